This is an optimization exercise on Yosys and OpenROAD, whose aim is small area, a short achievable clock period and few clock cycles, not a production implementation. Function was checked by simulation only, so behaviour that the tests miss may differ from the original. Runs are listed by start time; runs that overlapped did not see each other's results, and the first one shown may already differ from the original design. Some runs may be left out. An edit can pass the tests and still lose a function that they never use. Power figures rest on the tool's default switching activity, not on a simulated workload.

File: flow/config.mk
export PLATFORM = sky130hd
export DESIGN_NAME = mips
export DESIGN_NICKNAME = mips
export VERILOG_FILES = /design/flow/design.v
export SDC_FILE = /design/flow/constraint.sdc
export NUM_CORES = 4
export LEC_CHECK = 0
export CAP_MARGIN = 20
export CORE_MARGIN = 2
export CORE_UTILIZATION = 35
export PLACE_DENSITY = 0.6
export SLEW_MARGIN = 20
File: flow/constraint.sdc
create_clock -name core_clock -period 18.0 [get_ports {clk}]
set_input_delay 3.6000 -clock core_clock [delete_from_list [all_inputs] [get_ports {clk}]]
set_output_delay 3.6000 -clock core_clock [all_outputs]
set_load 0.01 [all_outputs]
File: flow/design.v
`timescale 1ns / 1ps
module alu(
    input [31:0] A,
    input [31:0] B,
    input [3:0] ALUOp,
    output reg [31:0] C,
    output N,
    output Z,
    output reg V,
    output reg Carry
    );
	assign N = C[31];
	assign Z = ~(|C);
	reg CS;
	integer i;
	always @(*) begin
		V = 0;
		Carry = 0;
		CS = 0;
		C = 32'b0;
		case (ALUOp)
			4'b0000: begin
				C = 32'b0;
			end
			4'b0001: begin
				{CS, C[30:0]} = A[30:0] + B[30:0];
				{Carry, C[31]} = A[31] + B[31] + CS;
				V = CS ^ Carry;
			end
			4'b0010: begin
				{CS, C[30:0]} = A[30:0] - B[30:0];
				{Carry, C[31]} = A[31] - B[31] - CS;
				V = CS ^ Carry;
			end
			4'b0011: begin
				C = A & B;
			end
			4'b0100: begin
				C = A | B;
			end
			4'b0101: begin
				C = ~(A|B);
			end
			4'b0110: begin
				C = A ^ B;
			end
			4'b0111: begin
				C = ($signed(A)<$signed(B)) ? 32'b1 : 32'b0;
			end
			4'b1000: begin
				C = ($unsigned(A)<$unsigned(B)) ? 32'b1 : 32'b0;
			end
			4'b1001: begin
				C = B << A[4:0];
			end
			4'b1010: begin
				C = $signed(B) >>> A[4:0];
			end
			4'b1011: begin
				C = B >> A[4:0];
			end
		endcase
	end
endmodule
`timescale 1ns / 1ps
module be(
    input [31:0] Addr,
    input [1:0] BEOp,
    output reg [3:0] Be,
    output reg ade
    );
	assign timer = (($unsigned(Addr) >= 32'h00007f00 && $unsigned(Addr) <= 32'h00007f0b) ||
									($unsigned(Addr) >= 32'h00007f10 && $unsigned(Addr) <= 32'h00007f1b)) ? 1 : 0;
	always @(*) begin
		case (BEOp)
			2'b00: begin
				Be = (Addr[1:0] == 2'b00) ? 4'b0001 :
						(Addr[1:0] == 2'b01) ? 4'b0010 :
						(Addr[1:0] == 2'b10) ? 4'b0100 :
						(Addr[1:0] == 2'b11) ? 4'b1000 :
						4'b0000;
				ade = timer;
			end
			2'b01: begin
				Be = (Addr[1] == 1'b0) ? 4'b0011 : 
						(Addr[1] == 1'b1) ? 4'b1100 :
						4'b0000;
				ade = Addr[0] || timer;
			end
			2'b10: begin
				Be = 4'b1111;
				ade = (Addr[1:0] == 2'b00) ? 0 : 1;
			end
			default: begin
				Be = 4'b1111;
				ade = (Addr[1:0] == 2'b00) ? 0 : 1;
			end
		endcase
	end
endmodule
`timescale 1ns / 1ps
module bridge(
    input [31:2] PrAddr,
    output [31:0] PrRD,
    input [31:0] PrWD,
    input PrWe,
    output [1:0] timer_addr,
    input [31:0] timer1_RD,
    input [31:0] timer2_RD,
    output [31:0] timer_WD,
    output timer1_We,
	 output timer2_We
    );
	assign timer1_hit = (PrAddr[31:4] == 28'h00007f0) ? 1 : 0;
	assign timer2_hit = (PrAddr[31:4] == 28'h00007f1) ? 1 : 0;
	assign timer1_We = (PrWe && timer1_hit) ? 1 : 0;
	assign timer2_We = (PrWe && timer2_hit) ? 1 : 0;
	assign timer_addr = PrAddr[4:2];
	assign PrRD = (timer1_hit) ? timer1_RD :
							(timer2_hit) ? timer2_RD :
							32'h17230000;
	assign timer_WD = PrWD;
endmodule
`timescale 1ns / 1ps
module cmp(
    input [31:0] Rd1,
    input [31:0] Rd2,
    input [2:0] CmpOp,
    output Branch
    );
	assign Branch = ((CmpOp == 3'b000 && Rd1 == Rd2) || 
							(CmpOp == 3'b001 && $signed(Rd1) >= 0) || 
							(CmpOp == 3'b010 && $signed(Rd1) > 0) ||
							(CmpOp == 3'b011 && $signed(Rd1) <= 0) || 
							(CmpOp == 3'b100 && $signed(Rd1) < 0) || 
							(CmpOp == 3'b101 && Rd1 != Rd2)) ? 1 : 0;
endmodule
`timescale 1ns / 1ps
module cp0(
	 input bdM,
    input [4:0] Addr,
    input [31:0] Din,
    input [31:0] PC4M,
    input [31:0] IRW,
    input [6:2] ExcCodeM,
    input [15:10] HWInt,
    input We,
	 input EXLSet,
    input EXLClr,
    input Clk,
    input Reset,
    output IntReq,
    output [31:0] ePC,
	 output exl,
    output [31:0] Dout
    );
	reg [7:2] IM;
	reg EXL, IE;
	assign exl = EXL;
	reg BD;
	reg [7:2] IP;
	reg [6:2] ExcCode;
	reg [31:2] EPC;
	assign ePC = {EPC, 2'b00};
	reg [31:0] PrID;
	assign Dout = ({1, Addr} == 6'b101100) ? {16'b0, IM[7:2], 8'b0, EXL, IE} :
						({1, Addr} == 6'b101101) ? {BD, 15'b0, IP[7:2], 3'b0, ExcCode[6:2], 2'b0} :
						({1, Addr} == 6'b101110) ? {EPC, 2'b00} :
						({1, Addr} == 6'b101111) ? PrID :
						32'h17230005;
	wire [3:0] ic;
	assign IntReq = (|(HWInt & IM) && IE && ~EXL) ? 1 : 0;
	integer i;
	always @(posedge Clk) begin
		if (Reset) begin
			IM <= 6'b0;
			EXL <= 0;
			IE <= 0;
			BD <= 0;
			IP <= 6'b0;
			ExcCode <= 5'b11111;
			EPC <= 0;
			PrID <= 0;
		end else begin
			if (~EXL)
				IP <= HWInt;
			if (EXLSet || IntReq) begin
				EXL <= 1;
				BD <= ((ic == 4'b0101 && bdM) || (ic == 4'b0110 && IRW != 32'h4200_0018) || ic == 4'b0111 || ic == 4'b1000 || ic == 4'b1001) ? 1 : 0;
				ExcCode <= ExcCodeM;
				EPC <= ((((ic == 4'b0101 && bdM) || (ic == 4'b0110 && IRW != 32'h4200_0018) || ic == 4'b0111 || ic == 4'b1000 || ic == 4'b1001) ? 1 : 0) ? PC4M - 8 : PC4M - 4) >> 2;
			end else if (EXLClr) begin
				EXL <= 0;
			end else if (We) begin
				case ({1, Addr})
					6'b101100: begin
						IM <= Din[15:10];
						{EXL, IE} <= {Din[1:0]};
					end
					6'b101110: EPC <= Din >> 2;
				endcase
			end
		end
	end
	ctrl atCP0 (
    .instr(IRW), 
    .ic(ic)
    );
endmodule
`timescale 1ns / 1ps
module ctrl(
    input [31:0] instr,
	 output [1:0] NPC_Sel,
	 output NPCOp,
	 output [2:0] CmpOp,
    output [1:0] ExtOp,
	 output ALUASrc,
	 output ALUBSrc,
    output [3:0] ALUOp,
	 output [2:0] MuDiOp,
	 output MuDiWrite,
	 output MuDiStart,
	 output AOSrc, 
	 output [1:0] BEOp, 
	 output MemWrite,
	 output [1:0] RegDst,
	 output LoadExtOp, 
	 output [1:0] DataSrc,
    output RegWrite,
	 output [3:0] ic,
	 output [5:0] A1,
	 output [5:0] A2,
	 output [5:0] A3,
	 output RI_exp,
	 output iseret,
	 output iscp0,
	 output cp0_we
    );
	wire [31:26] OpCode; 
	wire [25:21] rs; 
	wire [20:16] rt; 
	wire [15:11] rd; 
	wire [10:6] Shamt; 
	wire [5:0] Funct;
	wire [15:0] imm;
	wire [25:0] instr_index;
	assign OpCode = instr[31:26];
	assign rs = instr[25:21];
	assign rt = instr[20:16];
	assign rd = instr[15:11];
	assign Shamt = instr[10:6];
	assign Funct = instr[5:0];
	assign imm = instr[15:0];
	assign instr_index = instr[25:0];
		assign nop = (instr == 32'h0000_0000) ? 1 : 0;
		assign sll = (OpCode == 6'b000000 && rs == 5'b0 && (rt != 5'b0 || rd != 5'b0 || Shamt != 5'b0) && Funct == 6'b000000) ? 1 : 0;
		assign srl = (OpCode == 6'b000000 && rs == 5'b0 && Funct == 6'b000010) ? 1 : 0;
		assign sra = (OpCode == 6'b000000 && rs == 5'b0 && Funct == 6'b000011) ? 1 : 0;
		assign sllv = (OpCode == 6'b000000 && Shamt == 5'b0 && Funct == 6'b000100) ? 1 : 0;
		assign srlv = (OpCode == 6'b000000 && Shamt == 5'b0 && Funct == 6'b000110) ? 1 : 0;
		assign srav = (OpCode == 6'b000000 && Shamt == 5'b0 && Funct == 6'b000111) ? 1 : 0;
		assign jr = (OpCode == 6'b000000 && rt == 5'b0 && rd == 5'b0 && Shamt == 5'b0 && Funct == 6'b001000) ? 1 : 0;
		assign jalr = (OpCode == 6'b000000 && rt == 5'b0 && Shamt == 5'b0 && Funct == 6'b001001) ? 1 : 0;
		assign mfhi = (OpCode == 6'b000000 && rs == 5'b0 &&rt == 5'b0 && Shamt == 5'b0 && Funct == 6'b010000) ? 1 : 0;
		assign mthi = (OpCode == 6'b000000 && rt == 5'b0 && rd == 5'b0 && Shamt == 5'b0 && Funct == 6'b010001) ? 1 : 0;
		assign mflo = (OpCode == 6'b000000 && rs == 5'b0 &&rt == 5'b0 && Shamt == 5'b0 && Funct == 6'b010010) ? 1 : 0;
		assign mtlo = (OpCode == 6'b000000 && rt == 5'b0 && rd == 5'b0 && Shamt == 5'b0 && Funct == 6'b010011) ? 1 : 0;
		assign mult = (OpCode == 6'b000000 && rd == 5'b0 && Shamt == 5'b0 && Funct == 6'b011000) ? 1 : 0;
		assign multu = (OpCode == 6'b000000 && rd == 5'b0 && Shamt == 5'b0 && Funct == 6'b011001) ? 1 : 0;
		assign div = (OpCode == 6'b000000 && rd == 5'b0 && Shamt == 5'b0 && Funct == 6'b011010) ? 1 : 0;
		assign divu = (OpCode == 6'b000000 && rd == 5'b0 && Shamt == 5'b0 && Funct == 6'b011011) ? 1 : 0;
		assign add = (OpCode == 6'b000000 && Shamt == 5'b0 && Funct == 6'b100000) ? 1 : 0;
		assign addu = (OpCode == 6'b000000 && Shamt == 5'b0 && Funct == 6'b100001) ? 1 : 0;
		assign sub = (OpCode == 6'b000000 && Shamt == 5'b0 && Funct == 6'b100010) ? 1 : 0;
		assign subu = (OpCode == 6'b000000 && Shamt == 5'b0 && Funct == 6'b100011) ? 1 : 0;
		assign is_and = (OpCode == 6'b000000 && Shamt == 5'b0 && Funct == 6'b100100) ? 1 : 0;
		assign is_nor = (OpCode == 6'b000000 && Shamt == 5'b0 && Funct == 6'b100111) ? 1 : 0;
		assign is_or = (OpCode == 6'b000000 && Shamt == 5'b0 && Funct == 6'b100101) ? 1 : 0;
		assign is_xor = (OpCode == 6'b000000 && Shamt == 5'b0 && Funct == 6'b100110) ? 1 : 0;
		assign slt = (OpCode == 6'b000000 && Shamt == 5'b0 && Funct == 6'b101010) ? 1 : 0;
		assign sltu = (OpCode == 6'b000000 && Shamt == 5'b0 && Funct == 6'b101011) ? 1 : 0;
		assign bgez = (OpCode == 6'b000001 && rt == 5'b00001) ? 1 : 0;
		assign bltz = (OpCode == 6'b000001 && rt == 5'b00000) ? 1 : 0;
		assign beq = (OpCode == 6'b000100) ? 1 : 0;
		assign bne = (OpCode == 6'b000101) ? 1 : 0;
		assign blez = (OpCode == 6'b000110 && rt == 5'b00000) ? 1 : 0;
		assign bgtz = (OpCode == 6'b000111 && rt == 5'b00000) ? 1 : 0;
		assign addi = (OpCode == 6'b001000) ? 1 : 0;
		assign addiu = (OpCode == 6'b001001) ? 1 : 0;
		assign slti = (OpCode == 6'b001010) ? 1 : 0;
		assign sltiu = (OpCode == 6'b001011) ? 1 : 0;
		assign andi = (OpCode == 6'b001100) ? 1 : 0;
		assign ori = (OpCode == 6'b001101) ? 1 : 0;
		assign xori = (OpCode == 6'b001110) ? 1 : 0;
		assign lui = (OpCode == 6'b001111 && rs == 5'b0) ? 1 : 0;
		assign lb = (OpCode == 6'b100000) ? 1 : 0;
		assign lh = (OpCode == 6'b100001) ? 1 : 0;
		assign lw = (OpCode == 6'b100011) ? 1 : 0;
		assign lbu = (OpCode == 6'b100100) ? 1 : 0;
		assign lhu = (OpCode == 6'b100101) ? 1 : 0;
		assign sb = (OpCode == 6'b101000) ? 1 : 0;
		assign sh = (OpCode == 6'b101001) ? 1 : 0;
		assign sw = (OpCode == 6'b101011) ? 1 : 0;
		assign j = (OpCode == 6'b000010) ? 1 : 0;
		assign jal = (OpCode == 6'b000011) ? 1 : 0;
		assign mfc0 = (OpCode == 6'b010000 && rs == 5'b0 && Shamt == 5'b0 && Funct == 6'b0) ? 1 : 0;
		assign mtc0 = (OpCode == 6'b010000 && rs == 5'b00100 && Shamt == 5'b0 && Funct == 6'b0) ? 1 : 0;
		assign eret = (instr == 32'h4200_0018) ? 1 : 0;
	assign iseret = eret;
	assign cp0_we = mtc0;
	assign iscp0 = (mfc0 || mtc0) ? 1 : 0;
	assign RI_exp = (ic == 4'b1111) ? 1 : 0;
	assign ic = (add + addu + is_and + is_nor + is_or + sll + sllv + slt + sltu + sra + srav + srl + srlv + sub + subu + is_xor) ? 4'b0001 : 
	            (addi + addiu + andi + lui + ori + slti + sltiu + xori) ? 4'b0010 :
					(lb + lbu + lh + lhu + lw) ? 4'b0011 :
					(sb + sh + sw) ? 4'b0100 :
					(beq + bgez + bgtz + blez + bltz + bne) ? 4'b0101 :
					(j + eret) ? 4'b0110 :
					(jr) ? 4'b0111 :
					(jal) ? 4'b1000 :
					(jalr) ? 4'b1001 :
					(mfhi + mflo) ? 4'b1010 :
					(mthi + mtlo) ? 4'b1011 : 
					(div + divu + mult + multu) ? 4'b1100 :
					(mfc0) ? 4'b1101 :
					(mtc0) ? 4'b1110 :
					(nop) ? 4'b0000 :
					4'b1111;
	assign A1 = (ic == 4'b0101 || (ic == 4'b0010 && ~lui) || (ic == 4'b0001 && ~sll && ~sra && ~srl) || jalr || jr || ic == 4'b0011 || ic == 4'b1011 || ic == 4'b1100 || ic == 4'b0100) ? {1'b0, rs} :
					(ic == 4'b1101) ? {1, rd} :
					(mfhi) ? 6'b100001 :
					(mflo) ? 6'b100010 :
					6'b0;
	assign A2 = (beq || bne || ic == 4'b0001 || ic == 4'b1100 || mtc0 || ic == 4'b0100) ? {1'b0, rt} :
					6'b0;
	assign A3 = (ic == 4'b0001 || jalr || ic == 4'b1010) ? {0, rd} :
					(ic == 4'b0010 || ic == 4'b0011 || mfc0) ? {0, rt} :
					(jal) ? 6'b011111 :
					(mthi) ? 6'b100001 :
					(mtlo) ? 6'b100010 :
					(mtc0) ? {1, rd} :
					6'b0;
	assign NPC_Sel = (ic == 4'b0000 || ic == 4'b0010 || ic == 4'b0001 || ic == 4'b0011 || mfc0 || ic == 4'b1010 || ic == 4'b1011 || ic == 4'b1100 || mtc0 || ic == 4'b0100) ? 2'b00 :
	                 (j + jal) ? 2'b01 :
						  (ic == 4'b0101) ? 2'b10 :
						  (jr + jalr) ? 2'b11 :
						  2'b00;
	assign NPCOp = (j + jal) ? 1'b1 :
	               (ic == 4'b0101) ? 1'b0 :
						1'b0;
	assign CmpOp = (beq) ? 3'b000 :
						(bgez) ? 3'b001 :
						(bgtz) ? 3'b010 :
						(blez) ? 3'b011 :
						(bltz) ? 3'b100 :
						(bne) ? 3'b101 :
						3'b000;
	assign ExtOp = (andi + xori + ori) ? 2'b00 :
	               (addi || addiu || slti || sltiu || ic == 4'b0011 || ic == 4'b0100) ? 2'b01 :
						(lui) ? 2'b10 :
						2'b11; 
	assign ALUASrc = (ic == 4'b0010 || (ic == 4'b0001 && ~sll && ~sra && ~srl) || ic == 4'b0011 || ic == 4'b0100 || ic == 4'b1100) ? 1'b0 :
							(sll + sra + srl) ? 1'b1 :
							1'b0;
	assign ALUBSrc = (ic == 4'b0001 || ic == 4'b1100) ? 1'b0 :
	                (ic == 4'b0010 || ic == 4'b0011 || ic == 4'b0100) ? 1'b1 :
						 1'b0;
	assign ALUOp = ((addi + addiu + add + addu) || ic == 4'b0011 || ic == 4'b0100) ? 4'b0001 :
	               (sub + subu) ? 4'b0010 :
						(andi + is_and) ? 4'b0011 : 
						(lui + ori + is_or) ? 4'b0100 :
						(is_nor) ? 4'b0101 :
						(xori + is_xor) ? 4'b0110 :
						(slti + slt) ? 4'b0111 :
						(sltiu + sltu) ? 4'b1000 :
						(sll + sllv) ? 4'b1001 :
						(sra + srav) ? 4'b1010 :
						(srl + srlv) ? 4'b1011 :
						4'b0000;
	assign MuDiOp = (div) ? 3'b000 :
							(divu) ? 3'b001 :
							(mult) ? 3'b010 :
							(multu) ? 3'b011 :
							(mthi) ? 3'b110 :
							(mtlo) ? 3'b111 :
							(mfhi) ? 3'b100 :
							(mflo) ? 3'b101 :
							3'b000;
	assign MuDiWrite = (ic == 4'b1011) ? 1 : 0;
	assign MuDiStart = (ic == 4'b1100) ? 1 : 0;
	assign AOSrc = (ic == 4'b1010) ? 1'b0 : 1'b1;
	assign BEOp = (lb + lbu + sb) ? 2'b00 :
						(lh + lhu + sh) ? 2'b01 :
						(lw + sw) ? 2'b10 :
						2'b10; 
	assign MemWrite = (ic == 4'b0100) ? 1 : 0;
	assign RegDst = (ic == 4'b0001 || jalr || ic == 4'b1010) ? 2'b00 :
	                (ic == 4'b0010 || ic == 4'b0011 || mfc0) ? 2'b01 :
						 (jal) ? 2'b10 :
						 2'b00;
	assign LoadExtOp = (lb + lh) ? 1'b0 :
								(lbu + lhu) ? 1'b1 : 
								1'b0;
	assign DataSrc = (ic == 4'b0001 || ic == 4'b0010 || ic == 4'b1010) ? 2'b00 :
	                 (ic == 4'b0011 || mfc0) ? 2'b01 :
						  (jalr + jal) ? 2'b10 :
						  2'b00;
	assign RegWrite = (ic == 4'b0010 || ic == 4'b0001 || ic == 4'b0011 || jal || jalr || mfc0 || ic == 4'b1010) ? 1 : 0;
endmodule
`timescale 1ns / 1ps
module D(
	 input bdD,
    input [31:0] IRD,
    input [31:0] PC4D,
    input Clk,
    input Reset,
    input FlushE,
    input [2:0] Forward_RS_D_Sel,
    input [2:0] Forward_RT_D_Sel,
    input [31:0] PC4fromE,
    input [31:0] AO,
    input [31:0] PC4fromM,
    input [31:0] MUX_RF_WD_OUT,
    output Branch,
    output [1:0] NPC_Sel,
    output [31:0] NPC,
	 output [31:0] MF_RS_D_OUT,
    output reg [31:0] IRE,
    output reg [31:0] PC4E,
    output reg [31:0] RSE,
    output reg [31:0] RTE,
    output reg [31:0] EXTE,
    input [4:0] MUX_RF_A3_OUT,
    input We,
	 input exp_in,
	 input [6:2] ExcCodeF,
	 output iseretD,
	 output reg [6:2] ExcCodeE,
	 output reg bdE
    );
	wire [31:0] Rd1, Rd2, Ext, MF_RT_D_OUT;
	wire [2:0] CmpOp;
	wire [1:0] ExtOp;
	wire NPCOp;
	wire [6:2] ExcCode;
	always @(posedge Clk) begin
		if (Reset || exp_in) begin
			IRE <= 32'b0;
			PC4E <= 32'b0;
			RSE <= 32'b0;
			RTE <= 32'b0;
			EXTE <= 32'b0;
			ExcCodeE <= 5'b11111;
			bdE <= 0;
		end else if (FlushE) begin
			IRE <= 32'b0;
			PC4E <= PC4D;
			RSE <= 32'b0;
			RTE <= 32'b0;
			EXTE <= 32'b0;
			ExcCodeE <= 5'b11111;
			bdE <= 0;
		end else begin
			IRE <= IRD;
			PC4E <= PC4D;
			RSE <= MF_RS_D_OUT;
			RTE <= MF_RT_D_OUT;
			EXTE <= Ext;
			ExcCodeE <= ExcCode;
			bdE <= bdD;
		end
	end
	expD EXPD (
    .ExcCodeF(ExcCodeF), 
    .IRD(IRD), 
    .ExcCodeE(ExcCode)
    );
	ctrl controllerD (
    .instr(IRD),
    .NPC_Sel(NPC_Sel), 
	 .NPCOp(NPCOp),
	 .CmpOp(CmpOp),
    .ExtOp(ExtOp),
	 .iseret(iseretD)
    );
	grf GRFD (
    .A1(IRD[25:21]), 
    .A2(IRD[20:16]), 
    .A3(MUX_RF_A3_OUT), 
    .Wd(MUX_RF_WD_OUT), 
    .We(We), 
    .Clk(Clk), 
    .Reset(Reset), 
    .Rd1(Rd1), 
    .Rd2(Rd2)
    );
	cmp CMPD (
    .Rd1(MF_RS_D_OUT), 
    .Rd2(MF_RT_D_OUT), 
    .CmpOp(CmpOp), 
    .Branch(Branch)
    );
	npc NPCD (
    .PC4(PC4D), 
    .I26(IRD[25:0]), 
    .NPCOp(NPCOp), 
    .NPC(NPC)
    );
	ext EXTD (
    .ExtOp(ExtOp), 
    .Imm(IRD[15:0]), 
    .Ext(Ext)
    );
	mf MF_RS_D (
    .PC4E(PC4fromE), 
    .AO(AO), 
    .PC4M(PC4fromM), 
    .Wd(MUX_RF_WD_OUT), 
    .Rd(Rd1), 
    .Forward_Sel(Forward_RS_D_Sel), 
    .MF_OUT(MF_RS_D_OUT)
    );
	mf MF_RT_D (
    .PC4E(PC4fromE), 
    .AO(AO), 
    .PC4M(PC4fromM), 
    .Wd(MUX_RF_WD_OUT), 
    .Rd(Rd2), 
    .Forward_Sel(Forward_RT_D_Sel), 
    .MF_OUT(MF_RT_D_OUT)
    );
endmodule
`timescale 1ns / 1ps
module E(
	 input bdE,
    input [31:0] IRE,
    input [31:0] PC4E,
    input [31:0] RSE,
    input [31:0] RTE,
    input [31:0] EXTE,
    input Clk,
    input Reset,
	 output MuDiBusy,
	 output MuDiStart,
    output reg [31:0] IRM,
    output reg [31:0] PC4M,
    output reg [31:0] AOM,
    output reg [31:0] RTM,
    input [2:0] Forward_RS_E_Sel,
    input [2:0] Forward_RT_E_Sel,
    input [31:0] AO,
    input [31:0] PC4fromM,
    input [31:0] MUX_RF_WD_OUT,
	 input exp_in,
	 input [6:2] ExcCodeE,
	 output reg [6:2] ExcCodeM,
	 output reg bdM
    );
	wire [31:0] ALUASrcOut, ALUBSrcOut, C, MF_RS_E_OUT, MF_RT_E_OUT, MuDiOut;
	wire [3:0] ALUOp;
	wire [2:0] MuDiOp;
	wire ALUASrc, ALUBSrc, N, Z, V, Carry, MuDiWrite, AOSrc;
	wire [6:2] ExcCode;
	always @(posedge Clk) begin
		if (Reset || exp_in) begin
			IRM <= 32'b0;
			PC4M <= 32'b0;
			AOM <= 32'b0;
			RTM <= 32'b0;
			ExcCodeM <= 5'b11111;
			bdM <= 0;
		end else begin
			IRM <= IRE;
			PC4M <= PC4E;
			AOM <= (AOSrc == 1'b1) ? C : MuDiOut;
			RTM <= MF_RT_E_OUT;
			ExcCodeM <= ExcCode;
			bdM <= bdE;
		end
	end
	expE EXPE (
    .ExcCodeE(ExcCodeE), 
    .V(V), 
    .IRE(IRE), 
    .ExcCodeM(ExcCode)
    );
	ctrl controllerE (
    .instr(IRE),
    .ALUASrc(ALUASrc),
	 .ALUBSrc(ALUBSrc),
    .ALUOp(ALUOp),
	 .MuDiOp(MuDiOp),
	 .MuDiWrite(MuDiWrite),
	 .MuDiStart(MuDiStart),
	 .AOSrc(AOSrc)
    );
	mudi MuDi (
    .A(ALUASrcOut), 
    .B(ALUBSrcOut), 
    .MuDiOp(MuDiOp), 
    .start(MuDiStart), 
    .We(MuDiWrite), 
    .Din(MF_RS_E_OUT), 
    .Clk(Clk), 
    .Reset(Reset), 
    .buzy(MuDiBusy), 
    .Dout(MuDiOut), 
    .exp_in(exp_in)
    );
	alu ALUE (
    .A(ALUASrcOut), 
    .B(ALUBSrcOut), 
    .ALUOp(ALUOp), 
    .C(C), 
    .N(N), 
    .Z(Z), 
    .V(V), 
    .Carry(Carry)
    );
	MUX_ALU_A mux_alu_a_E (
    .Rd1(MF_RS_E_OUT), 
    .Shamt({27'b0, IRE[10:6]}), 
    .ALUSrc(ALUASrc), 
    .ALUSrcOut(ALUASrcOut)
    );
	MUX_ALU_B mux_alu_b_E (
    .Rd2(MF_RT_E_OUT), 
    .Ext(EXTE), 
    .ALUSrc(ALUBSrc), 
    .ALUSrcOut(ALUBSrcOut)
    );
	mf MF_RS_E (
    .AO(AO), 
    .PC4M(PC4fromM), 
    .Wd(MUX_RF_WD_OUT), 
    .Rd(RSE), 
    .Forward_Sel(Forward_RS_E_Sel), 
    .MF_OUT(MF_RS_E_OUT)
    );
	mf MF_RT_E (
    .AO(AO), 
    .PC4M(PC4fromM), 
    .Wd(MUX_RF_WD_OUT), 
    .Rd(RTE), 
    .Forward_Sel(Forward_RT_E_Sel), 
    .MF_OUT(MF_RT_E_OUT)
    );
endmodule
`timescale 1ns / 1ps
module F(
    input [31:0] NPC,
    input [1:0] NPC_Sel,
	 input Branch,
	 input [31:0] MF_RS_D_OUT,
    input Clk,
    input Reset,
    input StallF,
    input StallD,
    output reg [31:0] IRD,
    output reg [31:0] PC4D,
	 input exp_in,
	 input iseretD,
	 input [31:0] EPC,
	 output reg [6:2] ExcCodeF,
	 output reg bdD,
	 output [31:0] IAddr,
	 input [31:0] IData
    );
	wire [31:0] PCF_OUT, Instr, PC4, MUX_PC_OUT, NPC_exp;
	wire [6:2] ExcCode;
	assign PC4 = PCF_OUT + 4;
	assign NPC_exp = (exp_in) ? 32'h0000_4180 :
								(iseretD) ? EPC :
								MUX_PC_OUT;
	always @(posedge Clk) begin
		if (Reset || exp_in) begin
			IRD <= 32'b0;
			PC4D <= 32'b0;
			ExcCodeF <= 5'b11111;
			bdD <= 0;
		end else if (iseretD && ~StallD) begin
			IRD <= 32'b0;
			PC4D <= EPC + 4;
			ExcCodeF <= 5'b11111;
			bdD <= 0;
		end else if (~StallD) begin
			IRD <= (ExcCode == 5'b00100) ? 32'h8c001723 : Instr;
			PC4D <= PC4;
			ExcCodeF <= ExcCode;
			bdD <= Branch;
		end
	end
	expF EXPF (
    .PC(PCF_OUT), 
    .ExcCodeF(ExcCode)
    );
	pc PCF (
    .NPC(NPC_exp), 
    .Clk(Clk), 
    .Reset(Reset), 
    .En(exp_in || ~StallF), 
    .PC(PCF_OUT)
    );
	assign IAddr = PCF_OUT;
	assign Instr = IData;
	MUX_PC mux_pc_F (
    .add4(PC4), 
    .NPC(NPC), 
    .mf(MF_RS_D_OUT), 
    .NPC_Sel(NPC_Sel), 
    .Branch(Branch), 
    .MUX_PC_OUT(MUX_PC_OUT)
    );
endmodule
`timescale 1ns / 1ps
module M(
    input [31:0] IRM,
    input [31:0] PC4M,
    input [31:0] AOM,
    input [31:0] RTM,
    input Clk,
    input Reset,
    output reg [31:0] IRW,
    output reg [31:0] PC4W,
    output reg [31:0] AOW,
    output reg [31:0] DRW,
    input [2:0] Forward_RT_M_Sel,
    input [31:0] MUX_RF_WD_OUT,
	 output [31:0] D2write,
	 input [31:0] Dread_exp,
	 input exp_in,
	 input [6:2] ExcCodeM,
	 output [6:2] ExcCode,
	 input [31:0] PrRD,
	 output [31:2] PrAddr,
	 output [31:0] PrWD,
	 output PrWe,
	 output [11:0] DAddr,
	 output [31:0] DWData,
	 output [3:0] DBe,
	 output DWe,
	 input [31:0] DRData
    );
	wire [31:0] MF_RT_M_OUT, Dout;
	wire [3:0] Be;
	wire [1:0] BEOp;
	wire MemWrite;
	wire iscp0, ade_be;
	assign D2write = MF_RT_M_OUT;
	assign PrAddr = AOM[31:2];
	assign PrWD = MF_RT_M_OUT;
	assign PrWe = MemWrite;
	always @(posedge Clk) begin
		if (Reset || exp_in) begin
			IRW <= 32'b0;
			PC4W <= 32'b0;
			AOW <= 32'b0;
			DRW <= 32'b0;
		end else begin
			IRW <= IRM;
			PC4W <= PC4M;
			AOW <= AOM;
			DRW <= (iscp0) ? Dread_exp : 
						($unsigned(AOM) < 32'h0000_3000) ? Dout :
						PrRD;
		end
	end
	expM EXPM (
    .ExcCodeM(ExcCodeM), 
    .AOM(AOM), 
    .IRM(IRM), 
	 .ade_be(ade_be),
    .ExcCode(ExcCode)
    );
	ctrl controllerM (
    .instr(IRM),
    .MemWrite(MemWrite), 
	 .BEOp(BEOp), 
	 .iscp0(iscp0)
    );
	be BE (
    .Addr(AOM), 
    .BEOp(BEOp), 
    .Be(Be), 
    .ade(ade_be)
    );
	assign DAddr = AOM[13:2];
	assign DWData = MF_RT_M_OUT;
	assign DBe = Be;
	assign DWe = MemWrite && ~exp_in;
	assign Dout = DRData;
	mf MF_RT_M (
    .Wd(MUX_RF_WD_OUT), 
    .Rd(RTM), 
    .Forward_Sel(Forward_RT_M_Sel), 
    .MF_OUT(MF_RT_M_OUT)
    );
endmodule
`timescale 1ns / 1ps
module W(
    input [31:0] IRW,
    input [31:0] PC4W,
    input [31:0] AOW,
    input [31:0] DRW,
    output [4:0] MUX_RF_A3_OUT,
    output [31:0] MUX_RF_WD_OUT,
	 output RegWrite
    );
	wire [31:0] load_ext_out;
	wire [1:0] RegDst, DataSrc, BEOp;
	wire LoadExtOp;
	ctrl contorllerW (
    .instr(IRW),
	 .BEOp(BEOp),
	 .LoadExtOp(LoadExtOp),
    .RegDst(RegDst), 
    .DataSrc(DataSrc), 
    .RegWrite(RegWrite)
    );
	MUX_RF_A3 mux_rf_a3_W (
    .A3(IRW[15:11]), 
    .A2(IRW[20:16]), 
    .RegDst(RegDst), 
    .RegDstOut(MUX_RF_A3_OUT)
    );
	loadExt load_ext (
    .Dr(DRW), 
    .Addr(AOW[1:0]), 
    .BEOp(BEOp), 
    .LoadExtOp(LoadExtOp), 
    .Ext(load_ext_out)
    );
	MUX_RF_WD mux_rf_wd_W (
    .C(AOW), 
    .Dout(load_ext_out), 
    .PC(PC4W+4), 
    .DataSrc(DataSrc), 
    .DataSrcOut(MUX_RF_WD_OUT)
    );
endmodule
`timescale 1ns / 1ps
module datapath(
    input StallF,
    input StallD,
    input FlushE,
    input [2:0] Forward_RS_D_Sel,
    input [2:0] Forward_RT_D_Sel,
    input [2:0] Forward_RS_E_Sel,
    input [2:0] Forward_RT_E_Sel,
    input [2:0] Forward_RT_M_Sel,
    input Clk,
    input Reset,
    output [31:0] IRD,
	 output MuDiBusy,
	 output MuDiStart,
	 input [7:2] HWInt,
	 input [31:0] PrRD,
	 output [31:2] PrAddr,
	 output [31:0] PrWD,
	 output PrWe,
	 output [31:0] IAddr,
	 input [31:0] IData,
	 output [11:0] DAddr,
	 output [31:0] DWData,
	 output [3:0] DBe,
	 output DWe,
	 input [31:0] DRData
    );
	wire EXLSet, iseretD, cp0_we;
	wire [6:2] ExcCodeF, ExcCodeE, ExcCodeM, ExcCode;
	wire [31:0] EPC, D2write, Dread_exp;
	wire RegWrite, PrWeDM;
	assign PrWe = (PrWeDM && ~EXLSet) ? 1 : 0;
	wire [31:0] PC4D;
	wire [31:0] IRE, PC4E, RSE, RTE, EXTE;
	wire [31:0] IRM, PC4M, AOM, RTM;
	wire [31:0] IRW, PC4W, AOW, DRW;
	wire [31:0] NPC, MF_RS_D_OUT, MUX_RF_WD_OUT;
	wire [4:0] MUX_RF_A3_OUT;
	wire [1:0] NPC_Sel;
	wire Branch, bdD, bdE, bdM;
	wire [31:0] MF_EPC_OUT;
	assign MF_EPC_OUT = (IRD == 32'h4200_0018 && IRM[31:26] == 6'b010000 && IRM[25:21] == 5'b00100 && {1, IRM[15:11]} == 6'b101110) ?
								D2write : EPC;
	exception EXP (
    .Clk(Clk), 
    .Reset(Reset), 
	 .bdM(bdM),
    .IRM(IRM), 
    .D2write(D2write), 
    .PC4M(PC4M), 
    .IRW(IRW), 
    .ExcCode(ExcCode), 
    .HWInt(HWInt), 
    .EXLSet(EXLSet), 
    .EPC(EPC), 
    .Dread(Dread_exp)
    );
	F f (
    .NPC(NPC), 
    .NPC_Sel(NPC_Sel), 
    .Branch(Branch), 
	 .MF_RS_D_OUT(MF_RS_D_OUT),
    .Clk(Clk), 
    .Reset(Reset), 
    .StallF(StallF), 
    .StallD(StallD), 
    .IRD(IRD), 
    .PC4D(PC4D),
	 .exp_in(EXLSet),
	 .iseretD(iseretD),
	 .EPC(MF_EPC_OUT),
	 .ExcCodeF(ExcCodeF),
	 .bdD(bdD),
	 .IAddr(IAddr),
	 .IData(IData)
    );
	D d (
	 .bdD(bdD),
    .IRD(IRD), 
    .PC4D(PC4D), 
    .Clk(Clk), 
    .Reset(Reset), 
    .FlushE(FlushE), 
    .Forward_RS_D_Sel(Forward_RS_D_Sel), 
    .Forward_RT_D_Sel(Forward_RT_D_Sel), 
    .PC4fromE(PC4E), 
    .AO(AOM), 
    .PC4fromM(PC4M), 
    .MUX_RF_WD_OUT(MUX_RF_WD_OUT), 
    .Branch(Branch), 
    .NPC_Sel(NPC_Sel), 
    .NPC(NPC), 
	 .MF_RS_D_OUT(MF_RS_D_OUT),
    .IRE(IRE), 
    .PC4E(PC4E), 
    .RSE(RSE), 
    .RTE(RTE), 
    .EXTE(EXTE), 
    .MUX_RF_A3_OUT(MUX_RF_A3_OUT), 
    .We(RegWrite),
	 .exp_in(EXLSet),
	 .ExcCodeF(ExcCodeF),
	 .iseretD(iseretD),
	 .ExcCodeE(ExcCodeE),
	 .bdE(bdE)
    );
	E e (
	 .bdE(bdE),
    .IRE(IRE), 
    .PC4E(PC4E), 
    .RSE(RSE), 
    .RTE(RTE), 
    .EXTE(EXTE), 
	 .MuDiBusy(MuDiBusy),
	 .MuDiStart(MuDiStart),
    .Clk(Clk), 
    .Reset(Reset), 
    .IRM(IRM), 
    .PC4M(PC4M), 
    .AOM(AOM), 
    .RTM(RTM), 
    .Forward_RS_E_Sel(Forward_RS_E_Sel), 
    .Forward_RT_E_Sel(Forward_RT_E_Sel), 
    .AO(AOM), 
    .PC4fromM(PC4M), 
    .MUX_RF_WD_OUT(MUX_RF_WD_OUT),
	 .exp_in(EXLSet),
	 .ExcCodeE(ExcCodeE),
	 .ExcCodeM(ExcCodeM),
	 .bdM(bdM)
    );
	M m (
    .IRM(IRM), 
    .PC4M(PC4M), 
    .AOM(AOM), 
    .RTM(RTM), 
    .Clk(Clk), 
    .Reset(Reset), 
    .IRW(IRW), 
    .PC4W(PC4W), 
    .AOW(AOW), 
    .DRW(DRW), 
    .Forward_RT_M_Sel(Forward_RT_M_Sel), 
    .MUX_RF_WD_OUT(MUX_RF_WD_OUT),
	 .D2write(D2write),
	 .Dread_exp(Dread_exp),
	 .exp_in(EXLSet),
	 .ExcCodeM(ExcCodeM),
	 .ExcCode(ExcCode),
	 .PrRD(PrRD),
	 .PrAddr(PrAddr),
	 .PrWD(PrWD),
	 .PrWe(PrWeDM),
	 .DAddr(DAddr),
	 .DWData(DWData),
	 .DBe(DBe),
	 .DWe(DWe),
	 .DRData(DRData)
    );
	W w (
    .IRW(IRW), 
    .PC4W(PC4W), 
    .AOW(AOW), 
    .DRW(DRW), 
    .MUX_RF_A3_OUT(MUX_RF_A3_OUT), 
    .MUX_RF_WD_OUT(MUX_RF_WD_OUT), 
    .RegWrite(RegWrite)
    );
endmodule
`timescale 1ns / 1ps
module exception(
    input Clk,
    input Reset,
	 input bdM,
	 input [31:0] IRM,
	 input [31:0] D2write,
	 input [31:0] PC4M,
	 input [31:0] IRW,
	 input [6:2] ExcCode,
	 input [7:2] HWInt,
	 output EXLSet, 
	 output [31:0] EPC,
	 output [31:0] Dread
    );
	wire EXL, iseret, cp0_we, IntReq;
	assign EXLSet = ((~EXL && ExcCode != 5'b11111) || IntReq) ? 1 : 0;
	wire [6:2] ExcCode_int;
	assign ExcCode_int = (IntReq) ? 5'b0 : ExcCode;
	cp0 CP0 (
	 .bdM(bdM),
    .Addr(IRM[15:11]), 
    .Din(D2write), 
    .PC4M(PC4M), 
    .IRW(IRW), 
    .ExcCodeM(ExcCode_int), 
    .HWInt(HWInt), 
    .We(cp0_we), 
    .EXLSet(EXLSet), 
    .EXLClr(iseret), 
    .Clk(Clk), 
    .Reset(Reset), 
    .IntReq(IntReq), 
    .ePC(EPC), 
	 .exl(EXL),
    .Dout(Dread)
    );
	ctrl controllerExp (
    .instr(IRM),
    .iseret(iseret), 
    .cp0_we(cp0_we)
    );
endmodule
`timescale 1ns / 1ps
module expD(
    input [6:2] ExcCodeF,
    input [31:0] IRD,
    output [6:2] ExcCodeE
    );
	wire RI_exp;
	assign ExcCodeE = (RI_exp) ? 5'b01010 :
								ExcCodeF;
	ctrl riD (
    .instr(IRD),
    .RI_exp(RI_exp)
    );
endmodule
`timescale 1ns / 1ps
module expE(
    input [6:2] ExcCodeE,
    input V,
    input [31:0] IRE,
    output [6:2] ExcCodeM
    );
	wire cal_ov;
	assign cal_ov = ((IRE[31:26] == 6'b000000 && IRE[10:6] == 5'b0 && IRE[5:0] == 6'b100000) ||
							(IRE[31:26] == 6'b000000 && IRE[10:6] == 5'b0 && IRE[5:0] == 6'b100010) || 
							(IRE[31:26] == 6'b001000)) ? 1 : 0;
	wire [3:0] ic;
	assign ExcCodeM = (V && ic == 4'b0011) ? 5'b00100 :
								(V && ic == 4'b0100) ? 5'b00101 :
								(V && cal_ov) ? 5'b01100 :
								ExcCodeE;
	ctrl atE (
    .instr(IRE), 
    .ic(ic)
    );
endmodule
`timescale 1ns / 1ps
module expF(
    input [31:0] PC,
    output [6:2] ExcCodeF
    );
	assign ExcCodeF = (PC[1:0] != 2'b00 || 
								$unsigned(PC) > 32'h0000_4fff ||
								$unsigned(PC) < 32'h0000_3000) ? 5'b00100 :
								5'b11111;
endmodule
`timescale 1ns / 1ps
module expM(
    input [6:2] ExcCodeM,
    input [31:0] AOM,
    input [31:0] IRM,
	 input ade_be,
    output [6:2] ExcCode
    );
	wire [3:0] ic;
	assign addr_overflow = ($unsigned(AOM) < 32'h0000_3000 || 
										($unsigned(AOM) >= 32'h00007f00 && $unsigned(AOM) <= 32'h00007f0b) ||
										($unsigned(AOM) >= 32'h00007f10 && $unsigned(AOM) <= 32'h00007f1b)) ? 0 : 1;
	assign ExcCode = ((addr_overflow || ade_be) && ic == 4'b0011) ? 5'b00100 :
								((addr_overflow || ade_be || AOM == 32'h00007f08 || AOM == 32'h00007f18) && ic == 4'b0100) ? 
								5'b00101 : ExcCodeM;
	ctrl atM (
    .instr(IRM), 
    .ic(ic)
    );
endmodule
`timescale 1ns / 1ps
module ext(
    input [1:0] ExtOp,
    input [15:0] Imm,
    output reg [31:0] Ext
    );
	always @(*) begin
		case (ExtOp)
			2'b00: begin
				Ext = {16'b0, Imm};
			end
			2'b01: begin
				Ext = {{16{Imm[15]}}, Imm};
			end
			2'b10: begin
				Ext = {Imm, 16'b0};
			end
			2'b11: begin
				Ext = 32'h17230006;
			end
		endcase
	end
endmodule
`timescale 1ns / 1ps
module grf(
    input [4:0] A1,
    input [4:0] A2,
    input [4:0] A3,
    input [31:0] Wd,
    input We,
    input Clk,
    input Reset,
    output [31:0] Rd1,
    output [31:0] Rd2
    );
	reg [31:0] generalRegister[31:0];
	integer i;
	assign Rd1 = generalRegister[A1];
	assign Rd2 = generalRegister[A2];
	always @(posedge Clk) begin
		if (Reset) begin
			for(i=0; i<32; i=i+1) begin
				generalRegister[i] <= 0;
			end
		end else begin
			if (We == 1 && A3 != 0) begin
				generalRegister[A3] <= Wd;
			end
		end
	end
endmodule
`timescale 1ns / 1ps
module hazard(
    input [31:0] Instr,
	 input MuDiBusy,
    input Clk,
    input Reset,
    output stall,
    output [2:0] Forward_RS_D_Sel,
    output [2:0] Forward_RT_D_Sel,
    output [2:0] Forward_RS_E_Sel,
    output [2:0] Forward_RT_E_Sel,
    output [2:0] Forward_RT_M_Sel
    );
	wire [5:0] A1D, A2D, A3D;
	wire [3:0] icD;
	reg [5:0] A1E, A2E, A3E, A1M, A2M, A3M, A1W, A2W, A3W;
	reg [3:0] icE, icM, icW;
	wire stall_E, stall_M, stall_E_cal_r, stall_E_cal_i, stall_E_load, stall_M_load;
	assign stall = stall_E || stall_M || 
							(Instr == 32'h4200_0018 && icE == 4'b1110 && A3E == 6'b101110) ||  
							(((icD == 4'b1010) || (icD == 4'b1011) || (icD == 4'b1100)) && MuDiBusy); 
		assign stall_E = (A3E != 6'b0 && (
							  (icE == 4'b0001 && stall_E_cal_r) || 
							  (icE == 4'b0010 && stall_E_cal_i) || 
							  (icE == 4'b1010 && stall_E_mf) ||
							  (icE == 4'b0011 && stall_E_load) ||
							  (icE == 4'b1101 && stall_E_cp0_load)));
			assign stall_E_cal_r = ((icD == 4'b0101 && 
												((A1D != 6'b0 && A1D == A3E) || (A2D != 6'b0 && A2D == A3E))) || 
										  (icD == 4'b0111 && 
												A1D != 6'b0 && A1D == A3E) || 
										  (icD == 4'b1001 && 
												A1D != 6'b0 && A1D == A3E));
			assign stall_E_cal_i = stall_E_cal_r;
			assign stall_E_mf = stall_E_cal_r;
			assign stall_E_load = ((icD == 4'b0101 && 
												((A1D != 6'b0 && A1D == A3E) || (A2D != 6'b0 && A2D == A3E))) ||
										 (icD == 4'b0001 && 
												((A1D != 6'b0 && A1D == A3E) || (A2D != 6'b0 && A2D == A3E))) ||
										 (icD == 4'b0010 && 
												A1D != 6'b0 && A1D == A3E) ||
										 (icD == 4'b0011 && 
												A1D != 6'b0 && A1D == A3E) ||
										 (icD == 4'b0100 && 
												A1D != 6'b0 && A1D == A3E) ||
										 (icD == 4'b0111 && 
												A1D != 6'b0 && A1D == A3E) || 
										 (icD == 4'b1001 && 
												A1D != 6'b0 && A1D == A3E) ||
										 (icD == 4'b1100 && 
												((A1D != 6'b0 && A1D == A3E) || (A2D != 6'b0 && A2D == A3E))) || 
										 (icD == 4'b1011 && 
												A1D != 6'b0 && A1D == A3E));
			assign stall_E_cp0_load = stall_E_load;
		assign stall_M = (A3M != 6'b0 && (
								(icM == 4'b0011 && stall_M_load) ||
								(icM == 4'b1101 && stall_M_cp0_load)));
			assign stall_M_load = ((icD == 4'b0101 && 
												(A1D != 6'b0 && A1D == A3M || A2D != 6'b0 && A2D == A3M)) || 
										 (icD == 4'b0111 && 
												A1D != 6'b0 && A1D == A3M) || 
										 (icD == 4'b1001 && 
												A1D != 6'b0 && A1D == A3M));
			assign stall_M_cp0_load = stall_M_load;
	assign Forward_RS_D_Sel = ((A1D != 6'b0 && A3E != 6'b0 && A1D == A3E && 
												(icE == 4'b1000 || icE == 4'b1001)) ? 3'b100 :
										(A1D != 6'b0 && A3M != 6'b0 && A1D == A3M && 
												(icM == 4'b0001 || icM == 4'b0010 || icM == 4'b1010)) ? 3'b011 :
										(A1D != 6'b0 && A3M != 6'b0 && A1D == A3M && 
												(icM == 4'b1000 || icM == 4'b1001)) ? 3'b010 :
										(A1D != 6'b0 && A3W != 6'b0 && A1D == A3W && 
												(icW == 4'b0001 || icW == 4'b0010 || icW == 4'b0011 || icW == 4'b1000 || icW == 4'b1001 || icW == 4'b1010 || icW == 4'b1101)) ? 3'b001 :
										3'b000);
	assign Forward_RT_D_Sel = ((A2D != 6'b0 && A3E != 6'b0 && A2D == A3E && 
												(icE == 4'b1000 || icE == 4'b1001)) ? 3'b100 :
										(A2D != 6'b0 && A3M != 6'b0 && A2D == A3M && 
												(icM == 4'b0001 || icM == 4'b0010 || icM == 4'b1010)) ? 3'b011 :
										(A2D != 6'b0 && A3M != 6'b0 && A2D == A3M && 
												(icM == 4'b1000 || icM == 4'b1001)) ? 3'b010 :
										(A2D != 6'b0 && A3W != 6'b0 && A2D == A3W && 
												(icW == 4'b0001 || icW == 4'b0010 || icW == 4'b0011 || icW == 4'b1000 || icW == 4'b1001 || icW == 4'b1010 || icW == 4'b1101)) ? 3'b001 :
										3'b000);
	assign Forward_RS_E_Sel = ((A1E != 6'b0 && A3M != 6'b0 && A1E == A3M && 
												(icM == 4'b0001 || icM == 4'b0010 || icM == 4'b1010)) ? 3'b011 :
										(A1E != 6'b0 && A3M != 6'b0 && A1E == A3M && 
												(icM == 4'b1000 || icM == 4'b1001)) ? 3'b010 :
										(A1E != 6'b0 && A3W != 6'b0 && A1E == A3W && 
												(icW == 4'b0001 || icW == 4'b0010 || icW == 4'b0011 || icW == 4'b1000 || icW == 4'b1001 || icW == 4'b1010 || icW == 4'b1101)) ? 3'b001 :
										3'b000);
	assign Forward_RT_E_Sel = ((A2E != 6'b0 && A3M != 6'b0 && A2E == A3M && 
												(icM == 4'b0001 || icM == 4'b0010 || icM == 4'b1010)) ? 3'b011 :
										(A2E != 6'b0 && A3M != 6'b0 && A2E == A3M && 
												(icM == 4'b1000 || icM == 4'b1001)) ? 3'b010 :
										(A2E != 6'b0 && A3W != 6'b0 && A2E == A3W && 
												(icW == 4'b0001 || icW == 4'b0010 || icW == 4'b0011 || icW == 4'b1000 || icW == 4'b1001 || icW == 4'b1010 || icW == 4'b1101)) ? 3'b001 :
										3'b000);
	assign Forward_RT_M_Sel = ((A2M != 6'b0 && A3W != 6'b0 && A2M == A3W && 
												(icW == 4'b0001 || icW == 4'b0010 || icW == 4'b0011 || icW == 4'b1000 || icW == 4'b1001 || icW == 4'b1010 || icW == 4'b1101)) ? 3'b001 :
										3'b000);
	always @(posedge Clk) begin
		if (Reset) begin
			A1E <= 6'b0; A2E <= 6'b0; A3E <= 6'b0; 
			A1M <= 6'b0; A2M <= 6'b0; A3M <= 6'b0; 
			A1W <= 6'b0; A2W <= 6'b0; A3W <= 6'b0; 
			icE <= 4'b0; icM <= 4'b0; icW <= 4'b0;
		end else if (stall) begin
			A1E <= 6'b0; A2E <= 6'b0; A3E <= 6'b0; 
			A1M <= A1E; A2M <= A2E; A3M <= A3E; 
			A1W <= A1M; A2W <= A2M; A3W <= A3M; 
			icE <= icD; icM <= icE; icW <= icM;
		end else begin
			A1E <= A1D; A2E <= A2D; A3E <= A3D; 
			A1M <= A1E; A2M <= A2E; A3M <= A3E; 
			A1W <= A1M; A2W <= A2M; A3W <= A3M; 
			icE <= icD; icM <= icE; icW <= icM;
		end
	end
	ctrl at (
    .instr(Instr), 
    .A1(A1D), 
    .A2(A2D), 
    .A3(A3D), 
    .ic(icD)
    );
endmodule
`timescale 1ns / 1ps
module loadExt(
    input [31:0] Dr,
    input [1:0] Addr,
    input [1:0] BEOp,
    input LoadExtOp,
    output reg [31:0] Ext
    );
	always @(*) begin
		Ext = Dr;
		case (BEOp) 
			2'b00: begin
				case (Addr)
					2'b00: Ext = (LoadExtOp == 1'b0) ? {{24{Dr[7]}}, Dr[7:0]} : {24'b0, Dr[7:0]};
					2'b01: Ext = (LoadExtOp == 1'b0) ? {{24{Dr[15]}}, Dr[15:8]} : {24'b0, Dr[15:8]};
					2'b10: Ext = (LoadExtOp == 1'b0) ? {{24{Dr[23]}}, Dr[23:16]} : {24'b0, Dr[23:16]};
					2'b11: Ext = (LoadExtOp == 1'b0) ? {{24{Dr[31]}}, Dr[31:24]} : {24'b0, Dr[31:24]};
				endcase
			end
			2'b01: begin
				case (Addr[1])
					1'b0: Ext = (LoadExtOp == 1'b0) ? {{16{Dr[15]}}, Dr[15:0]} : {16'b0, Dr[15:0]};
					1'b1: Ext = (LoadExtOp == 1'b0) ? {{16{Dr[31]}}, Dr[31:16]} : {16'b0, Dr[31:16]};
				endcase
			end
			2'b10: begin
				Ext = Dr;
			end
		endcase
	end
endmodule
`timescale 1ns / 1ps
module mf(
    input [31:0] PC4E,
    input [31:0] AO,
    input [31:0] PC4M,
    input [31:0] Wd,
    input [31:0] Rd,
    input [2:0] Forward_Sel,
    output [31:0] MF_OUT
    );
	assign MF_OUT = (Forward_Sel == 3'b100) ? (PC4E+4) : 
	                (Forward_Sel == 3'b011) ? AO : 
						 (Forward_Sel == 3'b010) ? (PC4M+4) : 
						 (Forward_Sel == 3'b001) ? Wd : 
						 (Forward_Sel == 3'b000) ? Rd : 
						 32'h17230007; 
endmodule
`timescale 1ns / 1ps
module mudi(
    input [31:0] A,
    input [31:0] B,
    input [2:0] MuDiOp,
	 input start,
    input We,
    input [31:0] Din,
	 input Clk,
	 input Reset,
	 output buzy,
    output [31:0] Dout,
	 input exp_in
    );
	reg [31:0] hi_temp, lo_temp, hi, lo;
	reg is_mt_M;
	reg is_mudi_M;
	reg [31:0] dvsr;
	reg neg_q, neg_r, is_div;
	reg [32:0] part_rem;
	integer counter;
	assign buzy = (counter == 0) ? 0 : 1;
	assign Dout = (MuDiOp == 3'b100) ? hi : 
						(MuDiOp == 3'b101) ? lo :
						32'h17230004;
	always @(posedge Clk) begin
		if (Reset) begin
			hi_temp <= 32'b0;
			lo_temp <= 32'b0;
			hi <= 32'b0;
			lo <= 32'b0;
			is_mt_M <= 0;
			is_mudi_M <= 0;
			counter <= 0;
			is_div <= 0;
		end else if (exp_in) begin
			if (is_mt_M) begin
				hi <= hi_temp;
				lo <= lo_temp;
				hi_temp <= 0;
				lo_temp <= 0;
				is_mt_M <= 0;
				is_mudi_M <= 0;
				counter <= 0;
			end else if (is_mudi_M) begin
				hi_temp <= 0;
				lo_temp <= 0;
				is_mt_M <= 0;
				is_mudi_M <= 0;
				counter <= 0;
			end
		end else if (counter == 0 && start) begin
			case (MuDiOp)
				3'b000: begin
					if (B != 32'h0000_0000) begin
						lo_temp <= A[31] ? -A : A;
						hi_temp <= 32'b0;
						dvsr <= B[31] ? -B : B;
						neg_q <= A[31] ^ B[31];
						neg_r <= A[31];
						is_div <= 1;
						counter <= 34;
					end
				end
				3'b001: begin
					if (B != 32'h0000_0000) begin
						lo_temp <= A;
						hi_temp <= 32'b0;
						dvsr <= B;
						neg_q <= 0;
						neg_r <= 0;
						is_div <= 1;
						counter <= 34;
					end
				end
				3'b010: begin
					{hi_temp, lo_temp} <= $signed(A) * $signed(B);
					is_div <= 0;
					counter <= 5;
				end
				3'b011: begin
					{hi_temp, lo_temp} <= $unsigned(A) * $unsigned(B);
					is_div <= 0;
					counter <= 5;
				end
			endcase
		end else if (counter == 0 && ~start && We) begin
			case (MuDiOp)
				3'b110: begin
					hi_temp <= hi;
					lo_temp <= lo;
					hi <= Din;
				end
				3'b111: begin
					hi_temp <= hi;
					lo_temp <= lo;
					lo <= Din;
				end
			endcase
		end else if (counter == 1) begin
			hi <= hi_temp;
			lo <= lo_temp;
			hi_temp <= 0;
			lo_temp <= 0;
			counter <= 0;
		end else if (counter > 1) begin
			if (is_div && counter > 2) begin
				part_rem = {hi_temp, lo_temp[31]};
				if (part_rem >= {1'b0, dvsr}) begin
					hi_temp <= part_rem[31:0] - dvsr;
					lo_temp <= {lo_temp[30:0], 1'b1};
				end else begin
					hi_temp <= part_rem[31:0];
					lo_temp <= {lo_temp[30:0], 1'b0};
				end
			end else if (is_div) begin
				if (neg_q) lo_temp <= -lo_temp;
				if (neg_r) hi_temp <= -hi_temp;
			end
			counter <= counter - 1;
		end
		is_mt_M <= We;
		is_mudi_M <= start;
	end
endmodule
`timescale 1ns / 1ps
module MUX_RF_A3(
    input [4:0] A3,
    input [4:0] A2,
    input [1:0] RegDst,
    output reg [4:0] RegDstOut
    );
	always @(*) begin
		RegDstOut = A3;
		case(RegDst)
			2'b00: begin
				RegDstOut = A3;
			end
			2'b01: begin
				RegDstOut = A2;
			end
			2'b10: begin
				RegDstOut = 31;
			end
		endcase
	end
endmodule
module MUX_ALU_A(
    input [31:0] Rd1,
	 input [31:0] Shamt,
	 input ALUSrc,
	 output [31:0] ALUSrcOut
	 );
	assign ALUSrcOut = (ALUSrc == 1'b1) ? Shamt : Rd1;
endmodule
module MUX_ALU_B(
    input [31:0] Rd2,
	 input [31:0] Ext,
	 input ALUSrc,
	 output [31:0] ALUSrcOut
	 );
	assign ALUSrcOut = (ALUSrc == 1'b1) ? Ext : Rd2;
endmodule
module MUX_RF_WD(
    input [31:0] C,
	 input [31:0] Dout,
	 input [31:0] PC,
	 input [1:0] DataSrc,
	 output reg [31:0] DataSrcOut
	 );
	always @(*) begin
		DataSrcOut = C;
		case (DataSrc)
			2'b00: begin
				DataSrcOut = C;
			end
			2'b01: begin
				DataSrcOut = Dout;
			end
			2'b10: begin
				DataSrcOut = PC;
			end
		endcase
	end
endmodule
module MUX_PC(
	 input [31:0] add4,
	 input [31:0] NPC,
	 input [31:0] mf,
	 input [1:0] NPC_Sel,
	 input Branch,
	 output reg [31:0] MUX_PC_OUT
	 );
	always @(*) begin
		case (NPC_Sel)
			2'b00: begin
				MUX_PC_OUT = add4;
			end
			2'b01: begin
				MUX_PC_OUT = NPC;
			end
			2'b10: begin
				MUX_PC_OUT = (Branch == 1) ? NPC : add4;
			end
			2'b11: begin
				MUX_PC_OUT = mf;
			end
		endcase
	end
endmodule
`timescale 1ns / 1ps
module npc(
    input [31:0] PC4,
    input [25:0] I26,
    input NPCOp,
    output [31:0] NPC
    );
	assign NPC = (NPCOp == 1'b1) ? {PC4[31:28], I26[25:0], 2'b00} :
						(NPCOp == 1'b0) ? PC4 + {{14{I26[15]}}, I26[15:0], 2'b00} :
						32'h17230003;
endmodule
`timescale 1ns / 1ps
module pc(
    input [31:0] NPC,
    input Clk,
    input Reset,
    input En,
    output reg [31:0] PC
    );
	always @(posedge Clk) begin
		if (Reset) begin
			PC <= 32'h0000_3000;
		end else begin
			if (En) begin
				PC <= NPC;
			end
		end
	end
endmodule
`timescale 1ns / 1ps
module timer(
    input [1:0] Addr,
    input [31:0] Wd,
    input We,
	 input Clk,
	 input Reset,
    output [31:0] Rd,
    output IRQ
    );
	reg [1:0] state;
	reg IM, Enable;
	reg [2:1] Mode;
	reg [31:0] preset;
	reg [31:0] count;
	reg IR;
	assign Rd = (Addr == 2'b00) ? {28'b0, IM, Mode, Enable} :
						(Addr == 2'b01) ? preset :
						(Addr == 2'b10) ? count :
						32'h17230001;
	assign IRQ = (IR && IM) ? 1 : 0;
	always @(posedge Clk) begin
		if (Reset) begin
			IR <= 0;
			state <= 2'b00;
			{IM, Mode, Enable} <= 4'b0;
			preset <= 32'b0;
			count <= 32'b0;
		end else if (We) begin
			case (Addr)
				2'b00: {IM, Mode, Enable} <= Wd[3:0];
				2'b01: preset <= Wd;
			endcase
		end else begin
			case(state)
				2'b00: begin
					if (Enable) begin
						IR <= 0;
						state <= 2'b01;
					end
				end
				2'b01: begin
					count <= preset;
					state <= 2'b10;
				end
				2'b10: begin
					count <= count - 1;
					if (Enable == 1'b0) state <= 2'b00;
					else if (count == 32'd1) begin
						IR <= 1;
						state <= 2'b11;
					end
				end
				2'b11: begin
					if (Mode == 2'b01) begin
						IR <= 0;
					end
					if (Mode == 2'b00) Enable <= 0;
					state <= 2'b00;
				end
			endcase
		end
	end
endmodule
`timescale 1ns / 1ps
module cpu(
    input Clk,
    input Reset,
	 input [7:2] HWInt,
	 input [31:0] PrRD,
	 output [31:2] PrAddr,
	 output [31:0] PrWD,
	 output PrWe,
	 output [31:0] IAddr,
	 input [31:0] IData,
	 output [11:0] DAddr,
	 output [31:0] DWData,
	 output [3:0] DBe,
	 output DWe,
	 input [31:0] DRData
    );
	wire Stall, MuDiBusy, MuDiStart;
	wire [2:0] Forward_RS_D_Sel, Forward_RT_D_Sel, Forward_RS_E_Sel, Forward_RT_E_Sel, Forward_RT_M_Sel;
	wire [31:0] Instr;
	datapath pipeline_dp (
    .StallF(Stall), 
    .StallD(Stall), 
    .FlushE(Stall), 
    .Forward_RS_D_Sel(Forward_RS_D_Sel), 
    .Forward_RT_D_Sel(Forward_RT_D_Sel), 
    .Forward_RS_E_Sel(Forward_RS_E_Sel), 
    .Forward_RT_E_Sel(Forward_RT_E_Sel), 
    .Forward_RT_M_Sel(Forward_RT_M_Sel), 
    .Clk(Clk), 
    .Reset(Reset), 
    .IRD(Instr),
	 .MuDiBusy(MuDiBusy),
	 .MuDiStart(MuDiStart),
	 .HWInt(HWInt),
	 .PrRD(PrRD),
	 .PrAddr(PrAddr),
	 .PrWD(PrWD),
	 .PrWe(PrWe),
	 .IAddr(IAddr),
	 .IData(IData),
	 .DAddr(DAddr),
	 .DWData(DWData),
	 .DBe(DBe),
	 .DWe(DWe),
	 .DRData(DRData)
    );
	hazard pipeline_hzd (
    .Instr(Instr), 
	 .MuDiBusy(MuDiBusy || MuDiStart),
    .Clk(Clk), 
    .Reset(Reset), 
    .stall(Stall), 
    .Forward_RS_D_Sel(Forward_RS_D_Sel), 
    .Forward_RT_D_Sel(Forward_RT_D_Sel), 
    .Forward_RS_E_Sel(Forward_RS_E_Sel), 
    .Forward_RT_E_Sel(Forward_RT_E_Sel), 
    .Forward_RT_M_Sel(Forward_RT_M_Sel)
    );
endmodule
`timescale 1ns / 1ps
module mips(
    input clk,
    input reset,
    output [31:0] i_addr,
    input [31:0] i_data,
    output [11:0] d_addr,
    output [31:0] d_wdata,
    output [3:0] d_be,
    output d_we,
    input [31:0] d_rdata
    );
	wire [31:2] PrAddr;
	wire [31:0] PrRD, PrWD, timer1_RD, timer2_RD, timer_WD;
	wire PrWe, timer1_We, timer2_We, IRQ1, IRQ2;
	wire [1:0] timer_addr;
	cpu CPU ( 
    .Clk(clk), 
    .Reset(reset), 
    .HWInt({4'b0, IRQ2, IRQ1}), 
    .PrRD(PrRD), 
    .PrAddr(PrAddr), 
    .PrWD(PrWD), 
    .PrWe(PrWe),
    .IAddr(i_addr),
    .IData(i_data),
    .DAddr(d_addr),
    .DWData(d_wdata),
    .DBe(d_be),
    .DWe(d_we),
    .DRData(d_rdata)
    );
	bridge Bridge (
    .PrAddr(PrAddr), 
    .PrRD(PrRD), 
    .PrWD(PrWD), 
    .PrWe(PrWe), 
    .timer_addr(timer_addr), 
    .timer1_RD(timer1_RD), 
    .timer2_RD(timer2_RD), 
    .timer_WD(timer_WD), 
    .timer1_We(timer1_We), 
    .timer2_We(timer2_We)
    );
	timer timer1 (
    .Addr(timer_addr), 
    .Wd(timer_WD), 
    .We(timer1_We), 
    .Clk(clk), 
    .Reset(reset), 
    .Rd(timer1_RD), 
    .IRQ(IRQ1)
    );
	timer timer2 (
    .Addr(timer_addr), 
    .Wd(timer_WD), 
    .We(timer2_We), 
    .Clk(clk), 
    .Reset(reset), 
    .Rd(timer2_RD), 
    .IRQ(IRQ2)
    );
endmodule
File: flow/run.sh
#!/bin/bash
# synth_recipe.tcl (not shown) runs the flow's synth.tcl, then flattens the netlist and writes it again
# the make line also repeats each setting of config.mk as NAME=value (left out here)
make -C /OpenROAD-flow-scripts/flow DESIGN_CONFIG=/design/flow/config.mk WORK_HOME=/design/flow/orfs CLKGATE_MAP_FILE= SYNTH_SCRIPT=/design/flow/synth_recipe.tcl finish
==> flow_summary.yaml, run 1 <==
place:
  place_congestion: 1.11
  hpwl_um: 598000
  place_ws_ns: 2.75
  numPortBuffers: 146
cells_and_area:
  layout.nets: 20042
  layout-drive-gt1-share: 0.109
  top_register: "CPU.pipeline_dp.d.GRFD.generalRegister"
  largest_reg_flops: 1024
  area_growth_pct: 10.6
timing:
  rsz0062_at_grt: "false"
  fin_ws_ns: 2.46
  tightestPinTransition_ns: 1.29
  setup_viol: 0
  hold_viol: 0
  final.setup_skew_ns: 0.110
  relSlewSlack: 0.115
  drv_slew: 0
  clock.fmax_mhz: 64.3
  period_share: 0.864
  setup-tns-final_ns: 0
  period_needed_ns: 15.54
cts:
  cts_buffers: 221
  cts_setup_buffers: 0
  post_cts_resized: 0
  clk_pin_slew_worst_paths_ns: 0.06
  cts-root-buf: "clkbuf_16"
  cts_sinks: 1989
  clock_latency_ns: 0.96
  holdBufCountCts: 0
  clockBufferDepth: 4
  cts-htree-levels: 4
  cts_tree: "done"
critical_path:
  worstReg2RegEnd: "CPU.pipeline_dp.e.MuDi.hi_temp[29]$_SDFFE_PP0P_"
  path_class: "reg2reg"
  arrival_ns: 16.34
  timing.rr.start: "CPU.pipeline_dp.m.IRW[9]$_SDFF_PP0_"
  crit_path_start: "CPU.pipeline_dp.m.IRW[9]$_SDFF_PP0_"
  crit_top_cell: "fa_1"
  slowest_delay_ns: 0.87
  crit_slowest_cell: "inv_1"
  critPathLaunchType: "register"
  r2r.worst_path.cells: 45
  rrSetupSlack_ns: 2.46
  crit_fanout: 37
  critPathCapture: "CPU.pipeline_dp.e.MuDi.hi_temp[29]$_SDFFE_PP0P_"
  critical_path.endpoint_type: "register"
  worstPathRequired_ns: 18.79
floorplan:
  initial_core_util: 0.352
  fp.dieH_um: 700
  num_rows: 255
  die_w_um: 700
  die_area_um2: 490000
  core_area_um2: 482000
  pin_count: 147
synthesis:
  async_reset_ff_frac: 0
  syn_inst: 18228
  yosysWarnings: 238
  synth_enable_flop_cells: 1058
  synth_seq_area_share: 0.297
  syn_area_per_cell_um2: 9.30
  synthDistinctLibCells: 126
  yosysTopAreaCellShare: 0.187
  synth_area_um2: 170000
  netlist_top_cells_area: "edfxtp_1, fa_1, dfxtp_1"
  synth_flop_cell: "edfxtp_1"
  yosysTopAreaCell: "edfxtp_1"
  ys_ff_latch: 1989
global_routing:
  antenna_found_initial: 113
  overflow: 0
  grt_pass1_vias: 143974
  track_usage: 0.326
  grt_pass1_wl_um: 1130000
  grt_max_degree: 162
routing:
  via_per_inst: 6.16
  wl_per_cell_um: 33.3
  firstDrtPassIters: 7
  route.detailed.drc: 0
  dr.first_iter.drc_count: 23987
  ant_nets: 0
  routed_wl_um: 820000
  via_count: 151654
run_status:
  status: "timing/DRC/antenna clean"
worst_hold_path:
  hp-class: "reg2reg"
run:
  maxCapViolations: 0
-- synth_stat cells (45+ instances only) --
cell type	n
o21bai_1	45
o221ai_1	45
clkbuf_1	1051
o31ai_1	51
nand2b_1	87
buf_1	167
or4_1	47
o22ai_1	125
and2_1	86
a22oi_1	118
o21a_1	50
ha_1	585
mux2_2	45
nor2b_1	88
inv_1	2019
o21ai_0	563
nand3_1	286
nor4_1	112
a31oi_1	125
or3_1	105
nand4_1	103
nand2_1	1612
a21o_1	114
a221oi_1	104
a211oi_1	275
nor2_1	2901
xor2_1	204
and3_1	312
nor3_1	295
a21oi_1	1031
fa_1	1476
mux2i_1	167
edfxtp_1	1058
xnor2_1	296
dfxtp_1	931
mux4_2	648
a311oi_1	68
o211ai_1	119
buf_2	53
-- stage by stage --
stage                     std cells  hold slack, ns  area (µm²)   util
final                         24610           0.472      188000  0.389
after floorplan               18259           0.395      170000      -
after global placement        24111           0.457      180000  0.373
after detailed placement      24112           0.461      180000  0.373
after global routing          24539           0.484      187000  0.388
after CTS                     24515           0.461      187000  0.388
-- how the worst min path moves through the flow --
| stage | to | cells past startpoint | startpoint | slack [ns] |
|---|---|---|---|---|
| detailed placement | timer2.preset[23]$_SDFFE_PP0P_ | 2 | timer2.preset[23]$_SDFFE_PP0P_ | 0.46 |
| global placement | timer2.preset[13]$_SDFFE_PP0P_ | 2 | timer2.preset[13]$_SDFFE_PP0P_ | 0.46 |
| floorplan | CPU.pipeline_dp.e.ExcCodeM[4]$_SDFF_PP1_ | 2 | CPU.pipeline_dp.d.ExcCodeE[4]$_SDFF_PP1_ | 0.40 |
| finish | timer2.preset[4]$_SDFFE_PP0P_ | 2 | timer2.preset[4]$_SDFFE_PP0P_ | 0.47 |
| global route | CPU.pipeline_hzd.icM[0]$_SDFF_PP0_ | 1 | CPU.pipeline_hzd.icE[0]$_SDFF_PP0_ | 0.48 |
| CTS | CPU.pipeline_dp.e.ExcCodeM[4]$_SDFF_PP1_ | 2 | CPU.pipeline_dp.d.ExcCodeE[4]$_SDFF_PP1_ | 0.46 |
-- critical path: cells and delay by family (launching register included) --
kind	cells	cell delay (ns)
adders and majority gates	9	4.67
AOI/OAI and AO/OA	14	4.58
and+or+nand+nor	12	3.61
buffers and inverters	9	2.01
DFF	1	0.30
xor gates and xnor gates	1	0.17
-- cell type report --
type	count	area (µm²)
inverters	2046	7690
diodes	90	225
clock inverters	122	1270
fillers	47820	295000
repair buffers	743	6100
well taps	6425	8040
clock buffers	281	6000
flip-flops and latches	1989	50400
multi-input cells	12914	108000
-- logic make-up after synthesis --
group                    share of synthesized area
AND/OR/NAND/NOR                              0.162
buffers and inverters                       0.0757
AO/OA/AOI/OAI                                0.123
adder cells (fa/ha/maj)                      0.217
flip-flops                                   0.297
multiplexers                                0.0993
XOR/XNOR                                    0.0258
other                                    0.0000221
-- placed cells by master, fill, tap and decap left out, drive strengths merged, types with 596 or more instances in the layout --
cell / Yosys / final
nor2: 2905 / 2905
inv: 2028 / 2042
nand2: 1615 / 1615
fa: 1476 / 1476
edfxtp: 1058 / 1058
a21oi: 1031 / 1031
dfxtp: 931 / 931
mux4: 648 / 648
o21ai: 597 / 597
buf: 257 / 596
-- metal layers --
metal,share of wire,up-vias,routed length [µm],GRT usage
met2,0.40,11369,332000,0.457
met1,0.37,75745,304000,0.420
met5,0.0013,-,1030,0.0105
li1,-,62004,-,-
met4,0.072,76,59000,0.191
met3,0.15,2460,124000,0.131
Testbench counts, summed over its fixed seeds: cycles 63,897.
Power of run 1 is not shown: default switching activity piles up to over one toggle a cycle in this logic, so the estimate is an artifact.
==> run 2: changes to the inputs <==
--- a/flow/design.v
+++ b/flow/design.v
@@ -1355,110 +1355,150 @@
 	 input exp_in
     );
-	reg [31:0] hi_temp, lo_temp, hi, lo;
-	reg is_mt_M;
-	reg is_mudi_M;
-	reg [31:0] dvsr;
-	reg neg_q, neg_r, is_div;
-	reg [32:0] part_rem;
-	integer counter;
-	assign buzy = (counter == 0) ? 0 : 1;
-	assign Dout = (MuDiOp == 3'b100) ? hi : 
-						(MuDiOp == 3'b101) ? lo :
-						32'h17230004;
+	localparam R = 4;
+	localparam NIT = 32 / R;
+	localparam S_IDLE = 3'd0;
+	localparam S_MUL  = 3'd1;
+	localparam S_NORM = 3'd2;
+	localparam S_DIV  = 3'd3;
+	localparam S_FIX  = 3'd4;
+	reg [31:0] hi, lo;
+	reg [2:0] state;
+	reg [32:0] acc;    
+	reg [31:0] ql;     
+	reg [32:0] mc;     
+	reg [4:0] cnt;
+	reg sgn, neg_q, neg_r, undo_hi;
+	reg is_mt_M, is_mudi_M;
+	assign buzy = (state != S_IDLE);
+	assign Dout = MuDiOp[0] ? lo : hi;
+	wire last_mul = (cnt == NIT - 1);
+	wire signed [R:0] digit = {ql[R-1] & sgn & last_mul, ql[R-1:0]};
+	wire signed [R+34:0] prod = $signed(mc) * digit;
+	wire signed [R+34:0] msum = $signed({{(R+2){acc[32]}}, acc}) + prod;
+	wire [32:0] acc_n = msum[R+32:R];
+	wire [31:0] ql_n = {msum[R-1:0], ql[31:R]};
+	function [5:0] clz32;
+		input [31:0] x;
+		integer i;
+		reg found;
+		begin
+			clz32 = 6'd32;
+			found = 1'b0;
+			for (i = 31; i >= 0; i = i - 1)
+				if (!found && x[i]) begin
+					clz32 = 6'd31 - i[5:0];
+					found = 1'b1;
+				end
+		end
+	endfunction
+	wire [5:0] la = clz32(acc[31:0]);
+	wire [5:0] lb = clz32(mc[31:0]);
+	wire [5:0] kdiff = lb - la;
+	wire a_small = (la > lb);
+	wire [32:0] dsub = {1'b0, acc[31:0]} - {1'b0, mc[31:0]};
+	wire dge = ~dsub[32];
 	always @(posedge Clk) begin
 		if (Reset) begin
-			hi_temp <= 32'b0;
-			lo_temp <= 32'b0;
 			hi <= 32'b0;
 			lo <= 32'b0;
-			is_mt_M <= 0;
-			is_mudi_M <= 0;
-			counter <= 0;
-			is_div <= 0;
+			state <= S_IDLE;
+			cnt <= 5'd0;
 		end else if (exp_in) begin
 			if (is_mt_M) begin
-				hi <= hi_temp;
-				lo <= lo_temp;
-				hi_temp <= 0;
-				lo_temp <= 0;
-				is_mt_M <= 0;
-				is_mudi_M <= 0;
-				counter <= 0;
+				if (undo_hi) hi <= acc[31:0];
+				else lo <= acc[31:0];
+				state <= S_IDLE;
 			end else if (is_mudi_M) begin
-				hi_temp <= 0;
-				lo_temp <= 0;
-				is_mt_M <= 0;
-				is_mudi_M <= 0;
-				counter <= 0;
+				state <= S_IDLE;
 			end
-		end else if (counter == 0 && start) begin
-			case (MuDiOp)
-				3'b000: begin
-					if (B != 32'h0000_0000) begin
-						lo_temp <= A[31] ? -A : A;
-						hi_temp <= 32'b0;
-						dvsr <= B[31] ? -B : B;
-						neg_q <= A[31] ^ B[31];
-						neg_r <= A[31];
-						is_div <= 1;
-						counter <= 34;
+		end else begin
+			case (state)
+				S_IDLE: begin
+					if (start) begin
+						case (MuDiOp)
+							3'b000: begin
+								if (B != 32'h0000_0000) begin
+									acc <= {1'b0, A[31] ? -A : A};
+									mc <= {1'b0, B[31] ? -B : B};
+									neg_q <= A[31] ^ B[31];
+									neg_r <= A[31];
+									state <= S_NORM;
+								end
+							end
+							3'b001: begin
+								if (B != 32'h0000_0000) begin
+									acc <= {1'b0, A};
+									mc <= {1'b0, B};
+									neg_q <= 1'b0;
+									neg_r <= 1'b0;
+									state <= S_NORM;
+								end
+							end
+							3'b010: begin
+								acc <= 33'b0;
+								mc <= {A[31], A};
+								ql <= B;
+								sgn <= 1'b1;
+								cnt <= 5'd0;
+								state <= S_MUL;
+							end
+							3'b011: begin
+								acc <= 33'b0;
+								mc <= {1'b0, A};
+								ql <= B;
+								sgn <= 1'b0;
+								cnt <= 5'd0;
+								state <= S_MUL;
+							end
+						endcase
+					end else if (We) begin
+						case (MuDiOp)
+							3'b110: begin
+								acc <= {1'b0, hi};
+								undo_hi <= 1'b1;
+								hi <= Din;
+							end
+							3'b111: begin
+								acc <= {1'b0, lo};
+								undo_hi <= 1'b0;
+								lo <= Din;
+							end
+						endcase
 					end
 				end
-				3'b001: begin
-					if (B != 32'h0000_0000) begin
-						lo_temp <= A;
-						hi_temp <= 32'b0;
-						dvsr <= B;
-						neg_q <= 0;
-						neg_r <= 0;
-						is_div <= 1;
-						counter <= 34;
+				S_MUL: begin
+					acc <= acc_n;
+					ql <= ql_n;
+					cnt <= cnt + 5'd1;
+					if (last_mul) begin
+						hi <= acc_n[31:0];
+						lo <= ql_n;
+						state <= S_IDLE;
 					end
 				end
-				3'b010: begin
-					{hi_temp, lo_temp} <= $signed(A) * $signed(B);
-					is_div <= 0;
-					counter <= 5;
-				end
-				3'b011: begin
-					{hi_temp, lo_temp} <= $unsigned(A) * $unsigned(B);
-					is_div <= 0;
-					counter <= 5;
+				S_NORM: begin
+					ql <= 32'b0;
+					if (a_small) begin
+						state <= S_FIX;
+					end else begin
+						mc <= {1'b0, mc[31:0] << kdiff[4:0]};
+						cnt <= kdiff[4:0];
+						state <= S_DIV;
+					end
 				end
-			endcase
-		end else if (counter == 0 && ~start && We) begin
-			case (MuDiOp)
-				3'b110: begin
-					hi_temp <= hi;
-					lo_temp <= lo;
-					hi <= Din;
-				end
-				3'b111: begin
-					hi_temp <= hi;
-					lo_temp <= lo;
-					lo <= Din;
+				S_DIV: begin
+					if (dge) acc <= dsub;
+					ql <= {ql[30:0], dge};
+					mc <= {1'b0, 1'b0, mc[31:1]};
+					cnt <= cnt - 5'd1;
+					if (cnt == 5'd0) state <= S_FIX;
+				end
+				S_FIX: begin
+					hi <= neg_r ? -acc[31:0] : acc[31:0];
+					lo <= neg_q ? -ql : ql;
+					state <= S_IDLE;
 				end
+				default: state <= S_IDLE;
 			endcase
-		end else if (counter == 1) begin
-			hi <= hi_temp;
-			lo <= lo_temp;
-			hi_temp <= 0;
-			lo_temp <= 0;
-			counter <= 0;
-		end else if (counter > 1) begin
-			if (is_div && counter > 2) begin
-				part_rem = {hi_temp, lo_temp[31]};
-				if (part_rem >= {1'b0, dvsr}) begin
-					hi_temp <= part_rem[31:0] - dvsr;
-					lo_temp <= {lo_temp[30:0], 1'b1};
-				end else begin
-					hi_temp <= part_rem[31:0];
-					lo_temp <= {lo_temp[30:0], 1'b0};
-				end
-			end else if (is_div) begin
-				if (neg_q) lo_temp <= -lo_temp;
-				if (neg_r) hi_temp <= -hi_temp;
-			end
-			counter <= counter - 1;
 		end
 		is_mt_M <= We;
==> run 2 against run 1 <==
Effect of this change: still clean; non-clock buffer count is 166 lower; sequential share of layout area is 9.0 points higher; die area is 25% lower; routed wire length is 27% lower; final area is 25% lower; core utilization is 0.46 points higher; worst setup slack better by 4.9 ns; count of clock-buffer cells in the layout is 19 higher; via count is 25% lower; register-to-register slack better by 4.9 ns; cell count is 27% lower; largest cell class unchanged.
==> flow_summary.yaml, run 2 <==
global_routing:
  grt_pass1_wl_um: 825000
  grt_pass1_vias: 105935
  antenna_found_initial: 62
  overflow: 0
  track_usage: 0.316
  grt_max_degree: 98
synthesis:
  netlist_top_cells_area: "edfxtp_1, dfxtp_1, mux4_2"
  synth_enable_flop_cells: 1126
  yosysWarnings: 238
  ys_ff_latch: 1968
  synth_flop_cell: "edfxtp_1"
  synth_area_um2: 126000
  syn_inst: 13261
  yosysTopAreaCell: "edfxtp_1"
  async_reset_ff_frac: 0
  synthDistinctLibCells: 116
  synth_seq_area_share: 0.401
  syn_area_per_cell_um2: 9.54
  yosysMostFrequentCell: "nor2_1"
  yosysTopAreaCellShare: 0.267
  synth_common_cells: "nor2_1, nand2_1, edfxtp_1"
place:
  place_congestion: 1.06
  dp.cells: 17535
  hpwl_um: 422000
  placed_area_um2: 134000
  numPortBuffers: 146
  place_ws_ns: 7.81
critical_path:
  critPathLaunchType: "register"
  crit_family: "compound AO/OA/AOI/OAI gates"
  cp_num_buf_inv: 6
  worstPathRequired_ns: 18.79
  arrival_ns: 11.48
  crit_slowest_cell: "nor4_1"
  critical_path.endpoint_type: "register"
  crit_fanout: 68
  rrSetupSlack_ns: 7.31
  path_class: "reg2reg"
  slowest_delay_ns: 0.77
  crit_top_cell: "a21oi_1"
floorplan:
  fp.dieH_um: 605
  die_w_um: 605
  num_rows: 220
  core_area_um2: 359000
  die_area_um2: 366000
  initial_core_util: 0.352
  pin_count: 147
routing:
  via_per_inst: 6.30
  via_count: 113256
  route.detailed.drc: 0
  firstDrtPassIters: 11
  ant_nets: 0
  dr.first_iter.drc_count: 17613
  wl_per_cell_um: 33.2
  routed_wl_um: 596000
cts:
  holdBufCountCts: 0
  clockBufferDepth: 4
  cts_sinks: 1968
  cts_tree: "done"
  post_cts_resized: 0
  cts_setup_buffers: 0
  clk_pin_slew_worst_paths_ns: 0.06
  cts_buffers: 222
  cts-root-buf: "clkbuf_16"
  cts-htree-levels: 4
  clock_latency_ns: 0.96
timing:
  hold_viol: 0
  relSlewSlack: 0.0801
  timing.hold.ws_ns: 0.436
  drv_slew: 0
  period_needed_ns: 10.69
  fin_ws_ns: 7.31
  setup-tns-final_ns: 0
  rsz0062_at_grt: "false"
  period_share: 0.594
  setup_viol: 0
  tightestPinTransition_ns: 1.38
  clock.fmax_mhz: 93.6
  final.setup_skew_ns: 0.0965
run:
  maxCapViolations: 0
cells_and_area:
  layout.nets: 13470
  layout-drive-gt1-share: 0.135
  final_area_um2: 141000
  largestRegisters: "CPU.pipeline_dp.d.GRFD.generalRegister (1024), CPU.pipeline_dp.e.MuDi.acc (33), CPU.pipeline_dp.e.MuDi.mc (33)"
  final_util: 0.393
  fillers: 35599
  layout_common_cells: "nor2_1, nand2_1, edfxtp_1"
  top_register: "CPU.pipeline_dp.d.GRFD.generalRegister"
  final_common_cell: "nor2_1"
  fin_cells: 17966
  largest_reg_flops: 1024
  area_growth_pct: 11.7
run_status:
  status: "timing/DRC/antenna clean"
power:
  p_total_mw: 24.9
  peakVddDrop_mv: 0.127
  p_per_area_nw_per_um2: 176
  power.leakage_nw: 49.2
worst_hold_path:
  hp-class: "reg2reg"
[run 2: cell type report]
type | count | area [µm²] | area share
Multi-Input combinational cell | 9826 | 71100 | 0.503
Sequential cell | 1968 | 50700 | 0.359
Clock buffer | 300 | 6170 | 0.0437
Tap cell | 4773 | 5970 | 0.0423
Timing Repair Buffer | 577 | 4750 | 0.0336
Inverter | 392 | 1470 | 0.0104
Clock inverter | 105 | 1070 | 0.00756
Antenna cell | 25 | 62.6 | 0.000443
[run 2: where the power goes]
| group | switching, mW | internal (mW) | total (mW) |
|---|---|---|---|
| sequential | 0.663 | 5.32 | 5.99 |
| combinational | 9.69 | 4.49 | 14.2 |
| clock | 2.07 | 2.62 | 4.69 |
| total | 12.4 | 12.4 | 24.9 |
[run 2: cells by family after synthesis]
group           synth area share
flops                      0.401
compound gates             0.150
xor+xnor                  0.0284
other cells            0.0000297
simple gates               0.178
buf+inv                   0.0458
mux                        0.147
fa+ha+maj                 0.0496
[run 2: per-layer routing]
| layer | share of wire | GRT usage | up-vias |
|---|---|---|---|
| met5 | 0.00047 | 0 | - |
| met4 | 0.076 | 0.205 | 38 |
| met3 | 0.12 | 0.0854 | 1560 |
| met2 | 0.43 | 0.466 | 7535 |
| met1 | 0.37 | 0.407 | 56110 |
| li1 | - | - | 48013 |
[run 2: path summary, 6_finish.rpt]
path | from | end | depth (start not counted)
worst max-delay path | CPU.pipeline_dp.m.IRW[28]$_SDFF_PP0_ | CPU.pipeline_dp.e.ExcCodeM[2]$_SDFF_PP1_ | 39
worst min-delay path | CPU.pipeline_dp.d.IRE[15]$_SDFF_PP0_ | CPU.pipeline_dp.e.IRM[15]$_SDFF_PP0_ | 1
worst max register to register | CPU.pipeline_dp.m.IRW[28]$_SDFF_PP0_ | CPU.pipeline_dp.e.ExcCodeM[2]$_SDFF_PP1_ | 39
worst min register to register | CPU.pipeline_dp.d.IRE[15]$_SDFF_PP0_ | CPU.pipeline_dp.e.IRM[15]$_SDFF_PP0_ | 1
Testbench counts for the RTL of run 2, summed over its fixed seeds: cycles 58,994.
==> run 3: changes to the inputs <==
--- a/flow/design.v
+++ b/flow/design.v
@@ -12,52 +12,42 @@
 	assign N = C[31];
 	assign Z = ~(|C);
-	reg CS;
+	wire sub = (ALUOp != 4'b0001);
+	wire [31:0] Bx = sub ? ~B : B;
+	wire [33:0] Sg = {1'b0, A, 1'b1} + {1'b0, Bx, sub};
+	wire [32:0] S = Sg[33:1];
+	wire ovf = (A[31] == Bx[31]) && (S[31] != A[31]);
+	wire lt = S[31] ^ ovf;
+	wire ltu = ~S[32];
+	wire left = (ALUOp == 4'b1001);
+	reg [31:0] Brev, Rrev;
 	integer i;
+	always @(*) for (i = 0; i < 32; i = i + 1) Brev[i] = B[31 - i];
+	wire [31:0] Sin = left ? Brev : B;
+	wire fill = (ALUOp == 4'b1010) & B[31];
+	wire [63:0] Sx = {{32{fill}}, Sin} >> A[4:0];
+	always @(*) for (i = 0; i < 32; i = i + 1) Rrev[i] = Sx[31 - i];
+	wire [31:0] SH = left ? Rrev : Sx[31:0];
 	always @(*) begin
 		V = 0;
 		Carry = 0;
-		CS = 0;
 		C = 32'b0;
 		case (ALUOp)
-			4'b0000: begin
-				C = 32'b0;
-			end
 			4'b0001: begin
-				{CS, C[30:0]} = A[30:0] + B[30:0];
-				{Carry, C[31]} = A[31] + B[31] + CS;
-				V = CS ^ Carry;
+				C = S[31:0];
+				V = ovf;
 			end
 			4'b0010: begin
-				{CS, C[30:0]} = A[30:0] - B[30:0];
-				{Carry, C[31]} = A[31] - B[31] - CS;
-				V = CS ^ Carry;
-			end
-			4'b0011: begin
-				C = A & B;
-			end
-			4'b0100: begin
-				C = A | B;
-			end
-			4'b0101: begin
-				C = ~(A|B);
-			end
-			4'b0110: begin
-				C = A ^ B;
-			end
-			4'b0111: begin
-				C = ($signed(A)<$signed(B)) ? 32'b1 : 32'b0;
-			end
-			4'b1000: begin
-				C = ($unsigned(A)<$unsigned(B)) ? 32'b1 : 32'b0;
-			end
-			4'b1001: begin
-				C = B << A[4:0];
-			end
-			4'b1010: begin
-				C = $signed(B) >>> A[4:0];
-			end
-			4'b1011: begin
-				C = B >> A[4:0];
+				C = S[31:0];
+				V = ovf;
 			end
+			4'b0011: C = A & B;
+			4'b0100: C = A | B;
+			4'b0101: C = ~(A | B);
+			4'b0110: C = A ^ B;
+			4'b0111: C = {31'b0, lt};
+			4'b1000: C = {31'b0, ltu};
+			4'b1001: C = SH;
+			4'b1010: C = SH;
+			4'b1011: C = SH;
 		endcase
 	end
@@ -142,5 +132,5 @@
     input [31:0] Din,
     input [31:0] PC4M,
-    input [31:0] IRW,
+    input [1:0] JmpW,
     input [6:2] ExcCodeM,
     input [15:10] HWInt,
@@ -169,5 +159,5 @@
 						({1, Addr} == 6'b101111) ? PrID :
 						32'h17230005;
-	wire [3:0] ic;
+	wire bd = (JmpW[1] && bdM) || JmpW[0];
 	assign IntReq = (|(HWInt & IM) && IE && ~EXL) ? 1 : 0;
 	integer i;
@@ -187,7 +177,7 @@
 			if (EXLSet || IntReq) begin
 				EXL <= 1;
-				BD <= ((ic == 4'b0101 && bdM) || (ic == 4'b0110 && IRW != 32'h4200_0018) || ic == 4'b0111 || ic == 4'b1000 || ic == 4'b1001) ? 1 : 0;
+				BD <= bd;
 				ExcCode <= ExcCodeM;
-				EPC <= ((((ic == 4'b0101 && bdM) || (ic == 4'b0110 && IRW != 32'h4200_0018) || ic == 4'b0111 || ic == 4'b1000 || ic == 4'b1001) ? 1 : 0) ? PC4M - 8 : PC4M - 4) >> 2;
+				EPC <= (bd ? PC4M - 12 : PC4M - 8) >> 2;
 			end else if (EXLClr) begin
 				EXL <= 0;
@@ -203,8 +193,4 @@
 		end
 	end
-	ctrl atCP0 (
-    .instr(IRW), 
-    .ic(ic)
-    );
 endmodule
 `timescale 1ns / 1ps
@@ -311,16 +297,16 @@
 	assign iscp0 = (mfc0 || mtc0) ? 1 : 0;
 	assign RI_exp = (ic == 4'b1111) ? 1 : 0;
-	assign ic = (add + addu + is_and + is_nor + is_or + sll + sllv + slt + sltu + sra + srav + srl + srlv + sub + subu + is_xor) ? 4'b0001 : 
-	            (addi + addiu + andi + lui + ori + slti + sltiu + xori) ? 4'b0010 :
-					(lb + lbu + lh + lhu + lw) ? 4'b0011 :
-					(sb + sh + sw) ? 4'b0100 :
-					(beq + bgez + bgtz + blez + bltz + bne) ? 4'b0101 :
-					(j + eret) ? 4'b0110 :
+	assign ic = (add | addu | is_and | is_nor | is_or | sll | sllv | slt | sltu | sra | srav | srl | srlv | sub | subu | is_xor) ? 4'b0001 : 
+	            (addi | addiu | andi | lui | ori | slti | sltiu | xori) ? 4'b0010 :
+					(lb | lbu | lh | lhu | lw) ? 4'b0011 :
+					(sb | sh | sw) ? 4'b0100 :
+					(beq | bgez | bgtz | blez | bltz | bne) ? 4'b0101 :
+					(j | eret) ? 4'b0110 :
 					(jr) ? 4'b0111 :
 					(jal) ? 4'b1000 :
 					(jalr) ? 4'b1001 :
-					(mfhi + mflo) ? 4'b1010 :
-					(mthi + mtlo) ? 4'b1011 : 
-					(div + divu + mult + multu) ? 4'b1100 :
+					(mfhi | mflo) ? 4'b1010 :
+					(mthi | mtlo) ? 4'b1011 : 
+					(div | divu | mult | multu) ? 4'b1100 :
 					(mfc0) ? 4'b1101 :
 					(mtc0) ? 4'b1110 :
@@ -342,9 +328,9 @@
 					6'b0;
 	assign NPC_Sel = (ic == 4'b0000 || ic == 4'b0010 || ic == 4'b0001 || ic == 4'b0011 || mfc0 || ic == 4'b1010 || ic == 4'b1011 || ic == 4'b1100 || mtc0 || ic == 4'b0100) ? 2'b00 :
-	                 (j + jal) ? 2'b01 :
+	                 (j | jal) ? 2'b01 :
 						  (ic == 4'b0101) ? 2'b10 :
-						  (jr + jalr) ? 2'b11 :
+						  (jr | jalr) ? 2'b11 :
 						  2'b00;
-	assign NPCOp = (j + jal) ? 1'b1 :
+	assign NPCOp = (j | jal) ? 1'b1 :
 	               (ic == 4'b0101) ? 1'b0 :
 						1'b0;
@@ -356,25 +342,25 @@
 						(bne) ? 3'b101 :
 						3'b000;
-	assign ExtOp = (andi + xori + ori) ? 2'b00 :
+	assign ExtOp = (andi | xori | ori) ? 2'b00 :
 	               (addi || addiu || slti || sltiu || ic == 4'b0011 || ic == 4'b0100) ? 2'b01 :
 						(lui) ? 2'b10 :
 						2'b11; 
 	assign ALUASrc = (ic == 4'b0010 || (ic == 4'b0001 && ~sll && ~sra && ~srl) || ic == 4'b0011 || ic == 4'b0100 || ic == 4'b1100) ? 1'b0 :
-							(sll + sra + srl) ? 1'b1 :
+							(sll | sra | srl) ? 1'b1 :
 							1'b0;
 	assign ALUBSrc = (ic == 4'b0001 || ic == 4'b1100) ? 1'b0 :
 	                (ic == 4'b0010 || ic == 4'b0011 || ic == 4'b0100) ? 1'b1 :
 						 1'b0;
-	assign ALUOp = ((addi + addiu + add + addu) || ic == 4'b0011 || ic == 4'b0100) ? 4'b0001 :
-	               (sub + subu) ? 4'b0010 :
-						(andi + is_and) ? 4'b0011 : 
-						(lui + ori + is_or) ? 4'b0100 :
+	assign ALUOp = ((addi | addiu | add | addu) || ic == 4'b0011 || ic == 4'b0100) ? 4'b0001 :
+	               (sub | subu) ? 4'b0010 :
+						(andi | is_and) ? 4'b0011 : 
+						(lui | ori | is_or) ? 4'b0100 :
 						(is_nor) ? 4'b0101 :
-						(xori + is_xor) ? 4'b0110 :
-						(slti + slt) ? 4'b0111 :
-						(sltiu + sltu) ? 4'b1000 :
-						(sll + sllv) ? 4'b1001 :
-						(sra + srav) ? 4'b1010 :
-						(srl + srlv) ? 4'b1011 :
+						(xori | is_xor) ? 4'b0110 :
+						(slti | slt) ? 4'b0111 :
+						(sltiu | sltu) ? 4'b1000 :
+						(sll | sllv) ? 4'b1001 :
+						(sra | srav) ? 4'b1010 :
+						(srl | srlv) ? 4'b1011 :
 						4'b0000;
 	assign MuDiOp = (div) ? 3'b000 :
@@ -390,7 +376,7 @@
 	assign MuDiStart = (ic == 4'b1100) ? 1 : 0;
 	assign AOSrc = (ic == 4'b1010) ? 1'b0 : 1'b1;
-	assign BEOp = (lb + lbu + sb) ? 2'b00 :
-						(lh + lhu + sh) ? 2'b01 :
-						(lw + sw) ? 2'b10 :
+	assign BEOp = (lb | lbu | sb) ? 2'b00 :
+						(lh | lhu | sh) ? 2'b01 :
+						(lw | sw) ? 2'b10 :
 						2'b10; 
 	assign MemWrite = (ic == 4'b0100) ? 1 : 0;
@@ -399,13 +385,117 @@
 						 (jal) ? 2'b10 :
 						 2'b00;
-	assign LoadExtOp = (lb + lh) ? 1'b0 :
-								(lbu + lhu) ? 1'b1 : 
+	assign LoadExtOp = (lb | lh) ? 1'b0 :
+								(lbu | lhu) ? 1'b1 : 
 								1'b0;
 	assign DataSrc = (ic == 4'b0001 || ic == 4'b0010 || ic == 4'b1010) ? 2'b00 :
 	                 (ic == 4'b0011 || mfc0) ? 2'b01 :
-						  (jalr + jal) ? 2'b10 :
+						  (jalr | jal) ? 2'b10 :
 						  2'b00;
 	assign RegWrite = (ic == 4'b0010 || ic == 4'b0001 || ic == 4'b0011 || jal || jalr || mfc0 || ic == 4'b1010) ? 1 : 0;
 endmodule
+module dec(
+    input [31:0] instr,
+    output [28:0] ctl
+    );
+	wire [3:0] ALUOp, ic;
+	wire [2:0] MuDiOp;
+	wire [1:0] BEOp, RegDst, DataSrc;
+	wire ALUASrc, ALUBSrc, MuDiWrite, MuDiStart, AOSrc, MemWrite, iscp0, LoadExtOp, RegWrite, iseret, cp0_we;
+	wire cal_ov = ((instr[31:26] == 6'b000000 && instr[10:6] == 5'b0 && instr[5:0] == 6'b100000) ||
+						(instr[31:26] == 6'b000000 && instr[10:6] == 5'b0 && instr[5:0] == 6'b100010) || 
+						(instr[31:26] == 6'b001000)) ? 1 : 0;
+	ctrl c (
+    .instr(instr),
+    .ALUASrc(ALUASrc),
+	 .ALUBSrc(ALUBSrc),
+    .ALUOp(ALUOp),
+	 .MuDiOp(MuDiOp),
+	 .MuDiWrite(MuDiWrite),
+	 .MuDiStart(MuDiStart),
+	 .AOSrc(AOSrc),
+    .MemWrite(MemWrite), 
+	 .BEOp(BEOp), 
+	 .iscp0(iscp0),
+	 .LoadExtOp(LoadExtOp),
+    .RegDst(RegDst), 
+    .DataSrc(DataSrc), 
+    .RegWrite(RegWrite),
+	 .ic(ic),
+	 .iseret(iseret),
+	 .cp0_we(cp0_we)
+    );
+	assign ctl = {cp0_we, iseret,
+	              ((ic == 4'b0110 && instr != 32'h4200_0018) || ic == 4'b0111 || ic == 4'b1000 || ic == 4'b1001),
+	              (ic == 4'b0101),
+	              RegWrite, DataSrc, RegDst, LoadExtOp, iscp0, BEOp, MemWrite,
+	              cal_ov, (ic == 4'b0100), (ic == 4'b0011),
+	              AOSrc, MuDiStart, MuDiWrite, MuDiOp, ALUBSrc, ALUASrc, ALUOp};
+endmodule
+module pdec(
+    input [31:0] instr,
+    output [22:0] pd
+    );
+	wire [5:0] op = instr[31:26];
+	wire [4:0] rs = instr[25:21];
+	wire [4:0] rt = instr[20:16];
+	wire [4:0] rd = instr[15:11];
+	wire [4:0] sh = instr[10:6];
+	wire [5:0] fn = instr[5:0];
+	wire R = (op == 6'b000000);
+	wire rs0 = (rs == 5'b0), rt0 = (rt == 5'b0), rd0 = (rd == 5'b0), sh0 = (sh == 5'b0);
+	wire sll = R && rs0 && !(rt0 && rd0 && sh0) && fn == 6'b000000;
+	wire srl = R && rs0 && fn == 6'b000010;
+	wire sra = R && rs0 && fn == 6'b000011;
+	wire shv = R && sh0 && (fn == 6'b000100 || fn == 6'b000110 || fn == 6'b000111);
+	wire alur = R && sh0 && (fn == 6'b100000 || fn == 6'b100001 || fn == 6'b100010 || fn == 6'b100011 ||
+	                         fn == 6'b100100 || fn == 6'b100101 || fn == 6'b100110 || fn == 6'b100111 ||
+	                         fn == 6'b101010 || fn == 6'b101011);
+	wire jr = R && rt0 && rd0 && sh0 && fn == 6'b001000;
+	wire jalr = R && rt0 && sh0 && fn == 6'b001001;
+	wire mfhi = R && rs0 && rt0 && sh0 && fn == 6'b010000;
+	wire mflo = R && rs0 && rt0 && sh0 && fn == 6'b010010;
+	wire mt = R && rt0 && rd0 && sh0 && (fn == 6'b010001 || fn == 6'b010011);
+	wire md = R && rd0 && sh0 && (fn == 6'b011000 || fn == 6'b011001 || fn == 6'b011010 || fn == 6'b011011);
+	wire cal_r = sll || srl || sra || shv || alur;
+	wire bgez = (op == 6'b000001) && rt == 5'b00001;
+	wire bltz = (op == 6'b000001) && rt0;
+	wire beq = (op == 6'b000100);
+	wire bne = (op == 6'b000101);
+	wire blez = (op == 6'b000110) && rt0;
+	wire bgtz = (op == 6'b000111) && rt0;
+	wire b = bgez || bltz || beq || bne || blez || bgtz;
+	wire lui = (op == 6'b001111) && rs0;
+	wire cal_i_nl = (op == 6'b001000 || op == 6'b001001 || op == 6'b001010 || op == 6'b001011 ||
+	                 op == 6'b001100 || op == 6'b001101 || op == 6'b001110);
+	wire cal_i = cal_i_nl || lui;
+	wire load = (op == 6'b100000 || op == 6'b100001 || op == 6'b100011 || op == 6'b100100 || op == 6'b100101);
+	wire store = (op == 6'b101000 || op == 6'b101001 || op == 6'b101011);
+	wire j = (op == 6'b000010);
+	wire jal = (op == 6'b000011);
+	wire cop0 = (op == 6'b010000) && sh0 && fn == 6'b0;
+	wire mfc0 = cop0 && rs0;
+	wire mtc0 = cop0 && rs == 5'b00100;
+	wire eret = (instr == 32'h4200_0018);
+	wire nop = (instr == 32'b0);
+	wire known = cal_r || cal_i || load || store || b || j || eret || jr || jal || jalr ||
+	             mfhi || mflo || mt || md || mfc0 || mtc0 || nop;
+	wire [3:0] ic;
+	assign ic[0] = !known || cal_r || load || b || jr || jalr || mt || mfc0;
+	assign ic[1] = !known || cal_i || load || j || eret || jr || mfhi || mflo || mt || mtc0;
+	assign ic[2] = !known || store || b || j || eret || jr || md || mfc0 || mtc0;
+	assign ic[3] = !known || jal || jalr || mfhi || mflo || mt || md || mfc0 || mtc0;
+	wire use_rs = b || cal_i_nl || (cal_r && !sll && !sra && !srl) || jalr || jr || load || mt || md || store;
+	wire [5:0] A1 = use_rs ? {1'b0, rs} :
+	                mfc0 ? {1'b1, rd} :
+	                mfhi ? 6'b100001 :
+	                mflo ? 6'b100010 :
+	                6'b0;
+	wire [5:0] A2 = (beq || bne || cal_r || md || mtc0 || store) ? {1'b0, rt} : 6'b0;
+	wire [1:0] NPC_Sel = (j || jal) ? 2'b01 : b ? 2'b10 : (jr || jalr) ? 2'b11 : 2'b00;
+	wire NPCOp = j || jal;
+	wire [2:0] CmpOp = beq ? 3'b000 : bgez ? 3'b001 : bgtz ? 3'b010 : blez ? 3'b011 :
+	                   bltz ? 3'b100 : bne ? 3'b101 : 3'b000;
+	assign pd = {ic, A2, A1, eret, CmpOp, NPCOp, NPC_Sel};
+endmodule
 `timescale 1ns / 1ps
 module D(
@@ -437,5 +527,7 @@
 	 output iseretD,
 	 output reg [6:2] ExcCodeE,
-	 output reg bdE
+	 output reg bdE,
+	 output reg [28:0] ctlE,
+	 input [22:0] pdD
     );
 	wire [31:0] Rd1, Rd2, Ext, MF_RT_D_OUT;
@@ -444,8 +536,11 @@
 	wire NPCOp;
 	wire [6:2] ExcCode;
+	wire [28:0] ctlD, ctl0;
+	dec decD (.instr(IRD), .ctl(ctlD));
+	dec dec0 (.instr(32'b0), .ctl(ctl0));
 	always @(posedge Clk) begin
 		if (Reset || exp_in) begin
 			IRE <= 32'b0;
-			PC4E <= 32'b0;
+			PC4E <= 32'd4;
 			RSE <= 32'b0;
 			RTE <= 32'b0;
@@ -453,7 +548,8 @@
 			ExcCodeE <= 5'b11111;
 			bdE <= 0;
+			ctlE <= ctl0;
 		end else if (FlushE) begin
 			IRE <= 32'b0;
-			PC4E <= PC4D;
+			PC4E <= PC4D + 32'd4;
 			RSE <= 32'b0;
 			RTE <= 32'b0;
@@ -461,7 +557,8 @@
 			ExcCodeE <= 5'b11111;
 			bdE <= 0;
+			ctlE <= ctl0;
 		end else begin
 			IRE <= IRD;
-			PC4E <= PC4D;
+			PC4E <= PC4D + 32'd4;
 			RSE <= MF_RS_D_OUT;
 			RTE <= MF_RT_D_OUT;
@@ -469,4 +566,5 @@
 			ExcCodeE <= ExcCode;
 			bdE <= bdD;
+			ctlE <= ctlD;
 		end
 	end
@@ -478,10 +576,10 @@
 	ctrl controllerD (
     .instr(IRD),
-    .NPC_Sel(NPC_Sel), 
-	 .NPCOp(NPCOp),
-	 .CmpOp(CmpOp),
-    .ExtOp(ExtOp),
-	 .iseret(iseretD)
+    .ExtOp(ExtOp)
     );
+	assign NPC_Sel = pdD[1:0];
+	assign NPCOp = pdD[2];
+	assign CmpOp = pdD[5:3];
+	assign iseretD = pdD[6];
 	grf GRFD (
     .A1(IRD[25:21]), 
@@ -555,5 +653,9 @@
 	 input [6:2] ExcCodeE,
 	 output reg [6:2] ExcCodeM,
-	 output reg bdM
+	 output reg bdM,
+	 input [28:0] ctlE,
+	 output reg [28:0] ctlM,
+	 output [11:0] AOnext,
+	 output [31:0] RT_E
     );
 	wire [31:0] ALUASrcOut, ALUBSrcOut, C, MF_RS_E_OUT, MF_RT_E_OUT, MuDiOut;
@@ -562,12 +664,15 @@
 	wire ALUASrc, ALUBSrc, N, Z, V, Carry, MuDiWrite, AOSrc;
 	wire [6:2] ExcCode;
+	assign AOnext = C[13:2];
+	assign RT_E = MF_RT_E_OUT;    
 	always @(posedge Clk) begin
 		if (Reset || exp_in) begin
 			IRM <= 32'b0;
-			PC4M <= 32'b0;
+			PC4M <= 32'd4;
 			AOM <= 32'b0;
 			RTM <= 32'b0;
 			ExcCodeM <= 5'b11111;
 			bdM <= 0;
+			ctlM <= ctl0;
 		end else begin
 			IRM <= IRE;
@@ -577,4 +682,5 @@
 			ExcCodeM <= ExcCode;
 			bdM <= bdE;
+			ctlM <= ctlE;
 		end
 	end
@@ -582,17 +688,18 @@
     .ExcCodeE(ExcCodeE), 
     .V(V), 
-    .IRE(IRE), 
+    .isLoad(ctlE[12]), 
+    .isStore(ctlE[13]), 
+    .calOv(ctlE[14]), 
     .ExcCodeM(ExcCode)
     );
-	ctrl controllerE (
-    .instr(IRE),
-    .ALUASrc(ALUASrc),
-	 .ALUBSrc(ALUBSrc),
-    .ALUOp(ALUOp),
-	 .MuDiOp(MuDiOp),
-	 .MuDiWrite(MuDiWrite),
-	 .MuDiStart(MuDiStart),
-	 .AOSrc(AOSrc)
-    );
+	wire [28:0] ctl0;
+	dec dec0 (.instr(32'b0), .ctl(ctl0));
+	assign ALUASrc = ctlE[4];
+	assign ALUBSrc = ctlE[5];
+	assign ALUOp = ctlE[3:0];
+	assign MuDiOp = ctlE[8:6];
+	assign MuDiWrite = ctlE[9];
+	assign MuDiStart = ctlE[10];
+	assign AOSrc = ctlE[11];
 	mudi MuDi (
     .A(ALUASrcOut), 
@@ -665,5 +772,6 @@
 	 output reg bdD,
 	 output [31:0] IAddr,
-	 input [31:0] IData
+	 input [31:0] IData,
+	 output reg [22:0] pdD
     );
 	wire [31:0] PCF_OUT, Instr, PC4, MUX_PC_OUT, NPC_exp;
@@ -673,4 +781,8 @@
 								(iseretD) ? EPC :
 								MUX_PC_OUT;
+	wire [31:0] Inext = (ExcCode == 5'b00100) ? 32'h8c001723 : Instr;
+	wire [22:0] pd_n, pd_0;
+	pdec pdn (.instr(Inext), .pd(pd_n));
+	pdec pd0 (.instr(32'b0), .pd(pd_0));
 	always @(posedge Clk) begin
 		if (Reset || exp_in) begin
@@ -679,4 +791,5 @@
 			ExcCodeF <= 5'b11111;
 			bdD <= 0;
+			pdD <= pd_0;
 		end else if (iseretD && ~StallD) begin
 			IRD <= 32'b0;
@@ -684,6 +797,8 @@
 			ExcCodeF <= 5'b11111;
 			bdD <= 0;
+			pdD <= pd_0;
 		end else if (~StallD) begin
-			IRD <= (ExcCode == 5'b00100) ? 32'h8c001723 : Instr;
+			IRD <= Inext;
+			pdD <= pd_n;
 			PC4D <= PC4;
 			ExcCodeF <= ExcCode;
@@ -721,8 +836,8 @@
     input Clk,
     input Reset,
-    output reg [31:0] IRW,
-    output reg [31:0] PC4W,
-    output reg [31:0] AOW,
-    output reg [31:0] DRW,
+    output reg [31:0] WDW,
+    output reg [4:0] A3W,
+    output reg RegWriteW,
+    output reg [1:0] JmpW,
     input [2:0] Forward_RT_M_Sel,
     input [31:0] MUX_RF_WD_OUT,
@@ -740,5 +855,7 @@
 	 output [3:0] DBe,
 	 output DWe,
-	 input [31:0] DRData
+	 input [31:0] DRData,
+	 input [28:0] ctlM,
+	 input [11:0] AOnext
     );
 	wire [31:0] MF_RT_M_OUT, Dout;
@@ -746,4 +863,8 @@
 	wire [1:0] BEOp;
 	wire MemWrite;
+	wire [1:0] RegDst, DataSrc;
+	wire LoadExtOp, RegWrite;
+	wire [4:0] A3;
+	wire [31:0] DR, load_ext_out, WD;
 	wire iscp0, ade_be;
 	assign D2write = MF_RT_M_OUT;
@@ -751,32 +872,63 @@
 	assign PrWD = MF_RT_M_OUT;
 	assign PrWe = MemWrite;
+	wire memsel = !iscp0 && ($unsigned(AOM) < 32'h0000_3000);
+	wire [31:0] DRo = iscp0 ? Dread_exp : PrRD;
+	wire [31:0] ext_mem, ext_oth;
+	assign load_ext_out = memsel ? ext_mem : ext_oth;
 	always @(posedge Clk) begin
 		if (Reset || exp_in) begin
-			IRW <= 32'b0;
-			PC4W <= 32'b0;
-			AOW <= 32'b0;
-			DRW <= 32'b0;
+			WDW <= 32'b0;
+			A3W <= 5'b0;
+			RegWriteW <= 1'b0;
+			JmpW <= 2'b0;
 		end else begin
-			IRW <= IRM;
-			PC4W <= PC4M;
-			AOW <= AOM;
-			DRW <= (iscp0) ? Dread_exp : 
-						($unsigned(AOM) < 32'h0000_3000) ? Dout :
-						PrRD;
+			WDW <= WD;
+			A3W <= A3;
+			RegWriteW <= RegWrite;
+			JmpW <= {ctlM[25], ctlM[26]};
 		end
 	end
+	MUX_RF_A3 mux_rf_a3_M (
+    .A3(IRM[15:11]), 
+    .A2(IRM[20:16]), 
+    .RegDst(RegDst), 
+    .RegDstOut(A3)
+    );
+	loadExt load_ext_mem (
+    .Dr(Dout), 
+    .Addr(AOM[1:0]), 
+    .BEOp(BEOp), 
+    .LoadExtOp(LoadExtOp), 
+    .Ext(ext_mem)
+    );
+	loadExt load_ext_oth (
+    .Dr(DRo), 
+    .Addr(AOM[1:0]), 
+    .BEOp(BEOp), 
+    .LoadExtOp(LoadExtOp), 
+    .Ext(ext_oth)
+    );
+	MUX_RF_WD mux_rf_wd_M (
+    .C(AOM), 
+    .Dout(load_ext_out), 
+    .PC(PC4M), 
+    .DataSrc(DataSrc), 
+    .DataSrcOut(WD)
+    );
 	expM EXPM (
     .ExcCodeM(ExcCodeM), 
     .AOM(AOM), 
-    .IRM(IRM), 
+    .isLoad(ctlM[12]), 
+    .isStore(ctlM[13]), 
 	 .ade_be(ade_be),
     .ExcCode(ExcCode)
     );
-	ctrl controllerM (
-    .instr(IRM),
-    .MemWrite(MemWrite), 
-	 .BEOp(BEOp), 
-	 .iscp0(iscp0)
-    );
+	assign MemWrite = ctlM[15];
+	assign BEOp = ctlM[17:16];
+	assign iscp0 = ctlM[18];
+	assign LoadExtOp = ctlM[19];
+	assign RegDst = ctlM[21:20];
+	assign DataSrc = ctlM[23:22];
+	assign RegWrite = ctlM[24];
 	be BE (
     .Addr(AOM), 
@@ -785,8 +937,19 @@
     .ade(ade_be)
     );
-	assign DAddr = AOM[13:2];
-	assign DWData = MF_RT_M_OUT;
-	assign DBe = Be;
-	assign DWe = MemWrite && ~exp_in;
+	reg swe;
+	reg [11:0] daddr;
+	reg [31:0] swdata;
+	reg [3:0] sbe;
+	always @(posedge Clk) begin
+		if (Reset) swe <= 1'b0;
+		else swe <= MemWrite && ~exp_in;
+		daddr <= (!Reset && MemWrite && ~exp_in) ? AOM[13:2] : AOnext;
+		swdata <= MF_RT_M_OUT;
+		sbe <= Be;
+	end
+	assign DAddr = daddr;
+	assign DWData = swdata;
+	assign DBe = sbe;
+	assign DWe = swe;
 	assign Dout = DRData;
 	mf MF_RT_M (
@@ -799,43 +962,14 @@
 `timescale 1ns / 1ps
 module W(
-    input [31:0] IRW,
-    input [31:0] PC4W,
-    input [31:0] AOW,
-    input [31:0] DRW,
+    input [31:0] WDW,
+    input [4:0] A3W,
+    input RegWriteW,
     output [4:0] MUX_RF_A3_OUT,
     output [31:0] MUX_RF_WD_OUT,
 	 output RegWrite
     );
-	wire [31:0] load_ext_out;
-	wire [1:0] RegDst, DataSrc, BEOp;
-	wire LoadExtOp;
-	ctrl contorllerW (
-    .instr(IRW),
-	 .BEOp(BEOp),
-	 .LoadExtOp(LoadExtOp),
-    .RegDst(RegDst), 
-    .DataSrc(DataSrc), 
-    .RegWrite(RegWrite)
-    );
-	MUX_RF_A3 mux_rf_a3_W (
-    .A3(IRW[15:11]), 
-    .A2(IRW[20:16]), 
-    .RegDst(RegDst), 
-    .RegDstOut(MUX_RF_A3_OUT)
-    );
-	loadExt load_ext (
-    .Dr(DRW), 
-    .Addr(AOW[1:0]), 
-    .BEOp(BEOp), 
-    .LoadExtOp(LoadExtOp), 
-    .Ext(load_ext_out)
-    );
-	MUX_RF_WD mux_rf_wd_W (
-    .C(AOW), 
-    .Dout(load_ext_out), 
-    .PC(PC4W+4), 
-    .DataSrc(DataSrc), 
-    .DataSrcOut(MUX_RF_WD_OUT)
-    );
+	assign MUX_RF_A3_OUT = A3W;
+	assign MUX_RF_WD_OUT = WDW;
+	assign RegWrite = RegWriteW;
 endmodule
 `timescale 1ns / 1ps
@@ -865,5 +999,6 @@
 	 output [3:0] DBe,
 	 output DWe,
-	 input [31:0] DRData
+	 input [31:0] DRData,
+	 output [22:0] pdD
     );
 	wire EXLSet, iseretD, cp0_we;
@@ -875,11 +1010,18 @@
 	wire [31:0] IRE, PC4E, RSE, RTE, EXTE;
 	wire [31:0] IRM, PC4M, AOM, RTM;
-	wire [31:0] IRW, PC4W, AOW, DRW;
+	wire [31:0] WDW;
+	wire [28:0] ctlE, ctlM;
+	wire [11:0] AOnext;
+	wire [4:0] A3W;
+	wire RegWriteW;
+	wire [1:0] JmpW;
 	wire [31:0] NPC, MF_RS_D_OUT, MUX_RF_WD_OUT;
 	wire [4:0] MUX_RF_A3_OUT;
 	wire [1:0] NPC_Sel;
 	wire Branch, bdD, bdE, bdM;
-	wire [31:0] MF_EPC_OUT;
-	assign MF_EPC_OUT = (IRD == 32'h4200_0018 && IRM[31:26] == 6'b010000 && IRM[25:21] == 5'b00100 && {1, IRM[15:11]} == 6'b101110) ?
+	wire [31:0] MF_EPC_OUT, RT_E;
+	wire mtc0_epc_E = ctlE[28] && IRE[15:11] == 5'd14;
+	assign MF_EPC_OUT = (pdD[6] && mtc0_epc_E) ? RT_E :
+	                    (pdD[6] && IRM[31:26] == 6'b010000 && IRM[25:21] == 5'b00100 && {1, IRM[15:11]} == 6'b101110) ?
 								D2write : EPC;
 	exception EXP (
@@ -888,7 +1030,8 @@
 	 .bdM(bdM),
     .IRM(IRM), 
+    .ctlM(ctlM), 
     .D2write(D2write), 
     .PC4M(PC4M), 
-    .IRW(IRW), 
+    .JmpW(JmpW), 
     .ExcCode(ExcCode), 
     .HWInt(HWInt), 
@@ -914,5 +1057,6 @@
 	 .bdD(bdD),
 	 .IAddr(IAddr),
-	 .IData(IData)
+	 .IData(IData),
+	 .pdD(pdD)
     );
 	D d (
@@ -944,5 +1088,7 @@
 	 .iseretD(iseretD),
 	 .ExcCodeE(ExcCodeE),
-	 .bdE(bdE)
+	 .bdE(bdE),
+	 .ctlE(ctlE),
+	 .pdD(pdD)
     );
 	E e (
@@ -969,5 +1115,9 @@
 	 .ExcCodeE(ExcCodeE),
 	 .ExcCodeM(ExcCodeM),
-	 .bdM(bdM)
+	 .bdM(bdM),
+	 .ctlE(ctlE),
+	 .ctlM(ctlM),
+	 .AOnext(AOnext),
+	 .RT_E(RT_E)
     );
 	M m (
@@ -978,8 +1128,8 @@
     .Clk(Clk), 
     .Reset(Reset), 
-    .IRW(IRW), 
-    .PC4W(PC4W), 
-    .AOW(AOW), 
-    .DRW(DRW), 
+    .WDW(WDW), 
+    .A3W(A3W), 
+    .RegWriteW(RegWriteW), 
+    .JmpW(JmpW), 
     .Forward_RT_M_Sel(Forward_RT_M_Sel), 
     .MUX_RF_WD_OUT(MUX_RF_WD_OUT),
@@ -997,11 +1147,12 @@
 	 .DBe(DBe),
 	 .DWe(DWe),
-	 .DRData(DRData)
+	 .DRData(DRData),
+	 .ctlM(ctlM),
+	 .AOnext(AOnext)
     );
 	W w (
-    .IRW(IRW), 
-    .PC4W(PC4W), 
-    .AOW(AOW), 
-    .DRW(DRW), 
+    .WDW(WDW), 
+    .A3W(A3W), 
+    .RegWriteW(RegWriteW), 
     .MUX_RF_A3_OUT(MUX_RF_A3_OUT), 
     .MUX_RF_WD_OUT(MUX_RF_WD_OUT), 
@@ -1015,7 +1166,8 @@
 	 input bdM,
 	 input [31:0] IRM,
+	 input [28:0] ctlM,
 	 input [31:0] D2write,
 	 input [31:0] PC4M,
-	 input [31:0] IRW,
+	 input [1:0] JmpW,
 	 input [6:2] ExcCode,
 	 input [7:2] HWInt,
@@ -1033,5 +1185,5 @@
     .Din(D2write), 
     .PC4M(PC4M), 
-    .IRW(IRW), 
+    .JmpW(JmpW), 
     .ExcCodeM(ExcCode_int), 
     .HWInt(HWInt), 
@@ -1046,9 +1198,6 @@
     .Dout(Dread)
     );
-	ctrl controllerExp (
-    .instr(IRM),
-    .iseret(iseret), 
-    .cp0_we(cp0_we)
-    );
+	assign iseret = ctlM[27];
+	assign cp0_we = ctlM[28];
 endmodule
 `timescale 1ns / 1ps
@@ -1070,20 +1219,13 @@
     input [6:2] ExcCodeE,
     input V,
-    input [31:0] IRE,
+    input isLoad,
+    input isStore,
+    input calOv,
     output [6:2] ExcCodeM
     );
-	wire cal_ov;
-	assign cal_ov = ((IRE[31:26] == 6'b000000 && IRE[10:6] == 5'b0 && IRE[5:0] == 6'b100000) ||
-							(IRE[31:26] == 6'b000000 && IRE[10:6] == 5'b0 && IRE[5:0] == 6'b100010) || 
-							(IRE[31:26] == 6'b001000)) ? 1 : 0;
-	wire [3:0] ic;
-	assign ExcCodeM = (V && ic == 4'b0011) ? 5'b00100 :
-								(V && ic == 4'b0100) ? 5'b00101 :
-								(V && cal_ov) ? 5'b01100 :
+	assign ExcCodeM = (V && isLoad) ? 5'b00100 :
+								(V && isStore) ? 5'b00101 :
+								(V && calOv) ? 5'b01100 :
 								ExcCodeE;
-	ctrl atE (
-    .instr(IRE), 
-    .ic(ic)
-    );
 endmodule
 `timescale 1ns / 1ps
@@ -1101,19 +1243,15 @@
     input [6:2] ExcCodeM,
     input [31:0] AOM,
-    input [31:0] IRM,
+    input isLoad,
+    input isStore,
 	 input ade_be,
     output [6:2] ExcCode
     );
-	wire [3:0] ic;
 	assign addr_overflow = ($unsigned(AOM) < 32'h0000_3000 || 
 										($unsigned(AOM) >= 32'h00007f00 && $unsigned(AOM) <= 32'h00007f0b) ||
 										($unsigned(AOM) >= 32'h00007f10 && $unsigned(AOM) <= 32'h00007f1b)) ? 0 : 1;
-	assign ExcCode = ((addr_overflow || ade_be) && ic == 4'b0011) ? 5'b00100 :
-								((addr_overflow || ade_be || AOM == 32'h00007f08 || AOM == 32'h00007f18) && ic == 4'b0100) ? 
+	assign ExcCode = ((addr_overflow || ade_be) && isLoad) ? 5'b00100 :
+								((addr_overflow || ade_be || AOM == 32'h00007f08 || AOM == 32'h00007f18) && isStore) ? 
 								5'b00101 : ExcCodeM;
-	ctrl atM (
-    .instr(IRM), 
-    .ic(ic)
-    );
 endmodule
 `timescale 1ns / 1ps
@@ -1152,23 +1290,29 @@
     output [31:0] Rd2
     );
-	reg [31:0] generalRegister[31:0];
+	reg [31:0] r [31:1];
+	reg [31:0] o1, o2;
 	integer i;
-	assign Rd1 = generalRegister[A1];
-	assign Rd2 = generalRegister[A2];
-	always @(posedge Clk) begin
-		if (Reset) begin
-			for(i=0; i<32; i=i+1) begin
-				generalRegister[i] <= 0;
-			end
-		end else begin
-			if (We == 1 && A3 != 0) begin
-				generalRegister[A3] <= Wd;
-			end
+	always @(*) begin
+		o1 = 32'b0;
+		o2 = 32'b0;
+		for (i = 1; i < 32; i = i + 1) begin
+			o1 = o1 | ({32{A1 == i}} & r[i]);
+			o2 = o2 | ({32{A2 == i}} & r[i]);
 		end
 	end
+	assign Rd1 = o1;
+	assign Rd2 = o2;
+	wire [31:0] wd_r = Wd & {32{~Reset}};
+	genvar g;
+	generate for (g = 1; g < 32; g = g + 1) begin : regs
+		always @(posedge Clk) begin
+			if (Reset || (We && A3 == g)) r[g] <= wd_r;
+		end
+	end endgenerate
 endmodule
 `timescale 1ns / 1ps
 module hazard(
     input [31:0] Instr,
+    input [22:0] pdD,
 	 input MuDiBusy,
     input Clk,
@@ -1186,6 +1330,8 @@
 	reg [3:0] icE, icM, icW;
 	wire stall_E, stall_M, stall_E_cal_r, stall_E_cal_i, stall_E_load, stall_M_load;
-	assign stall = stall_E || stall_M || 
-							(Instr == 32'h4200_0018 && icE == 4'b1110 && A3E == 6'b101110) ||  
+	assign stall = stall_E || stall_M || (icD == 4'b0011 && icE == 4'b0100) ||
+							(pdD[6] && icE == 4'b1110 && A3E == 6'b101110 &&
+							 fsel_e(A2E, 6'b0, 4'b0, A3M, icM) == 3'b001 &&
+							 (icM == 4'b0011 || icM == 4'b1101)) ||
 							(((icD == 4'b1010) || (icD == 4'b1011) || (icD == 4'b1100)) && MuDiBusy); 
 		assign stall_E = (A3E != 6'b0 && (
@@ -1250,21 +1396,37 @@
 												(icW == 4'b0001 || icW == 4'b0010 || icW == 4'b0011 || icW == 4'b1000 || icW == 4'b1001 || icW == 4'b1010 || icW == 4'b1101)) ? 3'b001 :
 										3'b000);
-	assign Forward_RS_E_Sel = ((A1E != 6'b0 && A3M != 6'b0 && A1E == A3M && 
-												(icM == 4'b0001 || icM == 4'b0010 || icM == 4'b1010)) ? 3'b011 :
-										(A1E != 6'b0 && A3M != 6'b0 && A1E == A3M && 
-												(icM == 4'b1000 || icM == 4'b1001)) ? 3'b010 :
-										(A1E != 6'b0 && A3W != 6'b0 && A1E == A3W && 
-												(icW == 4'b0001 || icW == 4'b0010 || icW == 4'b0011 || icW == 4'b1000 || icW == 4'b1001 || icW == 4'b1010 || icW == 4'b1101)) ? 3'b001 :
-										3'b000);
-	assign Forward_RT_E_Sel = ((A2E != 6'b0 && A3M != 6'b0 && A2E == A3M && 
-												(icM == 4'b0001 || icM == 4'b0010 || icM == 4'b1010)) ? 3'b011 :
-										(A2E != 6'b0 && A3M != 6'b0 && A2E == A3M && 
-												(icM == 4'b1000 || icM == 4'b1001)) ? 3'b010 :
-										(A2E != 6'b0 && A3W != 6'b0 && A2E == A3W && 
-												(icW == 4'b0001 || icW == 4'b0010 || icW == 4'b0011 || icW == 4'b1000 || icW == 4'b1001 || icW == 4'b1010 || icW == 4'b1101)) ? 3'b001 :
-										3'b000);
-	assign Forward_RT_M_Sel = ((A2M != 6'b0 && A3W != 6'b0 && A2M == A3W && 
-												(icW == 4'b0001 || icW == 4'b0010 || icW == 4'b0011 || icW == 4'b1000 || icW == 4'b1001 || icW == 4'b1010 || icW == 4'b1101)) ? 3'b001 :
-										3'b000);
+	function [2:0] fsel_e;
+		input [5:0] a;
+		input [5:0] a3m;
+		input [3:0] icm;
+		input [5:0] a3w;
+		input [3:0] icw;
+		begin
+			fsel_e = (a != 6'b0 && a3m != 6'b0 && a == a3m && 
+							(icm == 4'b0001 || icm == 4'b0010 || icm == 4'b1010)) ? 3'b011 :
+						(a != 6'b0 && a3m != 6'b0 && a == a3m && 
+							(icm == 4'b1000 || icm == 4'b1001)) ? 3'b010 :
+						(a != 6'b0 && a3w != 6'b0 && a == a3w && 
+							(icw == 4'b0001 || icw == 4'b0010 || icw == 4'b0011 || icw == 4'b1000 || icw == 4'b1001 || icw == 4'b1010 || icw == 4'b1101)) ? 3'b001 :
+						3'b000;
+		end
+	endfunction
+	reg [2:0] fRSE, fRTE, fRTM;
+	assign Forward_RS_E_Sel = fRSE;
+	assign Forward_RT_E_Sel = fRTE;
+	assign Forward_RT_M_Sel = fRTM;
+	wire [5:0] A1E_n = stall ? 6'b0 : A1D;
+	wire [5:0] A2E_n = stall ? 6'b0 : A2D;
+	always @(posedge Clk) begin
+		if (Reset) begin
+			fRSE <= 3'b000;
+			fRTE <= 3'b000;
+			fRTM <= 3'b000;
+		end else begin
+			fRSE <= fsel_e(A1E_n, A3E, icE, A3M, icM);
+			fRTE <= fsel_e(A2E_n, A3E, icE, A3M, icM);
+			fRTM <= (fsel_e(A2E, 6'b0, 4'b0, A3M, icM) == 3'b001) ? 3'b001 : 3'b000;
+		end
+	end
 	always @(posedge Clk) begin
 		if (Reset) begin
@@ -1287,9 +1449,9 @@
 	ctrl at (
     .instr(Instr), 
-    .A1(A1D), 
-    .A2(A2D), 
-    .A3(A3D), 
-    .ic(icD)
+    .A3(A3D)
     );
+	assign A1D = pdD[12:7];
+	assign A2D = pdD[18:13];
+	assign icD = pdD[22:19];
 endmodule
 `timescale 1ns / 1ps
@@ -1334,7 +1496,7 @@
     output [31:0] MF_OUT
     );
-	assign MF_OUT = (Forward_Sel == 3'b100) ? (PC4E+4) : 
+	assign MF_OUT = (Forward_Sel == 3'b100) ? PC4E : 
 	                (Forward_Sel == 3'b011) ? AO : 
-						 (Forward_Sel == 3'b010) ? (PC4M+4) : 
+						 (Forward_Sel == 3'b010) ? PC4M : 
 						 (Forward_Sel == 3'b001) ? Wd : 
 						 (Forward_Sel == 3'b000) ? Rd : 
@@ -1367,15 +1529,28 @@
 	reg [31:0] ql;     
 	reg [32:0] mc;     
+	reg [34:0] m3;     
 	reg [4:0] cnt;
 	reg sgn, neg_q, neg_r, undo_hi;
+	reg last_mul;
 	reg is_mt_M, is_mudi_M;
 	assign buzy = (state != S_IDLE);
 	assign Dout = MuDiOp[0] ? lo : hi;
-	wire last_mul = (cnt == NIT - 1);
-	wire signed [R:0] digit = {ql[R-1] & sgn & last_mul, ql[R-1:0]};
-	wire signed [R+34:0] prod = $signed(mc) * digit;
-	wire signed [R+34:0] msum = $signed({{(R+2){acc[32]}}, acc}) + prod;
-	wire [32:0] acc_n = msum[R+32:R];
-	wire [31:0] ql_n = {msum[R-1:0], ql[31:R]};
+	wire [34:0] m1 = {{2{mc[32]}}, mc};
+	wire [34:0] m2 = {mc[32], mc, 1'b0};
+	wire [1:0] nl = ql[1:0];
+	wire [1:0] nh = ql[3:2];
+	reg last_sgn;    
+	wire top_neg = last_sgn & nh[1];    
+	wire [34:0] ppa = (nl == 2'd0) ? 35'b0 : (nl == 2'd1) ? m1 : (nl == 2'd2) ? m2 : m3;
+	wire [34:0] magb = top_neg ? (nh[0] ? m1 : m2) :
+	                   (nh == 2'd0) ? 35'b0 : (nh == 2'd1) ? m1 : (nh == 2'd2) ? m2 : m3;
+	wire [38:0] x = {{6{acc[32]}}, acc};
+	wire [38:0] y = {{4{ppa[34]}}, ppa};
+	wire [38:0] z = top_neg ? {~magb[34], ~magb[34], ~magb, 2'b11} : {magb[34], magb[34], magb, 2'b00};
+	wire [38:0] cs_s = x ^ y ^ z;
+	wire [38:0] cs_c = {(x[37:0] & y[37:0]) | (x[37:0] & z[37:0]) | (y[37:0] & z[37:0]), top_neg};
+	wire [38:0] msum = cs_s + cs_c;
+	wire [32:0] acc_n = msum[36:4];
+	wire [31:0] ql_n = {msum[3:0], ql[31:4]};
 	function [5:0] clz32;
 		input [31:0] x;
@@ -1398,105 +1573,23 @@
 	wire [32:0] dsub = {1'b0, acc[31:0]} - {1'b0, mc[31:0]};
 	wire dge = ~dsub[32];
+	wire go = (state == S_IDLE) && start;
 	always @(posedge Clk) begin
 		if (Reset) begin
-			hi <= 32'b0;
-			lo <= 32'b0;
 			state <= S_IDLE;
-			cnt <= 5'd0;
-		end else if (exp_in) begin
-			if (is_mt_M) begin
-				if (undo_hi) hi <= acc[31:0];
-				else lo <= acc[31:0];
-				state <= S_IDLE;
-			end else if (is_mudi_M) begin
-				state <= S_IDLE;
-			end
+		end else if (exp_in && (is_mt_M || is_mudi_M)) begin
+			state <= S_IDLE;
 		end else begin
 			case (state)
 				S_IDLE: begin
-					if (start) begin
-						case (MuDiOp)
-							3'b000: begin
-								if (B != 32'h0000_0000) begin
-									acc <= {1'b0, A[31] ? -A : A};
-									mc <= {1'b0, B[31] ? -B : B};
-									neg_q <= A[31] ^ B[31];
-									neg_r <= A[31];
-									state <= S_NORM;
-								end
-							end
-							3'b001: begin
-								if (B != 32'h0000_0000) begin
-									acc <= {1'b0, A};
-									mc <= {1'b0, B};
-									neg_q <= 1'b0;
-									neg_r <= 1'b0;
-									state <= S_NORM;
-								end
-							end
-							3'b010: begin
-								acc <= 33'b0;
-								mc <= {A[31], A};
-								ql <= B;
-								sgn <= 1'b1;
-								cnt <= 5'd0;
-								state <= S_MUL;
-							end
-							3'b011: begin
-								acc <= 33'b0;
-								mc <= {1'b0, A};
-								ql <= B;
-								sgn <= 1'b0;
-								cnt <= 5'd0;
-								state <= S_MUL;
-							end
-						endcase
-					end else if (We) begin
+					if (start && !exp_in)
 						case (MuDiOp)
-							3'b110: begin
-								acc <= {1'b0, hi};
-								undo_hi <= 1'b1;
-								hi <= Din;
-							end
-							3'b111: begin
-								acc <= {1'b0, lo};
-								undo_hi <= 1'b0;
-								lo <= Din;
-							end
+							3'b000, 3'b001: if (B != 32'h0000_0000) state <= S_NORM;
+							3'b010, 3'b011: state <= S_MUL;
 						endcase
-					end
-				end
-				S_MUL: begin
-					acc <= acc_n;
-					ql <= ql_n;
-					cnt <= cnt + 5'd1;
-					if (last_mul) begin
-						hi <= acc_n[31:0];
-						lo <= ql_n;
-						state <= S_IDLE;
-					end
-				end
-				S_NORM: begin
-					ql <= 32'b0;
-					if (a_small) begin
-						state <= S_FIX;
-					end else begin
-						mc <= {1'b0, mc[31:0] << kdiff[4:0]};
-						cnt <= kdiff[4:0];
-						state <= S_DIV;
-					end
-				end
-				S_DIV: begin
-					if (dge) acc <= dsub;
-					ql <= {ql[30:0], dge};
-					mc <= {1'b0, 1'b0, mc[31:1]};
-					cnt <= cnt - 5'd1;
-					if (cnt == 5'd0) state <= S_FIX;
-				end
-				S_FIX: begin
-					hi <= neg_r ? -acc[31:0] : acc[31:0];
-					lo <= neg_q ? -ql : ql;
-					state <= S_IDLE;
 				end
+				S_MUL: if (last_mul) state <= S_IDLE;
+				S_NORM: state <= a_small ? S_FIX : S_DIV;
+				S_DIV: if (cnt == 5'd0) state <= S_FIX;
+				S_FIX: state <= S_IDLE;
 				default: state <= S_IDLE;
 			endcase
@@ -1505,4 +1598,78 @@
 		is_mudi_M <= start;
 	end
+	always @(posedge Clk) begin
+		if (Reset) begin
+			hi <= 32'b0;
+			lo <= 32'b0;
+		end else if (exp_in && is_mt_M) begin
+			if (undo_hi) hi <= acc[31:0];
+			else lo <= acc[31:0];
+		end else if (state == S_IDLE) begin
+			if (!start && We && !exp_in) begin
+				if (MuDiOp == 3'b110) hi <= Din;
+				if (MuDiOp == 3'b111) lo <= Din;
+			end
+		end else if (state == S_MUL) begin
+			if (last_mul) begin
+				hi <= acc_n[31:0];
+				lo <= ql_n;
+			end
+		end else if (state == S_FIX) begin
+			hi <= neg_r ? -acc[31:0] : acc[31:0];
+			lo <= neg_q ? -ql : ql;
+		end
+	end
+	always @(posedge Clk) begin
+		case (state)
+			S_IDLE: begin
+				if (start) begin
+					case (MuDiOp)
+						3'b000: begin
+							acc <= {1'b0, A[31] ? -A : A};
+							mc <= {1'b0, B[31] ? -B : B};
+						end
+						3'b001: begin
+							acc <= {1'b0, A};
+							mc <= {1'b0, B};
+						end
+						default: begin
+							acc <= 33'b0;
+							mc <= {A[31] & ~MuDiOp[0], A};
+							m3 <= {{2{A[31] & ~MuDiOp[0]}}, A[31] & ~MuDiOp[0], A} + {A[31] & ~MuDiOp[0], A[31] & ~MuDiOp[0], A, 1'b0};
+						end
+					endcase
+					ql <= B;
+					neg_q <= (MuDiOp == 3'b000) & (A[31] ^ B[31]);
+					neg_r <= (MuDiOp == 3'b000) & A[31];
+					sgn <= ~MuDiOp[0];
+					cnt <= 5'd0;
+					last_mul <= (NIT == 1);
+					last_sgn <= (NIT == 1) & ~MuDiOp[0];
+				end else if (We) begin
+					acc <= {1'b0, MuDiOp[0] ? lo : hi};
+					undo_hi <= ~MuDiOp[0];
+				end
+			end
+			S_MUL: begin
+				cnt <= cnt + 5'd1;
+				last_mul <= (cnt == NIT - 2);
+				last_sgn <= (cnt == NIT - 2) & sgn;
+				acc <= acc_n;
+				ql <= ql_n;
+			end
+			S_NORM: begin
+				ql <= 32'b0;
+				mc <= {1'b0, mc[31:0] << kdiff[4:0]};
+				cnt <= kdiff[4:0];
+			end
+			S_DIV: begin
+				if (dge) acc <= dsub;
+				ql <= {ql[30:0], dge};
+				mc <= {1'b0, 1'b0, mc[31:1]};
+				cnt <= cnt - 5'd1;
+			end
+			default: ;
+		endcase
+	end
 endmodule
 `timescale 1ns / 1ps
@@ -1704,4 +1871,5 @@
 	wire [2:0] Forward_RS_D_Sel, Forward_RT_D_Sel, Forward_RS_E_Sel, Forward_RT_E_Sel, Forward_RT_M_Sel;
 	wire [31:0] Instr;
+	wire [22:0] pdD;
 	datapath pipeline_dp (
     .StallF(Stall), 
@@ -1729,8 +1897,10 @@
 	 .DBe(DBe),
 	 .DWe(DWe),
-	 .DRData(DRData)
+	 .DRData(DRData),
+	 .pdD(pdD)
     );
 	hazard pipeline_hzd (
     .Instr(Instr), 
+    .pdD(pdD), 
 	 .MuDiBusy(MuDiBusy || MuDiStart),
     .Clk(Clk), 
@@ -1760,7 +1930,9 @@
 	wire PrWe, timer1_We, timer2_We, IRQ1, IRQ2;
 	wire [1:0] timer_addr;
+	reg rst;
+	always @(posedge clk) rst <= reset;
 	cpu CPU ( 
     .Clk(clk), 
-    .Reset(reset), 
+    .Reset(rst), 
     .HWInt({4'b0, IRQ2, IRQ1}), 
     .PrRD(PrRD), 
@@ -1793,5 +1965,5 @@
     .We(timer1_We), 
     .Clk(clk), 
-    .Reset(reset), 
+    .Reset(rst), 
     .Rd(timer1_RD), 
     .IRQ(IRQ1)
@@ -1802,5 +1974,5 @@
     .We(timer2_We), 
     .Clk(clk), 
-    .Reset(reset), 
+    .Reset(rst), 
     .Rd(timer2_RD), 
     .IRQ(IRQ2)
==> flow/flow/run.sh (new file) <==
#!/bin/bash
# The standard layout (standard.sh: ORFS synthesis, floorplan, placement,
# CTS, routing) with two changes to how it is made, none to the constraints:
#  - timing repair aims for a setup slack of MARGIN ns at the design's clock
#    period, so it keeps shortening the critical paths after the period is met;
#  - the buffers ORFS puts on every input and output port are buf_4 cells
#    rather than the delay buffers it picks by default.
# make's full output goes to standard_flow.log; ORFS's per-step logs are under orfs/logs.
set -euo pipefail
MARGIN=12.5
bash standard.sh SETUP_SLACK_MARGIN=$MARGIN "BUFFER_PORTS_ARGS=-buffer_cell sky130_fd_sc_hd__buf_4" finish > standard_flow.log 2>&1
==> flow/standard.sh (new file) <==
#!/bin/bash
# synth_recipe.tcl (not shown) runs the flow's synth.tcl, then flattens the netlist and writes it again
# the make line also repeats each setting of config.mk as NAME=value (left out here)
make -C /OpenROAD-flow-scripts/flow DESIGN_CONFIG=/design/flow/config.mk WORK_HOME=/design/flow/orfs CLKGATE_MAP_FILE= SYNTH_SCRIPT=/design/flow/synth_recipe.tcl "${@:-finish}"
--- a/flow/config.mk
+++ b/flow/config.mk
@@ -6,7 +6,8 @@
 export NUM_CORES = 4
 export LEC_CHECK = 0
-export CAP_MARGIN = 20
+export CAP_MARGIN = 30
 export CORE_MARGIN = 2
-export CORE_UTILIZATION = 35
-export PLACE_DENSITY = 0.6
-export SLEW_MARGIN = 20
+export CORE_UTILIZATION = 50
+export PLACE_DENSITY = 0.62
+export SLEW_MARGIN = 30
+export TNS_END_PERCENT = 10
removed: flow/run.sh
==> run 3 against run 2 <==
Effect of this change: now fails the layout checks on max-capacitance violations, max-slew violations; die area down 36%; non-clock buffer count up 159; sequential share of layout area up 2.6 points; sequential power up 2%; first-iteration DRC count up 46%; cell count down 13%; worst hold slack worse by 0.011 ns; clock power down 1%; critical path type unchanged; largest cell class unchanged; largest power group unchanged.
==> flow_summary.yaml, run 3 <==
timing:
  clock.fmax_mhz: 168
  setup_viol: 0
  setup-tns-final_ns: 0
  hold_viol: 0
  period_share: 0.332
  final.setup_skew_ns: 0.143
  relSlewSlack: -0.127
  drv_slew: 5
  fin_ws_ns: 12.03
  period_needed_ns: 5.97
  rsz0062_at_grt: "true"
  tightestPinTransition_ns: 1.67
cts:
  cts_tree: "done"
  cts_sinks: 1967
  cts-htree-levels: 4
  holdBufCountCts: 0
  clockBufferDepth: 3
  cts_buffers: 207
  clock_latency_ns: 0.98
  clk_pin_slew_worst_paths_ns: 0.07
  cts-root-buf: "clkbuf_16"
power:
  p_per_area_nw_per_um2: 176
  power.leakage_nw: 49.8
  peakVddDrop_mv: 0.123
synthesis:
  yosysTopAreaCellShare: 0.296
  ys_ff_latch: 1967
  synthDistinctLibCells: 111
  yosysWarnings: 240
  syn_inst: 12364
  yosysMostFrequentCell: "edfxtp_1"
  synth_flop_cell: "edfxtp_1"
  synth_area_um2: 115000
  syn_area_per_cell_um2: 9.31
  netlist_top_cells_area: "edfxtp_1, dfxtp_1, a22oi_1"
  synth_seq_area_share: 0.441
  yosysTopAreaCell: "edfxtp_1"
  synth_enable_flop_cells: 1136
  async_reset_ff_frac: 0
  synth_common_cells: "edfxtp_1, nor2_1, nand2_1"
cells_and_area:
  top_register: "CPU.pipeline_dp.d.GRFD.r"
  layout.nets: 12775
  area_growth_pct: 14.7
  final_common_cell: "edfxtp_1"
  layout-drive-gt1-share: 0.137
  largestRegisters: "CPU.pipeline_dp.d.GRFD.r (992), CPU.pipeline_dp.e.MuDi.m3 (35)"
  final_area_um2: 132000
  layout_common_cells: "edfxtp_1, nor2_1, nand2_1"
  largest_reg_flops: 992
place:
  place_congestion: 1.10
  hpwl_um: 428000
  place_ws_ns: 10.56
  placed_area_um2: 121000
  numPortBuffers: 146
routing:
  routed_wl_um: 642000
  firstDrtPassIters: 32
  via_per_inst: 7.62
  route.detailed.drc: 0
  dr.first_iter.drc_count: 25683
  via_count: 119071
  wl_per_cell_um: 41.1
  ant_nets: 0
run_status:
  status: "finished with violations"
  violations: "max-capacitance violations, max-slew violations"
floorplan:
  die_area_um2: 234000
  core_area_um2: 229000
  die_w_um: 484
  fp.dieH_um: 484
  initial_core_util: 0.502
  num_rows: 176
  pin_count: 147
run:
  maxCapViolations: 1
critical_path:
  arrival_ns: 6.80
  worstPathRequired_ns: 18.83
  critical_path.endpoint_type: "register"
  critPathLaunchType: "register"
  path_class: "reg2reg"
  crit_fanout: 15
global_routing:
  antenna_found_initial: 84
  track_usage: 0.525
  grt_max_degree: 128
  grt_pass1_wl_um: 869000
  grt_pass1_vias: 108833
  overflow: 0
worst_hold_path:
  hp-class: "reg2reg"
## run 3: cell types whose count changed after synthesis, sizes merged, moves of 120 or more
cell and change:
clkbuf -125, a22o +128, nor2 -1134, nand4 +128
mux4 -592, a22oi +545, nand2 -156, and3 +306
and2 -120
## run 3: where the power goes
group | switching (mW) | internal [mW]
clock network | 2.07 | 2.56
registers | 0.700 | 5.41
logic | 8.59 | 3.89
total | 11.4 | 11.9
## run 3: cells by family after synthesis
logic type	share of synthesized area
compound gates	0.223
buf+inv	0.0449
fa+ha+maj	0.0401
mux	0.0393
xor+xnor	0.0362
flops	0.441
simple gates	0.176
## run 3: area by class of cell
type                    instances  area, µm²
flip-flops and latches       1967      50800
clock buffers                 249       5440
fillers                     19846      97400
well taps                    3026       3790
repair buffers                736       6630
multi-input cells            9063      62000
inverters                     389       1480
repair inverters                1       7.51
diodes                         56        140
clock inverters               140       1800
## run 3: per-layer routing
layer  track usage  vias to the layer above  routed length, µm
li1              -                    46692                  -
met1         0.641                    56632             219000
met2         0.712                    11987             248000
met3         0.247                     3702             108000
met4         0.400                       58              66500
met5        0.0108                        -                555
## run 3: through the flow
stage	instances	power, mW	util	hold WS [ns]
after floorplan	12364	12.3	-	0.346
after global placement	14979	16.8	0.526	0.409
after detailed placement	14988	17.0	0.527	0.410
after CTS	15530	22.0	0.571	0.429
after global routing	15576	23.6	0.575	0.437
final	15627	23.2	0.576	0.425
## run 3: final timing paths
| path | start | to | slack, ns | cells past startpoint |
|---|---|---|---|---|
| setup / recovery | CPU.pipeline_dp.f.IRD[22]$_SDFFE_PP0N_ | CPU.pipeline_dp.f.PCF.PC[29]$_SDFFE_PP0P_ | 12.03 | 18 |
| hold / removal | CPU.pipeline_dp.d.ctlE[25]$_SDFF_PP0_ | CPU.pipeline_dp.e.ctlM[25]$_SDFF_PP0_ | 0.42 | 1 |
| setup reg to reg | CPU.pipeline_dp.f.IRD[22]$_SDFFE_PP0N_ | CPU.pipeline_dp.f.PCF.PC[29]$_SDFFE_PP0P_ | 12.03 | 18 |
| hold reg to reg | CPU.pipeline_dp.d.ctlE[25]$_SDFF_PP0_ | CPU.pipeline_dp.e.ctlM[25]$_SDFF_PP0_ | 0.42 | 1 |
## run 3: critical path: stages (launching register included)
cell	delay, ns
dfxtp_4	0.42
buf_12	0.20
nand2b_4	0.28
nor2_4	0.23
a2111oi_0	0.58
and4b_1	0.28
nand4_1	0.71
o221ai_2	0.60
nand2_1	0.28
xnor2_1	0.31
nor4_1	0.09
and4_1	0.21
and4_2	0.28
o211ai_4	0.39
a31oi_4	0.13
buf_4	0.19
buf_4	0.14
or3_1	0.37
o211ai_1	0.09
## run 3: timing repair
item	4_1_cts	5_1_grt
gates resized for setup	293	111
setup buffers	135	32
cloned	18	4
endpoints found under the setup margin	624	539
pin swaps	75	21
Testbench counts for the RTL of run 3, summed over its fixed seeds: cycles 58,881.
==> run 4: changes to the inputs <==
==> flow/run.sh (new file) <==
#!/bin/bash
# synth_recipe.tcl (not shown) runs the flow's synth.tcl, then flattens the netlist and writes it again
# the make line also repeats each setting of config.mk as NAME=value (left out here)
make -C /OpenROAD-flow-scripts/flow DESIGN_CONFIG=/design/flow/config.mk WORK_HOME=/design/flow/orfs CLKGATE_MAP_FILE= SYNTH_SCRIPT=/design/flow/synth_recipe.tcl finish
--- a/flow/config.mk
+++ b/flow/config.mk
@@ -8,6 +8,5 @@
 export CAP_MARGIN = 30
 export CORE_MARGIN = 2
-export CORE_UTILIZATION = 50
-export PLACE_DENSITY = 0.62
+export CORE_UTILIZATION = 40
+export PLACE_DENSITY = 0.6
 export SLEW_MARGIN = 30
-export TNS_END_PERCENT = 10
removed: flow/flow/run.sh
removed: flow/standard.sh
==> run 4 against run 3 <==
Effect of this change: the run now finishes clean; worst setup slack got worse by 1.9 ns; sequential share of layout area rose by 0.38 points; routed wire length rose by 3.2%; largest cell class unchanged.
==> flow_summary.yaml, run 4 <==
cells_and_area:
  layout-drive-gt1-share: 0.104
  largest_reg_flops: 992
  final_common_cell: "edfxtp_1"
  fin_cells: 16261
  regArea_um2: 50800
  fillers: 27128
  layout_common_cells: "edfxtp_1, nor2_1, nand2_1"
  top_register: "CPU.pipeline_dp.d.GRFD.r"
  area_growth_pct: 13.5
  multi_input_area_um2: 60800
  largestRegisters: "CPU.pipeline_dp.d.GRFD.r (992), CPU.pipeline_dp.e.MuDi.m3 (35)"
  final_area_um2: 131000
  layout.nets: 12646
routing:
  wl_per_cell_um: 40.8
  dr.first_iter.drc_count: 23201
  firstDrtPassIters: 14
  route.detailed.drc: 0
  ant_nets: 0
  routed_wl_um: 663000
  via_count: 117175
  via_per_inst: 7.21
synthesis:
  synth_enable_flop_cells: 1136
  yosysWarnings: 240
  synthDistinctLibCells: 111
  async_reset_ff_frac: 0
  syn_inst: 12364
  netlist_top_cells_area: "edfxtp_1, dfxtp_1, a22oi_1"
  yosysMostFrequentCell: "edfxtp_1"
  synth_flop_cell: "edfxtp_1"
  synth_area_um2: 115000
  ys_ff_latch: 1967
  syn_area_per_cell_um2: 9.31
  synth_common_cells: "edfxtp_1, nor2_1, nand2_1"
  synth_seq_area_share: 0.441
  yosysTopAreaCell: "edfxtp_1"
  yosysTopAreaCellShare: 0.296
cts:
  cts_sinks: 1967
  post_cts_resized: 0
  cts_buffers: 223
  cts_tree: "done"
  cts-htree-levels: 4
  cts_setup_buffers: 0
  clockBufferDepth: 4
  cts-root-buf: "clkbuf_16"
  holdBufCountCts: 0
  clock_latency_ns: 1.01
  clk_pin_slew_worst_paths_ns: 0.06
place:
  hpwl_um: 454000
  dp.cells: 15785
  numPortBuffers: 146
  placed_area_um2: 123000
  place_congestion: 1.06
global_routing:
  overflow: 0
  grt_pass1_wl_um: 895000
  grt_pass1_vias: 106475
  grt_max_degree: 117
  track_usage: 0.436
  antenna_found_initial: 79
critical_path:
  crit_fanout: 27
  rrSetupSlack_ns: 10.13
  r2r.worst_path.cells: 18
  slowest_delay_ns: 0.77
  critPathLaunchType: "register"
  timing.rr.start: "CPU.pipeline_dp.f.pdD[13]$_SDFFE_PP0N_"
  worstPathRequired_ns: 18.80
  worstReg2RegEnd: "CPU.pipeline_dp.f.PCF.PC[8]$_SDFFE_PP0P_"
  critical_path.endpoint_type: "register"
  path_class: "reg2reg"
  crit_slowest_cell: "nand3_2"
  arrival_ns: 8.67
  worstPathCellList: "or4_1, a21oi_1, or4_2, buf_4, buf_4, nand3_2, nor2_4, buf_16, nand3_1, o211ai_1, xnor2_1, nand4_1, nor3_1, nand4_1, o211ai_4, a21o_1, nand3_1, a221oi_1"
worst_hold_path:
  min-delay-start: "CPU.pipeline_dp.d.ctlE[17]$_SDFF_PP1_"
  hp-class: "reg2reg"
  hold_depth: 1
  hold_end: "CPU.pipeline_dp.e.ctlM[17]$_SDFF_PP1_"
power:
  p_seq_frac: 0.266
  power_switching_share: 0.490
  peakVddDrop_mv: 0.130
  p_total_mw: 22.9
  power.leakage_nw: 48.5
  clkPwrFrac: 0.214
  power.share.combinational: 0.520
  power_switching_mw: 11.2
  intPower_mw: 11.7
  p_per_area_nw_per_um2: 176
timing:
  final.setup_skew_ns: 0.131
  rsz0062_at_grt: "false"
  setup_viol: 0
  tightestPinTransition_ns: 1.25
  period_share: 0.437
  relSlewSlack: 0.167
  timing.hold.ws_ns: 0.401
  period_needed_ns: 7.87
  hold_viol: 0
  drv_slew: 0
  setup-tns-final_ns: 0
  clock.fmax_mhz: 127
floorplan:
  die_area_um2: 292000
  die_w_um: 541
  initial_core_util: 0.401
  pin_count: 147
  core_area_um2: 287000
  num_rows: 197
  fp.dieH_um: 541
run_status:
  status: "timing/DRC/antenna clean"
run:
  maxCapViolations: 0
-- run 4: cell counts after synthesis --
Identical to the previous run, type by type.
-- run 4: cell type report --
cell class                 instances  area share
tap                             3781      0.0362
clock inverter                   140      0.0133
clock buffer                     271      0.0456
inverter                         389      0.0112
timing repair buffer             599      0.0387
sequential                      1967       0.388
multi-input combinational       9056       0.465
antenna                           58     0.00111
-- run 4: how the worst max path moves through the flow --
stage,end,cells after the start,slack [ns],startpoint
finish,CPU.pipeline_dp.f.PCF.PC[8]$_SDFFE_PP0P_,18,10.13,CPU.pipeline_dp.f.pdD[13]$_SDFFE_PP0N_
global route,CPU.pipeline_dp.f.PCF.PC[8]$_SDFFE_PP0P_,18,10.23,CPU.pipeline_dp.f.pdD[13]$_SDFFE_PP0N_
CTS,CPU.pipeline_dp.f.PCF.PC[8]$_SDFFE_PP0P_,18,10.74,CPU.pipeline_dp.f.pdD[13]$_SDFFE_PP0N_
detailed placement,CPU.pipeline_dp.f.pdD[8]$_SDFFE_PP0N_,13,10.74,i_data[29]
global placement,CPU.pipeline_dp.f.PCF.PC[8]$_SDFFE_PP0P_,17,8.38,CPU.pipeline_dp.f.pdD[13]$_SDFFE_PP0N_
floorplan,CPU.pipeline_dp.f.pdD[19]$_SDFFE_PP0N_,12,11.82,i_data[29]
-- run 4: layer usage --
layer	share of wire	wire (µm)	vias up	GRT usage
li1	-	-	46418	-
met1	0.37	246000	56788	0.558
met2	0.40	264000	10888	0.610
met3	0.14	95100	3051	0.162
met4	0.087	57700	30	0.286
met5	0.00045	298	-	0.00247
-- run 4: critical path: cells and delay by family, from the launching register on --
kind	cells	cell delay (ns)
flops	1	0.43
xor+xnor	1	0.27
simple gates	9	3.80
compound gates	5	1.90
buf+inv	3	1.20
-- run 4: per-stage QoR --
| step | utilization | setup WS, ns |
|---|---|---|
| after floorplan | - | 11.82 |
| after global placement | 0.425 | 8.38 |
| after detailed placement | 0.427 | 10.74 |
| after CTS | 0.454 | 10.74 |
| after global routing | 0.455 | 10.23 |
| final | 0.455 | 10.13 |
-- run 4: cell families after synthesis --
group / count (synthesis) / synth area share
mux: 347 / 0.0393
simple gates: 4142 / 0.176
compound gates: 3747 / 0.223
buf+inv: 1341 / 0.0449
flops: 1967 / 0.441
fa+ha+maj: 344 / 0.0401
xor+xnor: 476 / 0.0362
-- run 4: power groups by stage --
stage	combinational (mW)	clock, mW	sequential, mW
global route	12.2	5.07	6.11
global placement	11.1	0	6.13
floorplan	6.56	0	5.77
CTS	11.2	4.90	6.04
finish	11.9	4.92	6.10
detailed placement	11.2	0	6.13
==> run 5: changes to the inputs <==
==> flow/flow/run.sh (new file) <==
#!/bin/bash
# The standard layout (standard.sh: ORFS synthesis, floorplan, placement,
# CTS, routing) with three changes to how it is made, none to the constraints:
#  - timing repair aims for a setup slack of MARGIN ns at the design's clock
#    period, so it keeps shortening the critical paths after the period is met;
#  - timing repair does not clone gates (clones add load to their drivers);
#  - the buffers ORFS puts on every input and output port are buf_4 cells
#    rather than the delay buffers it picks by default.
# make's full output goes to standard_flow.log; ORFS's per-step logs are under orfs/logs.
set -euo pipefail
MARGIN=12.5
bash standard.sh SETUP_SLACK_MARGIN=$MARGIN SKIP_GATE_CLONING=1 "BUFFER_PORTS_ARGS=-buffer_cell sky130_fd_sc_hd__buf_4" finish > standard_flow.log 2>&1
==> flow/standard.sh (new file) <==
#!/bin/bash
# synth_recipe.tcl (not shown) runs the flow's synth.tcl, then flattens the netlist and writes it again
# the make line also repeats each setting of config.mk as NAME=value (left out here)
make -C /OpenROAD-flow-scripts/flow DESIGN_CONFIG=/design/flow/config.mk WORK_HOME=/design/flow/orfs CLKGATE_MAP_FILE= SYNTH_SCRIPT=/design/flow/synth_recipe.tcl "${@:-finish}"
--- a/flow/config.mk
+++ b/flow/config.mk
@@ -8,5 +8,6 @@
 export CAP_MARGIN = 30
 export CORE_MARGIN = 2
-export CORE_UTILIZATION = 40
-export PLACE_DENSITY = 0.6
+export CORE_UTILIZATION = 35
+export PLACE_DENSITY = 0.55
 export SLEW_MARGIN = 30
+export TNS_END_PERCENT = 0
removed: flow/run.sh
==> run 5 against run 4 <==
Effect of this change: sequential share of layout area fell by 0.90 points; combinational power up 4%; die area increased by 14%; non-clock buffer count increased by 152; core utilization fell by 4.6 points; highest routed layer unchanged; fmax up 35%; synthesized area did not move; worst setup slack improved by 2.0 ns; cell count is 4.2% higher; critical path depth increased by 2; worst hold slack improved by 0.0090 ns; via count down 1.7%.
==> flow_summary.yaml, run 5 <==
global_routing:
  met3_usage: 0.150
  grtUsageMet2: 0.505
  grtUsageMet1: 0.464
  grt_pass1_wl_um: 858000
  track_usage: 0.366
  grt_pass1_vias: 103305
  grt-busiest-layer: "met2"
  overflow: 0
  antenna_found_initial: 79
  grt_max_degree: 160
floorplan:
  die_w_um: 578
  num_rows: 210
  pin_count: 147
  fp.dieH_um: 578
  core_area_um2: 327000
  die_area_um2: 334000
  initial_core_util: 0.352
run:
  maxCapViolations: 0
critical_path:
  arrival_ns: 6.63
  r2r.worst_path.cells: 20
  crit_slowest_cell: "buf_4"
  critical_path.endpoint_type: "register"
  rrSetupSlack_ns: 12.18
  crit_fanout: 28
  worstReg2RegEnd: "CPU.pipeline_dp.f.PCF.PC[5]$_SDFFE_PP0P_"
  slowest_delay_ns: 0.61
  worstPathCellList: "buf_8, nand3b_1, buf_4, nor2_4, buf_4, a2111oi_0, nand4_1, nor4b_2, buf_4, o32ai_1, xor2_1, nand2_1, nor4_4, and4_1, and4_4, o211ai_4, buf_4, a21o_4, and4_1, a221o_1"
  timing.rr.start: "CPU.pipeline_dp.f.IRD[19]$_SDFFE_PP0N_"
  worstPathRequired_ns: 18.81
  path_class: "reg2reg"
  crit_top_cell: "buf_4"
  critPathLaunchType: "register"
cells_and_area:
  top_register: "CPU.pipeline_dp.d.GRFD.r"
  multi_input_area_um2: 62000
  layout-drive-gt1-share: 0.140
  final_area_um2: 134000
  layout.nets: 12796
  final_common_cell: "edfxtp_1"
  largest_reg_flops: 992
  largestRegisters: "CPU.pipeline_dp.d.GRFD.r (992), CPU.pipeline_dp.e.MuDi.m3 (35)"
  final_util: 0.409
  fillers: 32399
  layout_common_cells: "edfxtp_1, nor2_1, nand2_1"
  area_growth_pct: 16.3
  regArea_um2: 50800
worst_hold_path:
  hold_end: "CPU.pipeline_dp.e.MuDi.is_mt_M$_DFF_P_"
  hp-class: "reg2reg"
  hold_depth: 0
  min-delay-start: "CPU.pipeline_dp.d.ctlE[9]$_SDFF_PP0_"
synthesis:
  yosysWarnings: 240
  syn_area_per_cell_um2: 9.31
  syn_inst: 12364
  ys_ff_latch: 1967
  netlist_top_cells_area: "edfxtp_1, dfxtp_1, a22oi_1"
  synthDistinctLibCells: 111
  synth_seq_area_share: 0.441
  yosysMostFrequentCell: "edfxtp_1"
  synth_common_cells: "edfxtp_1, nor2_1, nand2_1"
  synth_area_um2: 115000
  yosysTopAreaCell: "edfxtp_1"
  yosysTopAreaCellShare: 0.296
  synth_flop_cell: "edfxtp_1"
  async_reset_ff_frac: 0
  synth_enable_flop_cells: 1136
power:
  p_total_mw: 23.3
  peakVddDrop_mv: 0.0894
  power.leakage_nw: 49.8
  p_per_area_nw_per_um2: 174
timing:
  relSlewSlack: 0.197
  hold_viol: 0
  clock.fmax_mhz: 172
  setup_viol: 0
  period_share: 0.323
  rsz0062_at_grt: "true"
  period_needed_ns: 5.82
  drv_slew: 0
  fin_ws_ns: 12.18
  tightestPinTransition_ns: 1.17
  setup-tns-final_ns: 0
  final.setup_skew_ns: 0.0981
place:
  placed_area_um2: 123000
  place_ws_ns: 10.80
  place_congestion: 1.07
  hpwl_um: 434000
  numPortBuffers: 146
cts:
  clk_pin_slew_worst_paths_ns: 0.08
  cts_tree: "done"
  cts-htree-levels: 4
  cts_sinks: 1967
  cts-root-buf: "clkbuf_16"
  clockBufferDepth: 4
  cts_buffers: 221
  clock_latency_ns: 0.97
routing:
  route.detailed.drc: 0
  via_per_inst: 6.80
  via_count: 115235
  wl_per_cell_um: 37.9
  firstDrtPassIters: 9
  routed_wl_um: 643000
  ant_nets: 0
  dr.first_iter.drc_count: 20671
run_status:
  status: "timing/DRC/antenna clean"
run 5: cell count changes in the layout (fill, tap and decap cells not counted), moves of 16 or more:
cell / previous run / this run
dfxtp_2: 14 / 30
a21oi_1: 799 / 781
nor4_1: 83 / 67
buf_4: 430 / 644
buf_6: 6 / 39
a2111oi_0: 93 / 71
dfxtp_1: 815 / 797
a21oi_2: 6 / 22
buf_12: 4 / 43
nor2_4: 62 / 83
clkdlybuf4s50_1: 146 / 0
run 5: cells by family after synthesis:
kind of cell	share of synthesized area
flip-flops	0.441
adder cells (fa/ha/maj)	0.0401
buffers and inverters	0.0449
XOR/XNOR	0.0362
multiplexers	0.0393
AO/OA/AOI/OAI	0.223
AND/OR/NAND/NOR	0.176
run 5: worst max-delay path: cells and delay by family (launching register included):
| family | cells | cell delay, ns |
|---|---|---|
| xor gates and xnor gates | 1 | 0.22 |
| AOI/OAI and AO/OA | 5 | 1.53 |
| DFF | 1 | 0.42 |
| buffers and inverters | 5 | 1.46 |
| and+or+nand+nor | 9 | 1.98 |
run 5: repair_timing:
item                                    CTS  global route
endpoints found under the setup margin  363           454
resized for setup                       184           202
setup buffers                           102           108
gates cloned                              0             0
hold buffers                              0             0
pin swaps                                41            55
run 5: worst max-delay path by stage:
stage / endpoint / depth (start not counted) / startpoint / slack (ns)
after global placement: CPU.pipeline_dp.f.PCF.PC[8]$_SDFFE_PP0P_ / 15 / CPU.pipeline_dp.f.pdD[13]$_SDFFE_PP0N_ / 8.31
after CTS: CPU.pipeline_dp.e.MuDi.hi[27]$_SDFFE_PP0P_ / 25 / CPU.pipeline_dp.e.MuDi.ql[3]$_DFFE_PP_ / 12.32
after detailed placement: CPU.pipeline_dp.f.PCF.PC[14]$_SDFFE_PP0P_ / 15 / CPU.pipeline_dp.f.pdD[13]$_SDFFE_PP0N_ / 10.80
final: CPU.pipeline_dp.f.PCF.PC[5]$_SDFFE_PP0P_ / 20 / CPU.pipeline_dp.f.IRD[19]$_SDFFE_PP0N_ / 12.18
after floorplan: CPU.pipeline_dp.f.pdD[19]$_SDFFE_PP0N_ / 12 / i_data[29] / 11.91
after global routing: CPU.pipeline_dp.e.MuDi.mc[23]$_DFFE_PP_ / 21 / CPU.pipeline_dp.e.MuDi.acc[25]$_DFFE_PP_ / 12.26
run 5: power by group:
part           switching [mW]  internal (mW)
Sequential              0.724           5.41
Clock                    2.03           2.74
Combinational            8.51           3.87
run 5: layout make-up:
cell class	instances	share of cell area
Antenna cell	44	0.000822
Clock buffer	265	0.0445
Clock inverter	134	0.0108
Inverter	389	0.0111
Multi-Input combinational cell	9056	0.463
Sequential cell	1967	0.379
Tap cell	4346	0.0406
Timing Repair Buffer	751	0.0494
run 5: layer usage:
metal | up-vias | part of all wire
li1 | 46677 | -
met4 | 46 | 0.086
met1 | 55800 | 0.37
met5 | - | 0.00098
met2 | 9914 | 0.39
met3 | 2798 | 0.15
run 5: through the flow:
step	instances	hold slack, ns
2_1_floorplan	12364	0.346
3_3_place_gp	16289	0.402
3_5_place_dp	16296	0.402
4_1_cts	16797	0.400
5_1_grt	16915	0.410
6_report	16952	0.410

## afterwards: timing with drivers on the ports
No port has a modelled driver above. Below, the same layouts with a new extraction and two added sets of constraints. Step 1 assumes that a clkbuf_16 drives the clock port and a buf_2 every other input. Step 2 moves the port delays by t, midway between the first and last clock arrival at a register: inputs arrive t later, outputs are due t later. That takes back most of the time a late clock gives input paths. Slacks: ideal ports / drivers / drivers and shift; pairs: ideal ports / drivers.
| run | shift t [ns] | setup slack, ns | hold slack, ns | worst data-port slew with drivers (ns) | pins driven straight from the clock port |
|---|---|---|---|---|---|
| run 1 | 1.014 | 2.457 / 2.457 / 2.457 | 0.472 / 0.472 / 0.472 | 0.22 | 1 |
| run 2 | 1.007 | 7.313 / 7.313 / 7.313 | 0.436 / 0.436 / 0.436 | 0.10 | 1 |
| run 3 | 1.020 | 12.031 / 12.031 / 11.456 | 0.425 / 0.425 / 0.425 | 0.07 | 1 |
| run 4 | 1.038 | 10.131 / 10.131 / 10.131 | 0.401 / 0.401 / 0.401 | 0.08 | 1 |
| run 5 | 1.014 | 12.178 / 12.178 / 11.575 | 0.410 / 0.410 / 0.410 | 0.07 | 1 |
For run 5, which loses most, drivers alone change the setup slack by 0.000 ns; drivers and shift together by -0.603 ns.
